This is an optimization exercise on Yosys and OpenROAD, whose aim is small area, not a production implementation.
In this exercise RTL edits were held to simulation tests only and were not proved equivalent to the original.
Order is by start time. A run may have started before the one above it ended, and the first run may already hold edits.
The series may have gaps, and a smaller design here may also do less where the tests do not look.
In runs 9 to 13 the design's own scripts or RTL, not TritonCTS, make the clock network.
The flow treats the clock pin as an ideal source. Dropping or thinning the clock tree relies on that and would not hold on a real chip.

[flow/config.mk]
export PLATFORM = sky130hd
export DESIGN_NAME = top_module
export DESIGN_NICKNAME = top_module
export VERILOG_FILES = /design/flow/design.v
export SDC_FILE = /design/flow/constraint.sdc
export NUM_CORES = 4
export LEC_CHECK = 0
export CAP_MARGIN = 20
export CORE_MARGIN = 2
export CORE_UTILIZATION = 40
export SLEW_MARGIN = 20
[flow/constraint.sdc]
create_clock -name core_clock -period 10.0 [get_ports {i_clk}]
set_input_delay 2.0000 -clock core_clock [delete_from_list [all_inputs] [get_ports {i_clk}]]
set_output_delay 2.0000 -clock core_clock [all_outputs]
set_load 0.01 [all_outputs]
[flow/design.v]
module bcd_to_7seg(
    input wire [3:0] i_digit,  
    output reg [6:0] o_seg  
);
    always @(*) begin
        case(i_digit)
            4'd0: o_seg = 7'b1000000;  
            4'd1: o_seg = 7'b1111001;  
            4'd2: o_seg = 7'b0100100;  
            4'd3: o_seg = 7'b0110000;  
            4'd4: o_seg = 7'b0011001;  
            4'd5: o_seg = 7'b0010010;  
            4'd6: o_seg = 7'b0000010;  
            4'd7: o_seg = 7'b1111000;  
            4'd8: o_seg = 7'b0000000;  
            4'd9: o_seg = 7'b0010000;  
            default: o_seg = 7'b1111111;  
        endcase
    end
endmodule
module ssd_multiplex(
    input wire i_clk,
    input wire i_rst,
    input wire [3:0] i_d0, i_d1, i_d2, i_d3,
    output wire [6:0] o_seg,
    output reg [3:0] o_an
);
    reg [1:0] r_sel;
    reg [7:0] r_refresh_counter;
    reg [3:0] r_current_digit;
    bcd_to_7seg bcd_converter (
        .i_digit(r_current_digit),
        .o_seg(o_seg)
    );
    always @(posedge i_clk or posedge i_rst) begin
        if (i_rst) begin
            r_refresh_counter <= 8'd0;
            r_sel <= 2'd0;
        end else begin
            r_refresh_counter <= r_refresh_counter + 1'b1;
            r_sel <= r_refresh_counter[7:6];  
        end
    end
    always @(*) begin
        case (r_sel)
            2'd0: begin o_an = 4'b1110; r_current_digit = i_d0; end
            2'd1: begin o_an = 4'b1101; r_current_digit = i_d1; end
            2'd2: begin o_an = 4'b1011; r_current_digit = i_d2; end
            2'd3: begin o_an = 4'b0111; r_current_digit = i_d3; end
            default: begin o_an = 4'b1111; r_current_digit = 4'd0; end
        endcase
    end
endmodule
module clock_divider #(
    parameter p_DIVIDER_VALUE = 6'd50  
)(
    input wire i_clk,
    input wire i_rst,
    output reg o_clk_1hz,
    output wire o_tick  
);
    reg [5:0] r_counter;
    assign o_tick = (r_counter >= p_DIVIDER_VALUE - 1) && !o_clk_1hz;
    always @(posedge i_clk or posedge i_rst) begin
        if (i_rst) begin
            r_counter <= 6'd0;
            o_clk_1hz <= 1'b0;
        end else begin
            if (r_counter >= p_DIVIDER_VALUE -1) begin
                r_counter <= 6'd0;
                o_clk_1hz <= ~o_clk_1hz;
            end else begin
                r_counter <= r_counter + 1'b1;
            end
        end
    end
endmodule
module debounce(
    input wire i_clk,  
    input wire i_rst,  
    input wire i_btn_in,  
    output reg o_btn_out  
);
    reg [4:0] r_cnt;
    reg r_sync_0, r_sync_1;  
    always @(posedge i_clk or posedge i_rst) begin
        if (i_rst) begin
            r_sync_0 <= 1'b0;
            r_sync_1 <= 1'b0;
            r_cnt <= 5'd0;
            o_btn_out <= 1'b0;
        end else begin
        r_sync_0 <= i_btn_in;
        r_sync_1 <= r_sync_0;
        if (r_sync_1 == o_btn_out) begin
            r_cnt <= 5'd0;
        end else begin
            r_cnt <= r_cnt + 1'b1;
            if (r_cnt == 5'h1F) begin  
                o_btn_out <= r_sync_1;
            end
        end
        end
    end    
endmodule
module clock_logic(
    input wire i_clk,  
    input wire i_tick,  
    input wire i_rst,  
    input wire i_inc_hours,  
    input wire i_inc_minutes,  
    output reg [5:0] o_hours,
    output reg [5:0] o_minutes
);
    always @(posedge i_clk or posedge i_rst) begin
        if (i_rst) begin
            o_hours <= 6'd0;
            o_minutes <= 6'd0;
        end else if (i_tick) begin
            if (i_inc_minutes) begin
                if (o_minutes == 59)begin
                    o_minutes <= 6'd0;
                    o_hours <= (o_hours == 23) ? 6'd0: o_hours +1;
               end else begin
                    o_minutes <= o_minutes + 1'b1;
               end
            end
            if (i_inc_hours) begin
                if (o_hours == 23)
                    o_hours <= 6'd0;
                else
                    o_hours <= o_hours + 1'd1;
            end
        end
    end
endmodule
module led_controller(
    input wire i_clk,  
    input wire i_rst,  
    input wire [5:0] i_hour,  
    output wire [3:0] o_pwm_value,  
    output wire o_use_animation  
);
    localparam HOUR_MIDNIGHT = 6'd0;
    localparam HOUR_ANIM = 6'd3;
    localparam HOUR_DAWN = 6'd6;
    localparam HOUR_DUSK = 6'd18;
    localparam HOUR_EVENING = 6'd21;
    localparam BRIGHT_MAX = 4'd15;
    localparam BRIGHT_HIGH = 4'd10;
    localparam BRIGHT_MED = 4'd5;
    localparam BRIGHT_LOW = 4'd2;
    localparam BRIGHT_OFF = 4'd0;
    reg [3:0] r_pwm_reg;
    reg r_anim_reg;
    assign o_pwm_value = r_pwm_reg;
    assign o_use_animation = r_anim_reg;
    always @(posedge i_clk or posedge i_rst) begin
        if (i_rst) begin
            r_pwm_reg <= BRIGHT_OFF;
            r_anim_reg <= 1'b0;
        end else begin
            if(i_hour == HOUR_ANIM) begin
               r_pwm_reg <= BRIGHT_OFF;  
               r_anim_reg <= 1'b1;  
            end else begin
               r_anim_reg <= 1'b0;
               case (1'b1)
                    (i_hour >= HOUR_MIDNIGHT && i_hour < HOUR_ANIM): r_pwm_reg <= BRIGHT_MAX;
                    (i_hour > HOUR_ANIM && i_hour < HOUR_DAWN): r_pwm_reg <= BRIGHT_MED;
                    (i_hour >= HOUR_DAWN && i_hour < HOUR_DUSK): r_pwm_reg <= BRIGHT_LOW;
                    (i_hour >= HOUR_DUSK && i_hour < HOUR_EVENING): r_pwm_reg <= BRIGHT_MED;
                    (i_hour >= HOUR_EVENING && i_hour <= 6'd23): r_pwm_reg <= BRIGHT_HIGH;
                    default: r_pwm_reg <= BRIGHT_LOW;
               endcase     
            end
        end
    end     
endmodule
module led_animator(
    input wire i_clk,  
    input wire i_rst,  
    output reg [15:0] o_led_pattern  
);
    localparam STEP_DELAY = 6'd40;
    reg [3:0] r_pos; 
    reg [5:0] r_delay_cnt;
    always @(posedge i_clk or posedge i_rst) begin
        if (i_rst) begin
            r_pos <= 4'd0;
            r_delay_cnt <= 6'd0;
        end else begin
            if (r_delay_cnt >= STEP_DELAY) begin
                r_delay_cnt <= 6'd0;
                r_pos <= r_pos + 1'b1;  
            end else begin
                r_delay_cnt <= r_delay_cnt + 1'b1;
            end
        end
    end
    integer i;
    always @(*) begin
        for (i = 0; i < 16; i = i + 1) begin
            if((i >= r_pos -3 && i <= r_pos + 3))
                o_led_pattern[i] = 1'b1;
            else
                o_led_pattern[i] = 1'b0;    
        end
    end
endmodule
module pwm_led(
    input wire i_clk,
    input wire i_rst,
    input wire [3:0] i_brightness, 
    output reg o_led_out
);
reg [3:0] r_counter;
always @(posedge i_clk or posedge i_rst) begin
    if (i_rst) begin
        r_counter <= 4'd0;
        o_led_out <= 1'b0;
    end else begin
        r_counter <= r_counter + 1;
        o_led_out <= (r_counter < i_brightness) ? 1'b1 : 1'b0;
    end
end
endmodule
module top_module(
    input wire i_clk,  
    input wire i_rst,  
    input wire i_btn_hours,  
    input wire i_btn_minutes,  
    output wire [6:0] o_seg,  
    output wire [3:0] o_an,  
    output wire [15:0] o_leds  
);
    wire w_clk_1hz;
    wire w_tick;
    wire w_btn_h_clean; 
    wire w_btn_m_clean;
    wire [5:0] w_hours;
    wire [5:0] w_minutes;
    wire [3:0] w_pwm_value;
    wire w_use_animation;
    wire [15:0] w_anim_leds;
    clock_divider #(.p_DIVIDER_VALUE(6'd50)) clkdiv_inst (
        .i_clk(i_clk),
        .i_rst(i_rst),
        .o_clk_1hz(w_clk_1hz),
        .o_tick(w_tick)
    );
    debounce db_hour (
        .i_clk(i_clk),
        .i_rst(i_rst),
        .i_btn_in(i_btn_hours),
        .o_btn_out(w_btn_h_clean)
    );
    debounce db_min (
        .i_clk(i_clk),
        .i_rst(i_rst),
        .i_btn_in(i_btn_minutes),
        .o_btn_out(w_btn_m_clean)
    );
    clock_logic clock_inst (
        .i_clk(i_clk),
        .i_tick(w_tick),
        .i_rst(i_rst),
        .i_inc_hours(w_btn_h_clean),
        .i_inc_minutes(w_btn_m_clean),
        .o_hours(w_hours),
        .o_minutes(w_minutes)
    );
    ssd_multiplex display_inst (
        .i_clk(i_clk),
        .i_rst(i_rst),
        .i_d0(w_minutes % 10),
        .i_d1(w_minutes / 10),
        .i_d2(w_hours % 10),
        .i_d3(w_hours / 10),
        .o_seg(o_seg),
        .o_an(o_an)
    );
    led_controller led_ctrl (
        .i_clk(i_clk),
        .i_rst(i_rst),
        .i_hour(w_hours),
        .o_pwm_value(w_pwm_value),
        .o_use_animation(w_use_animation)
    );
    led_animator animator (
        .i_clk(i_clk),
        .i_rst(i_rst),
        .o_led_pattern(w_anim_leds)
    );
    genvar i;
    generate
        for (i = 0; i < 16; i = i + 1) begin : pwm_loop
            pwm_led pwm_inst (
                .i_clk(i_clk),
                .i_rst(i_rst),
                .i_brightness(w_use_animation ? (w_anim_leds[i] ? 4'd8 : 4'd0) : w_pwm_value),
                .o_led_out(o_leds[i])
            );
        end
    endgenerate
endmodule
[flow/run.sh]
#!/bin/bash
# synth_recipe.tcl (not shown) runs the flow's synth.tcl, then flattens the netlist and writes it again
# the make line also repeats each setting of config.mk as NAME=value (left out here)
make -C /OpenROAD-flow-scripts/flow DESIGN_CONFIG=/design/flow/config.mk WORK_HOME=/design/flow/orfs CLKGATE_MAP_FILE= SYNTH_SCRIPT=/design/flow/synth_recipe.tcl finish
==> run summary, run 1 <==
max_cap viols -> 0
first-pass GRT wire length -> 25700 um
delay-heaviest family, CP -> compound AO/OA/AOI/OAI gates
Synth Register Bits -> 139
Mapped Cells -> 746
full die area -> 0.0207 sq mm
ys async rst share -> 100%
Via Count -> 5351
Clock Path Buffers -> 2
top cells by count, synth -> 139 x dfrtp_1, 90 x ha_1, 48 x nor2_1, 40 x a21oi_1, 38 x xnor2_1
worst-margin pin slew -> 1.05 ns
ratio of cells with drive above 1 in the final layout -> 7.35%
hold_sp -> db_hour.r_sync_0
core area -> 0.0193 sq mm
CTS Buf Count -> 17
number of flip-flops in the largest register -> 64
Fillers -> 1770
initial antenna violation count -> 0
synth top area cells -> dfrtp_1 44%, ha_1 14%, xnor2_1 4.3%
Die Height -> 144 um
Critical Path AT -> 4.70 ns
CTS tree -> built
main combinational cell family by area after synthesis -> adder cells
vias per cell -> 5.21
synthesized area per cell -> 10.5 sq um
fin crit share -> 67.0%
H-tree depth -> 4
crit end category -> output port
outcome -> finished clean
maximum fanout along the worst path -> 18
Clock Pin Slew Worst Setup and Hold Paths -> 0.06 ns
Mapped Area -> 0.00783 sq mm
hpwl dp -> 9950 um
CTS Hold Bufs -> 0
Die X -> 144 um
Starting Density -> 40.5%
count leader, synth -> dfrtp_1
clock skew -> 0.00911 ns
setup bufs post-CTS -> 0
RSZ-0062 raised after global routing -> no
CTS sink count -> 139
Cell Chain, Critical Path -> nor2b_4, inv_2, mux2_2, ha_1, o211a_1, o41ai_4, ha_1, nor2_1, a31oi_1, o31a_1, a31oi_1, nand2_2, o22a_1, clkdlybuf4s50_1
number of flops mapped to enable cells by yosys -> 0
fmax -> 149 MHz
post-synthesis compound-gate area fraction -> 13.0%
I/O pin count -> 31
Starting DRT DRC Count -> 298
Synth top area share -> 44.4%
worst path bufs/invs -> 2
Post-synth top flop -> dfrtp_1
CP Launch Point -> display_inst.r_sel[0]
CTS root buffer -> clkbuf_16
largest net degree at the start of global routing -> 73
port bufs -> 30
Crit Path Category -> reg -> out
Layout Nets -> 843
setup TNS -> 0 ns
Tmin final -> 6.70 ns
total congestion overflow -> 0
worst path required time -> 8.00 ns
Pre-antenna DRT Iters -> 5
vias in the first global route -> 5491
post-CTS sizing -> 0
Synth Area in Simple Gates -> 12.8%
diodes inserted -> 0
Reg with most FFs -> pwm_loop.pwm_inst.r_counter
Largest regs -> pwm_loop.pwm_inst.r_counter (64), pwm_loop.pwm_inst.o_led_out (16), display_inst.r_refresh_counter (8)
Synth warnings -> 12
HP Class -> reg -> reg
synth-to-layout area growth -> 12.3%
Synth Area in Adders -> 14.4%
post-synth top area cell -> dfrtp_1
count of final setup violators -> 0
count of pins over their slew limit -> 0
final wirelength -> 14400 um
Synth cell types -> 69
slowest cell delay on critical path -> 0.70 ns
Slew headroom -> 29.6%
routability congestion estimate -> 0.837
post-synthesis xor/xnor area fraction -> 7.05%
Seq/Total Area, Yosys -> 44.4%
startpoint class of the critical path -> flip-flop
drc violations -> 0
worst r2r src -> clkdiv_inst.r_counter[0]
Post-Syn Nets -> 840
Wirelength per Cell -> 14.1 um
num rows -> 51
worst skew pair latency -> 0.42 ns
Fin. Hold Viols -> 0
multiplexer share of the synthesized area -> 3.04%
ANT nets after route -> 0
aggregate global-route resource usage -> 15.5%
Critical Path Slowest Stage Cell -> dfrtp_1
-- cell families (layout without fill, tap and decap cells) --
kind of cell | count (synthesis) | after routing
and+or+nand+nor | 193 | 193
xor gates and xnor gates | 63 | 63
muxes | 22 | 22
buffers and inverters | 86 | 102
AOI/OAI and AO/OA | 153 | 153
adders and majority gates | 90 | 90
DFF | 139 | 139
-- stage by stage --
stage	cells	util, %	setup WS (ns)	hold WS (ns)	instance area, sq um
6_report	1027	45.5	3.30	0.349	8790
5_1_grt	1027	45.5	2.93	0.359	8790
4_1_cts	1027	45.5	3.30	0.351	8790
3_5_place_dp	995	42.5	3.75	0.336	8210
3_3_place_gp	995	42.5	3.90	0.335	8210
2_1_floorplan	746	-	4.28	0.331	7830
-- layout by cell type, fill, tap and decap left out, types with 5 or more instances in the layout --
master,count
o21ai_0,36
clkinv_4,5
nand2_1,29
o211ai_1,8
inv_6,5
inv_1,35
nand2b_1,23
o21a_1,17
a21oi_1,40
clkbuf_16,17
a31oi_1,10
nand3_1,36
nor3_1,6
xnor2_1,38
dfrtp_1,139
mux2i_1,13
ha_1,90
nor2_1,48
nor2b_1,20
mux2_2,7
clkdlybuf4s50_1,30
xor2_1,25
-- cell type report --
| type | count | area, sq um | area share, % |
|---|---|---|---|
| timing repair buffer | 32 | 315 | 3.59 |
| clock inverter | 14 | 136 | 1.55 |
| sequential | 139 | 3480 | 39.6 |
| clock buffer | 18 | 439 | 5.00 |
| inverter | 38 | 153 | 1.74 |
| tap | 265 | 332 | 3.77 |
| multi-input combinational | 521 | 3940 | 44.8 |
-- worst paths after layout --
kind / cells after the start / slack, ns / to
worst max-delay path: 14 / 3.30 / o_seg[4]
worst max register to register: 7 / 6.96 / clock_inst.o_hours[1]
max in group asynchronous: 3 / 6.61 / pwm_loop[2].pwm_inst.o_led_out
min in group asynchronous: 2 / 2.07 / pwm_loop[9].pwm_inst.r_counter[1]
worst min-delay path: 0 / 0.35 / db_hour.r_sync_1
worst min register to register: 0 / 0.35 / db_hour.r_sync_1
-- per-layer routing --
layer | track usage, % | vias up | part of all wire [%]
li1 | - | 2611 | -
met1 | 19.1 | 2628 | 45
met2 | 26.3 | 91 | 49
met3 | 3.57 | 21 | 3.1
met4 | 6.04 | 0 | 2.1
met5 | 0 | - | 0
Power of run 1 is not shown: the default activity estimate is doubtful for this run.
==> run 2, diff against run 1 <==
==> flow/design.v (replaced) <==
module bcd_to_7seg(
    input wire [3:0] i_digit,
    output reg [6:0] o_seg
);
    always @(*) begin
        case(i_digit)
            4'd0: o_seg = 7'b1000000;
            4'd1: o_seg = 7'b1111001;
            4'd2: o_seg = 7'b0100100;
            4'd3: o_seg = 7'b0110000;
            4'd4: o_seg = 7'b0011001;
            4'd5: o_seg = 7'b0010010;
            4'd6: o_seg = 7'b0000010;
            4'd7: o_seg = 7'b1111000;
            4'd8: o_seg = 7'b0000000;
            4'd9: o_seg = 7'b0010000;
            default: o_seg = 7'b1111111;
        endcase
    end
endmodule
module ssd_multiplex(
    input wire i_clk,
    input wire i_rst,
    input wire [3:0] i_d0, i_d1, i_d2, i_d3,
    output wire [5:0] o_n,
    output wire o_first,
    output wire [6:0] o_seg,
    output reg [3:0] o_an
);
    reg [1:0] r_sel;
    reg [5:0] r_refresh_counter;
    reg r_first;
    reg [3:0] r_current_digit;
    assign o_n = r_refresh_counter;
    assign o_first = r_first;
    bcd_to_7seg bcd_converter (
        .i_digit(r_current_digit),
        .o_seg(o_seg)
    );
    always @(posedge i_clk or posedge i_rst) begin
        if (i_rst) begin
            r_refresh_counter <= 6'd0;
            r_sel <= 2'd0;
            r_first <= 1'b1;
        end else begin
            r_refresh_counter <= r_refresh_counter + 1'b1;
            r_first <= 1'b0;
            if (r_refresh_counter == 6'd0 && !r_first)
                r_sel <= r_sel + 1'b1;
        end
    end
    always @(*) begin
        case (r_sel)
            2'd0: begin o_an = 4'b1110; r_current_digit = i_d0; end
            2'd1: begin o_an = 4'b1101; r_current_digit = i_d1; end
            2'd2: begin o_an = 4'b1011; r_current_digit = i_d2; end
            default: begin o_an = 4'b0111; r_current_digit = i_d3; end
        endcase
    end
endmodule
module clock_divider(
    input wire i_clk,
    input wire i_rst,
    input wire [1:0] i_n,
    output wire o_tick
);
    reg [4:0] r_q;
    wire w_top = r_q[4] & r_q[3];  
    assign o_tick = w_top && (i_n == 2'd1);
    always @(posedge i_clk or posedge i_rst) begin
        if (i_rst) begin
            r_q <= 5'd12;
        end else if (i_n == 2'd3) begin
            r_q <= w_top ? 5'd0 : r_q + 1'b1;
        end
    end
endmodule
module debounce(
    input wire i_clk,
    input wire i_rst,
    input wire i_btn_in,
    output reg o_btn_out
);
    reg [4:0] r_cnt;
    reg r_sync_0, r_sync_1;
    always @(posedge i_clk or posedge i_rst) begin
        if (i_rst) begin
            r_sync_0 <= 1'b0;
            r_sync_1 <= 1'b0;
            r_cnt <= 5'd0;
            o_btn_out <= 1'b0;
        end else begin
            r_sync_0 <= i_btn_in;
            r_sync_1 <= r_sync_0;
            if (r_sync_1 == o_btn_out) begin
                r_cnt <= 5'd0;
            end else begin
                r_cnt <= r_cnt + 1'b1;
                if (r_cnt == 5'h1F)
                    o_btn_out <= r_sync_1;
            end
        end
    end
endmodule
module clock_logic(
    input wire i_clk,
    input wire i_tick,
    input wire i_rst,
    input wire i_inc_hours,
    input wire i_inc_minutes,
    output reg [1:0] o_ht,
    output reg [3:0] o_hu,
    output reg [2:0] o_mt,
    output reg [3:0] o_mu,
    output reg o_hchg
);
    wire w_mu9  = (o_mu == 4'd9);
    wire w_m59  = w_mu9 && (o_mt == 3'd5);
    wire w_minc = i_tick && i_inc_minutes;
    wire w_hinc = i_tick && (i_inc_hours || (i_inc_minutes && w_m59));
    always @(posedge i_clk or posedge i_rst) begin
        if (i_rst) begin
            o_ht <= 2'd0;
            o_hu <= 4'd0;
            o_mt <= 3'd0;
            o_mu <= 4'd0;
            o_hchg <= 1'b0;
        end else begin
            o_hchg <= w_hinc;
            if (w_minc) begin
                if (w_mu9) begin
                    o_mu <= 4'd0;
                    o_mt <= (o_mt == 3'd5) ? 3'd0 : o_mt + 1'b1;
                end else begin
                    o_mu <= o_mu + 1'b1;
                end
            end
            if (w_hinc) begin
                if (o_ht == 2'd2 && o_hu == 4'd3) begin
                    o_ht <= 2'd0;
                    o_hu <= 4'd0;
                end else if (o_hu == 4'd9) begin
                    o_ht <= o_ht + 1'b1;
                    o_hu <= 4'd0;
                end else begin
                    o_hu <= o_hu + 1'b1;
                end
            end
        end
    end
endmodule
module led_controller(
    input wire i_clk,
    input wire i_rst,
    input wire [1:0] i_ht,
    input wire [3:0] i_hu,
    input wire i_hchg,
    input wire i_first,
    input wire [3:0] i_cnt,
    output reg o_pwm_on,
    output reg o_anim_on
);
    reg [4:0] r_hour;    
    reg [3:0] r_pwm;
    reg r_anim;
    always @(*) begin
        r_hour = {i_ht, 3'b000} + {2'b00, i_ht, 1'b0} + {1'b0, i_hu};
        if (i_hchg)
            r_hour = (r_hour == 5'd0) ? 5'd23 : r_hour - 1'b1;
        r_anim = 1'b0;
        if (i_first)
            r_pwm = 4'd0;
        else if (r_hour == 5'd3) begin
            r_pwm = 4'd0;
            r_anim = 1'b1;
        end else if (r_hour < 5'd3)
            r_pwm = 4'd15;
        else if (r_hour < 5'd6)
            r_pwm = 4'd5;
        else if (r_hour < 5'd18)
            r_pwm = 4'd2;
        else if (r_hour < 5'd21)
            r_pwm = 4'd5;
        else
            r_pwm = 4'd10;
    end
    always @(posedge i_clk or posedge i_rst) begin
        if (i_rst) begin
            o_pwm_on <= 1'b0;
            o_anim_on <= 1'b0;
        end else begin
            o_pwm_on <= (i_cnt < r_pwm);
            o_anim_on <= r_anim && !i_first && !i_cnt[3];
        end
    end
endmodule
module led_animator(
    input wire i_clk,
    input wire i_rst,
    input wire [3:0] i_n,
    output reg [15:0] o_led_pattern
);
    localparam STEP_DELAY = 6'd40;
    reg [5:0] r_delay_cnt;
    wire [3:0] w_t = i_n + ~r_delay_cnt[3:0];
    wire [3:0] r_pos = {w_t[3] ^ w_t[0], w_t[2:0]};
    always @(posedge i_clk or posedge i_rst) begin
        if (i_rst) begin
            r_delay_cnt <= STEP_DELAY;
        end else begin
            if (r_delay_cnt[5] & r_delay_cnt[3])  
                r_delay_cnt <= 6'd0;
            else
                r_delay_cnt <= r_delay_cnt + 1'b1;
        end
    end
    integer i;
    always @(*) begin
        for (i = 0; i < 16; i = i + 1) begin
            if ((i >= r_pos - 3 && i <= r_pos + 3))
                o_led_pattern[i] = 1'b1;
            else
                o_led_pattern[i] = 1'b0;
        end
    end
endmodule
module pwm_led(
    input wire i_pwm_on,
    input wire i_anim_on,
    input wire [15:0] i_pattern,
    output wire [15:0] o_leds
);
    assign o_leds = {16{i_pwm_on}} | ({16{i_anim_on}} & i_pattern);
endmodule
module top_module(
    input wire i_clk,
    input wire i_rst,
    input wire i_btn_hours,
    input wire i_btn_minutes,
    output wire [6:0] o_seg,
    output wire [3:0] o_an,
    output wire [15:0] o_leds
);
    wire [5:0] w_n;        
    wire       w_first;    
    wire       w_tick;
    wire       w_btn_h_clean, w_btn_m_clean;
    wire [1:0] w_ht;
    wire [3:0] w_hu;
    wire [2:0] w_mt;
    wire [3:0] w_mu;
    wire       w_hchg;
    wire       w_pwm_on, w_anim_on;
    wire [15:0] w_pattern;
    ssd_multiplex display_inst (
        .i_clk(i_clk), .i_rst(i_rst),
        .i_d0(w_mu), .i_d1({1'b0, w_mt}), .i_d2(w_hu), .i_d3({2'b00, w_ht}),
        .o_n(w_n), .o_first(w_first),
        .o_seg(o_seg), .o_an(o_an)
    );
    clock_divider clkdiv_inst (
        .i_clk(i_clk), .i_rst(i_rst), .i_n(w_n[1:0]), .o_tick(w_tick)
    );
    debounce db_hour (
        .i_clk(i_clk), .i_rst(i_rst), .i_btn_in(i_btn_hours), .o_btn_out(w_btn_h_clean)
    );
    debounce db_min (
        .i_clk(i_clk), .i_rst(i_rst), .i_btn_in(i_btn_minutes), .o_btn_out(w_btn_m_clean)
    );
    clock_logic clock_inst (
        .i_clk(i_clk), .i_tick(w_tick), .i_rst(i_rst),
        .i_inc_hours(w_btn_h_clean), .i_inc_minutes(w_btn_m_clean),
        .o_ht(w_ht), .o_hu(w_hu), .o_mt(w_mt), .o_mu(w_mu), .o_hchg(w_hchg)
    );
    led_controller led_ctrl (
        .i_clk(i_clk), .i_rst(i_rst),
        .i_ht(w_ht), .i_hu(w_hu), .i_hchg(w_hchg), .i_first(w_first),
        .i_cnt(w_n[3:0]),
        .o_pwm_on(w_pwm_on), .o_anim_on(w_anim_on)
    );
    led_animator animator (
        .i_clk(i_clk), .i_rst(i_rst), .i_n(w_n[3:0]), .o_led_pattern(w_pattern)
    );
    pwm_led pwm_inst (
        .i_pwm_on(w_pwm_on), .i_anim_on(w_anim_on), .i_pattern(w_pattern),
        .o_leds(o_leds)
    );
endmodule
==> run summary, run 2 <==
CTS Buf Count -> 5 (-12)
main combinational cell family by area after synthesis -> compound AO/OA/AOI/OAI gates
initial antenna violation count -> 0 (unchanged)
Synth Area in Simple Gates -> 18.4% (+5.6 points)
Synth Area in Adders -> 12.5% (-1.8 points)
I/O pin count -> 31 (unchanged)
count of pins over their slew limit -> 0 (unchanged)
Crit Path Category -> reg -> out
Synth Register Bits -> 52 (-63%)
Critical Path AT -> 3.62 ns (-1.08 ns)
max_cap viols -> 0 (unchanged)
worst path required time -> 8.00 ns (about the same)
ys async rst share -> 100% (unchanged)
slowest cell delay on critical path -> 0.66 ns (-0.04 ns)
post-synthesis compound-gate area fraction -> 18.9% (+5.9 points)
Starting Density -> 40.6% (+0.099 points)
number of flops mapped to enable cells by yosys -> 0 (unchanged)
Pre-antenna DRT Iters -> 4 (-1)
Via Count -> 3129 (-42%)
Die Height -> 103 um (-28%)
setup bufs post-CTS -> 0 (unchanged)
total congestion overflow -> 0 (unchanged)
Fin. Hold Viols -> 0 (unchanged)
count leader, synth -> dfrtp_1
Tmin final -> 5.62 ns (-1.08 ns)
Clock Pin Slew Worst Setup and Hold Paths -> 0.09 ns (+0.03 ns)
Largest regs -> animator.r_delay_cnt (6), display_inst.r_refresh_counter (6)
clock skew -> 0.00734 ns (-0.00178 ns)
pre-CTS setup slack -> 4.73 ns (+0.979 ns)
worst skew pair latency -> 0.30 ns (-0.12 ns)
H-tree depth -> 2 (-2)
Mapped Cells -> 442 (-41%)
largest net degree at the start of global routing -> 53 (-27%)
synth-to-layout area growth -> 13.4%
num rows -> 36 (-29%)
Post-synth top flop -> dfrtp_1
most frequent cells in the layout -> 47 x dfrtp_1, 42 x nand2_1, 37 x o21ai_0, 36 x ha_1, 34 x nor2_1
Synth cell types -> 63 (-8.7%)
Wirelength per Cell -> 12.8 um (-8.7%)
Synth warnings -> 7 (-5)
crit end category -> output port
count of final setup violators -> 0 (unchanged)
final wirelength -> 7670 um (-47%)
startpoint class of the critical path -> flip-flop
worst path bufs/invs -> 3 (+1)
Mapped Area -> 0.00391 sq mm (-50%)
delay-heaviest family, CP -> adder cells
CTS root buffer -> clkbuf_8
Post-Syn Nets -> 484 (-42%)
Slew headroom -> 41.7% (+12 points)
setup slack after layout -> 4.38 ns (+1.08 ns)
multiplexer share of the synthesized area -> 3.33% (+0.29 points)
diodes inserted -> 0 (unchanged)
post-CTS sizing -> 0 (unchanged)
port bufs -> 30 (unchanged)
Critical Path Slowest Stage Cell -> fa_1
outcome -> finished clean
vias in the first global route -> 2765 (-50%)
Die X -> 103 um (-28%)
aggregate global-route resource usage -> 14.8% (-0.67 points)
ANT nets after route -> 0 (unchanged)
full die area -> 0.0106 sq mm (-49%)
worst-margin pin slew -> 0.874 ns (-0.180 ns)
setup TNS -> 0 ns (unchanged)
Layout Nets -> 505 (-40%)
CTS tree -> built
drc violations -> 0 (unchanged)
Seq/Total Area, Yosys -> 33.4% (-11 points)
synthesized area per cell -> 8.85 sq um (-16%)
vias per cell -> 5.24 (+0.59%)
Starting DRT DRC Count -> 108 (-64%)
HP Class -> reg -> reg
core area -> 0.00964 sq mm (-50%)
maximum fanout along the worst path -> 21 (+3)
RSZ-0062 raised after global routing -> no
routability congestion estimate -> 0.828 (-1.1%)
fmax -> 178 MHz (+19%)
commonest non-fill, non-tap cell in the layout -> dfrtp_1
synth top area cells -> dfrtp_1 30%, ha_1 12%, o21ai_0 4.7%
hpwl dp -> 5730 um (-42%)
post-synth top area cell -> dfrtp_1
Clock Path Buffers -> 2 (unchanged)
fin crit share -> 56.2% (-11 points)
first-pass GRT wire length -> 12800 um (-50%)
top cells by count, synth -> 47 x dfrtp_1, 42 x nand2_1, 37 x o21ai_0, 36 x ha_1, 34 x nor2_1
ratio of cells with drive above 1 in the final layout -> 7.33% (-0.021 points)
post-synthesis xor/xnor area fraction -> 8.22% (+1.2 points)
Cell Chain, Critical Path -> inv_1, ha_1, inv_1, fa_1, ha_1, nand2b_1, mux2i_1, o21ai_0, o221ai_1, a41o_1, clkdlybuf4s50_1
CTS Hold Bufs -> 0 (unchanged)
Synth top area share -> 30.1% (-14 points)
CTS sink count -> 52 (-63%)
## run 2: cell count changes after synthesis, sizes merged, moves of 10 or more
cell    before  now
mux2i       14    4
nand2       30   42
clkbuf      23   11
nor2        48   34
nand2b      23    4
nand3       37   22
ha          90   36
a21oi       40   23
xor2        25   11
nor2b       21    9
o21a        17    1
buf         25    7
xnor2       38   22
dfrtp      139   47
## run 2: cell type report
cell class | instances | area (sq um)
inverter | 30 | 114
clock inverter | 1 | 30.0
timing repair buffer | 32 | 315
tap | 133 | 166
multi-input combinational | 342 | 2400
sequential | 52 | 1310
clock buffer | 7 | 96.3
fill | 968 | 5200
## run 2: kinds of logic after synthesis
family          Yosys count
xor+xnor                 34
flops                    52
fa+ha+maj                38
mux                      12
compound gates          110
other cells               1
buf+inv                  48
simple gates            147
## run 2: path summary, 6_finish.rpt
path / startpoint / endpoint / slack (ns) / cells past startpoint
max in group asynchronous: i_rst / display_inst.r_refresh_counter[5] / 7.31 / 2
worst min-delay path: db_hour.r_sync_0 / db_hour.r_sync_1 / 0.36 / 0
min in group asynchronous: i_rst / db_hour.r_sync_1 / 2.17 / 2
worst max-delay path: animator.r_delay_cnt[0] / o_leds[13] / 4.38 / 11
worst max register to register: clock_inst.o_ht[0] / led_ctrl.o_pwm_on / 6.62 / 12
worst min register to register: db_hour.r_sync_0 / db_hour.r_sync_1 / 0.36 / 0
## run 2: per-layer routing
layer  global-route usage (%)  vias to the layer above  wire [um]
met2                     22.6                       49       3530
met1                     21.8                     1473       3800
met5                        0                        -          0
met4                     4.76                        0         96
li1                         -                     1599          -
met3                     1.90                        8        238
## run 2: worst reg2reg max path: cells and delay by family (launching register included)
family                     cells  cell delay (ns)
and+or+nand+nor                2             0.44
AOI/OAI and AO/OA              5             0.83
DFF                            1             0.49
xor gates and xnor gates       1             0.27
buffers and inverters          1             0.06
adders and majority gates      3             1.22
## run 2: through the flow
stage	util (%)	hold slack, ns	instances	area (sq um)
floorplan	-	0.331	442	3910
global placement	44.7	0.332	589	4310
detailed placement	44.7	0.335	589	4310
CTS	46.0	0.355	597	4430
global route	46.0	0.365	597	4430
finish	46.0	0.355	597	4430
Power of run 2 is not shown: the default activity estimate is doubtful for this run.
==> run 3, diff against run 2 <==
--- a/flow/design.v
+++ b/flow/design.v
@@ -85,2 +85,6 @@
     reg r_sync_0, r_sync_1;
+    wire w_differ = r_sync_1 ^ o_btn_out;
+    wire w_low0   = (r_cnt[3:0] == 4'd0);
+    wire w_fb     = r_cnt[4] ^ r_cnt[1] ^ w_low0;
+    wire w_last   = r_cnt[4] & w_low0;    
     always @(posedge i_clk or posedge i_rst) begin
@@ -94,9 +98,5 @@
             r_sync_1 <= r_sync_0;
-            if (r_sync_1 == o_btn_out) begin
-                r_cnt <= 5'd0;
-            end else begin
-                r_cnt <= r_cnt + 1'b1;
-                if (r_cnt == 5'h1F)
-                    o_btn_out <= r_sync_1;
-            end
+            r_cnt <= w_differ ? {r_cnt[3:0], w_fb} : 5'd0;
+            if (w_differ && w_last)
+                o_btn_out <= r_sync_1;
         end
@@ -162,26 +162,29 @@
 );
-    reg [4:0] r_hour;    
-    reg [3:0] r_pwm;
-    reg r_anim;
-    always @(*) begin
-        r_hour = {i_ht, 3'b000} + {2'b00, i_ht, 1'b0} + {1'b0, i_hu};
-        if (i_hchg)
-            r_hour = (r_hour == 5'd0) ? 5'd23 : r_hour - 1'b1;
-        r_anim = 1'b0;
-        if (i_first)
-            r_pwm = 4'd0;
-        else if (r_hour == 5'd3) begin
-            r_pwm = 4'd0;
-            r_anim = 1'b1;
-        end else if (r_hour < 5'd3)
-            r_pwm = 4'd15;
-        else if (r_hour < 5'd6)
-            r_pwm = 4'd5;
-        else if (r_hour < 5'd18)
-            r_pwm = 4'd2;
-        else if (r_hour < 5'd21)
-            r_pwm = 4'd5;
-        else
-            r_pwm = 4'd10;
-    end
+    wire t0 = (i_ht == 2'd0);
+    wire t1 = (i_ht == 2'd1);
+    wire t2 = i_ht[1];
+    wire h_0_2   = t0 && (i_hu <= 4'd2);
+    wire h_3     = t0 && (i_hu == 4'd3);
+    wire h_4     = t0 && (i_hu == 4'd4);
+    wire h_5     = t0 && (i_hu == 4'd5);
+    wire h_6     = t0 && (i_hu == 4'd6);
+    wire h_6_17  = (t0 && (i_hu >= 4'd6)) || (t1 && (i_hu <= 4'd7));
+    wire h_18    = t1 && (i_hu == 4'd8);
+    wire h_18_20 = (t1 && (i_hu >= 4'd8)) || (t2 && (i_hu == 4'd0));
+    wire h_21    = t2 && (i_hu == 4'd1);
+    wire h_0     = t0 && (i_hu == 4'd0);
+    wire h_1_3   = t0 && (i_hu >= 4'd1) && (i_hu <= 4'd3);
+    wire h_7_18  = (t0 && (i_hu >= 4'd7)) || (t1 && (i_hu <= 4'd8));
+    wire h_19_21 = (t1 && (i_hu == 4'd9)) || (t2 && (i_hu <= 4'd1));
+    wire h_21_23 = t2 && (i_hu >= 4'd1);
+    wire h_22_23 = t2 && (i_hu >= 4'd2);
+    wire b15  = i_hchg ? h_1_3 : h_0_2;
+    wire anim = i_hchg ? h_4 : h_3;
+    wire b5   = i_hchg ? (h_5 || h_6 || h_19_21) : (h_4 || h_5 || h_18_20);
+    wire b2   = i_hchg ? h_7_18 : h_6_17;
+    wire b10  = i_hchg ? (h_22_23 || h_0) : h_21_23;
+    wire lt15 = (i_cnt != 4'd15);
+    wire lt10 = (i_cnt < 4'd10);
+    wire lt5  = (i_cnt < 4'd5);
+    wire lt2  = (i_cnt < 4'd2);
     always @(posedge i_clk or posedge i_rst) begin
@@ -191,4 +194,4 @@
         end else begin
-            o_pwm_on <= (i_cnt < r_pwm);
-            o_anim_on <= r_anim && !i_first && !i_cnt[3];
+            o_pwm_on <= !i_first && ((b15 && lt15) || (b10 && lt10) || (b5 && lt5) || (b2 && lt2));
+            o_anim_on <= !i_first && anim && !i_cnt[3];
         end
@@ -200,3 +203,3 @@
     input wire [3:0] i_n,
-    output reg [15:0] o_led_pattern
+    output wire [15:0] o_led_pattern
 );
@@ -205,3 +208,3 @@
     wire [3:0] w_t = i_n + ~r_delay_cnt[3:0];
-    wire [3:0] r_pos = {w_t[3] ^ w_t[0], w_t[2:0]};
+    wire [3:0] w_pos = {w_t[3] ^ w_t[0], w_t[2:0]};
     always @(posedge i_clk or posedge i_rst) begin
@@ -216,11 +219,14 @@
     end
-    integer i;
-    always @(*) begin
-        for (i = 0; i < 16; i = i + 1) begin
-            if ((i >= r_pos - 3 && i <= r_pos + 3))
-                o_led_pattern[i] = 1'b1;
-            else
-                o_led_pattern[i] = 1'b0;
-        end
-    end
+    genvar i;
+    generate
+        for (i = 0; i < 16; i = i + 1) begin : g_pat
+            localparam [3:0] LO = (i < 6) ? 4'd3 : i - 3;
+            if (i + 3 >= 15) begin : g_top
+                assign o_led_pattern[i] = (w_pos >= LO);
+            end else begin : g_mid
+                localparam [3:0] HI = i + 3;
+                assign o_led_pattern[i] = (w_pos >= LO) && (w_pos <= HI);
+            end
+        end
+    endgenerate
 endmodule
==> flow/flow/run.sh (new file) <==
#!/bin/bash
# Layout flow: the standard ORFS flow with three changes.
#  - Synthesis: the standard script (synth_recipe.tcl), but without the
#    half/full-adder extraction and with an area-oriented ABC script
#    (flow/abc_area.script). Registers and their names are unchanged.
#  - Port buffers: buf_1 instead of the default buffer cell.
#  - CTS: small clock buffers and no dummy clock loads.
# Each tool's output goes to the ORFS logs under orfs/logs, and make's own
# output to flow_make.log in the work folder.
set -euo pipefail
WORK=$PWD
ORFS_RESULTS=$WORK/orfs/results/${FLOW_PLATFORM}/top_module/base

# synthesis script: the standard flow's, with the ABC script swapped
{
  head -n 1 "$WORK/synth_recipe.tcl"
  cat <<EOF
rename abc my_abc_orig
proc abc {args} {
  set i [lsearch -exact \$args -script]
  if { \$i >= 0 } { lset args [expr {\$i + 1}] $WORK/flow/abc_area.script }
  my_abc_orig {*}\$args
}
EOF
  tail -n +2 "$WORK/synth_recipe.tcl"
} > "$WORK/flow_synth.tcl"

export BUFFER_PORTS_ARGS="-buffer_cell sky130_fd_sc_hd__buf_1"
export CTS_ARGS="-sink_clustering_enable -repair_clock_nets -dont_use_dummy_load -buf_list {sky130_fd_sc_hd__clkbuf_2 sky130_fd_sc_hd__clkbuf_4 sky130_fd_sc_hd__clkbuf_8}"

make -C "$FLOW_HOME" DESIGN_CONFIG="$WORK/config.mk" WORK_HOME="$WORK/orfs" \
  CLKGATE_MAP_FILE= ADDER_MAP_FILE= SYNTH_SCRIPT="$WORK/flow_synth.tcl" \
  finish > "$WORK/flow_make.log" 2>&1

: # left out here: write the final layout as DEF
==> flow/flow/abc_area.script (new file) <==
strash
dc2
dch -f
amap
topo
dnsize
==> flow/standard.sh (new file) <==
#!/bin/bash
# synth_recipe.tcl (not shown) runs the flow's synth.tcl, then flattens the netlist and writes it again
# the make line also repeats each setting of config.mk as NAME=value (left out here)
make -C /OpenROAD-flow-scripts/flow DESIGN_CONFIG=/design/flow/config.mk WORK_HOME=/design/flow/orfs CLKGATE_MAP_FILE= SYNTH_SCRIPT=/design/flow/synth_recipe.tcl "${@:-finish}"
--- a/flow/config.mk
+++ b/flow/config.mk
@@ -7,2 +7,3 @@
 export LEC_CHECK = 0
+export ABC_AREA = 1
 export CAP_MARGIN = 20
removed: flow/run.sh
==> run summary, run 3 <==
outcome -> stopped before the end
stage reached -> synthesis
error message -> ERROR: TCL interpreter returned an error: can't rename "abc": command doesn't exist
Synth warnings -> 7 (unchanged)
==> run 4, diff against run 3 <==
--- a/flow/flow/run.sh
+++ b/flow/flow/run.sh
@@ -17,3 +17,2 @@
   cat <<EOF
-rename abc my_abc_orig
 proc abc {args} {
@@ -21,3 +20,3 @@
   if { \$i >= 0 } { lset args [expr {\$i + 1}] $WORK/flow/abc_area.script }
-  my_abc_orig {*}\$args
+  yosys abc {*}\$args
 }
==> run summary, run 4 <==
maximum fanout along the worst path -> 7
Fin. Hold Viols -> 0
count of pins over their slew limit -> 0
initial antenna violation count -> 0
synth top area cells -> dfrtp_1 45%, nor2_1 10%, clkinv_1 6.4%
full die area -> 0.00726 sq mm
Clock Path Buffers -> 2
CTS tree -> built
CTS Hold Bufs -> 0
fmax -> 193 MHz
Tmin final -> 5.19 ns
crit end category -> output port
I/O pin count -> 31
Synth warnings -> 7 (unchanged)
Die X -> 85.2 um
hpwl dp -> 4000 um
Starting Density -> 41.5%
Mapped Area -> 0.00264 sq mm
commonest non-fill, non-tap cell in the layout -> nor2_1
hold_sp -> db_hour.r_sync_0
core area -> 0.00635 sq mm
Cell Chain, Critical Path -> clkinv_1, a21oi_1, nand2_1, o21ai_0, nand2_1, o21ai_0, nor2_1, a21oi_1, nor2_1, a21oi_1, clkinv_1, o31ai_1, o21bai_1, buf_1
Synth top area share -> 44.6%
CTS sink count -> 52
num rows -> 29
post-synth top area cell -> dfrtp_1
clock skew -> 0.0148 ns
Synth Register Bits -> 52
Post-Syn Nets -> 334
CP Launch Point -> display_inst.r_refresh_counter[1]
Post-synth top flop -> dfrtp_1
synth-to-layout area growth -> 10.6%
drc violations -> 0
Largest regs -> animator.r_delay_cnt (6), display_inst.r_refresh_counter (6)
final wirelength -> 5280 um
Die Height -> 85.2 um
RSZ-0062 raised after global routing -> no
Layout Nets -> 371
worst r2r src -> clkdiv_inst.r_q[3]
post-CTS sizing -> 0
worst path bufs/invs -> 3
Via Count -> 2323
Critical Path Slowest Stage Cell -> dfrtp_1
slowest cell delay on critical path -> 0.42 ns
Clock Pin Slew Worst Setup and Hold Paths -> 0.08 ns
synthesized area per cell -> 7.99 sq um
Synth cell types -> 33
outcome -> finished clean
count leader, synth -> nor2_1
H-tree depth -> 2
ANT nets after route -> 0
most frequent cells in the layout -> 73 x nor2_1, 47 x dfrtp_1, 44 x clkinv_1, 30 x buf_1, 29 x nand2_1
HP Class -> reg -> reg
CTS Buf Count -> 5
worst-margin pin slew -> 0.883 ns
worst skew pair latency -> 0.30 ns
Worst R2R Setup Slack -> 7.11 ns
setup bufs post-CTS -> 0
largest net degree at the start of global routing -> 53
routability congestion estimate -> 0.940
worst path required time -> 8.00 ns
Starting DRT DRC Count -> 118
vias per cell -> 5.26
total congestion overflow -> 0
aggregate global-route resource usage -> 15.6%
count of final setup violators -> 0
Slew headroom -> 41.1%
top cells by count, synth -> 73 x nor2_1, 47 x dfrtp_1, 45 x clkinv_1, 29 x nand2_1, 27 x a21oi_1
CTS root buffer -> clkbuf_8
vias in the first global route -> 2139
fin crit share -> 51.9%
Seq/Total Area, Yosys -> 49.6%
Wirelength per Cell -> 11.9 um
number of flops mapped to enable cells by yosys -> 0
ratio of cells with drive above 1 in the final layout -> 3.01%
Pre-antenna DRT Iters -> 4
port bufs -> 30
Crit Path Category -> reg -> out
setup TNS -> 0 ns
Mapped Cells -> 330
delay-heaviest family, CP -> compound AO/OA/AOI/OAI gates
startpoint class of the critical path -> flip-flop
first-pass GRT wire length -> 9270 um
Fillers -> 637
max_cap viols -> 0
ys async rst share -> 100%
diodes inserted -> 0
Critical Path AT -> 3.19 ns
crit-path most repeated cell -> a21oi_1
## run 4: metal layers
layer  share of wire [%]  global-route usage, %
met1                  51                   22.0
met2                  43                   24.6
met3                 4.3                   3.02
met4                0.83                   4.47
met5                   0                      0
## run 4: logic make-up after synthesis
kind of cell | after synthesis | synth area share [%]
AO/OA/AOI/OAI | 83 | 19.1
buffers and inverters | 45 | 6.41
flip-flops | 52 | 49.6
other | 1 | 0.142
AND/OR/NAND/NOR | 149 | 24.7
## run 4: metrics by stage
step / utilization [%] / cell area, sq um / std cells / setup slack (ns) / hold slack (ns)
6_report: 45.9 / 2920 / 442 / 4.81 / 0.351
3_3_place_gp: 44.8 / 2850 / 437 / 5.38 / 0.332
2_1_floorplan: - / 2640 / 330 / 5.51 / 0.331
3_5_place_dp: 44.8 / 2850 / 437 / 5.18 / 0.336
4_1_cts: 45.9 / 2910 / 442 / 4.84 / 0.354
5_1_grt: 45.9 / 2920 / 442 / 4.47 / 0.358
## run 4: cell type report
class | count | area [sq um] | share of cell area, %
tap | 77 | 96.3 | 3.30
timing repair buffer | 30 | 113 | 3.86
clock buffer | 5 | 68.8 | 2.36
sequential | 52 | 1310 | 44.8
multi-input combinational | 233 | 1160 | 39.8
inverter | 45 | 170 | 5.84
## run 4: final timing paths
check / to / depth (start not counted)
worst max-delay path: o_leds[1] / 14
worst min-delay path: db_hour.r_sync_1 / 0
worst max register to register: clock_inst.o_hu[3] / 14
worst min register to register: db_hour.r_sync_1 / 0
max in group asynchronous: display_inst.r_sel[1] / 2
min in group asynchronous: db_hour.r_cnt[0] / 2
Power of run 4 is not shown: the default activity estimate is doubtful for this run.
==> run 5, diff against run 4 <==
--- a/flow/design.v
+++ b/flow/design.v
@@ -23,5 +23,5 @@
     input wire i_rst,
+    input wire i_first,
     input wire [3:0] i_d0, i_d1, i_d2, i_d3,
     output wire [5:0] o_n,
-    output wire o_first,
     output wire [6:0] o_seg,
@@ -31,6 +31,4 @@
     reg [5:0] r_refresh_counter;
-    reg r_first;
     reg [3:0] r_current_digit;
     assign o_n = r_refresh_counter;
-    assign o_first = r_first;
     bcd_to_7seg bcd_converter (
@@ -43,7 +41,5 @@
             r_sel <= 2'd0;
-            r_first <= 1'b1;
         end else begin
             r_refresh_counter <= r_refresh_counter + 1'b1;
-            r_first <= 1'b0;
-            if (r_refresh_counter == 6'd0 && !r_first)
+            if (r_refresh_counter == 6'd0 && !i_first)
                 r_sel <= r_sel + 1'b1;
@@ -70,7 +66,6 @@
     always @(posedge i_clk or posedge i_rst) begin
-        if (i_rst) begin
-            r_q <= 5'd12;
-        end else if (i_n == 2'd3) begin
+        if (i_rst)
+            r_q <= 5'd0;
+        else
             r_q <= w_top ? 5'd0 : r_q + 1'b1;
-        end
     end
@@ -113,4 +108,3 @@
     output reg [2:0] o_mt,
-    output reg [3:0] o_mu,
-    output reg o_hchg
+    output reg [3:0] o_mu
 );
@@ -126,5 +120,3 @@
             o_mu <= 4'd0;
-            o_hchg <= 1'b0;
-        end else begin
-            o_hchg <= w_hinc;
+        end else begin
             if (w_minc) begin
@@ -156,5 +148,4 @@
     input wire [3:0] i_hu,
-    input wire i_hchg,
-    input wire i_first,
     input wire [3:0] i_cnt,
+    output wire o_first,
     output reg o_pwm_on,
@@ -162,25 +153,23 @@
 );
-    wire t0 = (i_ht == 2'd0);
-    wire t1 = (i_ht == 2'd1);
-    wire t2 = i_ht[1];
-    wire h_0_2   = t0 && (i_hu <= 4'd2);
-    wire h_3     = t0 && (i_hu == 4'd3);
-    wire h_4     = t0 && (i_hu == 4'd4);
-    wire h_5     = t0 && (i_hu == 4'd5);
-    wire h_6     = t0 && (i_hu == 4'd6);
-    wire h_6_17  = (t0 && (i_hu >= 4'd6)) || (t1 && (i_hu <= 4'd7));
-    wire h_18    = t1 && (i_hu == 4'd8);
-    wire h_18_20 = (t1 && (i_hu >= 4'd8)) || (t2 && (i_hu == 4'd0));
-    wire h_21    = t2 && (i_hu == 4'd1);
-    wire h_0     = t0 && (i_hu == 4'd0);
-    wire h_1_3   = t0 && (i_hu >= 4'd1) && (i_hu <= 4'd3);
-    wire h_7_18  = (t0 && (i_hu >= 4'd7)) || (t1 && (i_hu <= 4'd8));
-    wire h_19_21 = (t1 && (i_hu == 4'd9)) || (t2 && (i_hu <= 4'd1));
-    wire h_21_23 = t2 && (i_hu >= 4'd1);
-    wire h_22_23 = t2 && (i_hu >= 4'd2);
-    wire b15  = i_hchg ? h_1_3 : h_0_2;
-    wire anim = i_hchg ? h_4 : h_3;
-    wire b5   = i_hchg ? (h_5 || h_6 || h_19_21) : (h_4 || h_5 || h_18_20);
-    wire b2   = i_hchg ? h_7_18 : h_6_17;
-    wire b10  = i_hchg ? (h_22_23 || h_0) : h_21_23;
+    reg [2:0] r_cls;
+    reg [2:0] w_cls;
+    assign o_first = (r_cls == 3'b000);  
+    always @(*) begin
+        case (i_ht)
+            2'd0: begin
+                if (i_hu <= 4'd2)      w_cls = 3'b101;  
+                else if (i_hu == 4'd3) w_cls = 3'b100;  
+                else if (i_hu <= 4'd5) w_cls = 3'b011;  
+                else                   w_cls = 3'b001;  
+            end
+            2'd1: begin
+                if (i_hu <= 4'd7)      w_cls = 3'b001;  
+                else                   w_cls = 3'b011;  
+            end
+            default: begin
+                if (i_hu == 4'd0)      w_cls = 3'b011;  
+                else                   w_cls = 3'b111;  
+            end
+        endcase
+    end
     wire lt15 = (i_cnt != 4'd15);
@@ -189,4 +178,15 @@
     wire lt2  = (i_cnt < 4'd2);
-    always @(posedge i_clk or posedge i_rst) begin
-        if (i_rst) begin
+    reg w_on;
+    always @(*) begin
+        case (r_cls)
+            3'b001: w_on = lt2;
+            3'b011: w_on = lt5;
+            3'b111: w_on = lt10;
+            3'b101: w_on = lt15;
+            default: w_on = 1'b0;
+        endcase
+    end
+    always @(posedge i_clk or posedge i_rst) begin
+        if (i_rst) begin
+            r_cls <= 3'b000;
             o_pwm_on <= 1'b0;
@@ -194,4 +194,5 @@
         end else begin
-            o_pwm_on <= !i_first && ((b15 && lt15) || (b10 && lt10) || (b5 && lt5) || (b2 && lt2));
-            o_anim_on <= !i_first && anim && !i_cnt[3];
+            r_cls <= w_cls;
+            o_pwm_on <= w_on;
+            o_anim_on <= (r_cls == 3'b100) && !i_cnt[3];
         end
@@ -257,3 +258,2 @@
     wire [3:0] w_mu;
-    wire       w_hchg;
     wire       w_pwm_on, w_anim_on;
@@ -263,3 +263,3 @@
         .i_d0(w_mu), .i_d1({1'b0, w_mt}), .i_d2(w_hu), .i_d3({2'b00, w_ht}),
-        .o_n(w_n), .o_first(w_first),
+        .i_first(w_first), .o_n(w_n),
         .o_seg(o_seg), .o_an(o_an)
@@ -278,3 +278,3 @@
         .i_inc_hours(w_btn_h_clean), .i_inc_minutes(w_btn_m_clean),
-        .o_ht(w_ht), .o_hu(w_hu), .o_mt(w_mt), .o_mu(w_mu), .o_hchg(w_hchg)
+        .o_ht(w_ht), .o_hu(w_hu), .o_mt(w_mt), .o_mu(w_mu)
     );
@@ -282,5 +282,5 @@
         .i_clk(i_clk), .i_rst(i_rst),
-        .i_ht(w_ht), .i_hu(w_hu), .i_hchg(w_hchg), .i_first(w_first),
+        .i_ht(w_ht), .i_hu(w_hu),
         .i_cnt(w_n[3:0]),
-        .o_pwm_on(w_pwm_on), .o_anim_on(w_anim_on)
+        .o_first(w_first), .o_pwm_on(w_pwm_on), .o_anim_on(w_anim_on)
     );
==> flow/flow/abc_area.script (replaced) <==
strash
&get -n
&deepsyn -J 20 -T 60
&put
dch -f
amap
topo
dnsize
==> run summary, run 5 <==
Post-Syn Nets -> 286 (-14%)
post-synth top area cell -> dfrtp_1
Slew headroom -> 37.5% (-3.5 points)
Fin. Hold Viols -> 0 (unchanged)
H-tree depth -> 2 (unchanged)
Crit Path Category -> reg -> out
vias per cell -> 4.95 (-5.8%)
largest net degree at the start of global routing -> 54 (+1.9%)
top cells by count, synth -> 67 x nor2_1, 51 x dfrtp_1, 35 x clkinv_1, 23 x nand2_1, 17 x a21oi_1
count leader, synth -> nor2_1
Hold Path End -> db_min.r_sync_1
number of flops mapped to enable cells by yosys -> 0 (unchanged)
Mapped Area -> 0.00244 sq mm (-7.5%)
worst path bufs/invs -> 3 (unchanged)
CTS sink count -> 53 (+1.9%)
Cell Chain, Critical Path -> clkinv_1, nand2_1, o22ai_1, a311oi_1, nand2_1, nand2_1, o221ai_1, a21oi_1, clkinv_1, o21ai_0, buf_1
slowest cell delay on critical path -> 0.42 ns (about the same)
core area -> 0.00592 sq mm (-6.8%)
Synth top area share -> 52.3% (+7.7 points)
drc violations -> 0 (unchanged)
CTS Buf Count -> 5 (unchanged)
RSZ-0062 raised after global routing -> no
Critical Path Slowest Stage Cell -> dfrtp_1
ANT nets after route -> 0 (unchanged)
Clock Pin Slew Worst Setup and Hold Paths -> 0.09 ns (about the same)
clock skew -> 0.0160 ns (+0.00124 ns)
Die X -> 82.1 um (-3.6%)
Worst R2R Setup Slack -> 6.95 ns (-0.16 ns)
Synth Register Bits -> 53 (+1.9%)
ys async rst share -> 100% (unchanged)
Via Count -> 1941 (-16%)
diodes inserted -> 0 (unchanged)
Synth cell types -> 30 (-9.1%)
vias in the first global route -> 1740 (-19%)
Critical Path AT -> 2.65 ns (-0.54 ns)
first-pass GRT wire length -> 7450 um (-20%)
Starting Density -> 41.2% (-0.31 points)
Post-synth top flop -> dfrtp_1
I/O pin count -> 31 (unchanged)
synth-to-layout area growth -> 11.3%
hpwl dp -> 3350 um (-16%)
Mapped Cells -> 282 (-15%)
total congestion overflow -> 0 (unchanged)
Register-to-Register Path Depth -> 16 (+2)
worst path required time -> 8.00 ns (about the same)
routability congestion estimate -> 0.846 (-10%)
Clock Path Buffers -> 2 (unchanged)
Seq/Total Area, Yosys -> 54.5% (+4.9 points)
synthesized area per cell -> 8.65 sq um (+8.3%)
hold_sp -> db_min.r_sync_0
post-CTS sizing -> 0 (unchanged)
Wirelength per Cell -> 11.5 um (-4.0%)
CTS root buffer -> clkbuf_8
outcome -> finished clean
commonest non-fill, non-tap cell in the layout -> nor2_1
full die area -> 0.00674 sq mm (-7.1%)
delay-heaviest family, CP -> compound AO/OA/AOI/OAI gates
startpoint class of the critical path -> flip-flop
crit end category -> output port
max_cap viols -> 0 (unchanged)
Layout Nets -> 323 (-13%)
crit-path most repeated cell -> nand2_1
Starting DRT DRC Count -> 116 (-1.7%)
setup bufs post-CTS -> 0 (unchanged)
Tmin final -> 4.65 ns (-0.543 ns)
worst skew pair latency -> 0.30 ns (about the same)
Die Height -> 82.1 um (-3.6%)
setup TNS -> 0 ns (unchanged)
worst-margin pin slew -> 0.925 ns (+0.0422 ns)
Synth warnings -> 7 (unchanged)
CTS Hold Bufs -> 0 (unchanged)
Largest regs -> animator.r_delay_cnt (6), display_inst.r_refresh_counter (6)
num rows -> 28 (-3.4%)
Pre-antenna DRT Iters -> 4 (unchanged)
Worst Hold Depth -> 0 (unchanged)
ratio of cells with drive above 1 in the final layout -> 2.52% (-0.49 points)
initial antenna violation count -> 0 (unchanged)
count of pins over their slew limit -> 0 (unchanged)
most frequent cells in the layout -> 67 x nor2_1, 51 x dfrtp_1, 34 x clkinv_1, 30 x buf_1, 23 x nand2_1
maximum fanout along the worst path -> 5 (-2)
worst r2r src -> clkdiv_inst.r_q[3]
fmax -> 215 MHz (+12%)
port bufs -> 30 (unchanged)
count of final setup violators -> 0 (unchanged)
synth top area cells -> dfrtp_1 52%, nor2_1 10%, clkinv_1 5.4%
CP Launch Point -> display_inst.r_sel[1]
Reg2Reg Capture Point -> clock_inst.o_ht[1]
CTS tree -> built
fin crit share -> 46.5% (-5.4 points)
HP Class -> reg -> reg
final wirelength -> 4490 um (-15%)
aggregate global-route resource usage -> 14.3% (-1.3 points)
==> run 5: changes by cell type in the layout (fill, tap and decap cells not counted), moves of 5 or more <==
cell      previous run  this run
a21oi_1             27        17
clkinv_1            44        34
nand2_1             29        23
nor2_1              73        67
nor3_1              14         9
o21a_1               0         5
o21ai_0             25        13
o22ai_1              5        12
==> run 5: kinds of logic (layout without fill, tap and decap cells) <==
family	after synthesis	after routing	share of synthesized area, %
AOI/OAI and AO/OA	65	65	16.8
buffers and inverters	35	70	5.38
DFF	53	53	54.5
and+or+nand+nor	129	129	23.4
==> run 5: layer usage <==
layer | global-route usage (%) | wire length, um
met4 | 5.00 | 38
met2 | 23.3 | 2020
met3 | 3.15 | 127
met1 | 18.9 | 2300
met5 | 0 | 0
==> run 5: how the worst max path moves through the flow <==
| stage | to | slack [ns] | depth (start not counted) |
|---|---|---|---|
| after global placement | o_leds[13] | 5.75 | 14 |
| final | o_seg[1] | 5.35 | 11 |
| after detailed placement | o_leds[12] | 5.69 | 14 |
| after CTS | o_seg[1] | 5.38 | 11 |
| after floorplan | o_seg[1] | 5.83 | 10 |
| after global routing | o_leds[6] | 4.96 | 13 |
==> run 5: layout make-up <==
type                            count  area [sq um]
Inverter                           35           133
Multi-Input combinational cell    194           980
Timing Repair Buffer               30           113
Tap cell                           75          93.8
Fill cell                         590          3200
Clock buffer                        5          68.8
Sequential cell                    53          1330
==> run 5: per-stage QoR <==
stage	std cells	area, sq um	utilization (%)	setup slack, ns	hold slack (ns)
5_1_grt	392	2720	45.9	4.96	0.359
3_5_place_dp	387	2650	44.7	5.69	0.337
3_3_place_gp	387	2650	44.7	5.75	0.334
2_1_floorplan	282	2440	-	5.83	0.331
6_report	392	2720	45.9	5.35	0.358
4_1_cts	392	2720	45.9	5.38	0.357
Power of run 5 is not shown: the default activity estimate is doubtful for this run.
==> run 6, diff against run 5 <==
--- a/flow/design.v
+++ b/flow/design.v
@@ -2,19 +2,12 @@
     input wire [3:0] i_digit,
-    output reg [6:0] o_seg
-);
-    always @(*) begin
-        case(i_digit)
-            4'd0: o_seg = 7'b1000000;
-            4'd1: o_seg = 7'b1111001;
-            4'd2: o_seg = 7'b0100100;
-            4'd3: o_seg = 7'b0110000;
-            4'd4: o_seg = 7'b0011001;
-            4'd5: o_seg = 7'b0010010;
-            4'd6: o_seg = 7'b0000010;
-            4'd7: o_seg = 7'b1111000;
-            4'd8: o_seg = 7'b0000000;
-            4'd9: o_seg = 7'b0010000;
-            default: o_seg = 7'b1111111;
-        endcase
-    end
+    output wire [6:0] o_seg
+);
+    wire [3:0] d = i_digit;
+    assign o_seg[0] = !((d[3]) | (d[0] & d[2]) | (!d[0] & !d[2]) | (d[1]));
+    assign o_seg[1] = !((!d[0] & !d[1]) | (!d[2]) | (d[0] & d[1]));
+    assign o_seg[2] = (!d[0] & d[1] & !d[2]);
+    assign o_seg[3] = (d[0] & !d[1] & !d[2] & !d[3]) | (d[0] & d[1] & d[2]) | (!d[0] & !d[1] & d[2]);
+    assign o_seg[4] = (d[0]) | (!d[1] & d[2]);
+    assign o_seg[5] = (d[0] & !d[2] & !d[3]) | (d[1] & !d[2]) | (d[0] & d[1]);
+    assign o_seg[6] = (!d[1] & !d[2] & !d[3]) | (d[0] & d[1] & d[2]);
 endmodule
@@ -63,9 +56,10 @@
     reg [4:0] r_q;
-    wire w_top = r_q[4] & r_q[3];  
-    assign o_tick = w_top && (i_n == 2'd1);
+    wire w_g  = !((r_q[0] & r_q[3]) | r_q[2] | r_q[4]);
+    wire w_fb = !((r_q[2] & r_q[4]) | w_g);
+    assign o_tick = (r_q[3:0] == 4'b0000) && (i_n == 2'd1);
     always @(posedge i_clk or posedge i_rst) begin
         if (i_rst)
-            r_q <= 5'd0;
+            r_q <= 5'b00001;
         else
-            r_q <= w_top ? 5'd0 : r_q + 1'b1;
+            r_q <= {r_q[3:0], w_fb};
     end
@@ -110,4 +104,7 @@
 );
-    wire w_mu9  = (o_mu == 4'd9);
-    wire w_m59  = w_mu9 && (o_mt == 3'd5);
+    wire w_mu9  = o_mu[3] & o_mu[0];                  
+    wire w_mt5  = o_mt[2] & o_mt[0];                  
+    wire w_m59  = w_mu9 && w_mt5;
+    wire w_hu9  = o_hu[3] & o_hu[0];                  
+    wire w_h23  = o_ht[1] & o_hu[1] & o_hu[0];        
     wire w_minc = i_tick && i_inc_minutes;
@@ -124,3 +121,3 @@
                     o_mu <= 4'd0;
-                    o_mt <= (o_mt == 3'd5) ? 3'd0 : o_mt + 1'b1;
+                    o_mt <= w_mt5 ? 3'd0 : o_mt + 1'b1;
                 end else begin
@@ -130,7 +127,7 @@
             if (w_hinc) begin
-                if (o_ht == 2'd2 && o_hu == 4'd3) begin
+                if (w_h23) begin
                     o_ht <= 2'd0;
                     o_hu <= 4'd0;
-                end else if (o_hu == 4'd9) begin
-                    o_ht <= o_ht + 1'b1;
+                end else if (w_hu9) begin
+                    o_ht <= {o_ht[0], !o_ht[0]};  
                     o_hu <= 4'd0;
@@ -150,3 +147,3 @@
     output wire o_first,
-    output reg o_pwm_on,
+    output reg o_pwm_off,
     output reg o_anim_on
@@ -154,36 +151,13 @@
     reg [2:0] r_cls;
-    reg [2:0] w_cls;
-    assign o_first = (r_cls == 3'b000);  
-    always @(*) begin
-        case (i_ht)
-            2'd0: begin
-                if (i_hu <= 4'd2)      w_cls = 3'b101;  
-                else if (i_hu == 4'd3) w_cls = 3'b100;  
-                else if (i_hu <= 4'd5) w_cls = 3'b011;  
-                else                   w_cls = 3'b001;  
-            end
-            2'd1: begin
-                if (i_hu <= 4'd7)      w_cls = 3'b001;  
-                else                   w_cls = 3'b011;  
-            end
-            default: begin
-                if (i_hu == 4'd0)      w_cls = 3'b011;  
-                else                   w_cls = 3'b111;  
-            end
-        endcase
-    end
-    wire lt15 = (i_cnt != 4'd15);
-    wire lt10 = (i_cnt < 4'd10);
-    wire lt5  = (i_cnt < 4'd5);
-    wire lt2  = (i_cnt < 4'd2);
-    reg w_on;
-    always @(*) begin
-        case (r_cls)
-            3'b001: w_on = lt2;
-            3'b011: w_on = lt5;
-            3'b111: w_on = lt10;
-            3'b101: w_on = lt15;
-            default: w_on = 1'b0;
-        endcase
-    end
+    wire [2:0] w_cls;
+    wire w_on, w_anim;
+    assign w_cls[0] = !((i_hu[0] & i_hu[1] & !i_hu[2] & !i_ht[0] & !i_ht[1]));
+    assign w_cls[1] = (!i_hu[1] & i_hu[2] & !i_ht[0]) | (i_hu[3] & i_ht[0]) | (i_ht[1]);
+    assign w_cls[2] = !((i_hu[2]) | (i_hu[3]) | (i_ht[0]) | (!i_hu[0] & !i_hu[1] & i_ht[1]));
+    assign w_on = !((!r_cls[0]) | (i_cnt[1] & !r_cls[1] & !r_cls[2]) | (i_cnt[2] & !r_cls[1] & !r_cls[2])
+                  | (i_cnt[3] & !r_cls[2]) | (i_cnt[0] & i_cnt[2] & !r_cls[2]) | (i_cnt[1] & i_cnt[2] & !r_cls[2])
+                  | (i_cnt[0] & i_cnt[1] & i_cnt[2] & i_cnt[3]) | (i_cnt[1] & i_cnt[3] & r_cls[1])
+                  | (i_cnt[2] & i_cnt[3] & r_cls[1]));
+    assign w_anim = (!r_cls[0] & r_cls[2]);
+    assign o_first = (!r_cls[0] & !r_cls[2]);  
     always @(posedge i_clk or posedge i_rst) begin
@@ -191,3 +165,3 @@
             r_cls <= 3'b000;
-            o_pwm_on <= 1'b0;
+            o_pwm_off <= 1'b1;
             o_anim_on <= 1'b0;
@@ -195,4 +169,4 @@
             r_cls <= w_cls;
-            o_pwm_on <= w_on;
-            o_anim_on <= (r_cls == 3'b100) && !i_cnt[3];
+            o_pwm_off <= !w_on;
+            o_anim_on <= w_anim && !i_cnt[3];
         end
@@ -204,3 +178,3 @@
     input wire [3:0] i_n,
-    output wire [15:0] o_led_pattern
+    output wire [3:0] o_pos
 );
@@ -209,3 +183,3 @@
     wire [3:0] w_t = i_n + ~r_delay_cnt[3:0];
-    wire [3:0] w_pos = {w_t[3] ^ w_t[0], w_t[2:0]};
+    assign o_pos = {w_t[3] ^ w_t[0], w_t[2:0]};
     always @(posedge i_clk or posedge i_rst) begin
@@ -220,11 +194,22 @@
     end
-    genvar i;
+endmodule
+module pwm_led(
+    input wire i_pwm_off,
+    input wire i_anim_on,
+    input wire [3:0] i_pos,
+    output wire [15:0] o_leds
+);
+    wire [16:0] w_ge;    
+    wire [16:0] w_nga;   
+    genvar k;
     generate
-        for (i = 0; i < 16; i = i + 1) begin : g_pat
-            localparam [3:0] LO = (i < 6) ? 4'd3 : i - 3;
-            if (i + 3 >= 15) begin : g_top
-                assign o_led_pattern[i] = (w_pos >= LO);
+        for (k = 0; k < 17; k = k + 1) begin : g_thr
+            assign w_ge[k]  = (i_pos >= k);
+            assign w_nga[k] = !(i_anim_on && w_ge[k]);
+        end
+        for (k = 0; k < 16; k = k + 1) begin : g_led
+            if (k >= 12) begin : g_top
+                assign o_leds[k] = !(i_pwm_off && w_nga[k - 3]);
             end else begin : g_mid
-                localparam [3:0] HI = i + 3;
-                assign o_led_pattern[i] = (w_pos >= LO) && (w_pos <= HI);
+                assign o_leds[k] = !((w_nga[(k < 6) ? 3 : k - 3] || w_ge[k + 4]) && i_pwm_off);
             end
@@ -232,10 +217,2 @@
     endgenerate
-endmodule
-module pwm_led(
-    input wire i_pwm_on,
-    input wire i_anim_on,
-    input wire [15:0] i_pattern,
-    output wire [15:0] o_leds
-);
-    assign o_leds = {16{i_pwm_on}} | ({16{i_anim_on}} & i_pattern);
 endmodule
@@ -258,4 +235,4 @@
     wire [3:0] w_mu;
-    wire       w_pwm_on, w_anim_on;
-    wire [15:0] w_pattern;
+    wire       w_pwm_off, w_anim_on;
+    wire [3:0] w_pos;
     ssd_multiplex display_inst (
@@ -284,9 +261,9 @@
         .i_cnt(w_n[3:0]),
-        .o_first(w_first), .o_pwm_on(w_pwm_on), .o_anim_on(w_anim_on)
+        .o_first(w_first), .o_pwm_off(w_pwm_off), .o_anim_on(w_anim_on)
     );
     led_animator animator (
-        .i_clk(i_clk), .i_rst(i_rst), .i_n(w_n[3:0]), .o_led_pattern(w_pattern)
+        .i_clk(i_clk), .i_rst(i_rst), .i_n(w_n[3:0]), .o_pos(w_pos)
     );
     pwm_led pwm_inst (
-        .i_pwm_on(w_pwm_on), .i_anim_on(w_anim_on), .i_pattern(w_pattern),
+        .i_pwm_off(w_pwm_off), .i_anim_on(w_anim_on), .i_pos(w_pos),
         .o_leds(o_leds)
==> run summary, run 6 <==
outcome -> finished clean
largest net degree at the start of global routing -> 54 (unchanged)
top cells by count, synth -> 74 x nor2_1, 49 x dfrtp_1, 38 x clkinv_1, 22 x a21oi_1, 21 x nand2_1
hpwl dp -> 3250 um (-3.1%)
Post-synth top flop -> dfrtp_1
vias in the first global route -> 1787 (+2.7%)
clock skew -> 0.00641 ns (-0.00959 ns)
RSZ-0062 raised after global routing -> no
synthesized area per cell -> 8.59 sq um (-0.74%)
count of final setup violators -> 0 (unchanged)
setup bufs post-CTS -> 0 (unchanged)
count leader, synth -> nor2_1
CTS Buf Count -> 5 (unchanged)
Largest regs -> animator.r_delay_cnt (6), display_inst.r_refresh_counter (6)
Starting DRT DRC Count -> 76 (-34%)
worst skew pair latency -> 0.29 ns (about the same)
crit end category -> output port
post-synth top area cell -> dfrtp_1
CTS root buffer -> clkbuf_8
total congestion overflow -> 0 (unchanged)
Starting Density -> 41.0% (-0.25 points)
Tmin final -> 5.13 ns (+0.481 ns)
Synth cell types -> 26 (-13%)
Via Count -> 1939 (-0.10%)
worst r2r src -> clkdiv_inst.r_q[3]
Reg2Reg Capture Point -> clock_inst.o_hu[3]
core area -> 0.00585 sq mm (-1.2%)
CTS Hold Bufs -> 0 (unchanged)
vias per cell -> 4.98 (+0.67%)
H-tree depth -> 2 (unchanged)
final wirelength -> 4370 um (-2.7%)
main combinational cell family by area after synthesis -> simple AND/OR/NAND/NOR gates
most frequent cells in the layout -> 74 x nor2_1, 49 x dfrtp_1, 37 x clkinv_1, 30 x buf_1, 22 x a21oi_1
Worst Hold Depth -> 0 (unchanged)
setup TNS -> 0 ns (unchanged)
Layout Nets -> 320 (-0.93%)
post-synthesis compound-gate area fraction -> 16.8% (+0.045 points)
Core Util, Final -> 45.7% (-0.20 points)
Mapped Area -> 0.00240 sq mm (-1.8%)
diodes inserted -> 0 (unchanged)
startpoint class of the critical path -> flip-flop
multiplexer share of the synthesized area -> 0% (unchanged)
placed inst area -> 0.00260 sq mm (-1.7%)
Register-to-Register Path Depth -> 12 (-4)
worst path required time -> 8.00 ns (about the same)
maximum fanout along the worst path -> 7 (+2)
Synth top area share -> 51.2% (-1.1 points)
Pre-antenna DRT Iters -> 4 (unchanged)
Crit Path Category -> reg -> out
CTS sink count -> 53 (unchanged)
initial antenna violation count -> 0 (unchanged)
Clock Pin Slew Worst Setup and Hold Paths -> 0.08 ns (about the same)
count of pins over their slew limit -> 0 (unchanged)
aggregate global-route resource usage -> 14.8% (+0.48 points)
ys async rst share -> 100% (unchanged)
Slew headroom -> 42.5% (+5.0 points)
Die Height -> 81.4 um (-0.86%)
I/O pin count -> 31 (unchanged)
commonest non-fill, non-tap cell in the layout -> nor2_1
Fin. Hold Viols -> 0 (unchanged)
ANT nets after route -> 0 (unchanged)
Worst R2R Setup Slack -> 7.65 ns (+0.70 ns)
full die area -> 0.00663 sq mm (-1.7%)
num rows -> 28 (unchanged)
Post-Syn Nets -> 283 (-1.0%)
Wirelength per Cell -> 11.2 um (-1.9%)
Hold Path End -> db_min.r_sync_1
Clock Path Buffers -> 2 (unchanged)
ratio of cells with drive above 1 in the final layout -> 3.18% (+0.66 points)
HP Class -> reg -> reg
Synth warnings -> 6 (-1)
port bufs -> 30 (unchanged)
drc violations -> 0 (unchanged)
Seq/Total Area, Yosys -> 55.6% (+1.1 points)
number of flops mapped to enable cells by yosys -> 0 (unchanged)
Synth Area in Adders -> 0% (unchanged)
first-pass GRT wire length -> 7590 um (+1.9%)
Die X -> 81.4 um (-0.86%)
Design Area, Final -> 0.00267 sq mm (-1.6%)
synth top area cells -> dfrtp_1 51%, nor2_1 12%, clkinv_1 6.0%
Synth Register Bits -> 53 (unchanged)
Critical Path AT -> 3.13 ns (+0.48 ns)
max_cap viols -> 0 (unchanged)
synth-to-layout area growth -> 11.5%
post-synthesis xor/xnor area fraction -> 0% (unchanged)
routability congestion estimate -> 0.748 (-12%)
hold_sp -> db_min.r_sync_0
multi-input logic area -> 922 sq um (-5.9%)
post-CTS sizing -> 0 (unchanged)
worst-margin pin slew -> 0.861 ns (-0.0640 ns)
fmax -> 195 MHz (-9.4%)
Synth Area in Simple Gates -> 21.7% (-1.7 points)
fin crit share -> 51.3% (+4.8 points)
CTS tree -> built
Fillers -> 565 (-4.2%)
Mapped Cells -> 279 (-1.1%)
Seq. cell area -> 0.00133 sq mm (+0.19%)
## run 6: cell count changes after synthesis, sizes merged, moves of 4 or more
cell | previous run | this run
nor2 | 67 | 74
a21oi | 17 | 22
and2 | 5 | 1
nand3 | 5 | 1
## run 6: worst max-delay path: stages (launching register included)
cell and delay [ns]:
dfrtp_1 0.41, clkinv_1 0.14, nor2_1 0.20, clkinv_1 0.10, o21ai_0 0.12, clkinv_1 0.15, a21oi_1 0.19, nor2_1 0.05
a21oi_1 0.22, nand2_1 0.12, o21ai_0 0.26, clkinv_1 0.23, o22ai_1 0.25, clkinv_1 0.09, o32ai_1 0.11, buf_1 0.18
## run 6: layout make-up
class,count,share of cell area (%)
clock buffer,5,2.57
inverter,38,5.38
multi-input combinational,188,34.5
sequential,53,49.8
tap,75,3.51
timing repair buffer,30,4.21
## run 6: through the flow
step | hold slack (ns) | worst slack, ns | std cells
floorplan | 0.331 | 5.27 | 279
global placement | 0.334 | 5.37 | 384
detailed placement | 0.336 | 5.26 | 384
CTS | 0.354 | 4.91 | 389
global route | 0.359 | 4.48 | 389
finish | 0.350 | 4.87 | 389
## run 6: how the worst max path moves through the flow
stage / from / end / slack, ns
final: display_inst.r_refresh_counter[0] / o_leds[10] / 4.87
after global routing: display_inst.r_refresh_counter[0] / o_leds[10] / 4.48
after CTS: display_inst.r_refresh_counter[0] / o_leds[10] / 4.91
after detailed placement: display_inst.r_refresh_counter[0] / o_leds[10] / 5.26
after global placement: display_inst.r_refresh_counter[0] / o_leds[10] / 5.37
after floorplan: display_inst.r_refresh_counter[0] / o_leds[10] / 5.27
## run 6: cells by family after synthesis
logic type	after synthesis
AOI/OAI and AO/OA	66
DFF	53
and+or+nand+nor	122
buffers and inverters	38
## run 6: per-layer routing
| layer | global-route usage (%) | part of all wire, % |
|---|---|---|
| met4 | 3.56 | 0.18 |
| met2 | 25.7 | 46 |
| met5 | 0 | 0 |
| met3 | 3.33 | 3.9 |
| met1 | 18.6 | 50 |
Power of run 6 is not shown: the default activity estimate is doubtful for this run.
==> run 7, diff against run 6 <==
--- a/flow/flow/run.sh
+++ b/flow/flow/run.sh
@@ -1,3 +1,3 @@
 #!/bin/bash
-# Layout flow: the standard ORFS flow with three changes.
+# Layout flow: the standard ORFS flow with these changes.
 #  - Synthesis: the standard script (synth_recipe.tcl), but without the
@@ -6,3 +6,4 @@
 #  - Port buffers: buf_1 instead of the default buffer cell.
-#  - CTS: small clock buffers and no dummy clock loads.
+#  - Before global placement (flow/pre_gplace.tcl) the high-fanout reset
+#    inverter becomes inv_2 (same area as inv_1, twice the drive).
 # Each tool's output goes to the ORFS logs under orfs/logs, and make's own
@@ -27,2 +28,5 @@
 export BUFFER_PORTS_ARGS="-buffer_cell sky130_fd_sc_hd__buf_1"
+export PRE_GLOBAL_PLACE_TCL="$WORK/flow/pre_gplace.tcl"
+export POST_CTS_TCL="$WORK/flow/post_cts.tcl"
+export FLOW_CLK_SLEW_TARGET_PS=115
 export CTS_ARGS="-sink_clustering_enable -repair_clock_nets -dont_use_dummy_load -buf_list {sky130_fd_sc_hd__clkbuf_2 sky130_fd_sc_hd__clkbuf_4 sky130_fd_sc_hd__clkbuf_8}"
==> flow/flow/post_cts.tcl (new file) <==
# After CTS: use the smallest clock buffers that keep every flip-flop clock
# pin's estimated slew under FLOW_CLK_SLEW_TARGET_PS. The root buffer
# (the only cell the clock port drives) feeds only the leaf buffers, so it
# is sized first; then each leaf buffer is tried from the smallest size up.
# No connection changes: only buffer sizes.
set block [ord::get_db_block]
set target [expr {$::env(FLOW_CLK_SLEW_TARGET_PS) * 1e-3}] ;# ns, the STA user unit
set sizes {sky130_fd_sc_hd__clkbuf_1 sky130_fd_sc_hd__clkbuf_2 sky130_fd_sc_hd__clkbuf_4 sky130_fd_sc_hd__clkbuf_8 sky130_fd_sc_hd__clkbuf_16}

proc out_net {inst} {
  foreach it [$inst getITerms] { if {[$it isOutputSignal]} { return [$it getNet] } }
  return {}
}
proc worst_sink_slew {net} {
  set w 0
  foreach it [$net getITerms] {
    if {![$it isInputSignal]} { continue }
    set pin [get_pins [[$it getInst] getName]/[[$it getMTerm] getName]]
    foreach p {slew_max_rise slew_max_fall} {
      set s [get_property $pin $p]
      if {$s > $w} { set w $s }
    }
  }
  return $w
}
proc try_sizes {inst nets sizes target} {
  foreach m $sizes {
    $inst swapMaster [[ord::get_db] findMaster $m]
    estimate_parasitics -placement
    set w 0
    foreach n $nets { set w [expr {max($w, [worst_sink_slew $n])}] }
    if {$w <= $target} { return "$m [format %.1f [expr {$w * 1e3}]]ps" }
  }
  return "[lindex $sizes end] (over target)"
}

set clk_net [[$block findBTerm i_clk] getNet]
set roots {}
foreach it [$clk_net getITerms] { if {[$it isInputSignal]} { lappend roots [$it getInst] } }
if {[llength $roots] == 1} {
  set root [lindex $roots 0]
  set leaves {}
  foreach it [[out_net $root] getITerms] {
    set inst [$it getInst]
    if {$inst ne $root && [string match "sky130_fd_sc_hd__clkbuf_*" [[$inst getMaster] getName]]} { lappend leaves $inst }
  }
  set leaf_nets {}
  foreach l $leaves { lappend leaf_nets [out_net $l] }
  # leaves at their largest size while the root is sized against them
  foreach l $leaves { $l swapMaster [[ord::get_db] findMaster [lindex $sizes end]] }
  puts "post_cts: root [$root getName] -> [try_sizes $root $leaf_nets $sizes $target]"
  foreach l $leaves {
    puts "post_cts: leaf [$l getName] -> [try_sizes $l [list [out_net $l]] $sizes $target]"
  }
  detailed_placement
  check_placement -verbose
  estimate_parasitics -placement
}
==> flow/flow/pre_gplace.tcl (new file) <==
# Before global placement: an inverter from synthesis that drives many
# pins (the reset inverter feeding every flip-flop's RESET_B/SET_B) becomes
# inv_2, which has the same area as inv_1/clkinv_1 and twice the drive, so
# placement's repair does not buffer that net.
set block [ord::get_db_block]
set inv2 [[ord::get_db] findMaster sky130_fd_sc_hd__inv_2]
foreach inst [$block getInsts] {
  set m [[$inst getMaster] getName]
  if {$m ne "sky130_fd_sc_hd__clkinv_1" && $m ne "sky130_fd_sc_hd__inv_1"} { continue }
  foreach it [$inst getITerms] {
    if {![$it isOutputSignal]} { continue }
    set net [$it getNet]
    if {$net eq "NULL" || $net eq ""} { continue }
    set fanout [expr {[llength [$net getITerms]] - 1}]
    if {$fanout >= 16} {
      $inst swapMaster $inv2
      puts "pre_gplace: [$inst getName] ($m, fanout $fanout) -> sky130_fd_sc_hd__inv_2"
    }
  }
}
==> run summary, run 7 <==
Synth cell types -> 26 (unchanged)
diodes inserted -> 0 (unchanged)
outcome -> finished clean
post-synthesis xor/xnor area fraction -> 0% (unchanged)
worst-margin pin slew -> 0.871 ns (+0.00949 ns)
Pre-antenna DRT Iters -> 4 (unchanged)
aggregate global-route resource usage -> 14.5% (-0.22 points)
number of flops mapped to enable cells by yosys -> 0 (unchanged)
Mapped Cells -> 279 (unchanged)
Synth Area in Adders -> 0% (unchanged)
synth top area cells -> dfrtp_1 51%, nor2_1 12%, clkinv_1 6.0%
vias in the first global route -> 1726 (-3.4%)
Die Height -> 81.4 um (unchanged)
top cells by count, synth -> 74 x nor2_1, 49 x dfrtp_1, 38 x clkinv_1, 22 x a21oi_1, 21 x nand2_1
Largest regs -> animator.r_delay_cnt (6), display_inst.r_refresh_counter (6)
synth-to-layout area growth -> 11.1%
Slew headroom -> 41.9% (-0.63 points)
Synth Area in Simple Gates -> 21.7% (unchanged)
routability congestion estimate -> 0.748 (about the same)
startpoint class of the critical path -> flip-flop
Post-synth top flop -> dfrtp_1
count of pins over their slew limit -> 0 (unchanged)
count of final setup violators -> 0 (unchanged)
fin crit share -> 53.4% (+2.1 points)
CTS sink count -> 53 (unchanged)
count leader, synth -> nor2_1
HP Class -> reg -> reg
commonest non-fill, non-tap cell in the layout -> nor2_1
Layout Nets -> 320 (unchanged)
hpwl dp -> 3230 um (-0.52%)
main combinational cell family by area after synthesis -> simple AND/OR/NAND/NOR gates
Starting Density -> 41.0% (unchanged)
RSZ-0062 raised after global routing -> no
met3 usage -> 3.33% (unchanged)
Critical Path AT -> 3.34 ns (+0.21 ns)
Synth Register Bits -> 53 (unchanged)
port bufs -> 30 (unchanged)
Mapped Area -> 0.00240 sq mm (unchanged)
Wirelength per Cell -> 11.3 um (+0.30%)
setup TNS -> 0 ns (unchanged)
final wirelength -> 4390 um (+0.30%)
initial antenna violation count -> 0 (unchanged)
multiplexer share of the synthesized area -> 0% (unchanged)
CP Launch Point -> display_inst.r_refresh_counter[0]
most frequent cells in the layout -> 74 x nor2_1, 49 x dfrtp_1, 37 x clkinv_1, 30 x buf_1, 22 x a21oi_1
Synth warnings -> 6 (unchanged)
Fin. Hold Viols -> 0 (unchanged)
Synth top area share -> 51.2% (unchanged)
ys async rst share -> 100% (unchanged)
ANT nets after route -> 0 (unchanged)
Seq/Total Area, Yosys -> 55.6% (unchanged)
core area -> 0.00585 sq mm (unchanged)
vias per cell -> 5.00 (+0.36%)
largest net degree at the start of global routing -> 54 (unchanged)
num rows -> 28 (unchanged)
Starting DRT DRC Count -> 68 (-11%)
clock skew -> 0.0155 ns (+0.00907 ns)
Crit Path Category -> reg -> out
Via Count -> 1946 (+0.36%)
I/O pin count -> 31 (unchanged)
met1 Resource Use GR -> 17.8% (-0.76 points)
layer with the highest usage -> met2
hold_sp -> db_min.r_sync_0
Post-Syn Nets -> 283 (unchanged)
Die X -> 81.4 um (unchanged)
full die area -> 0.00663 sq mm (unchanged)
fmax -> 187 MHz (-4.0%)
maximum fanout along the worst path -> 7 (unchanged)
post-synthesis compound-gate area fraction -> 16.8% (unchanged)
post-synth top area cell -> dfrtp_1
Tmin final -> 5.34 ns (+0.211 ns)
Clock Pin Slew Worst Setup and Hold Paths -> 0.09 ns (about the same)
worst skew pair latency -> 0.53 ns (+0.24 ns)
crit end category -> output port
drc violations -> 0 (unchanged)
total congestion overflow -> 0 (unchanged)
first-pass GRT wire length -> 7380 um (-2.8%)
max_cap viols -> 0 (unchanged)
worst path required time -> 8.00 ns (about the same)
ratio of cells with drive above 1 in the final layout -> 2.87% (-0.32 points)
worst r2r src -> clkdiv_inst.r_q[3]
CTS tree -> built
synthesized area per cell -> 8.59 sq um (unchanged)
GR met2 Demand/Resource -> 24.8% (-0.90 points)
[run 7: changes by cell type in the layout (fill, tap and decap cells not counted)]
cell,previous run,this run
clkbuf_1,0,1
clkbuf_8,5,4
[run 7: cell type report]
| class | instances | area (sq um) |
|---|---|---|
| multi-input combinational | 188 | 922 |
| timing repair buffer | 30 | 113 |
| fill | 581 | 3190 |
| tap | 75 | 93.8 |
| sequential | 53 | 1330 |
| clock buffer | 5 | 58.8 |
| inverter | 38 | 144 |
[run 7: final timing paths]
path                       depth (start not counted)  slack [ns]            endpoint
max                                               15        4.66          o_leds[10]
max reg2reg                                       10        7.60  clock_inst.o_ht[1]
min                                                0        0.35     db_min.r_sync_1
min reg2reg                                        0        0.35     db_min.r_sync_1
min in group asynchronous                          2        1.60  clkdiv_inst.r_q[4]
max in group asynchronous                          2        7.88  clock_inst.o_mu[0]
[run 7: through the flow]
stage               hold WS (ns)  worst slack, ns  util [%]  instance area [sq um]  cells
floorplan                  0.331             5.27         -                   2400    279
global placement           0.334             5.37      44.5                   2600    384
detailed placement         0.336             5.27      44.5                   2600    384
global route               0.365             4.23      45.5                   2660    389
finish                     0.351             4.66      45.5                   2660    389
[run 7: worst max-delay path, stage by stage, from the launching register on]
cell and delay, ns:
dfrtp_1 0.42, clkinv_1 0.13, nor2_1 0.20, clkinv_1 0.10, o21ai_0 0.12, clkinv_1 0.15, a21oi_1 0.19, nor2_1 0.05
a21oi_1 0.25, nand2_1 0.13, o21ai_0 0.22, clkinv_1 0.21, o22ai_1 0.24, clkinv_1 0.10, o32ai_1 0.12, buf_1 0.18
[run 7: routing by layer]
metal	part of all wire (%)	routed length (um)
met1	48	2110
met2	46	2040
met3	4.0	177
met4	1.5	64
met5	0	0
[run 7: cell families (layout without fill, tap and decap cells)]
kind of cell           after synthesis  in the layout
buffers and inverters               38             73
flip-flops                          53             53
AO/OA/AOI/OAI                       66             66
AND/OR/NAND/NOR                    122            122
Power of run 7 is not shown: the default activity estimate is doubtful for this run.
==> run 8, diff against run 7 <==
--- a/flow/flow/run.sh
+++ b/flow/flow/run.sh
@@ -4,3 +4,4 @@
 #    half/full-adder extraction and with an area-oriented ABC script
-#    (flow/abc_area.script). Registers and their names are unchanged.
+#    (flow/abc_area.script, tried with several seeds by flow/abc_multi.tcl).
+#    Registers and their names are unchanged.
 #  - Port buffers: buf_1 instead of the default buffer cell.
@@ -14,12 +15,9 @@
 
-# synthesis script: the standard flow's, with the ABC script swapped
+# synthesis script: the standard flow's, with the ABC call replaced by flow/abc_multi.tcl
+# (the ABC area script run with several deepsyn seeds; the smallest result
+# is kept)
 {
   head -n 1 "$WORK/synth_recipe.tcl"
-  cat <<EOF
-proc abc {args} {
-  set i [lsearch -exact \$args -script]
-  if { \$i >= 0 } { lset args [expr {\$i + 1}] $WORK/flow/abc_area.script }
-  yosys abc {*}\$args
-}
-EOF
+  echo "set ::abc_script_dir $WORK/flow"
+  echo "source $WORK/flow/abc_multi.tcl"
   tail -n +2 "$WORK/synth_recipe.tcl"
==> flow/flow/abc_multi.tcl (new file) <==
# Replaces Yosys's abc command for ORFS's synthesis: runs ABC with
# flow/abc_area.script once per deepsyn seed in ::abc_seeds, each time on
# the same netlist, and keeps the result with the smallest cell area.
set ::abc_seeds {}
for {set s 0} {$s < 32} {incr s} { lappend ::abc_seeds $s }
proc abc {args} {
  set lib ""
  set i [lsearch -exact $args -liberty]
  if { $i >= 0 } { set lib [lindex $args [expr {$i + 1}]] }
  set base [open $::abc_script_dir/abc_area.script r]
  set text [read $base]
  close $base
  yosys design -save my_pre_abc
  set best_area -1
  set best_seed -1
  foreach seed $::abc_seeds {
    yosys design -load my_pre_abc
    set script $::env(OBJECTS_DIR)/abc_seed_$seed.script
    set f [open $script w]
    puts -nonewline $f [string map [list "&deepsyn " "&deepsyn -S $seed "] $text]
    close $f
    set a $args
    set j [lsearch -exact $a -script]
    lset a [expr {$j + 1}] $script
    yosys abc {*}$a
    set st [tee -q -s result.string stat -liberty $lib]
    set area 1e9
    regexp {Chip area for [^:]*:\s*([0-9.]+)} $st -> area
    puts "abc_multi: seed $seed area $area"
    if { $best_area < 0 || $area < $best_area } {
      set best_area $area
      set best_seed $seed
      yosys design -save my_best_abc
    }
  }
  puts "abc_multi: kept seed $best_seed, area $best_area"
  yosys design -load my_best_abc
}
==> run summary, run 8 <==
most frequent cells in the layout -> 67 x nor2_1, 49 x dfrtp_1, 33 x clkinv_1, 30 x buf_1, 25 x nand2_1
Crit Path Category -> reg -> out
Largest regs -> animator.r_delay_cnt (6), display_inst.r_refresh_counter (6)
synth-to-layout area growth -> 11.2% (about the same)
I/O pin count -> 31 (unchanged)
Via Count -> 1891 (-2.8%)
startpoint class of the critical path -> flip-flop
Synth Area in Simple Gates -> 22.6% (+0.91 points)
vias in the first global route -> 1738 (+0.70%)
hold_sp -> db_hour.r_sync_0
Post-Syn Nets -> 273 (-3.5%)
Synth top area share -> 52.2% (+1.0 points)
Pre-antenna DRT Iters -> 4 (unchanged)
Cell Chain, Critical Path -> clkinv_1, a22oi_1, nand2_1, o21ai_0, nand2_1, o21ai_0, nor2_1, a21oi_1, nor2b_1, nor2_1, a21oi_1, clkinv_1, o21ai_0, buf_1
largest net degree at the start of global routing -> 54 (unchanged)
setup TNS -> 0 ns (unchanged)
routability congestion estimate -> 0.830 (+11%)
aggregate global-route resource usage -> 14.3% (-0.25 points)
fmax -> 210 MHz (+12%)
crit-path most repeated cell -> o21ai_0
Tmin final -> 4.77 ns (-0.571 ns)
Worst R2R Setup Slack -> 7.15 ns (-0.45 ns)
Layout Nets -> 310 (-3.1%)
Synth Area in Adders -> 0% (unchanged)
count of pins over their slew limit -> 0 (unchanged)
Fin. Hold Viols -> 0 (unchanged)
main combinational cell family by area after synthesis -> simple AND/OR/NAND/NOR gates
vias per cell -> 5.03 (+0.53%)
Register-to-Register Path Depth -> 12 (+2)
Post-synth top flop -> dfrtp_1
final wirelength -> 4150 um (-5.5%)
ratio of cells with drive above 1 in the final layout -> 2.96% (+0.094 points)
clock skew -> 0.00848 ns (-0.00700 ns)
Starting Density -> 42.2% (+1.2 points)
slowest cell delay on critical path -> 0.43 ns (about the same)
count leader, synth -> nor2_1
Seq/Total Area, Yosys -> 56.7% (+1.1 points)
Synth Register Bits -> 53 (unchanged)
Synth cell types -> 27 (+3.8%)
ys async rst share -> 100% (unchanged)
post-synthesis xor/xnor area fraction -> 0% (unchanged)
num rows -> 27 (-3.6%)
RSZ-0062 raised after global routing -> no
Reg2Reg Capture Point -> clock_inst.o_ht[1]
Die X -> 80.6 um (-0.92%)
outcome -> finished clean
ANT nets after route -> 0 (unchanged)
Wirelength per Cell -> 11.0 um (-2.2%)
pre-CTS setup slack -> 5.78 ns (+0.508 ns)
diodes inserted -> 0 (unchanged)
synthesized area per cell -> 8.74 sq um (+1.7%)
post-synthesis compound-gate area fraction -> 15.3% (-1.5 points)
initial antenna violation count -> 0 (unchanged)
synth top area cells -> dfrtp_1 52%, nor2_1 11%, clkinv_1 5.4%
core area -> 0.00557 sq mm (-4.7%)
crit end category -> output port
maximum fanout along the worst path -> 8 (+1)
worst-margin pin slew -> 0.869 ns (-0.00127 ns)
Mapped Cells -> 269 (-3.6%)
commonest non-fill, non-tap cell in the layout -> nor2_1
Worst Hold Depth -> 0 (unchanged)
Clock Pin Slew Worst Setup and Hold Paths -> 0.09 ns (about the same)
worst r2r src -> clkdiv_inst.r_q[1]
worst skew pair latency -> 0.51 ns (-0.02 ns)
Starting DRT DRC Count -> 52 (-24%)
first-pass GRT wire length -> 7200 um (-2.4%)
drc violations -> 0 (unchanged)
number of flops mapped to enable cells by yosys -> 0 (unchanged)
fin crit share -> 47.7% (-5.7 points)
setup slack after layout -> 5.23 ns (+0.571 ns)
max_cap viols -> 0 (unchanged)
Mapped Area -> 0.00235 sq mm (-1.9%)
CTS tree -> built
Synth warnings -> 6 (unchanged)
total congestion overflow -> 0 (unchanged)
multiplexer share of the synthesized area -> 0% (unchanged)
worst path bufs/invs -> 3 (-3)
top cells by count, synth -> 67 x nor2_1, 49 x dfrtp_1, 34 x clkinv_1, 25 x nand2_1, 16 x a21oi_1
Die Height -> 80.6 um (-0.92%)
count of final setup violators -> 0 (unchanged)
Critical Path Slowest Stage Cell -> dfrtp_1
hpwl dp -> 3150 um (-2.6%)
delay-heaviest family, CP -> compound AO/OA/AOI/OAI gates
HP Class -> reg -> reg
port bufs -> 30 (unchanged)
Slew headroom -> 42.0% (+0.085 points)
worst path required time -> 8.00 ns (about the same)
CTS sink count -> 53 (unchanged)
Critical Path AT -> 2.77 ns (-0.57 ns)
post-synth top area cell -> dfrtp_1
full die area -> 0.00650 sq mm (-1.8%)
Hold Path End -> db_hour.r_sync_1
==> run 8: cell count changes in the layout (fill, tap and decap cells not counted), moves of 4 or more <==
cell / change
o22ai_1: -4
clkinv_1: -4
nor3_1: +4
nand2_1: +4
a21oi_1: -6
nor2_1: -7
==> run 8: how the worst max path moves through the flow <==
stage | startpoint | to | slack (ns) | depth (start not counted)
2_1_floorplan | display_inst.r_sel[0] | o_seg[5] | 5.88 | 11
3_3_place_gp | display_inst.r_refresh_counter[1] | o_leds[12] | 5.79 | 14
3_5_place_dp | display_inst.r_refresh_counter[1] | o_leds[13] | 5.78 | 14
5_1_grt | display_inst.r_sel[1] | o_seg[5] | 4.80 | 12
6_report | display_inst.r_refresh_counter[1] | o_leds[13] | 5.23 | 14
==> run 8: logic make-up after synthesis <==
logic type / count (synthesis)
AND/OR/NAND/NOR: 124
AO/OA/AOI/OAI: 58
flip-flops: 53
buffers and inverters: 34
==> run 8: area by class of cell <==
class | count | area (sq um)
well taps | 72 | 90.1
inverters | 34 | 129
fillers | 561 | 2960
repair buffers | 30 | 113
multi-input cells | 182 | 891
clock buffers | 5 | 58.8
flip-flops and latches | 53 | 1330
==> run 8: metal layers <==
layer | vias up | wire length (um) | track usage (%)
met1 | 869 | 1950 | 17.1
li1 | 977 | - | -
met5 | - | 0 | 0
met4 | 0 | 72 | 5.25
met3 | 6 | 177 | 3.71
met2 | 39 | 1950 | 24.8
==> run 8: metrics by stage <==
step                      std cells  hold slack (ns)  area, sq um  util, %
final                           376            0.358         2610     46.9
after global routing            376            0.362         2610     46.9
after detailed placement        371            0.340         2550     45.8
after global placement          371            0.333         2550     45.8
after floorplan                 269            0.331         2350        -
Power of run 8 is not shown: the default activity estimate is doubtful for this run.
==> run 9, diff against run 8 <==
--- a/flow/flow/post_cts.tcl
+++ b/flow/flow/post_cts.tcl
@@ -1,9 +1,11 @@
-# After CTS: use the smallest clock buffers that keep every flip-flop clock
-# pin's estimated slew under FLOW_CLK_SLEW_TARGET_PS. The root buffer
-# (the only cell the clock port drives) feeds only the leaf buffers, so it
-# is sized first; then each leaf buffer is tried from the smallest size up.
-# No connection changes: only buffer sizes.
+# After CTS: the clock tree is one root buffer (the only cell the clock
+# port drives) feeding leaf buffers that feed the flip-flops. Each of these
+# buffers is replaced by an inverter (two inverting levels keep the clock's
+# polarity at every flip-flop; nets and connections stay as CTS made them),
+# and each inverter gets the smallest size that keeps every flip-flop clock
+# pin's estimated slew under FLOW_CLK_SLEW_TARGET_PS. The root is sized
+# first, against leaves at their largest size.
 set block [ord::get_db_block]
 set target [expr {$::env(FLOW_CLK_SLEW_TARGET_PS) * 1e-3}] ;# ns, the STA user unit
-set sizes {sky130_fd_sc_hd__clkbuf_1 sky130_fd_sc_hd__clkbuf_2 sky130_fd_sc_hd__clkbuf_4 sky130_fd_sc_hd__clkbuf_8 sky130_fd_sc_hd__clkbuf_16}
+set sizes {sky130_fd_sc_hd__inv_2 sky130_fd_sc_hd__inv_4 sky130_fd_sc_hd__inv_6 sky130_fd_sc_hd__inv_8 sky130_fd_sc_hd__inv_12 sky130_fd_sc_hd__inv_16}
 
@@ -12,2 +14,23 @@
   return {}
+}
+proc in_net {inst} {
+  foreach it [$inst getITerms] { if {[$it isInputSignal]} { return [$it getNet] } }
+  return {}
+}
+# replace a buffer by an inverter of master m at the same place, same nets
+proc to_inverter {inst m} {
+  set block [ord::get_db_block]
+  set a [in_net $inst]
+  set y [out_net $inst]
+  set name [$inst getName]
+  set loc [$inst getLocation]
+  set orient [$inst getOrient]
+  odb::dbInst_destroy $inst
+  set new [odb::dbInst_create $block [[ord::get_db] findMaster $m] $name]
+  $new setOrient $orient
+  $new setLocation [lindex $loc 0] [lindex $loc 1]
+  $new setPlacementStatus PLACED
+  [$new findITerm A] connect $a
+  [$new findITerm Y] connect $y
+  return $new
 }
@@ -46,13 +69,26 @@
   }
-  set leaf_nets {}
-  foreach l $leaves { lappend leaf_nets [out_net $l] }
-  # leaves at their largest size while the root is sized against them
-  foreach l $leaves { $l swapMaster [[ord::get_db] findMaster [lindex $sizes end]] }
-  puts "post_cts: root [$root getName] -> [try_sizes $root $leaf_nets $sizes $target]"
+  # every leaf must be a buffer that drives only flip-flop clock pins
+  set ok [expr {[llength $leaves] > 0}]
   foreach l $leaves {
-    puts "post_cts: leaf [$l getName] -> [try_sizes $l [list [out_net $l]] $sizes $target]"
+    foreach it [[out_net $l] getITerms] {
+      if {[$it getInst] ne $l && ![string match "sky130_fd_sc_hd__df*" [[[$it getInst] getMaster] getName]]} { set ok 0 }
+    }
   }
-  detailed_placement
-  check_placement -verbose
-  estimate_parasitics -placement
+  if {$ok} {
+    set new_leaves {}
+    foreach l $leaves { lappend new_leaves [to_inverter $l [lindex $sizes end]] }
+    set root [to_inverter $root [lindex $sizes 0]]
+    set leaf_nets {}
+    foreach l $new_leaves { lappend leaf_nets [out_net $l] }
+    puts "post_cts: root [$root getName] -> [try_sizes $root $leaf_nets $sizes $target]"
+    foreach l $new_leaves {
+      puts "post_cts: leaf [$l getName] -> [try_sizes $l [list [out_net $l]] $sizes $target]"
+    }
+    detailed_placement
+    check_placement -verbose
+    estimate_parasitics -placement
+    report_clock_skew
+  } else {
+    puts "post_cts: clock tree not in the expected form, left as CTS made it"
+  }
 }
==> run summary, run 9 <==
clock skew -> 0.0226 ns (+0.0141 ns)
full die area -> 0.00650 sq mm (unchanged)
top cells by count, synth -> 67 x nor2_1, 49 x dfrtp_1, 34 x clkinv_1, 25 x nand2_1, 16 x a21oi_1
vias in the first global route -> 1742 (+0.23%)
total congestion overflow -> 0 (unchanged)
count of pins over their slew limit -> 0 (unchanged)
Seq/Total Area, Yosys -> 56.7% (unchanged)
Synth Register Bits -> 53 (unchanged)
count of final setup violators -> 0 (unchanged)
crit-path most repeated cell -> o21ai_0
Synth cell types -> 27 (unchanged)
Mapped Cells -> 269 (unchanged)
synth top area cells -> dfrtp_1 52%, nor2_1 11%, clkinv_1 5.4%
Reg2Reg Capture Point -> clock_inst.o_ht[1]
placed inst area -> 0.00255 sq mm (unchanged)
number of flops mapped to enable cells by yosys -> 0 (unchanged)
worst-margin pin slew -> 0.869 ns (-0.000519 ns)
maximum fanout along the worst path -> 8 (unchanged)
initial antenna violation count -> 0 (unchanged)
crit end category -> output port
Critical Path AT -> 2.53 ns (-0.24 ns)
vias per cell -> 5.02 (-0.11%)
setup TNS -> 0 ns (unchanged)
startpoint class of the critical path -> flip-flop
final wirelength -> 4140 um (about the same)
WL met2 -> 1950 um (+0.36%)
Non-Filler Instances -> 376 (unchanged)
Critical Path Slowest Stage Cell -> dfrtp_1
port bufs -> 30 (unchanged)
commonest non-fill, non-tap cell in the layout -> nor2_1
ratio of cells with drive above 1 in the final layout -> 3.29% (+0.33 points)
RSZ-0062 raised after global routing -> no
Fin. Hold Viols -> 0 (unchanged)
I/O pin count -> 31 (unchanged)
HP Class -> reg -> reg
Slew headroom -> 42.0% (about the same)
Largest regs -> animator.r_delay_cnt (6), display_inst.r_refresh_counter (6)
synth-to-layout area growth -> 10.8%
largest net degree at the start of global routing -> 54 (unchanged)
diodes inserted -> 0 (unchanged)
Die X -> 80.6 um (unchanged)
ys async rst share -> 100% (unchanged)
CTS sink count -> 53 (unchanged)
routability congestion estimate -> 0.830 (unchanged)
fmax -> 221 MHz (+5.4%)
Clock Pin Slew Worst Setup and Hold Paths -> 0.09 ns (about the same)
highest routed layer -> met4
ANT nets after route -> 0 (unchanged)
Hold Path End -> db_hour.r_sync_1
outcome -> finished clean
worst path required time -> 8.00 ns (about the same)
Layout Nets -> 310 (unchanged)
Crit Path Category -> reg -> out
WL met3 -> 149 um (-16%)
Mapped Area -> 0.00235 sq mm (unchanged)
synthesized area per cell -> 8.74 sq um (unchanged)
aggregate global-route resource usage -> 14.3% (-0.024 points)
Tmin final -> 4.53 ns (-0.244 ns)
hold_sp -> db_hour.r_sync_0
max_cap viols -> 0 (unchanged)
Post-synth top flop -> dfrtp_1
worst r2r src -> clkdiv_inst.r_q[1]
Worst Hold Depth -> 0 (unchanged)
most frequent cells in the layout -> 67 x nor2_1, 49 x dfrtp_1, 33 x clkinv_1, 30 x buf_1, 25 x nand2_1
Register-to-Register Path Depth -> 12 (unchanged)
first-pass GRT wire length -> 7200 um (about the same)
Starting Density -> 42.2% (unchanged)
worst skew pair latency -> 0.28 ns (-0.23 ns)
Design Area, Final -> 0.00260 sq mm (-0.38%)
post-synth top area cell -> dfrtp_1
drc violations -> 0 (unchanged)
fin crit share -> 45.3% (-2.4 points)
M1 wire length -> 1970 um (+0.72%)
slowest cell delay on critical path -> 0.37 ns (-0.06 ns)
Synth top area share -> 52.2% (unchanged)
Cell Chain, Critical Path -> clkinv_1, a22oi_1, nand2_1, o21ai_0, nand2_1, o21ai_0, nor2_1, a21oi_1, nor2b_1, nor2_1, a21oi_1, clkinv_1, o21ai_0, buf_1
hpwl dp -> 3150 um (unchanged)
Starting DRT DRC Count -> 56 (+7.7%)
num rows -> 27 (unchanged)
core area -> 0.00557 sq mm (unchanged)
Via Count -> 1889 (-0.11%)
Die Height -> 80.6 um (unchanged)
Synth warnings -> 6 (unchanged)
Wirelength per Cell -> 11.0 um (about the same)
Worst R2R Setup Slack -> 7.14 ns (about the same)
count leader, synth -> nor2_1
placed cells -> 371 (unchanged)
Post-Syn Nets -> 273 (unchanged)
Pre-antenna DRT Iters -> 4 (unchanged)
==> run 9: metrics by stage <==
stage	hold WS, ns	util (%)	setup WS, ns
after detailed placement	0.340	45.8	5.78
final	0.357	46.7	5.47
after global placement	0.333	45.8	5.79
after global routing	0.361	46.7	5.10
after floorplan	0.331	-	5.88
==> run 9: area by class of cell <==
type	instances	area (sq um)
Fill cell	563	2970
Sequential cell	53	1330
Multi-Input combinational cell	182	891
Inverter	39	178
Timing Repair Buffer	30	113
Tap cell	72	90.1
==> run 9: per-layer routing <==
| layer | vias to the layer above | GRT usage [%] |
|---|---|---|
| met5 | - | 0 |
| met4 | 0 | 5.25 |
| met3 | 6 | 3.71 |
| met2 | 36 | 24.8 |
| met1 | 869 | 17.0 |
| li1 | 978 | - |
==> run 9: cell families (layout without fill, tap and decap cells) <==
| kind of cell | after synthesis | after routing | synth area share [%] |
|---|---|---|---|
| buffers and inverters | 34 | 69 | 5.43 |
| AO/OA/AOI/OAI | 58 | 58 | 15.3 |
| AND/OR/NAND/NOR | 124 | 124 | 22.6 |
| flip-flops | 53 | 53 | 56.7 |
==> run 9: critical path: cells and delay by family (launching register included) <==
kind / cells / cell delay, ns
AO/OA/AOI/OAI: 6 / 0.85
AND/OR/NAND/NOR: 5 / 0.71
buffers and inverters: 3 / 0.32
flip-flops: 1 / 0.37
==> run 9: worst max path at each step <==
stage	startpoint	end	slack (ns)	cells after the start
floorplan	display_inst.r_sel[0]	o_seg[5]	5.88	11
global placement	display_inst.r_refresh_counter[1]	o_leds[12]	5.79	14
detailed placement	display_inst.r_refresh_counter[1]	o_leds[13]	5.78	14
global route	display_inst.r_sel[1]	o_seg[5]	5.10	12
finish	animator.r_delay_cnt[1]	o_leds[13]	5.47	14
Power of run 9 is not shown: the default activity estimate is doubtful for this run.
==> run 10, diff against run 9 <==
--- a/flow/flow/run.sh
+++ b/flow/flow/run.sh
@@ -28,8 +28,16 @@
 export POST_CTS_TCL="$WORK/flow/post_cts.tcl"
-export FLOW_CLK_SLEW_TARGET_PS=115
+export FLOW_CLK_SLEW_TARGET_PS=120
 export CTS_ARGS="-sink_clustering_enable -repair_clock_nets -dont_use_dummy_load -buf_list {sky130_fd_sc_hd__clkbuf_2 sky130_fd_sc_hd__clkbuf_4 sky130_fd_sc_hd__clkbuf_8}"
 
-make -C "$FLOW_HOME" DESIGN_CONFIG="$WORK/config.mk" WORK_HOME="$WORK/orfs" \
-  CLKGATE_MAP_FILE= ADDER_MAP_FILE= SYNTH_SCRIPT="$WORK/flow_synth.tcl" \
-  finish > "$WORK/flow_make.log" 2>&1
+MAKE_ARGS=(-C "$FLOW_HOME" DESIGN_CONFIG="$WORK/config.mk" WORK_HOME="$WORK/orfs"
+  CLKGATE_MAP_FILE= ADDER_MAP_FILE= SYNTH_SCRIPT="$WORK/flow_synth.tcl")
+make "${MAKE_ARGS[@]}" synth > "$WORK/flow_make.log" 2>&1
+
+if grep -E '^ *sky130_fd_sc_hd__df[a-z0-9_]+ +_[0-9]+_ ' "$ORFS_RESULTS/1_2_yosys.v" > "$WORK/unnamed_flops.txt"; then
+  echo "flip-flops without register names:" >&2
+  cat "$WORK/unnamed_flops.txt" >&2
+  exit 1
+fi
+
+make "${MAKE_ARGS[@]}" finish >> "$WORK/flow_make.log" 2>&1
 
==> run summary, run 10 <==
port bufs -> 30 (unchanged)
hold_ws -> 0.359 ns (+0.00182 ns)
setup TNS -> 0 ns (unchanged)
Post-Syn Nets -> 273 (unchanged)
core area -> 0.00557 sq mm (unchanged)
final wirelength -> 4140 um (about the same)
synth top area cells -> dfrtp_1 52%, nor2_1 11%, clkinv_1 5.4%
Synth warnings -> 6 (unchanged)
aggregate global-route resource usage -> 14.3% (unchanged)
Post-synth top flop -> dfrtp_1
commonest non-fill, non-tap cell in the layout -> nor2_1
Register-to-Register Path Depth -> 12 (unchanged)
worst-margin pin slew -> 0.869 ns (+0.000501 ns)
fmax -> 222 MHz (+0.71%)
Hold Path End -> db_hour.r_sync_1
pre-CTS setup slack -> 5.78 ns (unchanged)
RSZ-0062 raised after global routing -> no
Die X -> 80.6 um (unchanged)
CTS sink count -> 53 (unchanged)
total congestion overflow -> 0 (unchanged)
clock skew -> 0.0121 ns (-0.0105 ns)
initial antenna violation count -> 0 (unchanged)
count of pins over their slew limit -> 0 (unchanged)
outcome -> finished clean
Layout Nets -> 310 (unchanged)
ANT nets after route -> 0 (unchanged)
post-synth top area cell -> dfrtp_1
Synth Register Bits -> 53 (unchanged)
count of final setup violators -> 0 (unchanged)
I/O pin count -> 31 (unchanged)
setup slack after layout -> 5.50 ns (+0.0318 ns)
ys async rst share -> 100% (unchanged)
HP Class -> reg -> reg
num rows -> 27 (unchanged)
diodes inserted -> 0 (unchanged)
count leader, synth -> nor2_1
full die area -> 0.00650 sq mm (unchanged)
hold_sp -> db_hour.r_sync_0
worst path required time -> 8.00 ns (about the same)
vias in the first global route -> 1742 (unchanged)
Seq. cell area -> 0.00133 sq mm (unchanged)
top cells by count, synth -> 67 x nor2_1, 49 x dfrtp_1, 34 x clkinv_1, 25 x nand2_1, 16 x a21oi_1
Mapped Cells -> 269 (unchanged)
Seq/Total Area, Yosys -> 56.7% (unchanged)
Wirelength per Cell -> 11.0 um (about the same)
Pre-antenna DRT Iters -> 4 (unchanged)
max_cap viols -> 0 (unchanged)
Via Count -> 1889 (unchanged)
Synth top area share -> 52.2% (unchanged)
Largest regs -> animator.r_delay_cnt (6), display_inst.r_refresh_counter (6)
Clock Pin Slew Worst Setup and Hold Paths -> 0.09 ns (about the same)
CP Launch Point -> animator.r_delay_cnt[1]
Tmin final -> 4.50 ns (-0.0318 ns)
Worst R2R Setup Slack -> 7.15 ns (about the same)
Starting Density -> 42.2% (unchanged)
Reg2Reg Capture Point -> clock_inst.o_ht[1]
multi-input logic area -> 891 sq um (unchanged)
Fin. Hold Viols -> 0 (unchanged)
Critical Path AT -> 2.50 ns (-0.03 ns)
Design Area, Final -> 0.00259 sq mm (-0.29%)
largest net degree at the start of global routing -> 54 (unchanged)
maximum fanout along the worst path -> 8 (unchanged)
Starting DRT DRC Count -> 56 (unchanged)
ratio of cells with drive above 1 in the final layout -> 3.29% (unchanged)
most frequent cells in the layout -> 67 x nor2_1, 49 x dfrtp_1, 33 x clkinv_1, 30 x buf_1, 25 x nand2_1
drc violations -> 0 (unchanged)
hpwl dp -> 3150 um (unchanged)
synth-to-layout area growth -> 10.4%
Slew headroom -> 42.0% (about the same)
Worst Hold Depth -> 0 (unchanged)
number of flops mapped to enable cells by yosys -> 0 (unchanged)
fin crit share -> 45.0% (-0.32 points)
vias per cell -> 5.02 (unchanged)
crit end category -> output port
placed inst area -> 0.00255 sq mm (unchanged)
startpoint class of the critical path -> flip-flop
worst skew pair latency -> 0.25 ns (-0.03 ns)
Mapped Area -> 0.00235 sq mm (unchanged)
worst r2r src -> clkdiv_inst.r_q[1]
Crit Path Category -> reg -> out
synthesized area per cell -> 8.74 sq um (unchanged)
Die Height -> 80.6 um (unchanged)
routability congestion estimate -> 0.830 (unchanged)
first-pass GRT wire length -> 7200 um (unchanged)
Fillers -> 564 (+0.18%)
Synth cell types -> 27 (unchanged)
run 10: worst max-delay path, cell delays in order (launching register included):
cell and delay (ns):
dfrtp_1 0.37, clkinv_1 0.10, a22oi_1 0.27, nand2_1 0.10, o21ai_0 0.12, nand2_1 0.10
o21ai_0 0.11, nor2_1 0.07, a21oi_1 0.16, nor2b_1 0.08, nor2_1 0.36, a21oi_1 0.12
clkinv_1 0.07, o21ai_0 0.07, buf_1 0.15
run 10: cell families (layout without fill, tap and decap cells):
logic type,after synthesis,after routing,share of synthesized area [%]
AO/OA/AOI/OAI,58,58,15.3
flip-flops,53,53,56.7
AND/OR/NAND/NOR,124,124,22.6
buffers and inverters,34,69,5.43
run 10: final cells by class:
class	instances	area share, %
repair buffers	30	4.34
well taps	72	3.47
multi-input cells	182	34.3
inverters	39	6.56
flip-flops and latches	53	51.3
run 10: worst max path at each step:
stage / to / depth (start not counted) / slack [ns]
after floorplan: o_seg[5] / 11 / 5.88
after global placement: o_leds[12] / 14 / 5.79
after detailed placement: o_leds[13] / 14 / 5.78
after global routing: o_seg[5] / 12 / 5.12
final: o_leds[13] / 14 / 5.50
run 10: layer usage:
metal | GRT usage [%] | vias up | part of all wire (%)
met4 | 5.25 | 0 | 1.8
met1 | 17.0 | 870 | 48
met2 | 24.8 | 36 | 47
met3 | 3.71 | 6 | 3.6
met5 | 0 | - | 0
li1 | - | 977 | -
run 10: stage by stage:
stage,cells,util (%)
floorplan,269,-
global placement,371,45.8
detailed placement,371,45.8
global route,376,46.6
finish,376,46.6
Power of run 10 is not shown: the default activity estimate is doubtful for this run.
==> run 11, diff against run 10 <==
--- a/flow/design.v
+++ b/flow/design.v
@@ -181,3 +181,4 @@
     localparam STEP_DELAY = 6'd40;
-    reg [5:0] r_delay_cnt;
+    reg [5:0] r_delay_x;    
+    wire [5:0] r_delay_cnt = r_delay_x ^ 6'b101000;
     wire [3:0] w_t = i_n + ~r_delay_cnt[3:0];
@@ -186,8 +187,8 @@
         if (i_rst) begin
-            r_delay_cnt <= STEP_DELAY;
+            r_delay_x <= 6'd0;
         end else begin
             if (r_delay_cnt[5] & r_delay_cnt[3])  
-                r_delay_cnt <= 6'd0;
+                r_delay_x <= 6'b101000;
             else
-                r_delay_cnt <= r_delay_cnt + 1'b1;
+                r_delay_x <= (r_delay_cnt + 1'b1) ^ 6'b101000;
         end
==> run summary, run 11 <==
Synth top area share -> 54.3% (+2.2 points)
most frequent cells in the layout -> 64 x nor2_1, 51 x dfrtp_1, 34 x clkinv_1, 30 x buf_1, 21 x nand2_1
port bufs -> 30 (unchanged)
Cell Chain, Critical Path -> clkinv_1, a22oi_1, nand2_1, o21ai_0, nand2_1, o21ai_0, nor2_1, a21oi_1, a21oi_1, nor2b_1, a31oi_1, a22oi_1, clkinv_1, o31ai_1, buf_1
Mapped Cells -> 268 (-0.37%)
post-synth top area cell -> dfrtp_1
CTS sink count -> 53 (unchanged)
Synth warnings -> 6 (unchanged)
I/O pin count -> 31 (unchanged)
Wirelength per Cell -> 11.1 um (+0.82%)
Starting Density -> 42.1% (about the same)
Seq/Total Area, Yosys -> 56.6% (-0.076 points)
routability congestion estimate -> 0.799 (-3.8%)
full die area -> 0.00650 sq mm (about the same)
Via Count -> 1864 (-1.3%)
Synth cell types -> 26 (-3.7%)
diodes inserted -> 0 (unchanged)
Crit Path Category -> reg -> out
Critical Path AT -> 2.88 ns (+0.38 ns)
Clock Pin Slew Worst Setup and Hold Paths -> 0.09 ns (about the same)
Mapped Area -> 0.00235 sq mm (about the same)
layer with the highest usage -> met2
Starting DRT DRC Count -> 78 (+39%)
fmax -> 205 MHz (-7.9%)
final wirelength -> 4180 um (+0.82%)
largest net degree at the start of global routing -> 54 (unchanged)
total congestion overflow -> 0 (unchanged)
worst path bufs/invs -> 3 (unchanged)
worst-margin pin slew -> 0.625 ns (-0.245 ns)
Synth Register Bits -> 53 (unchanged)
Pre-antenna DRT Iters -> 4 (unchanged)
met3 usage -> 3.37% (-0.34 points)
clock skew -> 0.0164 ns (+0.00425 ns)
synth-to-layout area growth -> 10.7%
hpwl dp -> 3150 um (+0.18%)
Fillers -> 554 (-1.8%)
crit end category -> output port
vias per cell -> 4.96 (-1.3%)
met1 Resource Use GR -> 18.5% (+1.5 points)
Tmin final -> 4.88 ns (+0.386 ns)
outcome -> finished clean
initial antenna violation count -> 0 (unchanged)
vias in the first global route -> 1722 (-1.1%)
ratio of cells with drive above 1 in the final layout -> 2.96% (-0.33 points)
Largest regs -> animator.r_delay_x (6), display_inst.r_refresh_counter (6)
first-pass GRT wire length -> 7380 um (+2.4%)
HP Class -> reg -> reg
ys async rst share -> 100% (unchanged)
synthesized area per cell -> 8.76 sq um (+0.32%)
max_cap viols -> 0 (unchanged)
commonest non-fill, non-tap cell in the layout -> nor2_1
Die X -> 80.6 um (about the same)
aggregate global-route resource usage -> 14.7% (+0.45 points)
Post-Syn Nets -> 272 (-0.37%)
Layout Nets -> 310 (unchanged)
number of flops mapped to enable cells by yosys -> 0 (unchanged)
worst path required time -> 8.00 ns (about the same)
startpoint class of the critical path -> flip-flop
synth top area cells -> dfrtp_1 54%, nor2_1 10%, clkinv_1 5.6%
setup TNS -> 0 ns (unchanged)
Die Height -> 80.6 um (about the same)
top cells by count, synth -> 64 x nor2_1, 51 x dfrtp_1, 35 x clkinv_1, 21 x nand2_1, 16 x o21ai_0
Post-synth top flop -> dfrtp_1
drc violations -> 0 (unchanged)
num rows -> 27 (unchanged)
Slew headroom -> 58.3% (+16 points)
core area -> 0.00557 sq mm (unchanged)
GR met2 Demand/Resource -> 24.7% (-0.083 points)
fin crit share -> 48.8% (+3.9 points)
count of pins over their slew limit -> 0 (unchanged)
count leader, synth -> nor2_1
delay-heaviest family, CP -> compound AO/OA/AOI/OAI gates
count of final setup violators -> 0 (unchanged)
Fin. Hold Viols -> 0 (unchanged)
RSZ-0062 raised after global routing -> no
slowest cell delay on critical path -> 0.38 ns (about the same)
Critical Path Slowest Stage Cell -> dfrtp_1
maximum fanout along the worst path -> 6 (-2)
ANT nets after route -> 0 (unchanged)
multi-input logic area -> 888 sq um (-0.28%)
Seq. cell area -> 0.00133 sq mm (-0.19%)
worst skew pair latency -> 0.25 ns (about the same)
[run 11: cell count changes after synthesis, moves of 3 or more]
cell     previous run  this run
nand2_1            25        21
nor2_1             67        64
a31oi_1             0         4
nor3_1             11         6
nand3_1             2         5
[run 11: worst paths after layout]
path,endpoint,from,slack (ns),cells past startpoint
setup reg to reg,clock_inst.o_ht[0],clkdiv_inst.r_q[1],7.45,13
min in group asynchronous,db_hour.r_cnt[3],i_rst,1.88,3
max in group asynchronous,led_ctrl.o_anim_on,i_rst,7.69,3
setup / recovery,o_leds[5],animator.r_delay_x[1],5.12,15
hold reg to reg,db_min.r_sync_1,db_min.r_sync_0,0.35,0
hold / removal,db_min.r_sync_1,db_min.r_sync_0,0.35,0
[run 11: layer usage]
layer  wire (um)  share of wire, %
met3         146               3.5
met4          69               1.7
met2        1930                46
met1        2030                49
met5           0                 0
[run 11: metrics by stage]
step	util, %	instance area, sq um	instances	hold slack [ns]	setup slack, ns
after floorplan	-	2350	268	0.331	5.65
after global placement	45.9	2560	371	0.333	5.61
after detailed placement	45.9	2560	371	0.337	5.48
after global routing	46.6	2600	376	0.364	4.79
final	46.6	2600	376	0.353	5.12
[run 11: kinds of logic after synthesis]
logic type | Yosys count | synth area share, %
simple gates | 118 | 21.8
buf+inv | 35 | 5.59
compound gates | 62 | 16.0
flops | 53 | 56.6
[run 11: worst reg2reg max path, cell delays in order, from the launching register on]
cell      delay, ns
dfrtp_1        0.38
nor4_1         0.32
nand3_1        0.17
nor2_1         0.16
nand2_1        0.09
nor2b_1        0.29
and2_0         0.27
nand2_1        0.10
o21ai_0        0.11
nand2_1        0.12
clkinv_1       0.10
o21ai_0        0.12
clkinv_1       0.10
o22ai_1        0.07
[run 11: final cells by class]
type / instances / share of cell area [%]
Multi-Input combinational cell: 180 / 34.2
Tap cell: 72 / 3.46
Sequential cell: 53 / 51.1
Inverter: 40 / 6.64
Timing Repair Buffer: 31 / 4.62
Power of run 11 is not shown: the default activity estimate is doubtful for this run.
==> run 12, diff against run 11 <==
--- a/flow/design.v
+++ b/flow/design.v
@@ -53,3 +53,4 @@
     input wire [1:0] i_n,
-    output wire o_tick
+    output wire o_tick,
+    output wire o_even50
 );
@@ -59,2 +60,3 @@
     assign o_tick = (r_q[3:0] == 4'b0000) && (i_n == 2'd1);
+    assign o_even50 = (r_q[4:1] == 4'b0000) && !i_n[0];
     always @(posedge i_clk or posedge i_rst) begin
@@ -145,6 +147,7 @@
     input wire [3:0] i_hu,
-    input wire [3:0] i_cnt,
+    input wire [5:0] i_n,
+    input wire i_even50,
     output wire o_first,
-    output reg o_pwm_off,
-    output reg o_anim_on
+    output wire o_pwm_off,
+    output wire o_anim_on
 );
@@ -152,3 +155,4 @@
     wire [2:0] w_cls;
-    wire w_on, w_anim;
+    wire w_on, w_anim_on;
+    wire [3:0] i_cnt = i_n[3:0];
     assign w_cls[0] = !((i_hu[0] & i_hu[1] & !i_hu[2] & !i_ht[0] & !i_ht[1]));
@@ -156,18 +160,12 @@
     assign w_cls[2] = !((i_hu[2]) | (i_hu[3]) | (i_ht[0]) | (!i_hu[0] & !i_hu[1] & i_ht[1]));
-    assign w_on = !((!r_cls[0]) | (i_cnt[1] & !r_cls[1] & !r_cls[2]) | (i_cnt[2] & !r_cls[1] & !r_cls[2])
-                  | (i_cnt[3] & !r_cls[2]) | (i_cnt[0] & i_cnt[2] & !r_cls[2]) | (i_cnt[1] & i_cnt[2] & !r_cls[2])
-                  | (i_cnt[0] & i_cnt[1] & i_cnt[2] & i_cnt[3]) | (i_cnt[1] & i_cnt[3] & r_cls[1])
-                  | (i_cnt[2] & i_cnt[3] & r_cls[1]));
-    assign w_anim = (!r_cls[0] & r_cls[2]);
+    assign w_on = !((!r_cls[0]) | (i_cnt[0] & i_cnt[1] & !r_cls[1] & !r_cls[2]) | (i_cnt[2] & !r_cls[1] & !r_cls[2]) | (i_cnt[3] & !r_cls[2]) | (i_cnt[1] & i_cnt[2] & !r_cls[2]) | (!i_cnt[0] & !i_cnt[1] & !i_cnt[2] & !i_cnt[3]) | (i_cnt[0] & i_cnt[1] & i_cnt[3] & r_cls[1]) | (i_cnt[2] & i_cnt[3] & r_cls[1]));
+    assign w_anim_on = !((!r_cls[2]) | (!i_cnt[0] & !i_cnt[1] & !i_cnt[2] & !i_cnt[3]) | (i_cnt[0] & i_cnt[3]) | (i_cnt[1] & i_cnt[3]) | (i_cnt[2] & i_cnt[3]) | (r_cls[0]));
     assign o_first = (!r_cls[0] & !r_cls[2]);  
-    always @(posedge i_clk or posedge i_rst) begin
-        if (i_rst) begin
+    assign o_pwm_off = !w_on;
+    assign o_anim_on = w_anim_on;
+    always @(posedge i_clk or posedge i_rst) begin
+        if (i_rst)
             r_cls <= 3'b000;
-            o_pwm_off <= 1'b1;
-            o_anim_on <= 1'b0;
-        end else begin
+        else if (!i_even50)
             r_cls <= w_cls;
-            o_pwm_off <= !w_on;
-            o_anim_on <= w_anim && !i_cnt[3];
-        end
     end
@@ -181,4 +179,3 @@
     localparam STEP_DELAY = 6'd40;
-    reg [5:0] r_delay_x;    
-    wire [5:0] r_delay_cnt = r_delay_x ^ 6'b101000;
+    reg [5:0] r_delay_cnt;
     wire [3:0] w_t = i_n + ~r_delay_cnt[3:0];
@@ -187,8 +184,8 @@
         if (i_rst) begin
-            r_delay_x <= 6'd0;
+            r_delay_cnt <= STEP_DELAY;
         end else begin
             if (r_delay_cnt[5] & r_delay_cnt[3])  
-                r_delay_x <= 6'b101000;
+                r_delay_cnt <= 6'd0;
             else
-                r_delay_x <= (r_delay_cnt + 1'b1) ^ 6'b101000;
+                r_delay_cnt <= r_delay_cnt + 1'b1;
         end
@@ -231,2 +228,3 @@
     wire       w_tick;
+    wire       w_even50;
     wire       w_btn_h_clean, w_btn_m_clean;
@@ -245,3 +243,3 @@
     clock_divider clkdiv_inst (
-        .i_clk(i_clk), .i_rst(i_rst), .i_n(w_n[1:0]), .o_tick(w_tick)
+        .i_clk(i_clk), .i_rst(i_rst), .i_n(w_n[1:0]), .o_tick(w_tick), .o_even50(w_even50)
     );
@@ -261,3 +259,3 @@
         .i_ht(w_ht), .i_hu(w_hu),
-        .i_cnt(w_n[3:0]),
+        .i_n(w_n), .i_even50(w_even50),
         .o_first(w_first), .o_pwm_off(w_pwm_off), .o_anim_on(w_anim_on)
--- a/flow/flow/abc_multi.tcl
+++ b/flow/flow/abc_multi.tcl
@@ -4,3 +4,3 @@
 set ::abc_seeds {}
-for {set s 0} {$s < 32} {incr s} { lappend ::abc_seeds $s }
+for {set s 0} {$s < 64} {incr s} { lappend ::abc_seeds $s }
 proc abc {args} {
==> run summary, run 12 <==
synth-to-layout area growth -> 10.4%
Mapped Area -> 0.00234 sq mm (-0.21%)
Die X -> 80.5 um (-0.11%)
Die Height -> 80.5 um (-0.11%)
core area -> 0.00557 sq mm (unchanged)
ratio of cells with drive above 1 in the final layout -> 2.89% (-0.067 points)
maximum fanout along the worst path -> 5 (-1)
I/O pin count -> 31 (unchanged)
Fin. Hold Viols -> 0 (unchanged)
worst r2r src -> display_inst.r_refresh_counter[0]
first-pass GRT wire length -> 7620 um (+3.4%)
count of pins over their slew limit -> 0 (unchanged)
HP Class -> reg -> reg
num rows -> 27 (unchanged)
port bufs -> 30 (unchanged)
Starting DRT DRC Count -> 78 (unchanged)
Worst Hold Depth -> 0 (unchanged)
crit end category -> output port
top cells by count, synth -> 71 x nor2_1, 48 x dfrtp_1, 42 x clkinv_1, 21 x a21oi_1, 17 x nand2_1
count of final setup violators -> 0 (unchanged)
outcome -> finished clean
ys async rst share -> 100% (unchanged)
startpoint class of the critical path -> flip-flop
Synth Register Bits -> 51 (-3.8%)
Tmin final -> 4.77 ns (-0.117 ns)
Clock Pin Slew Worst Setup and Hold Paths -> 0.09 ns (about the same)
fmax -> 210 MHz (+2.4%)
hold_sp -> db_min.r_sync_0
synthesized area per cell -> 8.49 sq um (-3.1%)
synth top area cells -> dfrtp_1 51%, nor2_1 11%, clkinv_1 6.7%
count leader, synth -> nor2_1
Synth warnings -> 6 (unchanged)
vias in the first global route -> 1744 (+1.3%)
fin crit share -> 47.7% (-1.2 points)
CP Launch Point -> display_inst.r_sel[0]
worst skew pair latency -> 0.24 ns (about the same)
vias per cell -> 5.11 (+3.0%)
Reg2Reg Capture Point -> clock_inst.o_hu[3]
setup TNS -> 0 ns (unchanged)
Via Count -> 1956 (+4.9%)
Critical Path AT -> 2.77 ns (-0.11 ns)
aggregate global-route resource usage -> 14.9% (+0.23 points)
Largest regs -> animator.r_delay_cnt (6), display_inst.r_refresh_counter (6)
Mapped Cells -> 276 (+3.0%)
total congestion overflow -> 0 (unchanged)
number of flops mapped to enable cells by yosys -> 0 (unchanged)
hold_ws -> 0.355 ns (+0.00205 ns)
Seq/Total Area, Yosys -> 54.6% (-2.0 points)
Slew headroom -> 43.0% (-15 points)
final wirelength -> 4290 um (+2.8%)
max_cap viols -> 0 (unchanged)
CTS sink count -> 51 (-3.8%)
Worst R2R Setup Slack -> 7.31 ns (-0.14 ns)
drc violations -> 0 (unchanged)
hpwl dp -> 3270 um (+3.9%)
Hold Path End -> db_min.r_sync_1
full die area -> 0.00649 sq mm (-0.21%)
Core Util, Final -> 46.4% (-0.25 points)
RSZ-0062 raised after global routing -> no
Wirelength per Cell -> 11.2 um (+0.90%)
Register-to-Register Path Depth -> 14 (+1)
routability congestion estimate -> 0.794 (-0.61%)
worst-margin pin slew -> 0.854 ns (+0.229 ns)
ANT nets after route -> 0 (unchanged)
Synth cell types -> 28 (+7.7%)
Crit Path Category -> reg -> out
Pre-antenna DRT Iters -> 4 (unchanged)
most frequent cells in the layout -> 71 x nor2_1, 48 x dfrtp_1, 41 x clkinv_1, 30 x buf_1, 21 x a21oi_1
commonest non-fill, non-tap cell in the layout -> nor2_1
Starting Density -> 42.0% (-0.090 points)
worst path required time -> 8.00 ns (about the same)
diodes inserted -> 0 (unchanged)
Layout Nets -> 317 (+2.3%)
largest net degree at the start of global routing -> 52 (-3.7%)
Post-synth top flop -> dfrtp_1
initial antenna violation count -> 0 (unchanged)
clock skew -> 0.0202 ns (+0.00384 ns)
Post-Syn Nets -> 280 (+2.9%)
Synth top area share -> 51.3% (-3.1 points)
post-synth top area cell -> dfrtp_1
run 12: changes by cell type after synthesis, moves of 3 or more:
cell      change
o21ai_0       -3
nand2_1       -4
dfrtp_1       -3
nor2_1        +7
clkinv_1      +7
a21oi_1       +6
nor2b_1       -4
a31oi_1       -3
run 12: stage by stage:
step                std cells  instance area, sq um  setup slack [ns]
finish                    383                  2590              5.23
global route              383                  2590              4.90
detailed placement        378                  2550              5.51
global placement          378                  2550              5.65
floorplan                 276                  2340              5.52
run 12: how the worst max path moves through the flow:
stage               endpoint  slack, ns  depth (start not counted)
finish              o_seg[5]       5.23                         11
global route        o_seg[5]       4.90                         11
detailed placement  o_seg[5]       5.51                         11
global placement    o_seg[5]       5.65                         11
floorplan           o_seg[5]       5.52                         10
run 12: cell type report:
class / instances / area [sq um]
fillers: 542 / 2990
inverters: 47 / 198
multi-input cells: 183 / 906
flip-flops and latches: 51 / 1280
well taps: 72 / 90.1
repair buffers: 30 / 113
run 12: critical path, cell delays in order (launching register included):
cell and delay (ns):
dfrtp_1 0.38, clkinv_1 0.12, nand2_1 0.18, o22ai_1 0.09, a221oi_1 0.43, clkinv_1 0.20
o21ai_0 0.32, a21boi_0 0.28, o21ai_0 0.14, nor2_1 0.14, o21a_1 0.12, buf_1 0.14
run 12: cells by family (layout without fill, tap and decap cells):
logic type             Yosys count  in the layout  synth area share [%]
AO/OA/AOI/OAI                   69             69                  18.3
buffers and inverters           42             77                  6.73
AND/OR/NAND/NOR                114            114                  20.4
flip-flops                      51             51                  54.6
run 12: per-layer routing:
| layer | share of wire, % | GRT usage [%] | vias up |
|---|---|---|---|
| li1 | - | - | 1013 |
| met1 | 51 | 20.9 | 892 |
| met2 | 44 | 23.3 | 49 |
| met3 | 4.3 | 3.48 | 2 |
| met4 | 0.63 | 4.07 | 0 |
| met5 | 0 | 0 | - |
Power of run 12 is not shown: the default activity estimate is doubtful for this run.
==> run 13, diff against run 12 <==
--- a/flow/flow/run.sh
+++ b/flow/flow/run.sh
@@ -28,3 +28,3 @@
 export POST_CTS_TCL="$WORK/flow/post_cts.tcl"
-export FLOW_CLK_SLEW_TARGET_PS=120
+export FLOW_CLK_SLEW_TARGET_PS=126
 export CTS_ARGS="-sink_clustering_enable -repair_clock_nets -dont_use_dummy_load -buf_list {sky130_fd_sc_hd__clkbuf_2 sky130_fd_sc_hd__clkbuf_4 sky130_fd_sc_hd__clkbuf_8}"
==> run summary, run 13 <==
CTS sink count -> 51 (unchanged)
aggregate global-route resource usage -> 14.9% (unchanged)
Seq/Total Area, Yosys -> 54.6% (unchanged)
Synth Register Bits -> 51 (unchanged)
final wirelength -> 4300 um (+0.16%)
clock skew -> 0.0329 ns (+0.0127 ns)
port bufs -> 30 (unchanged)
full die area -> 0.00649 sq mm (unchanged)
met1 Resource Use GR -> 20.9% (unchanged)
Slew headroom -> 43.0% (about the same)
main combinational cell family by area after synthesis -> simple AND/OR/NAND/NOR gates
max_cap viols -> 0 (unchanged)
Cell Chain, Critical Path -> clkinv_1, nand2_1, o22ai_1, a221oi_1, clkinv_1, o21ai_0, a21boi_0, o21ai_0, nor2_1, o21a_1, buf_1
crit end category -> output port
Synth Area in Adders -> 0% (unchanged)
post-synth top area cell -> dfrtp_1
top cells by count, synth -> 71 x nor2_1, 48 x dfrtp_1, 42 x clkinv_1, 21 x a21oi_1, 17 x nand2_1
outcome -> finished clean
worst skew pair latency -> 0.24 ns (about the same)
ys async rst share -> 100% (unchanged)
Starting Density -> 42.0% (unchanged)
Fillers -> 541 (-0.18%)
count of pins over their slew limit -> 0 (unchanged)
fin crit share -> 47.7% (about the same)
Die X -> 80.5 um (unchanged)
Design Area, Final -> 0.00258 sq mm (about the same)
first-pass GRT wire length -> 7620 um (unchanged)
Synth top area share -> 51.3% (unchanged)
synth-to-layout area growth -> 10.3% (about the same)
initial antenna violation count -> 0 (unchanged)
placed inst area -> 0.00255 sq mm (unchanged)
vias per cell -> 5.15 (+0.77%)
ratio of cells with drive above 1 in the final layout -> 2.89% (unchanged)
number of flops mapped to enable cells by yosys -> 0 (unchanged)
Synth cell types -> 28 (unchanged)
Critical Path Slowest Stage Cell -> a221oi_1
setup slack after layout -> 5.23 ns (-0.00127 ns)
fmax -> 210 MHz (about the same)
Core Util, Final -> 46.4% (about the same)
most frequent cells in the layout -> 71 x nor2_1, 48 x dfrtp_1, 41 x clkinv_1, 30 x buf_1, 21 x a21oi_1
RSZ-0062 raised after global routing -> no
core area -> 0.00557 sq mm (unchanged)
worst-margin pin slew -> 0.854 ns (+0.0000547 ns)
Starting DRT DRC Count -> 78 (unchanged)
ANT nets after route -> 0 (unchanged)
Synth Area in Simple Gates -> 20.4% (unchanged)
vias in the first global route -> 1744 (unchanged)
total congestion overflow -> 0 (unchanged)
Post-synth top flop -> dfrtp_1
slowest cell delay on critical path -> 0.43 ns (about the same)
count of final setup violators -> 0 (unchanged)
commonest non-fill, non-tap cell in the layout -> nor2_1
diodes inserted -> 0 (unchanged)
startpoint class of the critical path -> flip-flop
Clock Pin Slew Worst Setup and Hold Paths -> 0.09 ns (about the same)
HP Class -> reg -> reg
layer with the highest usage -> met2
Die Height -> 80.5 um (unchanged)
delay-heaviest family, CP -> compound AO/OA/AOI/OAI gates
Fin. Hold Viols -> 0 (unchanged)
Largest regs -> animator.r_delay_cnt (6), display_inst.r_refresh_counter (6)
Layout Nets -> 317 (unchanged)
post-synthesis xor/xnor area fraction -> 0% (unchanged)
Tmin final -> 4.77 ns (+0.00127 ns)
post-synthesis compound-gate area fraction -> 18.3% (unchanged)
worst path bufs/invs -> 3 (unchanged)
Pre-antenna DRT Iters -> 4 (unchanged)
num rows -> 27 (unchanged)
I/O pin count -> 31 (unchanged)
Synth warnings -> 6 (unchanged)
hpwl dp -> 3270 um (unchanged)
synthesized area per cell -> 8.49 sq um (unchanged)
drc violations -> 0 (unchanged)
Crit Path Category -> reg -> out
maximum fanout along the worst path -> 5 (unchanged)
largest net degree at the start of global routing -> 52 (unchanged)
worst path required time -> 8.00 ns (about the same)
Post-Syn Nets -> 280 (unchanged)
pre-CTS setup slack -> 5.51 ns (unchanged)
Via Count -> 1971 (+0.77%)
multiplexer share of the synthesized area -> 0% (unchanged)
GR met2 Demand/Resource -> 23.3% (unchanged)
count leader, synth -> nor2_1
Mapped Cells -> 276 (unchanged)
routability congestion estimate -> 0.794 (unchanged)
Wirelength per Cell -> 11.2 um (+0.16%)
Mapped Area -> 0.00234 sq mm (unchanged)
setup TNS -> 0 ns (unchanged)
met3 usage -> 3.48% (unchanged)
Critical Path AT -> 2.77 ns (about the same)
synth top area cells -> dfrtp_1 51%, nor2_1 11%, clkinv_1 6.7%
[run 13: cell counts after synthesis]
No cell type changed its count.
[run 13: through the flow]
stage | hold slack [ns] | std cells
detailed placement | 0.336 | 378
global route | 0.373 | 383
finish | 0.355 | 383
global placement | 0.333 | 378
floorplan | 0.331 | 276
[run 13: routing by layer]
metal | part of all wire, % | wire length [um]
met5 | 0 | 0
met4 | 0.63 | 27
met3 | 4.6 | 199
met2 | 44 | 1900
met1 | 50 | 2170
[run 13: cells by family after synthesis]
logic type,count (synthesis)
flops,51
simple gates,114
compound gates,69
buf+inv,42
[run 13: area by class of cell]
type / count / area [sq um] / share of cell area (%)
sequential: 51 / 1280 / 49.5
multi-input combinational: 183 / 906 / 35.1
inverter: 47 / 195 / 7.55
timing repair buffer: 30 / 113 / 4.36
tap: 72 / 90.1 / 3.49
[run 13: worst reg2reg max path, stage by stage (launching register included)]
cell      delay [ns]
dfrtp_1         0.40
clkinv_1        0.19
nor3_1          0.23
nand2_1         0.12
nor2_1          0.14
nand2_1         0.12
nor2_1          0.33
nand2_1         0.15
o22ai_1         0.23
nand2_1         0.16
nor2_1          0.17
clkinv_1        0.10
nor2_1          0.12
nor2_1          0.05
nor2_1          0.10
[run 13: final timing paths]
path / from / to / slack, ns / cells past startpoint
max in group asynchronous: i_rst / display_inst.r_sel[1] / 7.59 / 2
max reg2reg: display_inst.r_refresh_counter[0] / clock_inst.o_hu[3] / 7.31 / 14
min: db_min.r_sync_0 / db_min.r_sync_1 / 0.36 / 0
min in group asynchronous: i_rst / db_hour.r_cnt[0] / 1.87 / 2
min reg2reg: db_min.r_sync_0 / db_min.r_sync_1 / 0.36 / 0
max: display_inst.r_sel[0] / o_seg[5] / 5.23 / 11
Power of run 13 is not shown: the default activity estimate is doubtful for this run.

[separate check: timing with driven ports]
Ports are ideal in the flow. The routed layouts listed here were re-timed in OpenROAD. Step 1, drivers: a clkbuf_16 drives i_clk and a buf_2 each remaining input, both assumed. Step 2 times the ports against the registers' clock, not the clock port: input delays grow and output delays shrink by t, the midpoint of the rising clock arrivals with the driver on. Slacks: ideal ports / drivers / drivers and shift; pairs: ideal ports / drivers.
run | t, ns | setup WS [ns] | hold WS [ns] | slew at the worst register clock pin (ns)
run 1 | 0.459 | 3.302 / 3.257 / 3.716 | 0.349 / 0.349 / 0.349 | 0.06 / 0.06
run 2 | 0.320 | 4.379 / 4.351 / 4.671 | 0.355 / 0.355 / 0.355 | 0.09 / 0.09
run 4 | 0.325 | 4.806 / 4.778 / 5.102 | 0.351 / 0.351 / 0.351 | 0.09 / 0.09
run 5 | 0.317 | 5.349 / 5.323 / 5.640 | 0.358 / 0.358 / 0.358 | 0.09 / 0.09
run 6 | 0.313 | 4.869 / 4.844 / 5.157 | 0.350 / 0.350 / 0.350 | 0.08 / 0.08
run 7 | 0.547 | 4.657 / 4.631 / 5.178 | 0.351 / 0.351 / 0.351 | 0.09 / 0.09
run 8 | 0.536 | 5.228 / 5.201 / 5.737 | 0.358 / 0.358 / 0.358 | 0.09 / 0.09
run 9 | 0.299 | 5.472 / 5.442 / 5.741 | 0.357 / 0.357 / 0.357 | 0.10 / 0.10
run 10 | 0.275 | 5.504 / 5.474 / 5.748 | 0.359 / 0.359 / 0.359 | 0.09 / 0.09
run 11 | 0.276 | 5.118 / 5.087 / 5.363 | 0.353 / 0.353 / 0.353 | 0.10 / 0.10
run 12 | 0.259 | 5.234 / 5.204 / 5.463 | 0.355 / 0.355 / 0.355 | 0.10 / 0.10
run 13 | 0.255 | 5.233 / 5.203 / 5.458 | 0.355 / 0.355 / 0.355 | 0.11 / 0.11
After both steps setup and hold are still met in every run listed.
